Source: an optimization exercise on an open RTL-to-GDS flow (aim: small area). Production flows keep margins and buffers that such runs may drop.
RTL that was checked went through simulation tests only; none was proved equivalent to the original.
Order is by start time. A run may have started before the one above it ended, and the first run may already hold edits.
The series may have gaps, and a smaller design here may also do less where the tests do not look.
The RTL of runs 1, 5, 8 to 11 and 14 was laid out without a check of its function.

==> flow/design.v <==
module clk (clk, rst, clkout, tick);
   input clk;			 
   input rst;			 
   output clkout;		 
   output tick;			 
	parameter num = 1;					 
	parameter clk0 = 'd50_000_000;	 
	parameter width = 'd26;				 
	reg [width-1:0] count;		 
	reg out;							 
	wire [25:0] a = clk0 / num;	 
	assign clkout = out;
	assign tick = (count >= a) && !out;
	always@(posedge clk or negedge rst)
		if(!rst)
		begin
			count <= 'd0;
			out <= 1'b0;
		end
		else if(count < a)
			count <= count + 'd1;
		else
		begin
			count <= 'd0;
			out <= ~out;
		end
endmodule
module debounce (clk,rst,key,key_pulse);
   parameter N = 1;				 
   parameter CW = 20;			 
	input clk, rst;
   input [N-1:0] key;			 
	output [N-1:0] key_pulse;	 
   reg [N-1:0] key_rst_pre;
   reg [N-1:0] key_rst;
   wire [N-1:0] key_edge;		 
	reg [N-1:0] key_sec_pre;
   reg [N-1:0] key_sec;
   reg [CW-1:0] cnt;
   assign key_edge = key_rst_pre & (~key_rst);
	assign key_pulse = key_sec_pre & (~key_sec);
	always @(posedge clk or negedge rst)
	if (!rst)
	begin
		key_rst <= {N{1'b1}};
		key_rst_pre <= {N{1'b1}};
	end
	else
	begin
		key_rst <= key;
		key_rst_pre <= key_rst;
	end
   always @(posedge clk or negedge rst)
	if(!rst)
		cnt <= {CW{1'b0}};
	else if(key_edge)
		cnt <= {CW{1'b0}};
	else
		cnt <= cnt + 1;
   always @(posedge clk  or  negedge rst)
	if (!rst)
		key_sec <= {N{1'b1}};
	else if (cnt == {CW{1'b1}})
		key_sec <= key;
   always @(posedge clk  or  negedge rst)
	if (!rst)
		key_sec_pre <= {N{1'b1}};
	else
		key_sec_pre <= key_sec;
endmodule
module score(clk, rst, key, start, A, B, player);
	input clk, rst, start;
	input [3:0] key;
	output [3:0] A, B;		 
	output [1:0] player;	 
	reg [3:0] a, b;			 
	reg [1:0] p;
	assign A = a;			 
	assign B = b;			 
	assign player = p;
	always@(posedge clk or negedge rst)
	if(!rst)
	begin
		a <= 4'h0;
		b <= 4'h0;
	end
	else
		if(start && (~^p))
			case(key)
			4'b0010: a <= a + 4'h1;
			4'b0011: b <= b + 4'h1;
			4'b0100: b <= b + 4'h1;
			4'b0110: a <= a + 4'h1;
			4'b0111: a <= a + 4'h1;
			4'b1000: b <= b + 4'h1;
			default: ;
			endcase
	always@(posedge clk or negedge rst)
	if(!rst)
		p <= 2'b00;
	else
		if(~^p)
		begin
			if(a == 4'h3)		 
				p <= 2'b10;
			if(b == 4'h3)		 
				p <= 2'b01;
		end
endmodule
module round(clk, ce_1k, rst, key, ready, start, col_r, col_g, row_o, A, B);
	input clk, ce_1k, rst;		 
	input [3:0] key;
	input ready, start;
	output [7:0] col_r;
	output [7:0] col_g;
	output [7:0] row_o;
	output [3:0] A, B;			 
	reg [7:0] red, green;
	reg [7:0] row;
	reg show;
	reg [10:0] count;
	integer pic;
	integer over;
	reg [8:0] cnt;
	wire [1:0] player;			 
	always@(posedge clk or negedge rst)
	if(!rst)
		show <= 1'b0;
	else
		if(~^player)
			begin
				if(ready)
					show <= 1'b0;
				if(start && (~show))
					show <= 1'b1;
			end
	always@(posedge clk or negedge rst)
	if(!rst)
		row <= 8'h01;
	else if(ce_1k)
	begin
		if(row == 8'h80)
			row <= 8'h01;
		else
			row <= row * 2;
	end
	assign row_o = ~row;
	assign col_r = red;
	assign col_g = green;
	score s1(clk, rst, key, start, A, B, player);
	always@(posedge clk or negedge rst)
	if(!rst)
	begin
		red <= 8'h00;
		green <= 8'h00;
		pic <= 0;
		over <= 0;
		cnt <= 9'h000;
		count <= 11'h001;
	end
	else if(ce_1k)
	begin
		if(pic < 8)
		begin
			case(pic)
			0: begin
				case(row)
					8'h01: 
					begin
						red <= 8'h00;
						green <= 8'h00;
					end
					8'h02: 
					begin
						red <= 8'he7;
						green <= 8'he7;
					end
					8'h04: 
					begin
						red <= 8'he7;
						green <= 8'he7;
					end
					8'h08: 
					begin
						red <= 8'he7;
						green <= 8'he7;
					end
					8'h10: 
					begin
						red <= 8'he7;
						green <= 8'he7;
					end
					8'h20: 
					begin
						red <= 8'h00;
						green <= 8'h00;
					end
					8'h40: 
					begin
						red <= 8'h00;
						green <= 8'h00;
					end
					8'h80: 
					begin
						red <= 8'h00;
						green <= 8'h00;
					end
					default: 
					begin
						red <= 8'h00;
						green <= 8'h00;
					end
				endcase
				end
			1: begin
				case(row)
					8'h01: 
					begin
						red <= 8'h00;
						green <= 8'h00;
					end
					8'h02: 
					begin
						red <= 8'h24;
						green <= 8'h24;
					end
					8'h04: 
					begin
						red <= 8'hc3;
						green <= 8'hc3;
					end
					8'h08: 
					begin
						red <= 8'hc3;
						green <= 8'hc3;
					end
					8'h10: 
					begin
						red <= 8'h24;
						green <= 8'h24;
					end
					8'h20: 
					begin
						red <= 8'h00;
						green <= 8'h00;
					end
					8'h40: 
					begin
						red <= 8'h00;
						green <= 8'h00;
					end
					8'h80: 
					begin
						red <= 8'h00;
						green <= 8'h00;
					end
					default: 
					begin
						red <= 8'h00;
						green <= 8'h00;
					end
				endcase
				end
			2: begin
				case(row)
					8'h01: 
					begin
						red <= 8'h00;
						green <= 8'h00;
					end
					8'h02: 
					begin
						red <= 8'h42;
						green <= 8'h42;
					end
					8'h04: 
					begin
						red <= 8'he7;
						green <= 8'he7;
					end
					8'h08: 
					begin
						red <= 8'he7;
						green <= 8'he7;
					end
					8'h10: 
					begin
						red <= 8'h42;
						green <= 8'h42;
					end
					8'h20: 
					begin
						red <= 8'h00;
						green <= 8'h00;
					end
					8'h40: 
					begin
						red <= 8'h00;
						green <= 8'h00;
					end
					8'h80: 
					begin
						red <= 8'h00;
						green <= 8'h00;
					end
					default: 
					begin
						red <= 8'h00;
						green <= 8'h00;
					end
				endcase
				end
			3: begin			 
				case(row)
					8'h01: 
					begin
						red <= 8'hc3;
						green <= 8'hc3;
					end
					8'h02: 
					begin
						red <= 8'hc3;
						green <= 8'hc3;
					end
					8'h04: 
					begin
						red <= 8'h0c;
						green <= 8'h0c;
					end
					8'h08: 
					begin
						red <= 8'h30;
						green <= 8'h30;
					end
					8'h10: 
					begin
						red <= 8'hc3;
						green <= 8'hc3;
					end
					8'h20: 
					begin
						red <= 8'hc3;
						green <= 8'hc3;
					end
					8'h40: 
					begin
						red <= 8'h3c;
						green <= 8'h3c;
					end
					8'h80: 
					begin
						red <= 8'h3c;
						green <= 8'h3c;
					end
					default: 
					begin
						red <= 8'h00;
						green <= 8'h00;
					end
				endcase
				end
			4: begin			 
				case(row)
					8'h01: 
					begin
						red <= 8'hff;
						green <= 8'hff;
					end
					8'h02: 
					begin
						red <= 8'h18;
						green <= 8'h18;
					end
					8'h04: 
					begin
						red <= 8'h18;
						green <= 8'h18;
					end
					8'h08: 
					begin
						red <= 8'h18;
						green <= 8'h18;
					end
					8'h10: 
					begin
						red <= 8'h18;
						green <= 8'h18;
					end
					8'h20: 
					begin
						red <= 8'h18;
						green <= 8'h18;
					end
					8'h40: 
					begin
						red <= 8'h18;
						green <= 8'h18;
					end
					8'h80: 
					begin
						red <= 8'hff;
						green <= 8'hff;
					end
					default: 
					begin
						red <= 8'h00;
						green <= 8'h00;
					end
				endcase
				end
			5: begin			 
				case(row)
					8'h01: 
					begin
						red <= 8'h18;
						green <= 8'h18;
					end
					8'h02: 
					begin
						red <= 8'h24;
						green <= 8'h24;
					end
					8'h04: 
					begin
						red <= 8'h24;
						green <= 8'h24;
					end
					8'h08: 
					begin
						red <= 8'h7e;
						green <= 8'h7e;
					end
					8'h10: 
					begin
						red <= 8'h7e;
						green <= 8'h7e;
					end
					8'h20: 
					begin
						red <= 8'hc3;
						green <= 8'hc3;
					end
					8'h40: 
					begin
						red <= 8'hc3;
						green <= 8'hc3;
					end
					8'h80: 
					begin
						red <= 8'h18;
						green <= 8'h18;
					end
					default: 
					begin
						red <= 8'h00;
						green <= 8'h00;
					end
				endcase
				end
			6: begin			 
				case(row)
					8'h01: 
					begin
						red <= 8'hc3;
						green <= 8'hc3;
					end
					8'h02: 
					begin
						red <= 8'hc3;
						green <= 8'hc3;
					end
					8'h04: 
					begin
						red <= 8'h3f;
						green <= 8'h3f;
					end
					8'h08: 
					begin
						red <= 8'h1f;
						green <= 8'h1f;
					end
					8'h10: 
					begin
						red <= 8'h3b;
						green <= 8'h3b;
					end
					8'h20: 
					begin
						red <= 8'h73;
						green <= 8'h73;
					end
					8'h40: 
					begin
						red <= 8'he3;
						green <= 8'he3;
					end
					8'h80: 
					begin
						red <= 8'h3f;
						green <= 8'h3f;
					end
					default: 
					begin
						red <= 8'h00;
						green <= 8'h00;
					end
				endcase
				end
			7: begin			 
				case(row)
					8'h01: 
					begin
						red <= 8'hff;
						green <= 8'hff;
					end
					8'h02: 
					begin
						red <= 8'h18;
						green <= 8'h18;
					end
					8'h04: 
					begin
						red <= 8'h18;
						green <= 8'h18;
					end
					8'h08: 
					begin
						red <= 8'h18;
						green <= 8'h18;
					end
					8'h10: 
					begin
						red <= 8'h18;
						green <= 8'h18;
					end
					8'h20: 
					begin
						red <= 8'h18;
						green <= 8'h18;
					end
					8'h40: 
					begin
						red <= 8'h18;
						green <= 8'h18;
					end
					8'h80: 
					begin
						red <= 8'hff;
						green <= 8'hff;
					end
					default: 
					begin
						red <= 8'h00;
						green <= 8'h00;
					end
				endcase
				end
			default: begin
				case(row)
					8'h01: 
					begin
						red <= 8'h00;
						green <= 8'h00;
					end
					8'h02: 
					begin
						red <= 8'h00;
						green <= 8'h00;
					end
					8'h04: 
					begin
						red <= 8'h00;
						green <= 8'h00;
					end
					8'h08: 
					begin
						red <= 8'h00;
						green <= 8'h00;
					end
					8'h10: 
					begin
						red <= 8'h00;
						green <= 8'h00;
					end
					8'h20: 
					begin
						red <= 8'h00;
						green <= 8'h00;
					end
					8'h40: 
					begin
						red <= 8'h00;
						green <= 8'h00;
					end
					8'h80: 
					begin
						red <= 8'h00;
						green <= 8'h00;
					end
					default: 
					begin
						red <= 8'h00;
						green <= 8'h00;
					end
				endcase
				end
			endcase
			cnt <= cnt + 1;
			if(cnt == 9'd500)
			begin
				cnt <= 9'h000;
				pic <= pic + 1;
			end
		end
		else if(~show)
		begin
			green <= 8'h00;
			red <= 8'h00;
			count <= 11'h001;
		end
		else if(show)
			if(|count)
			begin
				case(key)
				4'b0001:
				begin
					case(row)
						8'h01: 
						begin
							red <= 8'h00;
							green <= 8'h00;
						end
						8'h02: 
						begin
							red <= 8'h00;
							green <= 8'he7;
						end
						8'h04: 
						begin
							red <= 8'h00;
							green <= 8'he7;
						end
						8'h08: 
						begin
							red <= 8'h00;
							green <= 8'he7;
						end
						8'h10: 
						begin
							red <= 8'h00;
							green <= 8'he7;
						end
						8'h20: 
						begin
							red <= 8'h00;
							green <= 8'h00;
						end
						8'h40: 
						begin
							red <= 8'h00;
							green <= 8'h00;
						end
						8'h80: 
						begin
							red <= 8'h00;
							green <= 8'h00;
						end
						default: 
						begin
							red <= 8'h00;
							green <= 8'h00;
						end
					endcase
				end
				4'b0010:
				begin
					case(row)
						8'h01: 
						begin
							red <= 8'h00;
							green <= 8'h00;
						end
						8'h02: 
						begin
							red <= 8'h04;
							green <= 8'he0;
						end
						8'h04: 
						begin
							red <= 8'h03;
							green <= 8'he0;
						end
						8'h08: 
						begin
							red <= 8'h03;
							green <= 8'he0;
						end
						8'h10: 
						begin
							red <= 8'h04;
							green <= 8'he0;
						end
						8'h20: 
						begin
							red <= 8'h00;
							green <= 8'h00;
						end
						8'h40: 
						begin
							red <= 8'h00;
							green <= 8'h00;
						end
						8'h80: 
						begin
							red <= 8'h00;
							green <= 8'h00;
						end
						default: 
						begin
							red <= 8'h00;
							green <= 8'h00;
						end
					endcase
				end
				4'b0011:
				begin
					case(row)
						8'h01: 
						begin
							red <= 8'h00;
							green <= 8'h00;
						end
						8'h02: 
						begin
							red <= 8'he0;
							green <= 8'h02;
						end
						8'h04: 
						begin
							red <= 8'he0;
							green <= 8'h07;
						end
						8'h08: 
						begin
							red <= 8'he0;
							green <= 8'h07;
						end
						8'h10: 
						begin
							red <= 8'he0;
							green <= 8'h02;
						end
						8'h20: 
						begin
							red <= 8'h00;
							green <= 8'h00;
						end
						8'h40: 
						begin
							red <= 8'h00;
							green <= 8'h00;
						end
						8'h80: 
						begin
							red <= 8'h00;
							green <= 8'h00;
						end
						default: 
						begin
							red <= 8'h00;
							green <= 8'h00;
						end
					endcase
				end
				4'b0100:
				begin
					case(row)
						8'h01: 
						begin
							red <= 8'h00;
							green <= 8'h00;
						end
						8'h02: 
						begin
							red <= 8'h20;
							green <= 8'h07;
						end
						8'h04: 
						begin
							red <= 8'hc0;
							green <= 8'h07;
						end
						8'h08: 
						begin
							red <= 8'hc0;
							green <= 8'h07;
						end
						8'h10: 
						begin
							red <= 8'h20;
							green <= 8'h07;
						end
						8'h20: 
						begin
							red <= 8'h00;
							green <= 8'h00;
						end
						8'h40: 
						begin
							red <= 8'h00;
							green <= 8'h00;
						end
						8'h80: 
						begin
							red <= 8'h00;
							green <= 8'h00;
						end
						default: 
						begin
							red <= 8'h00;
							green <= 8'h00;
						end
					endcase
				end
				4'b0101:
				begin
					case(row)
						8'h01: 
						begin
							red <= 8'h00;
							green <= 8'h00;
						end
						8'h02: 
						begin
							red <= 8'h00;
							green <= 8'h24;
						end
						8'h04: 
						begin
							red <= 8'h00;
							green <= 8'hc3;
						end
						8'h08: 
						begin
							red <= 8'h00;
							green <= 8'hc3;
						end
						8'h10: 
						begin
							red <= 8'h00;
							green <= 8'h24;
						end
						8'h20: 
						begin
							red <= 8'h00;
							green <= 8'h00;
						end
						8'h40: 
						begin
							red <= 8'h00;
							green <= 8'h00;
						end
						8'h80: 
						begin
							red <= 8'h00;
							green <= 8'h00;
						end
						default: 
						begin
							red <= 8'h00;
							green <= 8'h00;
						end
					endcase
				end
				4'b0110:
				begin
					case(row)
						8'h01: 
						begin
							red <= 8'h00;
							green <= 8'h00;
						end
						8'h02: 
						begin
							red <= 8'h02;
							green <= 8'h20;
						end
						8'h04: 
						begin
							red <= 8'h07;
							green <= 8'hc0;
						end
						8'h08: 
						begin
							red <= 8'h07;
							green <= 8'hc0;
						end
						8'h10: 
						begin
							red <= 8'h02;
							green <= 8'h20;
						end
						8'h20: 
						begin
							red <= 8'h00;
							green <= 8'h00;
						end
						8'h40: 
						begin
							red <= 8'h00;
							green <= 8'h00;
						end
						8'h80: 
						begin
							red <= 8'h00;
							green <= 8'h00;
						end
						default: 
						begin
							red <= 8'h00;
							green <= 8'h00;
						end
					endcase
				end
				4'b0111:
				begin
					case(row)
						8'h01: 
						begin
							red <= 8'h00;
							green <= 8'h00;
						end
						8'h02: 
						begin
							red <= 8'h07;
							green <= 8'h40;
						end
						8'h04: 
						begin
							red <= 8'h07;
							green <= 8'he0;
						end
						8'h08: 
						begin
							red <= 8'h07;
							green <= 8'he0;
						end
						8'h10: 
						begin
							red <= 8'h07;
							green <= 8'h40;
						end
						8'h20: 
						begin
							red <= 8'h00;
							green <= 8'h00;
						end
						8'h40: 
						begin
							red <= 8'h00;
							green <= 8'h00;
						end
						8'h80: 
						begin
							red <= 8'h00;
							green <= 8'h00;
						end
						default: 
						begin
							red <= 8'h00;
							green <= 8'h00;
						end
					endcase
				end
				4'b1000:
				begin
					case(row)
						8'h01: 
						begin
							red <= 8'h00;
							green <= 8'h00;
						end
						8'h02: 
						begin
							red <= 8'h40;
							green <= 8'h04;
						end
						8'h04: 
						begin
							red <= 8'he0;
							green <= 8'h03;
						end
						8'h08: 
						begin
							red <= 8'he0;
							green <= 8'h03;
						end
						8'h10: 
						begin
							red <= 8'h40;
							green <= 8'h04;
						end
						8'h20: 
						begin
							red <= 8'h00;
							green <= 8'h00;
						end
						8'h40: 
						begin
							red <= 8'h00;
							green <= 8'h00;
						end
						8'h80: 
						begin
							red <= 8'h00;
							green <= 8'h00;
						end
						default: 
						begin
							red <= 8'h00;
							green <= 8'h00;
						end
					endcase
				end
				4'b1001:
				begin
					case(row)
						8'h01: 
						begin
							red <= 8'h00;
							green <= 8'h00;
						end
						8'h02: 
						begin
							red <= 8'h00;
							green <= 8'h42;
						end
						8'h04: 
						begin
							red <= 8'h00;
							green <= 8'he7;
						end
						8'h08: 
						begin
							red <= 8'h00;
							green <= 8'he7;
						end
						8'h10: 
						begin
							red <= 8'h00;
							green <= 8'h42;
						end
						8'h20: 
						begin
							red <= 8'h00;
							green <= 8'h00;
						end
						8'h40: 
						begin
							red <= 8'h00;
							green <= 8'h00;
						end
						8'h80: 
						begin
							red <= 8'h00;
							green <= 8'h00;
						end
						default: 
						begin
							red <= 8'h00;
							green <= 8'h00;
						end
					endcase
				end
				default:
				begin
					case(row)
						8'h01: 
						begin
							red <= 8'h00;
							green <= 8'h00;
						end
						8'h02: 
						begin
							red <= 8'h00;
							green <= 8'h00;
						end
						8'h04: 
						begin
							red <= 8'h00;
							green <= 8'h00;
						end
						8'h08: 
						begin
							red <= 8'h00;
							green <= 8'h00;
						end
						8'h10: 
						begin
							red <= 8'h00;
							green <= 8'h00;
						end
						8'h20: 
						begin
							red <= 8'h00;
							green <= 8'h00;
						end
						8'h40: 
						begin
							red <= 8'h00;
							green <= 8'h00;
						end
						8'h80: 
						begin
							red <= 8'h00;
							green <= 8'h00;
						end
						default: 
						begin
							red <= 8'h00;
							green <= 8'h00;
						end
					endcase
				end
				endcase
			count <= count + 1;
			end
			else
				if((A != 3) && (B != 3))
					count <= 11'h001;
		else if(^player)
		begin
			if(over < 4)
			begin
				case(over)
				0: begin				 
					case(row)
					8'h01: 
					begin
						red <= 8'h3c;
						green <= 8'h3c;
					end
					8'h02: 
					begin
						red <= 8'hc3;
						green <= 8'hc3;
					end
					8'h04: 
					begin
						red <= 8'hc3;
						green <= 8'hc3;
					end
					8'h08: 
					begin
						red <= 8'hc3;
						green <= 8'hc3;
					end
					8'h10: 
					begin
						red <= 8'hc3;
						green <= 8'hc3;
					end
					8'h20: 
					begin
						red <= 8'h3c;
						green <= 8'h3c;
					end
					8'h40: 
					begin
						red <= 8'h3c;
						green <= 8'h3c;
					end
					8'h80: 
					begin
						red <= 8'h3c;
						green <= 8'h3c;
					end
					default: 
					begin
						red <= 8'h00;
						green <= 8'h00;
					end
				endcase
				end
				1: begin				 
					case(row)
					8'h01: 
					begin
						red <= 8'hc3;
						green <= 8'hc3;
					end
					8'h02: 
					begin
						red <= 8'h42;
						green <= 8'h42;
					end
					8'h04: 
					begin
						red <= 8'h66;
						green <= 8'h66;
					end
					8'h08: 
					begin
						red <= 8'h24;
						green <= 8'h24;
					end
					8'h10: 
					begin
						red <= 8'h3c;
						green <= 8'h3c;
					end
					8'h20: 
					begin
						red <= 8'h18;
						green <= 8'h18;
					end
					8'h40: 
					begin
						red <= 8'h18;
						green <= 8'h18;
					end
					8'h80: 
					begin
						red <= 8'h81;
						green <= 8'h81;
					end
					default: 
					begin
						red <= 8'h00;
						green <= 8'h00;
					end
				endcase
				end
				2: begin				 
					case(row)
					8'h01: 
					begin
						red <= 8'hff;
						green <= 8'hff;
					end
					8'h02: 
					begin
						red <= 8'h03;
						green <= 8'h03;
					end
					8'h04: 
					begin
						red <= 8'h3f;
						green <= 8'h3f;
					end
					8'h08: 
					begin
						red <= 8'h3f;
						green <= 8'h3f;
					end
					8'h10: 
					begin
						red <= 8'h03;
						green <= 8'h03;
					end
					8'h20: 
					begin
						red <= 8'hff;
						green <= 8'hff;
					end
					8'h40: 
					begin
						red <= 8'hff;
						green <= 8'hff;
					end
					8'h80: 
					begin
						red <= 8'hff;
						green <= 8'hff;
					end
					default: 
					begin
						red <= 8'h00;
						green <= 8'h00;
					end
				endcase
				end
				3: begin				 
					case(row)
					8'h01: 
					begin
						red <= 8'hc3;
						green <= 8'hc3;
					end
					8'h02: 
					begin
						red <= 8'hc3;
						green <= 8'hc3;
					end
					8'h04: 
					begin
						red <= 8'h3f;
						green <= 8'h3f;
					end
					8'h08: 
					begin
						red <= 8'h1f;
						green <= 8'h1f;
					end
					8'h10: 
					begin
						red <= 8'h3b;
						green <= 8'h3b;
					end
					8'h20: 
					begin
						red <= 8'h73;
						green <= 8'h73;
					end
					8'h40: 
					begin
						red <= 8'he3;
						green <= 8'he3;
					end
					8'h80: 
					begin
						red <= 8'h3f;
						green <= 8'h3f;
					end
					default: 
					begin
						red <= 8'h00;
						green <= 8'h00;
					end
				endcase
				end
				endcase
				cnt <= cnt + 1;
				if(cnt == 'd500)
				begin
					cnt <= 9'h000;
					over <= over + 1;
				end
			end
			else
			begin
				case(player)
				2'b10: 
				begin
					red <= 8'h0f;
					green <= 8'hf0;
				end
				2'b01:
				begin
					red <= 8'hf0;
					green <= 8'h0f;
				end
				endcase
			end
		end
	end
endmodule
module segment(clk, ce, rst, num1, num2, DIG, Y);
	input clk, ce, rst;			 
	input [3:0] num1, num2;		 
	output [7:0] DIG;				 
	output [7:0] Y;				 
	reg cnt;							 
	reg [7:0] DIG_r, Y_r;
	function [7:0] seg;
		input [3:0] n;
		case(n)
		4'd0: seg = 8'hc0;
		4'd1: seg = 8'hf9;
		4'd2: seg = 8'ha4;
		4'd3: seg = 8'hb0;
		4'd4: seg = 8'h99;
		4'd5: seg = 8'h92;
		4'd6: seg = 8'h82;
		4'd7: seg = 8'hf8;
		4'd8: seg = 8'h80;
		4'd9: seg = 8'h90;
		default: seg = 8'h00;
		endcase
	endfunction
	assign DIG = ~DIG_r;
	assign Y = ~Y_r;
	always@(posedge clk or negedge rst)
	if(!rst)
		cnt <= 1'b0;
	else if(ce)
		cnt <= cnt + 1'd1;
	always@(posedge clk or negedge rst)
	if(!rst)
		DIG_r <= 8'h00;
	else if(ce)
		case(cnt)
			1'b0: DIG_r <= 8'h10;
			1'b1: DIG_r <= 8'h20;
			default: DIG_r <= 8'h00;
		endcase
	always@(posedge clk or negedge rst)
	if(!rst)
		Y_r <= 8'h00;
	else if(ce)
		case(cnt)
			1'b0: Y_r <= seg(num1);
			1'b1: Y_r <= seg(num2);
		endcase
endmodule
module lcd_1602_driver(
                clk    ,
                rst_n  ,
                lcd_en ,
                lcd_rw ,   
                lcd_rs ,
                lcd_data,
					 A, B
              );
	input        clk    ;
	input        rst_n  ;
	input [3:0] A, B;
	output       lcd_en ;
	output       lcd_rw ;
	output       lcd_rs ;
	output [7:0] lcd_data;
	wire         clk;
	wire         rst_n  ;
	wire         lcd_en ;
	wire         lcd_rw;
	reg  [7:0]   lcd_data;
	reg          lcd_rs  ;
	wire         write_flag;
	reg [5:0]    c_state ;
	reg [5:0]    n_state ;
	reg [127:0]  r_row_1;
	reg [127:0]  r_row_2;
	wire  [127:0]  row_1;
	wire  [127:0]  row_2;
	assign row_1 = r_row_1;
	assign row_2 = r_row_2;
	parameter TIME_20MS = 1000_000 ;  
	parameter TIME_500HZ= 100_000  ; 
	parameter         IDLE=    8'h00  ;   
	parameter SET_FUNCTION=    8'h01  ;       
	parameter     DISP_OFF=    8'h03  ;
	parameter   DISP_CLEAR=    8'h02  ;
	parameter   ENTRY_MODE=    8'h06  ;
	parameter   DISP_ON   =    8'h07  ;
	parameter    ROW1_ADDR=    8'h05  ;       
	parameter       ROW1_0=    8'h04  ;
	parameter       ROW1_1=    8'h0C  ;
	parameter       ROW1_2=    8'h0D  ;
	parameter       ROW1_3=    8'h0F  ;
	parameter       ROW1_4=    8'h0E  ;
	parameter       ROW1_5=    8'h0A  ;
	parameter       ROW1_6=    8'h0B  ;
	parameter       ROW1_7=    8'h09  ;
	parameter       ROW1_8=    8'h08  ;
	parameter       ROW1_9=    8'h18  ;
	parameter       ROW1_A=    8'h19  ;
	parameter       ROW1_B=    8'h1B  ;
	parameter       ROW1_C=    8'h1A  ;
	parameter       ROW1_D=    8'h1E  ;
	parameter       ROW1_E=    8'h1F  ;
	parameter       ROW1_F=    8'h1D  ;
	parameter    ROW2_ADDR=    8'h1C  ;
	parameter       ROW2_0=    8'h14  ;
	parameter       ROW2_1=    8'h15  ;
	parameter       ROW2_2=    8'h17  ;
	parameter       ROW2_3=    8'h16  ;
	parameter       ROW2_4=    8'h12  ;
	parameter       ROW2_5=    8'h13  ;
	parameter       ROW2_6=    8'h11  ;
	parameter       ROW2_7=    8'h10  ;
	parameter       ROW2_8=    8'h30  ;
	parameter       ROW2_9=    8'h31  ;
	parameter       ROW2_A=    8'h33  ;
	parameter       ROW2_B=    8'h32  ;
	parameter       ROW2_C=    8'h36  ;
	parameter       ROW2_D=    8'h37  ;
	parameter       ROW2_E=    8'h35  ;
	parameter       ROW2_F=    8'h34  ;
	reg [19:0] cnt_20ms ;
	always  @(posedge clk or negedge rst_n)begin
		 if(rst_n==1'b0)begin
			  cnt_20ms<=0;
		 end
		 else if(cnt_20ms == TIME_20MS -1)begin
			  cnt_20ms<=cnt_20ms;
		 end
		 else
			  cnt_20ms<=cnt_20ms + 1 ;
	end
	wire delay_done = (cnt_20ms==TIME_20MS-1)? 1'b1 : 1'b0 ;
	reg [19:0] cnt_500hz;
	always  @(posedge clk or negedge rst_n)begin
		 if(rst_n==1'b0)begin
			  cnt_500hz <= 0;
		 end
		 else if(delay_done==1)begin
			  if(cnt_500hz== TIME_500HZ - 1)
					cnt_500hz<=0;
			  else
					cnt_500hz<=cnt_500hz + 1 ;
		 end
		 else
			  cnt_500hz<=0;
	end
	assign lcd_en = (cnt_500hz>(TIME_500HZ-1)/2)? 1'b0 : 1'b1;
	assign write_flag = (cnt_500hz==TIME_500HZ - 1) ? 1'b1 : 1'b0 ;
	always@(posedge clk or negedge rst_n)
	if(!rst_n)
	begin
		r_row_1 <= "Player A : 0    ";
		r_row_2 <= "Player B : 0    ";
	end
	else
	begin
		case(A)		 
		4'h1: r_row_1 <= "Player A : 1    ";
		4'h2: r_row_1 <= "Player A : 2    ";
		4'h3: r_row_1 <= "Player A : 3    ";
		default: r_row_1 <= "Player A : 0    ";
		endcase
		case(B)		 
		4'h1: r_row_2 <= "Player B : 1    ";
		4'h2: r_row_2 <= "Player B : 2    ";
		4'h3: r_row_2 <= "Player B : 3    ";
		default: r_row_2 <= "Player B : 0    ";
		endcase
	end
	always  @(posedge clk or negedge rst_n)begin
		 if(rst_n==1'b0)begin
			  c_state <= IDLE    ;
		 end
		 else if(write_flag==1) begin
			  c_state<= n_state  ;
		 end
		 else
			  c_state<=c_state   ;
	end
	always  @(*)begin
		 case (c_state)
			  IDLE: n_state = SET_FUNCTION ;
	SET_FUNCTION: n_state = DISP_OFF     ;
		 DISP_OFF: n_state = DISP_CLEAR   ;
	  DISP_CLEAR: n_state = ENTRY_MODE   ;
	  ENTRY_MODE: n_state = DISP_ON      ;
	  DISP_ON   : n_state = ROW1_ADDR    ;
		ROW1_ADDR: n_state = ROW1_0       ;
			ROW1_0: n_state = ROW1_1       ;
			ROW1_1: n_state = ROW1_2       ;
			ROW1_2: n_state = ROW1_3       ;
			ROW1_3: n_state = ROW1_4       ;
			ROW1_4: n_state = ROW1_5       ;
			ROW1_5: n_state = ROW1_6       ;
			ROW1_6: n_state = ROW1_7       ;
			ROW1_7: n_state = ROW1_8       ;
			ROW1_8: n_state = ROW1_9       ;
			ROW1_9: n_state = ROW1_A       ;
			ROW1_A: n_state = ROW1_B       ;
			ROW1_B: n_state = ROW1_C       ;
			ROW1_C: n_state = ROW1_D       ;
			ROW1_D: n_state = ROW1_E       ;
			ROW1_E: n_state = ROW1_F       ;
			ROW1_F: n_state = ROW2_ADDR    ;
		ROW2_ADDR: n_state = ROW2_0       ;
			ROW2_0: n_state = ROW2_1       ;
			ROW2_1: n_state = ROW2_2       ;
			ROW2_2: n_state = ROW2_3       ;
			ROW2_3: n_state = ROW2_4       ;
			ROW2_4: n_state = ROW2_5       ;
			ROW2_5: n_state = ROW2_6       ;
			ROW2_6: n_state = ROW2_7       ;
			ROW2_7: n_state = ROW2_8       ;
			ROW2_8: n_state = ROW2_9       ;
			ROW2_9: n_state = ROW2_A       ;
			ROW2_A: n_state = ROW2_B       ;
			ROW2_B: n_state = ROW2_C       ;
			ROW2_C: n_state = ROW2_D       ;
			ROW2_D: n_state = ROW2_E       ;
			ROW2_E: n_state = ROW2_F       ;
			ROW2_F: n_state = ROW1_ADDR    ;
		  default: n_state = IDLE         ;
		endcase 
		end   
		assign lcd_rw = 0;
		always  @(posedge clk or negedge rst_n)begin
			 if(rst_n==1'b0)begin
				  lcd_rs <= 0 ;    
			 end
			 else if(write_flag == 1)begin
				  if((n_state==SET_FUNCTION)||(n_state==DISP_OFF)||
					  (n_state==DISP_CLEAR)||(n_state==ENTRY_MODE)||
					  (n_state==DISP_ON ) ||(n_state==ROW1_ADDR)||
					  (n_state==ROW2_ADDR))begin
				  lcd_rs<=0 ;
				  end 
				  else  begin
				  lcd_rs<= 1;
				  end
			 end
			 else begin
				  lcd_rs<=lcd_rs;
			 end     
		end                   
		always  @(posedge clk or negedge rst_n)begin
			 if(rst_n==1'b0)begin
				  lcd_data<=0 ;
			 end
			 else  if(write_flag)begin
				  case(n_state)
						  IDLE: lcd_data <= 8'h00;
				SET_FUNCTION: lcd_data <= 8'h38;  
					 DISP_OFF: lcd_data <= 8'h08;
				  DISP_CLEAR: lcd_data <= 8'h01;
				  ENTRY_MODE: lcd_data <= 8'h06;
				  DISP_ON   : lcd_data <= 8'h0c;
					ROW1_ADDR: lcd_data <= 8'h80;  
						ROW1_0: lcd_data <= row_1 [127:120];
						ROW1_1: lcd_data <= row_1 [119:112];
						ROW1_2: lcd_data <= row_1 [111:104];
						ROW1_3: lcd_data <= row_1 [103: 96];
						ROW1_4: lcd_data <= row_1 [ 95: 88];
						ROW1_5: lcd_data <= row_1 [ 87: 80];
						ROW1_6: lcd_data <= row_1 [ 79: 72];
						ROW1_7: lcd_data <= row_1 [ 71: 64];
						ROW1_8: lcd_data <= row_1 [ 63: 56];
						ROW1_9: lcd_data <= row_1 [ 55: 48];
						ROW1_A: lcd_data <= row_1 [ 47: 40];
						ROW1_B: lcd_data <= row_1 [ 39: 32];
						ROW1_C: lcd_data <= row_1 [ 31: 24];
						ROW1_D: lcd_data <= row_1 [ 23: 16];
						ROW1_E: lcd_data <= row_1 [ 15:  8];
						ROW1_F: lcd_data <= row_1 [  7:  0];
					ROW2_ADDR: lcd_data <= 8'hc0;       
						ROW2_0: lcd_data <= row_2 [127:120];
						ROW2_1: lcd_data <= row_2 [119:112];
						ROW2_2: lcd_data <= row_2 [111:104];
						ROW2_3: lcd_data <= row_2 [103: 96];
						ROW2_4: lcd_data <= row_2 [ 95: 88];
						ROW2_5: lcd_data <= row_2 [ 87: 80];
						ROW2_6: lcd_data <= row_2 [ 79: 72];
						ROW2_7: lcd_data <= row_2 [ 71: 64];
						ROW2_8: lcd_data <= row_2 [ 63: 56];
						ROW2_9: lcd_data <= row_2 [ 55: 48];
						ROW2_A: lcd_data <= row_2 [ 47: 40];
						ROW2_B: lcd_data <= row_2 [ 39: 32];
						ROW2_C: lcd_data <= row_2 [ 31: 24];
						ROW2_D: lcd_data <= row_2 [ 23: 16];
						ROW2_E: lcd_data <= row_2 [ 15:  8];
						ROW2_F: lcd_data <= row_2 [  7:  0];
				  endcase                     
			 end
			 else
					  lcd_data<=lcd_data ;
		end
endmodule
module beep(clk, rst, beep);
	parameter DIV5M = 4;			 
	parameter DIV4HZ = 6250000;	 
	input clk;				 
	input rst;				 
	output beep;			 
	reg [23:0] counter4Hz;		 
	reg [3:0] counter5MHz;		 
	reg [13:0] count, origin;	 
	reg audiof;						 
	reg clk_5MHz, clk_4Hz;		 
	reg [4:0] j;					 
	reg [5:0] len;					 
	wire ce_5MHz = (counter5MHz == DIV5M) && !clk_5MHz;
	wire ce_4Hz = (counter4Hz == DIV4HZ) && !clk_4Hz;
	assign beep= audiof;
	always @(posedge clk or negedge rst)       
	if(!rst)
	begin
		counter5MHz <= 0;
		clk_5MHz <= 0;
	end
	else
		if(counter5MHz==DIV5M)
		begin
			counter5MHz <= 0;
			clk_5MHz <= ~clk_5MHz;
		end
		else
			counter5MHz <= counter5MHz + 1;
	always @(posedge clk or negedge rst)       
	if(!rst)
	begin
		counter4Hz <= 0;
		clk_4Hz <= 0;
	end
	else
		if(counter4Hz == DIV4HZ)
		begin
			counter4Hz <= 0;
			clk_4Hz <= ~clk_4Hz;
		end
		else
			counter4Hz <= counter4Hz + 1;
	always @(posedge clk or negedge rst)
	if(!rst)
	begin
		audiof <= 0;
		count <= 0;
	end
	else if(ce_5MHz)
		if(origin == 'd10000)
			audiof <= 0;
		else if(count == 'd9556)
		begin
			count <= origin;
			audiof <= ~audiof;
		end
		else
			count <= count + 1;
	always @(posedge clk or negedge rst)
	if(!rst)
		origin <= 'd10000;
	else if(ce_4Hz)
		 case(j)
		 'd0 : origin <= 'd10000;
		 'd1 : origin <= 'd0;
		 'd2 : origin <= 'd1045;
		 'd3 : origin <= 'd1972;
		 'd4 : origin <= 'd2398;
		 'd5 : origin <= 'd3180;
		 'd6 : origin <= 'd3875;
		 'd7 : origin <= 'd4495;
		 'd8 : origin <= 'd4779;
		 'd9 : origin <= 'd5300;
		 'd10: origin <= 'd5765;
		 'd11: origin <= 'd5978;
		 'd12: origin <= 'd6368;
		 'd13: origin <= 'd6716;
		 'd14: origin <= 'd7026;
		 'd15: origin <= 'd7175;
		 'd16: origin <= 'd7428;
		 'd17: origin <= 'd7660;
		 'd18: origin <= 'd7767;
		 'd19: origin <= 'd7962;
		 'd20: origin <= 'd8136;
		 'd21: origin <= 'd8291;
		 default: origin <= 'd011111;
		 endcase
	always @(posedge clk or negedge rst)
	if(!rst)
	begin
		len <= 0;
		j <= 0;
	end
	else if(ce_4Hz)
		begin
			len <= len + 1;
			case(len)
			0 : j <= 10;
			1 : j <= 6;
			2 : j <= 5;
			3 : j <= 6;
			4 : j <= 6;
			5 : j <= 9;
			6 : j <= 9;
			7 : j <= 10;
			8 : j <= 9;
			9 : j <= 5;
			10: j <= 3;
			11: j <= 5;
			12: j <= 5;
			13: j <= 5;
			14: j <= 5;
			15: j <= 3;
			16: j <= 5;
			17: j <= 5;
			18: j <= 3;
			19: j <= 5;
			20: j <= 5;
			21: j <= 5;
			22: j <= 5;
			23: j <= 9;
			24: j <= 8;
			25: j <= 8;
			26: j <= 7;
			27: j <= 8;
			28: j <= 8;
			29: j <= 8;
			30: j <= 8;
			31: j <= 9;
			32: j <= 10;
			33: j <= 6;
			34: j <= 5;
			35: j <= 6;
			36: j <= 6;
			37: j <= 6;
			38: j <= 9;
			39: j <= 10;
			40: j <= 9;
			41: j <= 5;
			42: j <= 3;
			43: j <= 8;
			44: j <= 5;
			45: j <= 5;
			46: j <= 5;
			47: j <= 5;
			48: j <= 3;
			49: j <= 5;
			50: j <= 5;
			51: j <= 3;
			52: j <= 5;
			53: j <= 5;
			54: j <= 5;
			55: j <= 9;
			56: j <= 8;
			57: j <= 8;
			58: j <= 6;
			59: j <= 6;
			60: j <= 6;
			61: j <= 6;
			62: j <= 6;
			63: j <= 0;
			default: j <= 0;
			endcase
		end
endmodule
module Game520(clk, rst, row, r_col, g_col, led,
	btn1_i, btn2_i, btn3_i, ready_i, start_i, btn6_i, btn7_i, btn8_i,
	DIG, Y, lcd_en, lcd_rw, lcd_rs, lcd_data, speaker);
	input clk, rst;						 
	input btn1_i, btn2_i, btn3_i, btn6_i, btn7_i, btn8_i;		 
	input ready_i, start_i;				 
	output [7:0] row, r_col, g_col;	 
	output [7:0] led;						 
	output [7:0] DIG, Y;					 
	output       lcd_en ;				 
	output       lcd_rw ;				 
	output       lcd_rs ;				 
	output [7:0] lcd_data;				 
	output speaker;						 
	wire clk_1k, ce_1k;
	wire btn1, btn2, btn3, btn6, btn7, btn8;
	wire [2:0] btn123, btn678;
	wire ready, start;
	reg btn;
	reg [2:0] b123, b678;
	reg [3:0] a;
	wire [3:0] key;		 
	wire [3:0] A, B;
	reg r;
	assign led = {btn123, ~r, r, btn678};
	clk #(.num(1000), .clk0(5000)) c1(clk, rst, clk_1k, ce_1k);
	debounce #(.CW(8)) u2(clk, rst, btn1_i, btn1);
	debounce #(.CW(8)) u3(clk, rst, btn2_i, btn2);
	debounce #(.CW(8)) u4(clk, rst, btn3_i, btn3);
	debounce #(.CW(8)) u5(clk, rst, btn6_i, btn6);
	debounce #(.CW(8)) u6(clk, rst, btn7_i, btn7);
	debounce #(.CW(8)) u7(clk, rst, btn8_i, btn8);
	debounce #(.CW(8)) u8(clk, rst, ready_i, ready);
	debounce #(.CW(8)) u9(clk, rst, start_i, start);
	always@(posedge clk or negedge rst)
	if(!rst)
	begin
		btn <= 1'b0;
		r <= 1'b0;
	end
	else
		if((A != 3) && (B != 3))
		begin
			if(ready)
			begin
				btn <= 1'b1;
				r <= 1'b1;
			end
			if(start)
			begin
				btn <= 1'b0;
				r <= 1'b0;
			end
		end
	always@(posedge clk or negedge rst)
	if(!rst)
		b123 <= 3'b000;
	else
	begin
		if(ready)
			b123 <= 3'b000;
		if(btn)
			if(btn1)
				b123 <= 3'b100;
			else if(btn2)
				b123 <= 3'b010;
			else if(btn3)
				b123 <= 3'b001;
	end
	always@(posedge clk or negedge rst)
	if(!rst)
		b678 <= 3'b000;
	else
	begin
		if(ready)
			b678 <= 3'b000;
		if(btn)
			if(btn6)
				b678 <= 3'b100;
			else if(btn7)
				b678 <= 3'b010;
			else if(btn8)
				b678 <= 3'b001;
	end
	assign btn123 = b123;
	assign btn678 = b678;
	always@*
	begin
		case(btn123)
		'b100: a = 'd0;
		'b010: a = 'd3;
		'b001: a = 'd6;
		default: a = 'd0;
		endcase
		case(btn678)
		'b100: a = a + 'd1;
		'b010: a = a + 'd2;
		'b001: a = a + 'd3;
		default: a = 'd0;
		endcase
	end
	assign key = a;
	round r1(clk, ce_1k, rst, key, ready, start, r_col, g_col, row, A, B);
	segment s1(clk, ce_1k, rst, A, B, DIG, Y);
	lcd_1602_driver #(.TIME_20MS(2000), .TIME_500HZ(20)) l1(clk, rst, lcd_en, lcd_rw, lcd_rs, lcd_data, A, B);
	beep #(.DIV5M(0), .DIV4HZ(9999)) b1(clk, rst, speaker);
endmodule
==> flow/run.sh <==
#!/bin/bash
# synth_recipe.tcl (not shown) runs the flow's synth.tcl, then flattens the netlist and writes it again
# the make line also repeats each setting of config.mk as NAME=value (left out here)
make -C /OpenROAD-flow-scripts/flow DESIGN_CONFIG=/design/flow/config.mk WORK_HOME=/design/flow/orfs CLKGATE_MAP_FILE= SYNTH_SCRIPT=/design/flow/synth_recipe.tcl finish
==> flow/config.mk <==
export PLATFORM = sky130hd
export DESIGN_NAME = Game520
export DESIGN_NICKNAME = Game520
export VERILOG_FILES = /design/flow/design.v
export SDC_FILE = /design/flow/constraint.sdc
export NUM_CORES = 4
export LEC_CHECK = 0
export CAP_MARGIN = 20
export CORE_MARGIN = 2
export CORE_UTILIZATION = 40
export SLEW_MARGIN = 20
==> flow/constraint.sdc <==
create_clock -name core_clock -period 10.0 [get_ports {clk}]
set_input_delay 2.0000 -clock core_clock [delete_from_list [all_inputs] [get_ports {clk}]]
set_output_delay 2.0000 -clock core_clock [all_outputs]
set_load 0.01 [all_outputs]
==> tab_implementation.tex, run 1 <==
\begin{tabular}{lr}
\hline
Metric & Value \\
\hline
\multicolumn{2}{l}{\textbf{Place}} \\
Final Wtd Congestion & 0.891 \\
Detailed placer's ending HPWL & 29.9 mm \\
Placed Instance Area & 21300 um2 \\
Number of buffers added on ports & 62 \\
\multicolumn{2}{l}{\textbf{Floorplan}} \\
Die area & 51900 um2 \\
CORE AREA & 49200 um2 \\
Initial cell density of the core & 40.7\% \\
Top-level port count & 70 \\
Floorplan die width & 228 um \\
FP Rows & 81 \\
Die extent in y & 228 um \\
\multicolumn{2}{l}{\textbf{CTS}} \\
Hold-fix buffer count after cts & 0 \\
TritonCTS buffer count & 43 \\
Post-CTS setup buffer count & 0 \\
Worst-case clock buffer depth & 3 \\
TritonCTS clock tree & done \\
Cells resized by post-CTS repair & 0 \\
Clock network latency to the later pin of the worst-skew pair & 570 ps \\
Register clock-pin slew on the reported worst setup and hold paths & 60 ps \\
CTS sink count & 387 \\
Clock Tree Root & sky130\_fd\_sc\_hd\_\_clkbuf\_16 \\
Maximum level of the CTS H-tree & 2 \\
\multicolumn{2}{l}{\textbf{Yosys}} \\
Synthesized cell area & 20000 um2 \\
Post-synthesis sequential element count & 387 \\
Count of flip-flops with a built-in enable after synthesis & 0 \\
Async set or reset register ratio after synthesis & 100\% \\
Mapped Avg Cell Area & 9.48 um2 \\
Part of the Yosys area used for sequential elements & 48.6\% \\
Distinct cell type count of the synthesized netlist & 81 \\
Number of instances in the synthesized netlist & 2111 \\
Main synth FF type & sky130\_fd\_sc\_hd\_\_dfrtp\_1 \\
Synth warn & 8 \\
\multicolumn{2}{l}{\textbf{Global route}} \\
First-pass GRT wire length & 74.3 mm \\
Number of global-route vias before repair & 14800 \\
Largest net degree at the start of global routing & 143 \\
Number of antenna violations at the first check in global routing & 0 \\
GRT Overall Usage & 16.8\% \\
Overflow after GRT & 0 \\
\multicolumn{2}{l}{\textbf{Worst setup path}} \\
Worst flop-to-flop path startpoint & b123[2] \\
Kind of end point of the critical path & output pin \\
Slack of the worst reg-to-reg path & 6380 ps \\
Series of cell instances along the critical path & nor4\_1 -> nand4\_1 -> a211oi\_1 -> clkdlybuf4s50\_1 \\
Worst path max stage delay & 570 ps \\
Required time of the critical path & 8000 ps \\
Critical path class & reg -> out \\
Slowest cell on the critical path & sky130\_fd\_sc\_hd\_\_clkdlybuf4s50\_1 \\
End of the worst register-to-register path & r1.s1.b[1] \\
Worst-path fanout max & 5 \\
Data arrival, critical path & 2440 ps \\
R2R cell count & 9 \\
Launching element type of the critical path & flip-flop \\
\multicolumn{2}{l}{\textbf{Drt}} \\
TritonRoute pass-1 iters & 6 \\
Iteration-0 DRC count of the detailed router & 1184 \\
Drt via density & 5.35 \\
Antenna Violating Nets Remaining & 0 \\
Number of DRC violations after detailed routing & 0 \\
Routed length per placed instance & 15.2 um \\
Vias after detailed routing & 15300 \\
Aggregate routed wire length & 43.4 mm \\
\multicolumn{2}{l}{\textbf{STA}} \\
Max Freq & 225 MHz \\
Unrepaired setup endpoints after global routing & false \\
Transition time at the pin with the least slew margin & 967 ps \\
Worst setup skew after layout & 17.5 ps \\
Setup total negative slack & 0 ps \\
Final-report setup violation count & 0 \\
Post-layout min period & 4440 ps \\
Max Slew Vio Count & 0 \\
Share of the clock period used by the worst path & 44.4\% \\
Max-Slew Margin vs Limit & 35.1\% \\
Final Hold Vio Count & 0 \\
\multicolumn{2}{l}{\textbf{Finish}} \\
Layout cell share with drive strength beyond 1 & 7.11\% \\
Most common cell after layout, fill and taps aside & sky130\_fd\_sc\_hd\_\_dfrtp\_1 \\
Most frequent cells in the layout & sky130\_fd\_sc\_hd\_\_dfrtp\_1 (348), sky130\_fd\_sc\_hd\_\_nand2\_1 (212), sky130\_fd\_sc\_hd\_\_nor2\_1 (200), sky130\_fd\_sc\_hd\_\_o21ai\_0 (127), sky130\_fd\_sc\_hd\_\_xnor2\_1 (120) \\
Net count, final & 2227 \\
Inserted Diodes & 0 \\
Final cell area excluding filler cells & 22700 um2 \\
Layout area overhead & 13.3\% \\
\multicolumn{2}{l}{\textbf{Min path}} \\
Hold path start & u9.key\_rst \\
Min-delay worst type & reg -> reg \\
Worst Hold Path Cells & 0 \\
Sink of the worst hold path & u9.key\_rst\_pre \\
\multicolumn{2}{l}{\textbf{Run}} \\
Max-cap violations & 0 \\
\multicolumn{2}{l}{\textbf{Outcome}} \\
Result of the run & no timing/DRC/antenna violations \\
\hline
\end{tabular}
cell usage after synthesis (all sizes together) (14+ instances only):
| cell | n | area [um2] |
|---|---|---|
| a211oi | 15 | 125 |
| a21oi | 107 | 536 |
| a31oi | 19 | 119 |
| and3 | 65 | 407 |
| and4 | 15 | 131 |
| buf | 21 | 135 |
| clkbuf | 76 | 287 |
| dfrtp | 348 | 8710 |
| dfstp | 39 | 1020 |
| ha | 55 | 688 |
| inv | 83 | 312 |
| mux2 | 16 | 180 |
| nand2 | 212 | 796 |
| nand2b | 14 | 87.6 |
| nand3 | 115 | 581 |
| nand4 | 54 | 338 |
| nor2 | 200 | 751 |
| nor2b | 44 | 275 |
| nor3 | 28 | 140 |
| nor4 | 45 | 333 |
| o211ai | 16 | 120 |
| o21ai | 135 | 676 |
| o22ai | 18 | 113 |
| or3 | 19 | 119 |
| xnor2 | 120 | 1050 |
| xor2 | 73 | 639 |
layout make-up:
class	instances	area (um2)
Clock buffer	63	1230
Clock inverter	16	173
Fill cell	4676	26500
Inverter	84	315
Multi-Input combinational cell	1570	9660
Sequential cell	387	9730
Tap cell	664	831
Timing Repair Buffer	75	736
worst max path at each step:
stage | cells past startpoint | start | slack (ps) | endpoint
detailed placement | 4 | l1.cnt_500hz[13] | 6160 | lcd_en
global placement | 4 | l1.cnt_500hz[12] | 6150 | lcd_en
finish | 4 | l1.cnt_500hz[12] | 5560 | lcd_en
floorplan | 3 | l1.cnt_500hz[9] | 6820 | lcd_en
CTS | 4 | l1.cnt_500hz[13] | 5550 | lcd_en
global route | 4 | l1.cnt_500hz[13] | 5430 | lcd_en
flip-flops by register name, summed over array words and instances (netlist names), 9 cells and up:
name	count
r1.cnt	9
b1.count	14
b1.origin	14
l1.cnt_20ms	20
r1.over	32
b1.counter4Hz	24
r1.count	11
l1.cnt_500hz	20
r1.pic	32
c1.count	26
logic make-up after synthesis:
kind of cell    count (synthesis)  share of synthesized area (%)
simple gates                  851                           21.3
compound gates                415                           12.9
flops                         387                           48.6
xor+xnor                      193                           8.44
buf+inv                       181                           3.68
fa+ha+maj                      56                           3.54
mux                            26                           1.52
other cells                     2                         0.0375
routing by layer:
layer	up-vias	track usage (%)	wire (um)	share of wire, %
li1	7517	-	-	-
met1	7389	24.0	20900	48
met2	337	25.8	19300	44
met3	64	3.46	2250	5.2
met5	-	0	0	0
met4	0	4.93	981	2.3
critical path: cells and delay by family (launching register included):
kind | cells | cell delay (ps)
and+or+nand+nor | 2 | 640
AOI/OAI and AO/OA | 1 | 250
DFF | 1 | 430
buffers and inverters | 1 | 570
stage by stage:
step	instances	worst slack, ps	utilization [%]	hold slack [ps]
floorplan	2138	6820	-	354
global placement	2780	6150	43.3	356
detailed placement	2780	6160	43.3	357
CTS	2859	5550	46.1	366
global route	2859	5430	46.1	367
finish	2859	5560	46.1	363
Power of run 1 is not shown: the default activity estimate is doubtful for this run.
==> run 2: changes to the inputs <==
==> flow/design.v (replaced) <==
module debounce (clk, rst, key, key_pulse);
	input clk, rst;
	input key;				 
	output key_pulse;		 
	reg key_rst, key_rst_pre;
	reg key_sec, key_sec_pre;
	reg [7:0] cnt;
	wire key_edge = key_rst_pre & ~key_rst;
	assign key_pulse = key_sec_pre & ~key_sec;
	always @(posedge clk or negedge rst)
	if (!rst)
	begin
		key_rst <= 1'b1;
		key_sec <= 1'b1;
		cnt <= 8'd0;
	end
	else
	begin
		key_rst <= key;
		if (key_edge)
			cnt <= 8'd0;
		else
			cnt <= cnt + 8'd1;
		if (&cnt)
			key_sec <= key;
	end
	always @(posedge clk)
	begin
		key_rst_pre <= key_rst;
		key_sec_pre <= key_sec;
	end
endmodule
module Game520(clk, rst, row, r_col, g_col, led,
	btn1_i, btn2_i, btn3_i, ready_i, start_i, btn6_i, btn7_i, btn8_i,
	DIG, Y, lcd_en, lcd_rw, lcd_rs, lcd_data, speaker);
	input clk, rst;						 
	input btn1_i, btn2_i, btn3_i, btn6_i, btn7_i, btn8_i;		 
	input ready_i, start_i;				 
	output [7:0] row, r_col, g_col;	 
	output [7:0] led;						 
	output [7:0] DIG, Y;					 
	output       lcd_en ;				 
	output       lcd_rw ;				 
	output       lcd_rs ;				 
	output [7:0] lcd_data;				 
	output speaker;						 
	reg [1:0] t3;
	reg [4:0] t20;
	reg [9:0] t1k;
	always @(posedge clk or negedge rst)
	if (!rst)
	begin
		t3 <= 2'd0;
		t20 <= 5'd0;
		t1k <= 10'd0;
	end
	else
	begin
		t3 <= (t3 == 2'd2) ? 2'd0 : t3 + 2'd1;
		if (t20 == 5'd19)
		begin
			t20 <= 5'd0;
			t1k <= (t1k == 10'd999) ? 10'd0 : t1k + 10'd1;
		end
		else
			t20 <= t20 + 5'd1;
	end
	wire ce_1k = (t3 == 2'd2) && (t20[1:0] == 2'd1);		 
	wire ce_5m = ~t20[0];										 
	wire ce_4hz = (t1k == 10'd499) && (t20 == 5'd19);		 
	wire btn1, btn2, btn3, btn6, btn7, btn8, ready, start;
	debounce u2(clk, rst, btn1_i, btn1);
	debounce u3(clk, rst, btn2_i, btn2);
	debounce u4(clk, rst, btn3_i, btn3);
	debounce u5(clk, rst, btn6_i, btn6);
	debounce u6(clk, rst, btn7_i, btn7);
	debounce u7(clk, rst, btn8_i, btn8);
	debounce u8(clk, rst, ready_i, ready);
	debounce u9(clk, rst, start_i, start);
	reg [1:0] sa, sb;		 
	reg pover;				 
	reg btn;					 
	reg [1:0] ca, cb;		 
	reg show;
	wire a3 = &sa;
	wire b3 = &sb;
	wire notover = ~a3 & ~b3;
	assign led = {ca == 2'd1, ca == 2'd2, ca == 2'd3, ~btn, btn,
		cb == 2'd1, cb == 2'd2, cb == 2'd3};
	reg [3:0] key;
	always @*
	begin
		case (ca)
		2'd2: key = 4'd3;
		2'd3: key = 4'd6;
		default: key = 4'd0;
		endcase
		if (cb == 2'd0)
			key = 4'd0;
		else
			key = key + {2'b00, cb};
	end
	wire a_wins = (key == 4'd2) || (key == 4'd6) || (key == 4'd7);
	wire b_wins = (key == 4'd3) || (key == 4'd4) || (key == 4'd8);
	always @(posedge clk or negedge rst)
	if (!rst)
	begin
		sa <= 2'd0;
		sb <= 2'd0;
		pover <= 1'b0;
		btn <= 1'b0;
		ca <= 2'd0;
		cb <= 2'd0;
		show <= 1'b0;
	end
	else
	begin
		pover <= a3 | b3;
		if (start && !pover)
		begin
			if (a_wins)
				sa <= sa + 2'd1;
			if (b_wins)
				sb <= sb + 2'd1;
		end
		if (notover)
		begin
			if (ready)
				btn <= 1'b1;
			if (start)
				btn <= 1'b0;
		end
		if (ready)
		begin
			ca <= 2'd0;
			cb <= 2'd0;
		end
		if (btn)
		begin
			if (btn1)
				ca <= 2'd1;
			else if (btn2)
				ca <= 2'd2;
			else if (btn3)
				ca <= 2'd3;
			if (btn6)
				cb <= 2'd1;
			else if (btn7)
				cb <= 2'd2;
			else if (btn8)
				cb <= 2'd3;
		end
		if (!pover)
		begin
			if (ready)
				show <= 1'b0;
			if (start && !show)
				show <= 1'b1;
		end
	end
	reg [2:0] rp;			 
	reg [3:0] ph;
	reg [10:0] x;
	reg [7:0] red, green;
	assign row = ~(8'h01 << rp);
	assign r_col = red;
	assign g_col = green;
	function [63:0] pict;	 
		input [3:0] n;
		case (n)
		4'd0: pict = 64'h00_00_00_e7_e7_e7_e7_00;
		4'd1: pict = 64'h00_00_00_24_c3_c3_24_00;
		4'd2: pict = 64'h00_00_00_42_e7_e7_42_00;
		4'd3: pict = 64'h3c_3c_c3_c3_30_0c_c3_c3;	 
		4'd4: pict = 64'hff_18_18_18_18_18_18_ff;	 
		4'd5: pict = 64'h18_c3_c3_7e_7e_24_24_18;	 
		4'd6: pict = 64'h3f_e3_73_3b_1f_3f_c3_c3;	 
		4'd7: pict = 64'hff_18_18_18_18_18_18_ff;	 
		4'd8: pict = 64'h3c_3c_3c_c3_c3_c3_c3_3c;	 
		4'd9: pict = 64'h3c_3c_3c_c3_c3_c3_c3_3c;	 
		4'd10: pict = 64'h81_18_18_3c_24_66_42_c3;	 
		4'd11: pict = 64'hff_ff_ff_03_3f_3f_03_ff;	 
		4'd12: pict = 64'h3f_e3_73_3b_1f_3f_c3_c3;	 
		default: pict = 64'h0;
		endcase
	endfunction
	function [15:0] res;
		input [3:0] k;
		input mid;
		case (k)
		4'd1: res = mid ? 16'h00e7 : 16'h00e7;
		4'd2: res = mid ? 16'h03e0 : 16'h04e0;
		4'd3: res = mid ? 16'he007 : 16'he002;
		4'd4: res = mid ? 16'hc007 : 16'h2007;
		4'd5: res = mid ? 16'h00c3 : 16'h0024;
		4'd6: res = mid ? 16'h07c0 : 16'h0220;
		4'd7: res = mid ? 16'h07e0 : 16'h0740;
		4'd8: res = mid ? 16'he003 : 16'h4004;
		4'd9: res = mid ? 16'h00e7 : 16'h0042;
		default: res = 16'h0000;
		endcase
	endfunction
	wire [63:0] pic_bits = pict(ph);
	wire [7:0] prow = pic_bits[{rp, 3'b000} +: 8];
	wire rows14 = (rp == 3'd1) || (rp == 3'd4);
	wire rows23 = (rp == 3'd2) || (rp == 3'd3);
	wire [15:0] rrow = (rows14 | rows23) ? res(key, rows23) : 16'h0000;
	always @(posedge clk or negedge rst)
	if (!rst)
	begin
		rp <= 3'd0;
		ph <= 4'd0;
		x <= 11'd0;
		red <= 8'h00;
		green <= 8'h00;
	end
	else if (ce_1k)
	begin
		rp <= rp + 3'd1;
		if (ph == 4'd8)
		begin
			if (!show)
			begin
				red <= 8'h00;
				green <= 8'h00;
				x <= 11'd1;
			end
			else if (|x)
			begin
				red <= rrow[15:8];
				green <= rrow[7:0];
				x <= x + 11'd1;
			end
			else if (notover)
				x <= 11'd1;
			else if (pover)
			begin
				red <= prow;
				green <= prow;
				x <= 11'd1;
				ph <= 4'd9;
			end
		end
		else if (ph == 4'd13)
		begin
			red <= a3 ? 8'h0f : 8'hf0;
			green <= a3 ? 8'hf0 : 8'h0f;
		end
		else
		begin
			red <= prow;
			green <= prow;
			if (x == 11'd500)
			begin
				x <= {10'd0, ph == 4'd7};
				ph <= ph + 4'd1;
			end
			else
				x <= x + 11'd1;
		end
	end
	reg seg_on;
	reg [1:0] sc;
	always @(posedge clk or negedge rst)
	if (!rst)
		seg_on <= 1'b0;
	else if (ce_1k)
		seg_on <= 1'b1;
	always @(posedge clk)
	if (ce_1k)
		sc <= rp[0] ? sb : sa;
	reg [7:0] yseg;
	always @*
		case (sc)
		2'd0: yseg = 8'h3f;
		2'd1: yseg = 8'h06;
		2'd2: yseg = 8'h5b;
		default: yseg = 8'h4f;
		endcase
	assign DIG = seg_on ? (rp[0] ? 8'hef : 8'hdf) : 8'hff;
	assign Y = seg_on ? yseg : 8'hff;
	reg [5:0] cs;
	reg [1:0] dig;			 
	wire lcd_idle = (cs == 6'd0);
	wire lcd_go = ~lcd_idle | (t1k == 10'd100);		 
	wire lcd_write = lcd_go & (t20 == 5'd18);
	assign lcd_en = ~(lcd_go & (t20 >= 5'd9) & (t20 <= 5'd18));
	assign lcd_rw = 1'b0;
	assign lcd_rs = cs[5];
	always @(posedge clk or negedge rst)
	if (!rst)
		cs <= 6'd0;
	else if (lcd_write)
	begin
		if (cs[5])
		begin
			if (&cs[3:0])
				cs <= {5'b00011, ~cs[4]};
			else
				cs <= cs + 6'd1;
		end
		else if (cs == 6'd6)
			cs <= 6'd32;
		else if (cs == 6'd7)
			cs <= 6'd48;
		else
			cs <= cs + 6'd1;
	end
	always @(posedge clk)
	if ((t20 == 5'd17) && cs[5] && (cs[3:0] == 4'd10))
		dig <= cs[4] ? sb : sa;
	reg [7:0] lcd_d;
	always @*
		if (cs[5])
			case (cs[3:0])
			4'd0: lcd_d = 8'h50;		 
			4'd1: lcd_d = 8'h6c;		 
			4'd2: lcd_d = 8'h61;		 
			4'd3: lcd_d = 8'h79;		 
			4'd4: lcd_d = 8'h65;		 
			4'd5: lcd_d = 8'h72;		 
			4'd7: lcd_d = cs[4] ? 8'h42 : 8'h41;	 
			4'd9: lcd_d = 8'h3a;		 
			4'd11: lcd_d = {6'b001100, dig};
			default: lcd_d = 8'h20;
			endcase
		else
			case (cs[2:0])
			3'd1: lcd_d = 8'h38;
			3'd2: lcd_d = 8'h08;
			3'd3: lcd_d = 8'h01;
			3'd4: lcd_d = 8'h06;
			3'd5: lcd_d = 8'h0c;
			3'd6: lcd_d = 8'h80;
			3'd7: lcd_d = 8'hc0;
			default: lcd_d = 8'h00;
			endcase
	assign lcd_data = lcd_d;
	reg [5:0] len;
	reg beat1;				 
	reg [13:0] tc;			 
	reg aud;
	assign speaker = aud;
	reg [3:0] note;
	always @*
		case (len)
		6'd0: note = 4'd6;
		6'd1: note = 4'd0;
		6'd2: note = 4'd10;
		6'd3: note = 4'd6;
		6'd4: note = 4'd5;
		6'd5: note = 4'd6;
		6'd6: note = 4'd6;
		6'd7: note = 4'd9;
		6'd8: note = 4'd9;
		6'd9: note = 4'd10;
		6'd10: note = 4'd9;
		6'd11: note = 4'd5;
		6'd12: note = 4'd3;
		6'd13: note = 4'd5;
		6'd14: note = 4'd5;
		6'd15: note = 4'd5;
		6'd16: note = 4'd5;
		6'd17: note = 4'd3;
		6'd18: note = 4'd5;
		6'd19: note = 4'd5;
		6'd20: note = 4'd3;
		6'd21: note = 4'd5;
		6'd22: note = 4'd5;
		6'd23: note = 4'd5;
		6'd24: note = 4'd5;
		6'd25: note = 4'd9;
		6'd26: note = 4'd8;
		6'd27: note = 4'd8;
		6'd28: note = 4'd7;
		6'd29: note = 4'd8;
		6'd30: note = 4'd8;
		6'd31: note = 4'd8;
		6'd32: note = 4'd8;
		6'd33: note = 4'd9;
		6'd34: note = 4'd10;
		6'd35: note = 4'd6;
		6'd36: note = 4'd5;
		6'd37: note = 4'd6;
		6'd38: note = 4'd6;
		6'd39: note = 4'd6;
		6'd40: note = 4'd9;
		6'd41: note = 4'd10;
		6'd42: note = 4'd9;
		6'd43: note = 4'd5;
		6'd44: note = 4'd3;
		6'd45: note = 4'd8;
		6'd46: note = 4'd5;
		6'd47: note = 4'd5;
		6'd48: note = 4'd5;
		6'd49: note = 4'd5;
		6'd50: note = 4'd3;
		6'd51: note = 4'd5;
		6'd52: note = 4'd5;
		6'd53: note = 4'd3;
		6'd54: note = 4'd5;
		6'd55: note = 4'd5;
		6'd56: note = 4'd5;
		6'd57: note = 4'd9;
		6'd58: note = 4'd8;
		6'd59: note = 4'd8;
		6'd60: note = 4'd6;
		6'd61: note = 4'd6;
		6'd62: note = 4'd6;
		6'd63: note = 4'd6;
		default: note = 4'd0;
		endcase
	reg [13:0] org;
	always @*
		case (note)
		4'd3: org = 14'd1972;
		4'd5: org = 14'd3180;
		4'd6: org = 14'd3875;
		4'd7: org = 14'd4495;
		4'd8: org = 14'd4779;
		4'd9: org = 14'd5300;
		default: org = 14'd5765;
		endcase
	wire rest = (len == 6'd1) || ((len == 6'd0) && !beat1);
	always @(posedge clk or negedge rst)
	if (!rst)
	begin
		len <= 6'd0;
		beat1 <= 1'b0;
		tc <= 14'd0;
		aud <= 1'b0;
	end
	else
	begin
		if (ce_4hz)
		begin
			len <= len + 6'd1;
			beat1 <= 1'b1;
		end
		if (ce_5m)
		begin
			if (rest)
				aud <= 1'b0;
			else if (tc == 14'd9556)
			begin
				tc <= org;
				aud <= ~aud;
			end
			else
				tc <= tc + 14'd1;
		end
	end
endmodule
==> run 2 against run 1 <==
Wire length decreased by 37%. Via count down 37%. Hold slack improved by 43 ps. Global-route usage up 1.4 points. Clock-buffer cell count down 46. Sequential cell count decreased by 196. First-iteration DRC count is 38% lower.
==> tab_implementation.tex, run 2 <==
\begin{tabular}{lr}
\hline
Metric & Value \\
\hline
\multicolumn{2}{l}{\textbf{Outcome}} \\
Result of the run & no timing/DRC/antenna violations (unchanged) \\
\multicolumn{2}{l}{\textbf{Run}} \\
Max-cap violations & 0 (unchanged) \\
\multicolumn{2}{l}{\textbf{STA}} \\
Max-Slew Margin vs Limit & 37.2\% (was 35.1\%) \\
Worst setup skew after layout & 14.6 ps (was 17.5 ps) \\
Post-layout min period & 4650 ps (was 4440 ps) \\
Max Slew Vio Count & 0 (unchanged) \\
Final-report setup violation count & 0 (unchanged) \\
Unrepaired setup endpoints after global routing & false (unchanged) \\
Share of the clock period used by the worst path & 46.5\% (was 44.4\%) \\
Transition time at the pin with the least slew margin & 935 ps (was 967 ps) \\
Setup total negative slack & 0 ps (unchanged) \\
Final Hold Vio Count & 0 (unchanged) \\
Max Freq & 215 MHz (was 225 MHz) \\
\multicolumn{2}{l}{\textbf{Finish}} \\
Total area of sequential cells & 4740 um2 (was 9730 um2) \\
Inserted Diodes & 0 (unchanged) \\
Multi-input gate area & 6220 um2 (was 9660 um2) \\
Layout area overhead & 12.7\% (was 13.3\%) \\
Final cell area excluding filler cells & 12900 um2 (was 22700 um2) \\
Leading registers by flop count & tc x14, x x11, t1k x10 (was r1.over x32, r1.pic x32, c1.count x26) \\
Number of standard cells in the final layout excluding fillers & 1730 (was 2859) \\
Most frequent cells in the layout & sky130\_fd\_sc\_hd\_\_dfrtp\_1 (155), sky130\_fd\_sc\_hd\_\_nor2\_1 (148), sky130\_fd\_sc\_hd\_\_o21ai\_0 (113), sky130\_fd\_sc\_hd\_\_nand2\_1 (111), sky130\_fd\_sc\_hd\_\_nand3\_1 (77) (was sky130\_fd\_sc\_hd\_\_dfrtp\_1 (348), sky130\_fd\_sc\_hd\_\_nand2\_1 (212), sky130\_fd\_sc\_hd\_\_nor2\_1 (200), sky130\_fd\_sc\_hd\_\_o21ai\_0 (127), sky130\_fd\_sc\_hd\_\_xnor2\_1 (120)) \\
Largest register FFs & 14 \\
Most common cell after layout, fill and taps aside & sky130\_fd\_sc\_hd\_\_dfrtp\_1 (unchanged) \\
Net count, final & 1394 (was 2227) \\
Filler Cells Inserted & 2807 (was 4676) \\
Layout cell share with drive strength beyond 1 & 7.73\% (was 7.11\%) \\
Register containing the most flip-flops in the final layout & tc \\
\multicolumn{2}{l}{\textbf{Drt}} \\
Aggregate routed wire length & 27.4 mm (was 43.4 mm) \\
Iteration-0 DRC count of the detailed router & 729 (was 1184) \\
Drt via density & 5.58 (was 5.35) \\
Antenna Violating Nets Remaining & 0 (unchanged) \\
Vias after detailed routing & 9649 (was 15300) \\
TritonRoute pass-1 iters & 5 (was 6) \\
Routed length per placed instance & 15.8 um (was 15.2 um) \\
Number of DRC violations after detailed routing & 0 (unchanged) \\
\multicolumn{2}{l}{\textbf{Worst setup path}} \\
Worst-path fanout max & 22 (was 5) \\
R2R cell count & 9 (unchanged) \\
End of the worst register-to-register path & red[2] (was r1.s1.b[1]) \\
Worst flop-to-flop path startpoint & rp[1] (was b123[2]) \\
Data arrival, critical path & 2650 ps (was 2440 ps) \\
Required time of the critical path & 8000 ps (about the same) \\
Critical path class & reg -> out (unchanged) \\
Kind of end point of the critical path & output pin (unchanged) \\
Slack of the worst reg-to-reg path & 6590 ps (was 6380 ps) \\
Launching element type of the critical path & flip-flop (unchanged) \\
\multicolumn{2}{l}{\textbf{Min path}} \\
Sink of the worst hold path & u5.key\_rst\_pre (was u9.key\_rst\_pre) \\
Worst Hold Path Cells & 0 (unchanged) \\
Hold path start & u5.key\_rst (was u9.key\_rst) \\
Min-delay worst type & reg -> reg (unchanged) \\
\multicolumn{2}{l}{\textbf{CTS}} \\
Hold-fix buffer count after cts & 0 (unchanged) \\
TritonCTS clock tree & done (unchanged) \\
Cells resized by post-CTS repair & 0 (unchanged) \\
Clock Tree Root & sky130\_fd\_sc\_hd\_\_clkbuf\_16 (unchanged) \\
CTS sink count & 191 (was 387) \\
TritonCTS buffer count & 17 (was 43) \\
Clock network latency to the later pin of the worst-skew pair & 440 ps (was 570 ps) \\
Register clock-pin slew on the reported worst setup and hold paths & 90 ps (was 60 ps) \\
Maximum level of the CTS H-tree & 4 (was 2) \\
Post-CTS setup buffer count & 0 (unchanged) \\
Worst-case clock buffer depth & 2 (was 3) \\
\multicolumn{2}{l}{\textbf{Floorplan}} \\
Initial cell density of the core & 40.3\% (was 40.7\%) \\
Die area & 30100 um2 (was 51900 um2) \\
FP Rows & 62 (was 81) \\
Floorplan die width & 173 um (was 228 um) \\
CORE AREA & 28500 um2 (was 49200 um2) \\
Top-level port count & 70 (unchanged) \\
Die extent in y & 173 um (was 228 um) \\
\multicolumn{2}{l}{\textbf{Yosys}} \\
Library cell with the largest summed area after synthesis & sky130\_fd\_sc\_hd\_\_dfrtp\_1 (unchanged) \\
Synth warn & 2 (was 8) \\
Area share of the leading cell type in the synthesized netlist & 33.8\% (was 43.5\%) \\
Synthesized cell area & 11500 um2 (was 20000 um2) \\
Distinct cell type count of the synthesized netlist & 86 (was 81) \\
Part of the Yosys area used for sequential elements & 41.3\% (was 48.6\%) \\
Count of flip-flops with a built-in enable after synthesis & 4 (was 0) \\
Main synth FF type & sky130\_fd\_sc\_hd\_\_dfrtp\_1 (unchanged) \\
Top post-synthesis cells by area & sky130\_fd\_sc\_hd\_\_dfrtp\_1 (34\%), sky130\_fd\_sc\_hd\_\_ha\_1 (5.4\%), sky130\_fd\_sc\_hd\_\_o21ai\_0 (4.9\%) (was sky130\_fd\_sc\_hd\_\_dfrtp\_1 (43\%), sky130\_fd\_sc\_hd\_\_xnor2\_1 (5.2\%), sky130\_fd\_sc\_hd\_\_dfstp\_2 (5.1\%)) \\
Async set or reset register ratio after synthesis & 89.5\% (was 100\%) \\
Number of instances in the synthesized netlist & 1317 (was 2111) \\
Mapped Avg Cell Area & 8.72 um2 (was 9.48 um2) \\
Post-synthesis sequential element count & 191 (was 387) \\
Most common cell in the netlist & sky130\_fd\_sc\_hd\_\_dfrtp\_1 (unchanged) \\
Synth top cells by count & sky130\_fd\_sc\_hd\_\_dfrtp\_1 (155), sky130\_fd\_sc\_hd\_\_nor2\_1 (148), sky130\_fd\_sc\_hd\_\_o21ai\_0 (113) (was sky130\_fd\_sc\_hd\_\_dfrtp\_1 (348), sky130\_fd\_sc\_hd\_\_nand2\_1 (212), sky130\_fd\_sc\_hd\_\_nor2\_1 (200)) \\
\multicolumn{2}{l}{\textbf{Global route}} \\
Number of antenna violations at the first check in global routing & 0 (unchanged) \\
First-pass GRT wire length & 45.7 mm (was 74.3 mm) \\
Overflow after GRT & 0 (unchanged) \\
GRT Overall Usage & 18.3\% (was 16.8\%) \\
Largest net degree at the start of global routing & 64 (was 143) \\
Number of global-route vias before repair & 8818 (was 14800) \\
\multicolumn{2}{l}{\textbf{Place}} \\
Final Wtd Congestion & 0.911 (was 0.891) \\
Number of buffers added on ports & 61 (was 62) \\
Placed Instance Area & 12300 um2 (was 21300 um2) \\
Cells after DPL & 1698 (was 2780) \\
Detailed placer's ending HPWL & 19.3 mm (was 29.9 mm) \\
\hline
\end{tabular}
==> run 2: cell types whose count changed after synthesis, sizes merged, moves of 40 or more <==
| cell | change |
|---|---|
| xnor2 | -89 |
| nor2 | -50 |
| and3 | -46 |
| xor2 | -46 |
| dfrtp | -193 |
| inv | -41 |
| nand2 | -100 |
| nor4 | -40 |
==> run 2: stage by stage <==
step / util (%) / worst slack (ps) / hold WS (ps)
2_1_floorplan: - / 6490 / 395
3_3_place_gp: 43.2 / 5940 / 397
3_5_place_dp: 43.2 / 5870 / 399
4_1_cts: 45.5 / 5370 / 404
5_1_grt: 45.5 / 5210 / 412
6_report: 45.5 / 5350 / 407
==> run 2: per-layer routing <==
| metal | track usage [%] | wire (um) |
|---|---|---|
| met5 | 0 | 0 |
| met2 | 27.8 | 12200 |
| met1 | 26.4 | 13200 |
| met4 | 6.25 | 566 |
| met3 | 2.96 | 1350 |
==> run 2: kinds of logic after synthesis <==
| kind of cell | Yosys count | synth area share, % |
|---|---|---|
| AOI/OAI and AO/OA | 332 | 18.5 |
| xor gates and xnor gates | 58 | 4.42 |
| adders and majority gates | 51 | 5.62 |
| buffers and inverters | 126 | 4.79 |
| DFF | 191 | 41.3 |
| muxes | 27 | 2.54 |
| other | 2 | 0.0654 |
| and+or+nand+nor | 530 | 22.8 |
==> run 2: worst max-delay path by stage <==
stage / startpoint / end / slack, ps / cells after the start
3_3_place_gp: rp[2] / row[3] / 5940 / 4
6_report: rp[2] / row[3] / 5350 / 4
4_1_cts: rp[2] / row[3] / 5370 / 4
2_1_floorplan: cs[0] / lcd_data[0] / 6490 / 6
3_5_place_dp: rp[2] / row[3] / 5870 / 4
5_1_grt: rp[2] / row[3] / 5210 / 4
==> run 2: area by class of cell <==
type	count	share of cell area (%)
inverter	48	1.39
clock inverter	15	1.81
sequential	191	36.6
timing repair buffer	69	5.19
tap	384	3.71
clock buffer	17	3.29
multi-input combinational	1006	48.0
==> run 2: worst max-delay path: stages (launching register included) <==
cell	delay [ps]
sky130_fd_sc_hd__dfrtp_1	790
sky130_fd_sc_hd__clkinv_1	500
sky130_fd_sc_hd__ha_1	340
sky130_fd_sc_hd__inv_1	50
sky130_fd_sc_hd__clkdlybuf4s50_1	530
Power of run 2 is not shown: the default activity estimate is doubtful for this run.
==> run 3: changes to the inputs <==
==> flow/design.v (replaced) <==
module timebase(clk, rst, ce_1k, ce_5m, ce_4hz, t20, t2000);
	input clk, rst;
	output ce_1k;		 
	output ce_5m;		 
	output ce_4hz;		 
	output [4:0] t20;	 
	output t2000;		 
	reg [1:0] t3;
	reg [4:0] t20;
	reg [9:0] t1k;		 
	always @(posedge clk or negedge rst)
	if (!rst)
	begin
		t3 <= 2'd0;
		t20 <= 5'd0;
		t1k <= 10'd0;
	end
	else
	begin
		t3 <= (t3 == 2'd2) ? 2'd0 : t3 + 2'd1;
		if (t20 == 5'd19)
		begin
			t20 <= 5'd0;
			t1k <= (t1k == 10'h2b2) ? 10'd0 : {t1k[8:0], ~(t1k[9] ^ t1k[6])};	 
		end
		else
			t20 <= t20 + 5'd1;
	end
	wire ce_1k = (t3 == 2'd2) && (t20[1:0] == 2'd1);		 
	wire ce_5m = ~t20[0];										 
	wire ce_4hz = (t1k == 10'h0ad) && (t20 == 5'd19);	 
	assign t2000 = (t1k == 10'h1f3);	 
endmodule
module debounce (clk, rst, key, key_pulse);
	input clk, rst;
	input key;				 
	output key_pulse;		 
	reg key_rst, key_rst_pre;
	reg key_sec, key_sec_pre;
	reg [7:0] cnt;
	wire key_edge = key_rst_pre & ~key_rst;
	wire low0 = ~|cnt[6:0];
	wire fb = cnt[7] ^ cnt[5] ^ cnt[4] ^ cnt[3] ^ low0;	 
	wire last = cnt[7] & low0;		 
	assign key_pulse = key_sec_pre & ~key_sec;
	always @(posedge clk or negedge rst)
	if (!rst)
	begin
		key_rst <= 1'b1;
		key_sec <= 1'b1;
		cnt <= 8'd0;
	end
	else
	begin
		key_rst <= key;
		if (key_edge)
			cnt <= 8'd0;
		else
			cnt <= {cnt[6:0], fb};
		if (last)
			key_sec <= key;
	end
	always @(posedge clk)
	begin
		key_rst_pre <= key_rst;
		key_sec_pre <= key_sec;
	end
endmodule
module score(clk, rst, key, start, A, B, pover);
	input clk, rst, start;
	input [3:0] key;		 
	output [1:0] A, B;		 
	output pover;			 
	reg [1:0] sa, sb;
	reg pover;
	assign A = sa;
	assign B = sb;
	wire a_wins = (key == 4'd2) || (key == 4'd6) || (key == 4'd7);
	wire b_wins = (key == 4'd3) || (key == 4'd4) || (key == 4'd8);
	always @(posedge clk or negedge rst)
	if (!rst)
	begin
		sa <= 2'd0;
		sb <= 2'd0;
		pover <= 1'b0;
	end
	else
	begin
		pover <= (&sa) | (&sb);
		if (start && !pover)
		begin
			if (a_wins)
				sa <= sa + 2'd1;
			if (b_wins)
				sb <= sb + 2'd1;
		end
	end
endmodule
module round(clk, ce_1k, rst, key, ready, start, A, B, pover, col_r, col_g, row_o, rp0);
	input clk, ce_1k, rst;		 
	input [3:0] key;			 
	input ready, start;
	input [1:0] A, B;			 
	input pover;				 
	output [7:0] col_r, col_g, row_o;
	output rp0;					 
	wire a3 = &A;
	wire notover = ~a3 & ~(&B);
	reg show;
	always @(posedge clk or negedge rst)
	if (!rst)
		show <= 1'b0;
	else if (!pover)
	begin
		if (ready)
			show <= 1'b0;
		if (start && !show)
			show <= 1'b1;
	end
	reg [2:0] rp;			 
	reg [3:0] ph;
	reg [10:0] x;
	reg [4:0] id;
	reg [2:0] rs;
	wire [10:0] x1 = x + 11'd1;
	assign row_o = ~(8'h01 << rp);
	assign rp0 = rp[0];
	function [3:0] pid;
		input [3:0] n;
		case (n)
		4'd0: pid = 4'd1;
		4'd1: pid = 4'd2;
		4'd2: pid = 4'd3;
		4'd3: pid = 4'd4;		 
		4'd4: pid = 4'd5;		 
		4'd5: pid = 4'd6;		 
		4'd6: pid = 4'd7;		 
		4'd7: pid = 4'd5;		 
		4'd8: pid = 4'd8;		 
		4'd9: pid = 4'd8;		 
		4'd10: pid = 4'd9;		 
		4'd11: pid = 4'd10;	 
		4'd12: pid = 4'd7;		 
		default: pid = 4'd0;
		endcase
	endfunction
	always @(posedge clk or negedge rst)
	if (!rst)
	begin
		rp <= 3'd0;
		ph <= 4'd0;
		x <= 11'd0;
		id <= 5'd0;
		rs <= 3'd0;
	end
	else if (ce_1k)
	begin
		rp <= rp + 3'd1;
		if (ph == 4'd8)
		begin
			if (!show)
			begin
				id <= 5'd0;
				x <= 11'd1;
			end
			else if (|x)
			begin
				id <= {1'b1, key};
				rs <= rp;
				x <= x1;
			end
			else if (notover)
				x <= 11'd1;
			else if (pover)
			begin
				id <= {1'b0, pid(ph)};
				rs <= rp;
				x <= 11'd1;
				ph <= 4'd9;
			end
		end
		else if (ph == 4'd13)
			id <= 5'd11;
		else
		begin
			id <= {1'b0, pid(ph)};
			rs <= rp;
			if (x == 11'd500)
			begin
				x <= {10'd0, ph == 4'd7};
				ph <= ph + 4'd1;
			end
			else
				x <= x1;
		end
	end
	function [63:0] pict;	 
		input [3:0] n;
		case (n)
		4'd1: pict = 64'h00_00_00_e7_e7_e7_e7_00;
		4'd2: pict = 64'h00_00_00_24_c3_c3_24_00;
		4'd3: pict = 64'h00_00_00_42_e7_e7_42_00;
		4'd4: pict = 64'h3c_3c_c3_c3_30_0c_c3_c3;	 
		4'd5: pict = 64'hff_18_18_18_18_18_18_ff;	 
		4'd6: pict = 64'h18_c3_c3_7e_7e_24_24_18;	 
		4'd7: pict = 64'h3f_e3_73_3b_1f_3f_c3_c3;	 
		4'd8: pict = 64'h3c_3c_3c_c3_c3_c3_c3_3c;	 
		4'd9: pict = 64'h81_18_18_3c_24_66_42_c3;	 
		4'd10: pict = 64'hff_ff_ff_03_3f_3f_03_ff;	 
		default: pict = 64'h0;
		endcase
	endfunction
	function [15:0] res;
		input [3:0] k;
		input mid;
		case (k)
		4'd1: res = mid ? 16'h00e7 : 16'h00e7;
		4'd2: res = mid ? 16'h03e0 : 16'h04e0;
		4'd3: res = mid ? 16'he007 : 16'he002;
		4'd4: res = mid ? 16'hc007 : 16'h2007;
		4'd5: res = mid ? 16'h00c3 : 16'h0024;
		4'd6: res = mid ? 16'h07c0 : 16'h0220;
		4'd7: res = mid ? 16'h07e0 : 16'h0740;
		4'd8: res = mid ? 16'he003 : 16'h4004;
		4'd9: res = mid ? 16'h00e7 : 16'h0042;
		default: res = 16'h0000;
		endcase
	endfunction
	wire [63:0] pic_bits = pict(id[3:0]);
	wire [7:0] prow = pic_bits[{rs, 3'b000} +: 8];
	wire rows14 = (rs == 3'd1) || (rs == 3'd4);
	wire rows23 = (rs == 3'd2) || (rs == 3'd3);
	wire [15:0] rrow = (rows14 | rows23) ? res(id[3:0], rows23) : 16'h0000;
	reg [15:0] cols;
	always @*
		if (id[4])
			cols = rrow;
		else if (id[3:0] == 4'd11)
			cols = a3 ? 16'h0ff0 : 16'hf00f;
		else
			cols = {prow, prow};
	assign col_r = cols[15:8];
	assign col_g = cols[7:0];
endmodule
module segment(clk, ce_1k, rst, rp0, A, B, DIG, Y);
	input clk, ce_1k, rst;
	input rp0;				 
	input [1:0] A, B;		 
	output [7:0] DIG, Y;
	reg seg_on;
	reg [1:0] sc;
	always @(posedge clk or negedge rst)
	if (!rst)
		seg_on <= 1'b0;
	else if (ce_1k)
		seg_on <= 1'b1;
	always @(posedge clk)
	if (ce_1k)
		sc <= rp0 ? B : A;
	reg [7:0] yseg;
	always @*
		case (sc)
		2'd0: yseg = 8'h3f;
		2'd1: yseg = 8'h06;
		2'd2: yseg = 8'h5b;
		default: yseg = 8'h4f;
		endcase
	assign DIG = seg_on ? (rp0 ? 8'hef : 8'hdf) : 8'hff;
	assign Y = seg_on ? yseg : 8'hff;
endmodule
module lcd_1602_driver(clk, rst, t20, t2000, A, B, lcd_en, lcd_rw, lcd_rs, lcd_data);
	input clk, rst;
	input [4:0] t20;		 
	input t2000;			 
	input [1:0] A, B;		 
	output lcd_en, lcd_rw, lcd_rs;
	output [7:0] lcd_data;
	reg [5:0] cs;
	reg [1:0] dig;			 
	wire lcd_idle = (cs == 6'd0);
	wire lcd_go = ~lcd_idle | t2000;		 
	wire lcd_write = lcd_go & (t20 == 5'd18);
	assign lcd_en = ~(lcd_go & (t20 >= 5'd9) & (t20 <= 5'd18));
	assign lcd_rw = 1'b0;
	assign lcd_rs = cs[5];
	always @(posedge clk or negedge rst)
	if (!rst)
		cs <= 6'd0;
	else if (lcd_write)
	begin
		if (cs[5])
		begin
			if (&cs[3:0])
				cs <= {5'b00011, ~cs[4]};
			else
				cs <= cs + 6'd1;
		end
		else if (cs == 6'd6)
			cs <= 6'd32;
		else if (cs == 6'd7)
			cs <= 6'd48;
		else
			cs <= cs + 6'd1;
	end
	always @(posedge clk)
	if ((t20 == 5'd17) && cs[5] && (cs[3:0] == 4'd10))
		dig <= cs[4] ? B : A;
	reg [7:0] lcd_d;
	always @*
		if (cs[5])
			case (cs[3:0])
			4'd0: lcd_d = 8'h50;		 
			4'd1: lcd_d = 8'h6c;		 
			4'd2: lcd_d = 8'h61;		 
			4'd3: lcd_d = 8'h79;		 
			4'd4: lcd_d = 8'h65;		 
			4'd5: lcd_d = 8'h72;		 
			4'd7: lcd_d = cs[4] ? 8'h42 : 8'h41;	 
			4'd9: lcd_d = 8'h3a;		 
			4'd11: lcd_d = {6'b001100, dig};
			default: lcd_d = 8'h20;
			endcase
		else
			case (cs[2:0])
			3'd1: lcd_d = 8'h38;
			3'd2: lcd_d = 8'h08;
			3'd3: lcd_d = 8'h01;
			3'd4: lcd_d = 8'h06;
			3'd5: lcd_d = 8'h0c;
			3'd6: lcd_d = 8'h80;
			3'd7: lcd_d = 8'hc0;
			default: lcd_d = 8'h00;
			endcase
	assign lcd_data = lcd_d;
endmodule
module beep(clk, rst, ce_5m, ce_4hz, speaker);
	input clk, rst;
	input ce_5m, ce_4hz;		 
	output speaker;
	reg [5:0] len;
	reg beat1;				 
	reg [13:0] tc;			 
	reg aud;
	assign speaker = aud;
	reg [3:0] note;
	always @*
		case (len)
		6'd0: note = 4'd6;
		6'd1: note = 4'd0;
		6'd2: note = 4'd10;
		6'd3: note = 4'd6;
		6'd4: note = 4'd5;
		6'd5: note = 4'd6;
		6'd6: note = 4'd6;
		6'd7: note = 4'd9;
		6'd8: note = 4'd9;
		6'd9: note = 4'd10;
		6'd10: note = 4'd9;
		6'd11: note = 4'd5;
		6'd12: note = 4'd3;
		6'd13: note = 4'd5;
		6'd14: note = 4'd5;
		6'd15: note = 4'd5;
		6'd16: note = 4'd5;
		6'd17: note = 4'd3;
		6'd18: note = 4'd5;
		6'd19: note = 4'd5;
		6'd20: note = 4'd3;
		6'd21: note = 4'd5;
		6'd22: note = 4'd5;
		6'd23: note = 4'd5;
		6'd24: note = 4'd5;
		6'd25: note = 4'd9;
		6'd26: note = 4'd8;
		6'd27: note = 4'd8;
		6'd28: note = 4'd7;
		6'd29: note = 4'd8;
		6'd30: note = 4'd8;
		6'd31: note = 4'd8;
		6'd32: note = 4'd8;
		6'd33: note = 4'd9;
		6'd34: note = 4'd10;
		6'd35: note = 4'd6;
		6'd36: note = 4'd5;
		6'd37: note = 4'd6;
		6'd38: note = 4'd6;
		6'd39: note = 4'd6;
		6'd40: note = 4'd9;
		6'd41: note = 4'd10;
		6'd42: note = 4'd9;
		6'd43: note = 4'd5;
		6'd44: note = 4'd3;
		6'd45: note = 4'd8;
		6'd46: note = 4'd5;
		6'd47: note = 4'd5;
		6'd48: note = 4'd5;
		6'd49: note = 4'd5;
		6'd50: note = 4'd3;
		6'd51: note = 4'd5;
		6'd52: note = 4'd5;
		6'd53: note = 4'd3;
		6'd54: note = 4'd5;
		6'd55: note = 4'd5;
		6'd56: note = 4'd5;
		6'd57: note = 4'd9;
		6'd58: note = 4'd8;
		6'd59: note = 4'd8;
		6'd60: note = 4'd6;
		6'd61: note = 4'd6;
		6'd62: note = 4'd6;
		6'd63: note = 4'd6;
		default: note = 4'd0;
		endcase
	reg [13:0] org;
	always @*
		case (note)
		4'd3: org = 14'h0adc;	 
		4'd5: org = 14'h1ee1;	 
		4'd6: org = 14'h076f;	 
		4'd7: org = 14'h38a1;	 
		4'd8: org = 14'h2502;	 
		4'd9: org = 14'h24e5;	 
		default: org = 14'h1ed4;	 
		endcase
	wire rest = (len == 6'd1) || ((len == 6'd0) && !beat1);
	always @(posedge clk or negedge rst)
	if (!rst)
	begin
		len <= 6'd0;
		beat1 <= 1'b0;
		tc <= 14'd0;
		aud <= 1'b0;
	end
	else
	begin
		if (ce_4hz)
		begin
			len <= len + 6'd1;
			beat1 <= 1'b1;
		end
		if (ce_5m)
		begin
			if (rest)
				aud <= 1'b0;
			else if (tc == 14'h1456)	 
			begin
				tc <= org;
				aud <= ~aud;
			end
			else
				tc <= {tc[12:0], ~(tc[13] ^ tc[12])};
		end
	end
endmodule
module Game520(clk, rst, row, r_col, g_col, led,
	btn1_i, btn2_i, btn3_i, ready_i, start_i, btn6_i, btn7_i, btn8_i,
	DIG, Y, lcd_en, lcd_rw, lcd_rs, lcd_data, speaker);
	input clk, rst;						 
	input btn1_i, btn2_i, btn3_i, btn6_i, btn7_i, btn8_i;		 
	input ready_i, start_i;				 
	output [7:0] row, r_col, g_col;	 
	output [7:0] led;						 
	output [7:0] DIG, Y;					 
	output       lcd_en ;				 
	output       lcd_rw ;				 
	output       lcd_rs ;				 
	output [7:0] lcd_data;				 
	output speaker;						 
	wire ce_1k, ce_5m, ce_4hz, t2000;
	wire [4:0] t20;
	timebase tb0(clk, rst, ce_1k, ce_5m, ce_4hz, t20, t2000);
	wire btn1, btn2, btn3, btn6, btn7, btn8, ready, start;
	debounce u2(clk, rst, btn1_i, btn1);
	debounce u3(clk, rst, btn2_i, btn2);
	debounce u4(clk, rst, btn3_i, btn3);
	debounce u5(clk, rst, btn6_i, btn6);
	debounce u6(clk, rst, btn7_i, btn7);
	debounce u7(clk, rst, btn8_i, btn8);
	debounce u8(clk, rst, ready_i, ready);
	debounce u9(clk, rst, start_i, start);
	reg btn;					 
	reg [1:0] ca, cb;		 
	wire [1:0] A, B;		 
	wire pover;
	wire notover = ~(&A) & ~(&B);
	assign led = {ca == 2'd1, ca == 2'd2, ca == 2'd3, ~btn, btn,
		cb == 2'd1, cb == 2'd2, cb == 2'd3};
	reg [3:0] key;
	always @*
	begin
		case (ca)
		2'd2: key = 4'd3;
		2'd3: key = 4'd6;
		default: key = 4'd0;
		endcase
		if (cb == 2'd0)
			key = 4'd0;
		else
			key = key + {2'b00, cb};
	end
	always @(posedge clk or negedge rst)
	if (!rst)
	begin
		btn <= 1'b0;
		ca <= 2'd0;
		cb <= 2'd0;
	end
	else
	begin
		if (notover)
		begin
			if (ready)
				btn <= 1'b1;
			if (start)
				btn <= 1'b0;
		end
		if (ready)
		begin
			ca <= 2'd0;
			cb <= 2'd0;
		end
		if (btn)
		begin
			if (btn1)
				ca <= 2'd1;
			else if (btn2)
				ca <= 2'd2;
			else if (btn3)
				ca <= 2'd3;
			if (btn6)
				cb <= 2'd1;
			else if (btn7)
				cb <= 2'd2;
			else if (btn8)
				cb <= 2'd3;
		end
	end
	wire rp0;
	score s1(clk, rst, key, start, A, B, pover);
	round r1(clk, ce_1k, rst, key, ready, start, A, B, pover, r_col, g_col, row, rp0);
	segment sg(clk, ce_1k, rst, rp0, A, B, DIG, Y);
	lcd_1602_driver l1(clk, rst, t20, t2000, A, B, lcd_en, lcd_rw, lcd_rs, lcd_data);
	beep b1(clk, rst, ce_5m, ce_4hz, speaker);
endmodule
==> run 3 against run 2 <==
Clock skew shrank 6.4 ps. Wire length shrank 16%. Global-route usage shrank 1.3 points. Non-clock buffer count shrank 5. Final area shrank 7.5%. Final cell count shrank 13%. Sequential cell count shrank 8. Sequential share of layout area grew 1.3 points. Area after synthesis shrank 7.2%. Register-to-register slack gained 590 ps. Critical path depth grew 5. Largest cell class unchanged. Highest routed layer unchanged.
==> tab_implementation.tex, run 3 <==
\begin{tabular}{lr}
\hline
Metric & Value \\
\hline
\multicolumn{2}{l}{\textbf{Outcome}} \\
Result of the run & no timing/DRC/antenna violations (unchanged) \\
\multicolumn{2}{l}{\textbf{Place}} \\
Final Wtd Congestion & 0.871 (was 0.911) \\
Number of buffers added on ports & 61 (unchanged) \\
Pre-CTS worst setup slack & 4750 ps (was 5870 ps) \\
Placed Instance Area & 11400 um2 (was 12300 um2) \\
Detailed placer's ending HPWL & 16.0 mm (was 19.3 mm) \\
\multicolumn{2}{l}{\textbf{Yosys}} \\
Most common cell in the netlist & sky130\_fd\_sc\_hd\_\_dfrtp\_1 (unchanged) \\
Library cell with the largest summed area after synthesis & sky130\_fd\_sc\_hd\_\_dfrtp\_1 (unchanged) \\
Count of flip-flops with a built-in enable after synthesis & 4 (unchanged) \\
Main synth FF type & sky130\_fd\_sc\_hd\_\_dfrtp\_1 (unchanged) \\
Post-synthesis sequential element count & 183 (was 191) \\
Area share of the leading cell type in the synthesized netlist & 34.5\% (was 33.8\%) \\
Synth warn & 8 (was 2) \\
Synthesized cell area & 10700 um2 (was 11500 um2) \\
Number of instances in the synthesized netlist & 1141 (was 1317) \\
Part of the Yosys area used for sequential elements & 42.6\% (was 41.3\%) \\
Synth top cells by count & sky130\_fd\_sc\_hd\_\_dfrtp\_1 (147), sky130\_fd\_sc\_hd\_\_nor2\_1 (94), sky130\_fd\_sc\_hd\_\_nand2\_1 (89) (was sky130\_fd\_sc\_hd\_\_dfrtp\_1 (155), sky130\_fd\_sc\_hd\_\_nor2\_1 (148), sky130\_fd\_sc\_hd\_\_o21ai\_0 (113)) \\
Distinct cell type count of the synthesized netlist & 96 (was 86) \\
Async set or reset register ratio after synthesis & 89.1\% (was 89.5\%) \\
Top post-synthesis cells by area & sky130\_fd\_sc\_hd\_\_dfrtp\_1 (34\%), sky130\_fd\_sc\_hd\_\_ha\_1 (5.4\%), sky130\_fd\_sc\_hd\_\_and2\_1 (4.2\%) (was sky130\_fd\_sc\_hd\_\_dfrtp\_1 (34\%), sky130\_fd\_sc\_hd\_\_ha\_1 (5.4\%), sky130\_fd\_sc\_hd\_\_o21ai\_0 (4.9\%)) \\
Mapped Avg Cell Area & 9.35 um2 (was 8.72 um2) \\
\multicolumn{2}{l}{\textbf{Drt}} \\
Number of DRC violations after detailed routing & 0 (unchanged) \\
Vias after detailed routing & 8218 (was 9649) \\
Iteration-0 DRC count of the detailed router & 499 (was 729) \\
TritonRoute pass-1 iters & 23 (was 5) \\
Drt via density & 5.46 (was 5.58) \\
Antenna Violating Nets Remaining & 0 (unchanged) \\
Aggregate routed wire length & 22.9 mm (was 27.4 mm) \\
Routed length per placed instance & 15.2 um (was 15.8 um) \\
\multicolumn{2}{l}{\textbf{Global route}} \\
Number of global-route vias before repair & 7814 (was 8818) \\
GRT Max-Usage Layer & met2 (unchanged) \\
Number of antenna violations at the first check in global routing & 0 (unchanged) \\
GRT Overall Usage & 17.0\% (was 18.3\%) \\
Met3 GRT Util & 2.98\% (was 2.96\%) \\
Largest net degree at the start of global routing & 100 (was 64) \\
Overflow after GRT & 0 (unchanged) \\
Grt met1 use & 25.0\% (was 26.4\%) \\
Global Route met2 Usage & 25.4\% (was 27.8\%) \\
First-pass GRT wire length & 39.8 mm (was 45.7 mm) \\
\multicolumn{2}{l}{\textbf{CTS}} \\
Register clock-pin slew on the reported worst setup and hold paths & 80 ps (was 90 ps) \\
CTS sink count & 183 (was 191) \\
TritonCTS buffer count & 17 (unchanged) \\
Worst-case clock buffer depth & 2 (unchanged) \\
Post-CTS setup buffer count & 0 (unchanged) \\
TritonCTS clock tree & done (unchanged) \\
Clock network latency to the later pin of the worst-skew pair & 430 ps (was 440 ps) \\
Hold-fix buffer count after cts & 0 (unchanged) \\
Clock Tree Root & sky130\_fd\_sc\_hd\_\_clkbuf\_16 (unchanged) \\
Maximum level of the CTS H-tree & 4 (unchanged) \\
Cells resized by post-CTS repair & 0 (unchanged) \\
\multicolumn{2}{l}{\textbf{Floorplan}} \\
Initial cell density of the core & 40.8\% (was 40.3\%) \\
FP Rows & 59 (was 62) \\
CORE AREA & 26100 um2 (was 28500 um2) \\
Die extent in y & 167 um (was 173 um) \\
Top-level port count & 70 (unchanged) \\
Floorplan die width & 167 um (was 173 um) \\
Die area & 28000 um2 (was 30100 um2) \\
\multicolumn{2}{l}{\textbf{Finish}} \\
Net count, final & 1214 (was 1394) \\
Layout cell share with drive strength beyond 1 & 8.46\% (was 7.73\%) \\
Register containing the most flip-flops in the final layout & b1.tc (was tc) \\
Most frequent cells in the layout & sky130\_fd\_sc\_hd\_\_dfrtp\_1 (147), sky130\_fd\_sc\_hd\_\_nor2\_1 (94), sky130\_fd\_sc\_hd\_\_nand2\_1 (89), sky130\_fd\_sc\_hd\_\_and2\_1 (71) (was sky130\_fd\_sc\_hd\_\_dfrtp\_1 (155), sky130\_fd\_sc\_hd\_\_nor2\_1 (148), sky130\_fd\_sc\_hd\_\_o21ai\_0 (113), sky130\_fd\_sc\_hd\_\_nand2\_1 (111), sky130\_fd\_sc\_hd\_\_nand3\_1 (77)) \\
Final cell area excluding filler cells & 12000 um2 (was 12900 um2) \\
Layout area overhead & 12.3\% (was 12.7\%) \\
Leading registers by flop count & b1.tc x14, r1.x x11, tb0.t1k x10 (was tc x14, x x11, t1k x10) \\
Most common cell after layout, fill and taps aside & sky130\_fd\_sc\_hd\_\_dfrtp\_1 (unchanged) \\
Largest register FFs & 14 (unchanged) \\
Inserted Diodes & 0 (unchanged) \\
\multicolumn{2}{l}{\textbf{Worst setup path}} \\
Worst-path fanout max & 22 (unchanged) \\
Required time of the critical path & 8000 ps (about the same) \\
Data arrival, critical path & 3770 ps (was 2650 ps) \\
Launching element type of the critical path & flip-flop (unchanged) \\
Critical path class & reg -> out (unchanged) \\
Kind of end point of the critical path & output pin (unchanged) \\
\multicolumn{2}{l}{\textbf{STA}} \\
Worst setup skew after layout & 8.20 ps (was 14.6 ps) \\
Final-report setup violation count & 0 (unchanged) \\
Final Hold Vio Count & 0 (unchanged) \\
Max Slew Vio Count & 0 (unchanged) \\
Setup total negative slack & 0 ps (unchanged) \\
Max-Slew Margin vs Limit & 40.0\% (was 37.2\%) \\
Final WS setup & 4230 ps (was 5350 ps) \\
Max Freq & 173 MHz (was 215 MHz) \\
Transition time at the pin with the least slew margin & 899 ps (was 935 ps) \\
Unrepaired setup endpoints after global routing & false (unchanged) \\
Post-layout min period & 5770 ps (was 4650 ps) \\
Share of the clock period used by the worst path & 57.7\% (was 46.5\%) \\
\multicolumn{2}{l}{\textbf{Run}} \\
Max-cap violations & 0 (unchanged) \\
\multicolumn{2}{l}{\textbf{Min path}} \\
Min-delay worst type & reg -> reg (unchanged) \\
\hline
\end{tabular}
==> run 3: cell types whose count changed after synthesis, moves of 12 or more <==
cell	previous run	this run
sky130_fd_sc_hd__a211oi_1	10	22
sky130_fd_sc_hd__and2_1	5	71
sky130_fd_sc_hd__nor4_1	3	18
sky130_fd_sc_hd__or3_1	20	0
sky130_fd_sc_hd__and3_1	17	4
sky130_fd_sc_hd__xor2_1	27	3
sky130_fd_sc_hd__o21ai_0	113	61
sky130_fd_sc_hd__nand3_1	77	22
sky130_fd_sc_hd__nand2b_1	15	39
sky130_fd_sc_hd__nor2_1	148	94
sky130_fd_sc_hd__nor2b_1	39	14
sky130_fd_sc_hd__nand2_1	111	89
==> run 3: layout make-up <==
type | count | area [um2]
tap | 335 | 419
timing repair buffer | 64 | 634
sequential | 183 | 4540
multi-input combinational | 838 | 5580
clock inverter | 15 | 180
clock buffer | 17 | 425
inverter | 53 | 199
fill | 2497 | 14200
==> run 3: final timing paths <==
kind,from,endpoint,slack (ps),depth (start not counted)
worst max-delay path,r1.id[0],r_col[1],4230,9
worst min-delay path,u3.key_rst,u3.key_rst_pre,400,0
worst max register to register,ca[1],s1.sb[1],7180,11
worst min register to register,u3.key_rst,u3.key_rst_pre,400,0
max in group asynchronous,rst,r1.x[10],6950,2
min in group asynchronous,rst,u6.cnt[1],1670,1
==> run 3: routing by layer <==
metal,up-vias,part of all wire [%]
li1,4081,-
met2,191,44
met1,3925,51
met3,21,4.2
met4,0,1.2
met5,-,0
==> run 3: kinds of logic after synthesis <==
family | after synthesis | share of synthesized area, %
adder cells (fa/ha/maj) | 47 | 5.59
multiplexers | 39 | 3.92
AO/OA/AOI/OAI | 272 | 17.5
buffers and inverters | 126 | 5.32
flip-flops | 183 | 42.6
AND/OR/NAND/NOR | 436 | 22.0
XOR/XNOR | 36 | 3.03
other | 2 | 0.0704
==> run 3: critical path: stages, from the launching register on <==
cell	delay, ps
sky130_fd_sc_hd__dfrtp_1	490
sky130_fd_sc_hd__inv_1	180
sky130_fd_sc_hd__ha_1	690
sky130_fd_sc_hd__nor2_1	230
sky130_fd_sc_hd__a221oi_1	300
sky130_fd_sc_hd__o221ai_1	180
sky130_fd_sc_hd__a211oi_1	450
sky130_fd_sc_hd__nor2_1	70
sky130_fd_sc_hd__o21ai_1	170
sky130_fd_sc_hd__clkdlybuf4s50_1	560
==> run 3: through the flow <==
step | instances | utilization (%) | hold WS [ps]
floorplan | 1147 | - | 391
global placement | 1473 | 43.5 | 394
detailed placement | 1473 | 43.5 | 394
CTS | 1505 | 45.8 | 405
global route | 1505 | 45.8 | 409
finish | 1505 | 45.8 | 404
Power of run 3 is not shown: the default activity estimate is doubtful for this run.
==> run 4: changes to the inputs <==
==> flow/flow/run.sh (new file) <==
#!/bin/bash
# Layout flow: the standard synthesis, then the combinational logic
# between the registers is mapped again with a stronger ABC script (the
# registers, their names and cell types are kept as the standard synthesis
# made them), then the standard layout from floorplan to finish.
# Each tool's output goes to a log file of its own in this folder.
set -euo pipefail
work=$(pwd)
res=$work/orfs/results/$FLOW_PLATFORM/Game520/base
yosys_bin=$FLOW_HOME/../tools/install/yosys/bin/yosys
lib=$FLOW_HOME/platforms/$FLOW_PLATFORM/lib/sky130_fd_sc_hd__tt_025C_1v80.lib

# 1. standard synthesis
bash standard.sh "$res/1_2_yosys.v" > "$work/flow_1_synth.log" 2>&1
cp "$res/1_2_yosys.v" "$work/standard_1_2_yosys.v"

# 2. map the combinational logic again
dontuse=$(grep -o -- "-dont_use [A-Za-z0-9_]*" "$work/orfs/logs/$FLOW_PLATFORM/Game520/base/1_2_yosys.log" | sort -u | tr '\n' ' ')
abc_script=$(tr -d '\n' < "$work/flow/abc.script" | sed 's/[&#]/\\&/g')
sed -e "s#@LIB@#$lib#g" -e "s#@NET@#$work/standard_1_2_yosys.v#g" \
    -e "s#@OUT@#$res/1_2_yosys.v#g" -e "s#@MID@#$work/resynth_mid.v#g" -e "s#@TOP@#$FLOW_TOP#g" \
    -e "s#@DONTUSE@#$dontuse#g" -e "s#@ABC@#$abc_script#g" \
    "$work/flow/resynth.ys" > "$work/resynth.ys"
"$yosys_bin" -s "$work/resynth.ys" > "$work/flow_2_resynth.log" 2>&1

# 3. standard layout on the new netlist
bash standard.sh > "$work/flow_3_layout.log" 2>&1
test -f "$work/out/final.def"
==> flow/flow/abc.script (new file) <==
strash;&get,-n;&deepsyn,-T,60;&dch;&nf,-R,1000;&put
==> flow/flow/resynth.ys (new file) <==
# Combinational cells are read as their logic functions and flattened away;
# the flip-flop cells stay as they are (black boxes keep their instances,
# names and types). ABC maps the logic between them again.
read_liberty -ignore_miss_func @LIB@
blackbox sky130_fd_sc_hd__df* sky130_fd_sc_hd__edf* sky130_fd_sc_hd__sdf*
read_verilog @NET@
hierarchy -top @TOP@
flatten
opt_clean -purge
opt
abc -liberty @LIB@ @DONTUSE@ -script +@ABC@
opt_clean -purge
write_verilog -noattr @MID@
# read the mapped netlist back against the library's cells, then finish it
# as the standard synthesis does (tie cells, buffers for pass-through wires)
design -reset
read_liberty -lib -ignore_miss_dir -setattr blackbox @LIB@
read_verilog @MID@
hierarchy -top @TOP@
splitnets
opt_clean -purge
hilomap -singleton -hicell sky130_fd_sc_hd__conb_1 HI -locell sky130_fd_sc_hd__conb_1 LO
insbuf -buf sky130_fd_sc_hd__buf_4 A X
check -assert
stat -liberty @LIB@
write_verilog -noattr -nohex -nodec @OUT@
==> flow/standard.sh (new file) <==
#!/bin/bash
# synth_recipe.tcl (not shown) runs the flow's synth.tcl, then flattens the netlist and writes it again
# the make line also repeats each setting of config.mk as NAME=value (left out here)
make -C /OpenROAD-flow-scripts/flow DESIGN_CONFIG=/design/flow/config.mk WORK_HOME=/design/flow/orfs CLKGATE_MAP_FILE= SYNTH_SCRIPT=/design/flow/synth_recipe.tcl "${@:-finish}"
removed: flow/run.sh
==> run 4 against run 3 <==
Synthesized cell count decreased by 26%. Non-clock buffer count down 1. Global-route usage is 0.43 points lower.
==> tab_implementation.tex, run 4 <==
\begin{tabular}{lr}
\hline
Metric & Value \\
\hline
\multicolumn{2}{l}{\textbf{Drt}} \\
Routed length per placed instance & 14.2 um (was 15.2 um) \\
TritonRoute pass-1 iters & 5 (was 23) \\
Vias after detailed routing & 6259 (was 8218) \\
Drt via density & 5.16 (was 5.46) \\
Iteration-0 DRC count of the detailed router & 294 (was 499) \\
Aggregate routed wire length & 17.2 mm (was 22.9 mm) \\
Number of DRC violations after detailed routing & 0 (unchanged) \\
Antenna Violating Nets Remaining & 0 (unchanged) \\
\multicolumn{2}{l}{\textbf{STA}} \\
Hold WS & 402 ps (was 404 ps) \\
Worst setup skew after layout & 14.2 ps (was 8.20 ps) \\
Final-report setup violation count & 0 (unchanged) \\
Transition time at the pin with the least slew margin & 934 ps (was 899 ps) \\
Post-layout min period & 5710 ps (was 5770 ps) \\
Final Hold Vio Count & 0 (unchanged) \\
Share of the clock period used by the worst path & 57.1\% (was 57.7\%) \\
Max Freq & 175 MHz (was 173 MHz) \\
Max Slew Vio Count & 0 (unchanged) \\
Setup total negative slack & 0 ps (unchanged) \\
Unrepaired setup endpoints after global routing & false (unchanged) \\
Max-Slew Margin vs Limit & 37.7\% (was 40.0\%) \\
\multicolumn{2}{l}{\textbf{CTS}} \\
CTS sink count & 183 (unchanged) \\
Post-CTS setup buffer count & 0 (unchanged) \\
TritonCTS buffer count & 17 (unchanged) \\
Register clock-pin slew on the reported worst setup and hold paths & 70 ps (was 80 ps) \\
TritonCTS clock tree & done (unchanged) \\
Clock network latency to the later pin of the worst-skew pair & 430 ps (about the same) \\
Clock Tree Root & sky130\_fd\_sc\_hd\_\_clkbuf\_16 (unchanged) \\
Hold-fix buffer count after cts & 0 (unchanged) \\
Worst-case clock buffer depth & 2 (unchanged) \\
Maximum level of the CTS H-tree & 4 (unchanged) \\
Cells resized by post-CTS repair & 0 (unchanged) \\
\multicolumn{2}{l}{\textbf{Worst setup path}} \\
Launching element type of the critical path & flip-flop (unchanged) \\
Worst-path fanout max & 17 (was 22) \\
Data arrival, critical path & 3710 ps (was 3770 ps) \\
Critical path class & reg -> out (unchanged) \\
Required time of the critical path & 8000 ps (about the same) \\
Kind of end point of the critical path & output pin (unchanged) \\
R2R cell count & 11 (unchanged) \\
\multicolumn{2}{l}{\textbf{Finish}} \\
Layout area overhead & 17.8\% (was 12.3\%) \\
Layout cell share with drive strength beyond 1 & 5.22\% (was 8.46\%) \\
Most common cell after layout, fill and taps aside & sky130\_fd\_sc\_hd\_\_dfrtp\_1 (unchanged) \\
Largest register FFs & 14 (unchanged) \\
Most frequent cells in the layout & sky130\_fd\_sc\_hd\_\_dfrtp\_1 (147), sky130\_fd\_sc\_hd\_\_nor2\_1 (88), sky130\_fd\_sc\_hd\_\_nand2\_1 (75), sky130\_fd\_sc\_hd\_\_and2\_0 (66), sky130\_fd\_sc\_hd\_\_clkdlybuf4s50\_1 (60) (was sky130\_fd\_sc\_hd\_\_dfrtp\_1 (147), sky130\_fd\_sc\_hd\_\_nor2\_1 (94), sky130\_fd\_sc\_hd\_\_nand2\_1 (89), sky130\_fd\_sc\_hd\_\_and2\_1 (71)) \\
Inserted Diodes & 0 (unchanged) \\
Multi-input gate area & 3730 um2 (was 5580 um2) \\
Register containing the most flip-flops in the final layout & b1.tc (unchanged) \\
Leading registers by flop count & b1.tc x14, r1.x x11, tb0.t1k x10 (unchanged) \\
Total area of sequential cells & 4540 um2 (unchanged) \\
Filler Cells Inserted & 1959 (was 2497) \\
Net count, final & 935 (was 1214) \\
\multicolumn{2}{l}{\textbf{Global route}} \\
Overflow after GRT & 0 (unchanged) \\
Number of antenna violations at the first check in global routing & 0 (unchanged) \\
First-pass GRT wire length & 29.7 mm (was 39.8 mm) \\
Met3 GRT Util & 3.09\% (was 2.98\%) \\
Grt met1 use & 23.2\% (was 25.0\%) \\
GRT Overall Usage & 16.5\% (was 17.0\%) \\
Largest net degree at the start of global routing & 106 (was 100) \\
Global Route met2 Usage & 25.4\% (about the same) \\
Number of global-route vias before repair & 5966 (was 7814) \\
GRT Max-Usage Layer & met2 (unchanged) \\
\multicolumn{2}{l}{\textbf{Min path}} \\
Worst Hold Path Cells & 0 (unchanged) \\
Min-delay worst type & reg -> reg (unchanged) \\
\multicolumn{2}{l}{\textbf{Yosys}} \\
Synth warn & 8 (unchanged) \\
Synthesized cell area & 8410 um2 (was 10700 um2) \\
Mapped Avg Cell Area & 9.93 um2 (was 9.35 um2) \\
Number of instances in the synthesized netlist & 847 (was 1141) \\
\multicolumn{2}{l}{\textbf{Floorplan}} \\
Die extent in y & 149 um (was 167 um) \\
Floorplan die width & 149 um (was 167 um) \\
Initial cell density of the core & 40.4\% (was 40.8\%) \\
CORE AREA & 20800 um2 (was 26100 um2) \\
Die area & 22200 um2 (was 28000 um2) \\
FP Rows & 53 (was 59) \\
Top-level port count & 70 (unchanged) \\
\multicolumn{2}{l}{\textbf{Place}} \\
Detailed placer's ending HPWL & 12.0 mm (was 16.0 mm) \\
Number of buffers added on ports & 61 (unchanged) \\
Final Wtd Congestion & 0.889 (was 0.871) \\
\multicolumn{2}{l}{\textbf{Outcome}} \\
Result of the run & no timing/DRC/antenna violations (unchanged) \\
\multicolumn{2}{l}{\textbf{Run}} \\
Max-cap violations & 0 (unchanged) \\
\hline
\end{tabular}
-- run 4: metal layers --
| layer | part of all wire (%) | vias to the layer above | wire length [um] |
|---|---|---|---|
| li1 | - | 3147 | - |
| met1 | 49 | 2956 | 8410 |
| met2 | 45 | 133 | 7760 |
| met3 | 4.2 | 23 | 727 |
| met4 | 1.7 | 0 | 287 |
| met5 | 0 | - | 0 |
-- run 4: final timing paths --
kind	end	startpoint	slack, ps
setup / recovery	g_col[6]	r1.rs[1]	4290
hold / removal	u9.key_rst_pre	u9.key_rst	400
setup reg to reg	r1.x[8]	r1.x[4]	6480
hold reg to reg	u9.key_rst_pre	u9.key_rst	400
max in group asynchronous	u7.cnt[0]	rst	6980
min in group asynchronous	tb0.t20[3]	rst	1650
-- run 4: final cells by class --
cell class / instances / area share [%]
clock buffers: 21 / 4.55
clock inverters: 11 / 1.20
inverters: 24 / 0.910
multi-input cells: 636 / 37.7
flip-flops and latches: 183 / 45.8
well taps: 275 / 3.47
repair buffers: 63 / 6.33
-- run 4: stage by stage --
stage | cell area (um2) | utilization, % | std cells | worst slack [ps]
floorplan | 8430 | - | 853 | 5480
global placement | 9340 | 44.8 | 1181 | 4790
detailed placement | 9340 | 44.8 | 1181 | 4770
CTS | 9900 | 47.6 | 1213 | 4310
global route | 9900 | 47.6 | 1213 | 3900
finish | 9900 | 47.6 | 1213 | 4290
-- run 4: worst max-delay path: stages, from the launching register on --
cell and delay [ps]:
sky130_fd_sc_hd__dfrtp_1 560, sky130_fd_sc_hd__or2_0 420, sky130_fd_sc_hd__o31ai_1 220, sky130_fd_sc_hd__o21ai_0 160
sky130_fd_sc_hd__a32oi_1 310, sky130_fd_sc_hd__nor3_1 100, sky130_fd_sc_hd__a22oi_1 230, sky130_fd_sc_hd__nor2_1 100
sky130_fd_sc_hd__o211a_1 240, sky130_fd_sc_hd__a22oi_1 180, sky130_fd_sc_hd__nand2_1 90, sky130_fd_sc_hd__or2_0 190
sky130_fd_sc_hd__clkdlybuf4s50_1 480
Power of run 4 is not shown: the default activity estimate is doubtful for this run.
==> run 5: changes to the inputs <==
--- a/flow/design.v
+++ b/flow/design.v
@@ -31,39 +31,39 @@
 	wire ce_4hz = (t1k == 10'h0ad) && (t20 == 5'd19);	 
 	assign t2000 = (t1k == 10'h1f3);	 
 endmodule
-module debounce (clk, rst, key, key_pulse);
+module debounce (clk, rst, run, key, key_pulse);
 	input clk, rst;
+	input run;				 
 	input key;				 
 	output key_pulse;		 
 	reg key_rst, key_rst_pre;
-	reg key_sec, key_sec_pre;
+	reg nkey_sec, nkey_sec_pre;		 
 	reg [7:0] cnt;
 	wire key_edge = key_rst_pre & ~key_rst;
 	wire low0 = ~|cnt[6:0];
 	wire fb = cnt[7] ^ cnt[5] ^ cnt[4] ^ cnt[3] ^ low0;	 
-	wire last = cnt[7] & low0;		 
-	assign key_pulse = key_sec_pre & ~key_sec;
+	wire last = run & cnt[7] & low0;		 
+	assign key_pulse = ~nkey_sec_pre & nkey_sec;
 	always @(posedge clk or negedge rst)
 	if (!rst)
 	begin
 		key_rst <= 1'b1;
-		key_sec <= 1'b1;
-		cnt <= 8'd0;
+		nkey_sec <= 1'b0;
 	end
 	else
 	begin
 		key_rst <= key;
-		if (key_edge)
-			cnt <= 8'd0;
-		else
-			cnt <= {cnt[6:0], fb};
 		if (last)
-			key_sec <= key;
+			nkey_sec <= ~key;
 	end
 	always @(posedge clk)
 	begin
+		if (key_edge | ~run)
+			cnt <= {7'd0, ~run};
+		else
+			cnt <= {cnt[6:0], fb};
 		key_rst_pre <= key_rst;
-		key_sec_pre <= key_sec;
+		nkey_sec_pre <= nkey_sec;
 	end
 endmodule
 module score(clk, rst, key, start, A, B, pover);
@@ -119,10 +119,10 @@
 	end
 	reg [2:0] rp;			 
 	reg [3:0] ph;
-	reg [10:0] x;
+	reg [10:0] x;			 
 	reg [4:0] id;
-	reg [2:0] rs;
-	wire [10:0] x1 = x + 11'd1;
+	reg h;
+	wire [10:0] x1 = {x[9:0], x[10] ^ x[8] ^ ~|x[9:0]};	 
 	assign row_o = ~(8'h01 << rp);
 	assign rp0 = rp[0];
 	function [3:0] pid;
@@ -151,11 +151,12 @@
 		ph <= 4'd0;
 		x <= 11'd0;
 		id <= 5'd0;
-		rs <= 3'd0;
+		h <= 1'b0;
 	end
 	else if (ce_1k)
 	begin
 		rp <= rp + 3'd1;
+		h <= 1'b0;
 		if (ph == 4'd8)
 		begin
 			if (!show)
@@ -166,26 +167,28 @@
 			else if (|x)
 			begin
 				id <= {1'b1, key};
-				rs <= rp;
 				x <= x1;
 			end
 			else if (notover)
+			begin
 				x <= 11'd1;
+				h <= 1'b1;
+			end
 			else if (pover)
 			begin
 				id <= {1'b0, pid(ph)};
-				rs <= rp;
 				x <= 11'd1;
 				ph <= 4'd9;
 			end
+			else
+				h <= 1'b1;
 		end
 		else if (ph == 4'd13)
 			id <= 5'd11;
 		else
 		begin
 			id <= {1'b0, pid(ph)};
-			rs <= rp;
-			if (x == 11'd500)
+			if (x == 11'h44c)	 
 			begin
 				x <= {10'd0, ph == 4'd7};
 				ph <= ph + 4'd1;
@@ -227,9 +230,11 @@
 		endcase
 	endfunction
 	wire [63:0] pic_bits = pict(id[3:0]);
+	wire [2:0] rs = rp - 3'd1;				 
+	wire [2:0] rr = rp - {2'b01, h} + 3'd1;	 
 	wire [7:0] prow = pic_bits[{rs, 3'b000} +: 8];
-	wire rows14 = (rs == 3'd1) || (rs == 3'd4);
-	wire rows23 = (rs == 3'd2) || (rs == 3'd3);
+	wire rows14 = (rr == 3'd1) || (rr == 3'd4);
+	wire rows23 = (rr == 3'd2) || (rr == 3'd3);
 	wire [15:0] rrow = (rows14 | rows23) ? res(id[3:0], rows23) : 16'h0000;
 	reg [15:0] cols;
 	always @*
@@ -275,66 +280,61 @@
 	input [1:0] A, B;		 
 	output lcd_en, lcd_rw, lcd_rs;
 	output [7:0] lcd_data;
-	reg [5:0] cs;
+	reg row;
+	reg [4:0] k;
 	reg [1:0] dig;			 
-	wire lcd_idle = (cs == 6'd0);
+	wire lcd_idle = (k == 5'd0);
 	wire lcd_go = ~lcd_idle | t2000;		 
 	wire lcd_write = lcd_go & (t20 == 5'd18);
+	wire chars = (k >= 5'd7);
 	assign lcd_en = ~(lcd_go & (t20 >= 5'd9) & (t20 <= 5'd18));
 	assign lcd_rw = 1'b0;
-	assign lcd_rs = cs[5];
+	assign lcd_rs = chars;
 	always @(posedge clk or negedge rst)
 	if (!rst)
-		cs <= 6'd0;
+	begin
+		row <= 1'b0;
+		k <= 5'd0;
+	end
 	else if (lcd_write)
 	begin
-		if (cs[5])
+		if (k == 5'd22)
 		begin
-			if (&cs[3:0])
-				cs <= {5'b00011, ~cs[4]};
-			else
-				cs <= cs + 6'd1;
+			k <= 5'd6;
+			row <= ~row;
 		end
-		else if (cs == 6'd6)
-			cs <= 6'd32;
-		else if (cs == 6'd7)
-			cs <= 6'd48;
 		else
-			cs <= cs + 6'd1;
+			k <= k + 5'd1;
 	end
 	always @(posedge clk)
-	if ((t20 == 5'd17) && cs[5] && (cs[3:0] == 4'd10))
-		dig <= cs[4] ? B : A;
+	if ((t20 == 5'd17) && (k == 5'd17))
+		dig <= row ? B : A;
 	reg [7:0] lcd_d;
 	always @*
-		if (cs[5])
-			case (cs[3:0])
-			4'd0: lcd_d = 8'h50;		 
-			4'd1: lcd_d = 8'h6c;		 
-			4'd2: lcd_d = 8'h61;		 
-			4'd3: lcd_d = 8'h79;		 
-			4'd4: lcd_d = 8'h65;		 
-			4'd5: lcd_d = 8'h72;		 
-			4'd7: lcd_d = cs[4] ? 8'h42 : 8'h41;	 
-			4'd9: lcd_d = 8'h3a;		 
-			4'd11: lcd_d = {6'b001100, dig};
-			default: lcd_d = 8'h20;
-			endcase
-		else
-			case (cs[2:0])
-			3'd1: lcd_d = 8'h38;
-			3'd2: lcd_d = 8'h08;
-			3'd3: lcd_d = 8'h01;
-			3'd4: lcd_d = 8'h06;
-			3'd5: lcd_d = 8'h0c;
-			3'd6: lcd_d = 8'h80;
-			3'd7: lcd_d = 8'hc0;
-			default: lcd_d = 8'h00;
-			endcase
+		case (k)
+		5'd1: lcd_d = 8'h38;
+		5'd2: lcd_d = 8'h08;
+		5'd3: lcd_d = 8'h01;
+		5'd4: lcd_d = 8'h06;
+		5'd5: lcd_d = 8'h0c;
+		5'd6: lcd_d = row ? 8'hc0 : 8'h80;	 
+		5'd7: lcd_d = 8'h50;		 
+		5'd8: lcd_d = 8'h6c;		 
+		5'd9: lcd_d = 8'h61;		 
+		5'd10: lcd_d = 8'h79;		 
+		5'd11: lcd_d = 8'h65;		 
+		5'd12: lcd_d = 8'h72;		 
+		5'd14: lcd_d = row ? 8'h42 : 8'h41;	 
+		5'd16: lcd_d = 8'h3a;		 
+		5'd18: lcd_d = {6'b001100, dig};
+		5'd13, 5'd15, 5'd17, 5'd19, 5'd20, 5'd21, 5'd22: lcd_d = 8'h20;
+		default: lcd_d = 8'h00;
+		endcase
 	assign lcd_data = lcd_d;
 endmodule
-module beep(clk, rst, ce_5m, ce_4hz, speaker);
+module beep(clk, rst, run, ce_5m, ce_4hz, speaker);
 	input clk, rst;
+	input run;					 
 	input ce_5m, ce_4hz;		 
 	output speaker;
 	reg [5:0] len;
@@ -428,7 +428,6 @@
 	begin
 		len <= 6'd0;
 		beat1 <= 1'b0;
-		tc <= 14'd0;
 		aud <= 1'b0;
 	end
 	else
@@ -442,15 +441,21 @@
 		begin
 			if (rest)
 				aud <= 1'b0;
-			else if (tc == 14'h1456)	 
-			begin
-				tc <= org;
+			else if (tc_end)
 				aud <= ~aud;
-			end
-			else
-				tc <= {tc[12:0], ~(tc[13] ^ tc[12])};
 		end
 	end
+	wire tc_end = (tc == 14'h1456);	 
+	always @(posedge clk)
+	if (!run)
+		tc <= 14'd0;
+	else if (ce_5m && !rest)
+	begin
+		if (tc_end)
+			tc <= org;
+		else
+			tc <= {tc[12:0], ~(tc[13] ^ tc[12])};
+	end
 endmodule
 module Game520(clk, rst, row, r_col, g_col, led,
 	btn1_i, btn2_i, btn3_i, ready_i, start_i, btn6_i, btn7_i, btn8_i,
@@ -470,14 +475,20 @@
 	wire [4:0] t20;
 	timebase tb0(clk, rst, ce_1k, ce_5m, ce_4hz, t20, t2000);
 	wire btn1, btn2, btn3, btn6, btn7, btn8, ready, start;
-	debounce u2(clk, rst, btn1_i, btn1);
-	debounce u3(clk, rst, btn2_i, btn2);
-	debounce u4(clk, rst, btn3_i, btn3);
-	debounce u5(clk, rst, btn6_i, btn6);
-	debounce u6(clk, rst, btn7_i, btn7);
-	debounce u7(clk, rst, btn8_i, btn8);
-	debounce u8(clk, rst, ready_i, ready);
-	debounce u9(clk, rst, start_i, start);
+	reg run;
+	always @(posedge clk or negedge rst)
+	if (!rst)
+		run <= 1'b0;
+	else
+		run <= 1'b1;
+	debounce u2(clk, rst, run, btn1_i, btn1);
+	debounce u3(clk, rst, run, btn2_i, btn2);
+	debounce u4(clk, rst, run, btn3_i, btn3);
+	debounce u5(clk, rst, run, btn6_i, btn6);
+	debounce u6(clk, rst, run, btn7_i, btn7);
+	debounce u7(clk, rst, run, btn8_i, btn8);
+	debounce u8(clk, rst, run, ready_i, ready);
+	debounce u9(clk, rst, run, start_i, start);
 	reg btn;					 
 	reg [1:0] ca, cb;		 
 	wire [1:0] A, B;		 
@@ -540,5 +551,5 @@
 	round r1(clk, ce_1k, rst, key, ready, start, A, B, pover, r_col, g_col, row, rp0);
 	segment sg(clk, ce_1k, rst, rp0, A, B, DIG, Y);
 	lcd_1602_driver l1(clk, rst, t20, t2000, A, B, lcd_en, lcd_rw, lcd_rs, lcd_data);
-	beep b1(clk, rst, ce_5m, ce_4hz, speaker);
+	beep b1(clk, rst, run, ce_5m, ce_4hz, speaker);
 endmodule
--- a/flow/flow/run.sh
+++ b/flow/flow/run.sh
@@ -23,6 +23,8 @@
     "$work/flow/resynth.ys" > "$work/resynth.ys"
 "$yosys_bin" -s "$work/resynth.ys" > "$work/flow_2_resynth.log" 2>&1
 
-# 3. standard layout on the new netlist
-bash standard.sh > "$work/flow_3_layout.log" 2>&1
+# 3. standard layout on the new netlist, with the ports buffered by the
+# smallest buffer and a clock tree of smaller buffers (flow/layout.args)
+mapfile -t layout_args < <(grep -v '^#' "$work/flow/layout.args" | grep .)
+bash standard.sh "${layout_args[@]}" finish > "$work/flow_3_layout.log" 2>&1
 test -f "$work/out/final.def"
==> flow/flow/layout.args (new file) <==
# one make variable per line, passed to standard.sh for the layout steps
BUFFER_PORTS_ARGS=-buffer_cell sky130_fd_sc_hd__buf_1
CTS_ARGS=-sink_clustering_enable -repair_clock_nets -dont_use_dummy_load -buf_list sky130_fd_sc_hd__clkbuf_8 -root_buf sky130_fd_sc_hd__clkbuf_16
==> run 5 against run 4 <==
Final cell count grew 0.99%. Clock skew grew 23 ps. Global-route usage shrank 0.21 points. Sequential cell count shrank 1. Core utilization shrank 2.5 points. Non-clock buffer count grew 1. Worst setup slack lost 1100 ps. Highest routed layer unchanged. Synthesized cell count grew 4.1%. Wire length shrank 2.4%.
==> tab_implementation.tex, run 5 <==
\begin{tabular}{lr}
\hline
Metric & Value \\
\hline
\multicolumn{2}{l}{\textbf{CTS}} \\
Cells resized by post-CTS repair & 0 (unchanged) \\
Clock network latency to the later pin of the worst-skew pair & 390 ps (was 430 ps) \\
Maximum level of the CTS H-tree & 4 (unchanged) \\
TritonCTS buffer count & 17 (unchanged) \\
Register clock-pin slew on the reported worst setup and hold paths & 100 ps (was 70 ps) \\
TritonCTS clock tree & done (unchanged) \\
Clock Tree Root & sky130\_fd\_sc\_hd\_\_clkbuf\_16 (unchanged) \\
Worst-case clock buffer depth & 2 (unchanged) \\
CTS sink count & 182 (was 183) \\
Hold-fix buffer count after cts & 0 (unchanged) \\
Post-CTS setup buffer count & 0 (unchanged) \\
\multicolumn{2}{l}{\textbf{Finish}} \\
Layout area overhead & 9.78\% (was 17.8\%) \\
Inserted Diodes & 0 (unchanged) \\
Layout cell share with drive strength beyond 1 & 3.13\% (was 5.22\%) \\
Register containing the most flip-flops in the final layout & b1.tc (unchanged) \\
Net count, final & 972 (was 935) \\
Most frequent cells in the layout & sky130\_fd\_sc\_hd\_\_nand2\_1 (99), sky130\_fd\_sc\_hd\_\_dfxtp\_1 (94), sky130\_fd\_sc\_hd\_\_o21ai\_0 (79), sky130\_fd\_sc\_hd\_\_dfrtp\_1 (76), sky130\_fd\_sc\_hd\_\_nor2\_1 (72) (was sky130\_fd\_sc\_hd\_\_dfrtp\_1 (147), sky130\_fd\_sc\_hd\_\_nor2\_1 (88), sky130\_fd\_sc\_hd\_\_nand2\_1 (75), sky130\_fd\_sc\_hd\_\_and2\_0 (66), sky130\_fd\_sc\_hd\_\_clkdlybuf4s50\_1 (60)) \\
Leading registers by flop count & b1.tc x14, r1.x x11, tb0.t1k x10 (unchanged) \\
Largest register FFs & 14 (unchanged) \\
Most common cell after layout, fill and taps aside & sky130\_fd\_sc\_hd\_\_nand2\_1 (was sky130\_fd\_sc\_hd\_\_dfrtp\_1) \\
\multicolumn{2}{l}{\textbf{STA}} \\
Max Slew Vio Count & 0 (unchanged) \\
Share of the clock period used by the worst path & 67.9\% (was 57.1\%) \\
Final-report setup violation count & 0 (unchanged) \\
Hold WS & 404 ps (was 402 ps) \\
Transition time at the pin with the least slew margin & 861 ps (was 934 ps) \\
Post-layout min period & 6790 ps (was 5710 ps) \\
Setup total negative slack & 0 ps (unchanged) \\
Unrepaired setup endpoints after global routing & false (unchanged) \\
Final WS setup & 3210 ps (was 4290 ps) \\
Final Hold Vio Count & 0 (unchanged) \\
Max Freq & 147 MHz (was 175 MHz) \\
Worst setup skew after layout & 37.4 ps (was 14.2 ps) \\
Max-Slew Margin vs Limit & 42.1\% (was 37.7\%) \\
\multicolumn{2}{l}{\textbf{Run}} \\
Max-cap violations & 0 (unchanged) \\
\multicolumn{2}{l}{\textbf{Worst setup path}} \\
Launching element type of the critical path & flip-flop (unchanged) \\
Kind of end point of the critical path & output pin (unchanged) \\
Critical path class & reg -> out (unchanged) \\
R2R cell count & 9 (was 11) \\
Worst-path fanout max & 15 (was 17) \\
End of the worst register-to-register path & r1.x[0] (was r1.x[8]) \\
Data arrival, critical path & 4790 ps (was 3710 ps) \\
Required time of the critical path & 8000 ps (about the same) \\
Worst flop-to-flop path startpoint & r1.x[8] (was r1.x[4]) \\
Slack of the worst reg-to-reg path & 7040 ps (was 6480 ps) \\
\multicolumn{2}{l}{\textbf{Floorplan}} \\
Floorplan die width & 146 um (was 149 um) \\
Initial cell density of the core & 41.1\% (was 40.4\%) \\
Die area & 21300 um2 (was 22200 um2) \\
Die extent in y & 146 um (was 149 um) \\
FP Rows & 51 (was 53) \\
Top-level port count & 70 (unchanged) \\
CORE AREA & 19700 um2 (was 20800 um2) \\
\multicolumn{2}{l}{\textbf{Drt}} \\
Drt via density & 5.15 (was 5.16) \\
Number of DRC violations after detailed routing & 0 (unchanged) \\
Routed length per placed instance & 13.7 um (was 14.2 um) \\
Aggregate routed wire length & 16.8 mm (was 17.2 mm) \\
Iteration-0 DRC count of the detailed router & 262 (was 294) \\
TritonRoute pass-1 iters & 4 (was 5) \\
Vias after detailed routing & 6309 (was 6259) \\
Antenna Violating Nets Remaining & 0 (unchanged) \\
\multicolumn{2}{l}{\textbf{Place}} \\
Detailed placer's ending HPWL & 12.1 mm (was 12.0 mm) \\
Number of buffers added on ports & 61 (unchanged) \\
Pre-CTS worst setup slack & 3690 ps (was 4770 ps) \\
Final Wtd Congestion & 0.900 (was 0.889) \\
\multicolumn{2}{l}{\textbf{Global route}} \\
Overflow after GRT & 0 (unchanged) \\
First-pass GRT wire length & 29.0 mm (was 29.7 mm) \\
Largest net degree at the start of global routing & 69 (was 106) \\
Number of global-route vias before repair & 5861 (was 5966) \\
GRT Overall Usage & 16.3\% (was 16.5\%) \\
Number of antenna violations at the first check in global routing & 0 (unchanged) \\
\multicolumn{2}{l}{\textbf{Min path}} \\
Worst Hold Path Cells & 0 (unchanged) \\
Sink of the worst hold path & u4.nkey\_sec\_pre (was u9.key\_rst\_pre) \\
Hold path start & u4.nkey\_sec (was u9.key\_rst) \\
Min-delay worst type & reg -> reg (unchanged) \\
\multicolumn{2}{l}{\textbf{Yosys}} \\
Synth warn & 8 (unchanged) \\
Synthesized cell area & 8070 um2 (was 8410 um2) \\
Number of instances in the synthesized netlist & 882 (was 847) \\
Mapped Avg Cell Area & 9.15 um2 (was 9.93 um2) \\
\multicolumn{2}{l}{\textbf{Outcome}} \\
Result of the run & no timing/DRC/antenna violations (unchanged) \\
\hline
\end{tabular}
[run 5: worst max path at each step]
stage	startpoint	to	slack, ps	cells past startpoint
6_report	r1.id[0]	r_col[5]	3210	20
5_1_grt	r1.id[0]	r_col[5]	2680	20
4_1_cts	r1.id[0]	r_col[5]	3240	20
3_5_place_dp	r1.id[0]	r_col[5]	3690	20
3_3_place_gp	r1.id[0]	r_col[5]	3900	20
2_1_floorplan	r1.id[0]	r_col[5]	4260	19
[run 5: per-layer routing]
| metal | up-vias | global-route usage, % | share of wire (%) |
|---|---|---|---|
| met1 | 2894 | 23.5 | 50 |
| met2 | 156 | 24.4 | 43 |
| li1 | 3238 | - | - |
| met3 | 21 | 3.66 | 5.0 |
| met4 | 0 | 5.15 | 1.5 |
| met5 | - | 0 | 0 |
[run 5: worst max-delay path: stages, from the launching register on]
cell                       delay (ps)
sky130_fd_sc_hd__dfrtp_1          650
sky130_fd_sc_hd__clkinv_1         230
sky130_fd_sc_hd__nand2_1          150
sky130_fd_sc_hd__nor3b_1           70
sky130_fd_sc_hd__a21oi_1          190
sky130_fd_sc_hd__a21oi_1           60
sky130_fd_sc_hd__o21ai_0          250
sky130_fd_sc_hd__nor3_1            80
sky130_fd_sc_hd__a221o_1          300
sky130_fd_sc_hd__nor4_1           540
sky130_fd_sc_hd__nor2_1            80
sky130_fd_sc_hd__o21ai_0          170
sky130_fd_sc_hd__o211ai_1         160
sky130_fd_sc_hd__a21o_1           200
sky130_fd_sc_hd__o21ai_0          240
sky130_fd_sc_hd__o21ai_0          160
sky130_fd_sc_hd__or2_0            240
sky130_fd_sc_hd__a21oi_1          260
sky130_fd_sc_hd__or3_1            150
sky130_fd_sc_hd__nand3_1           70
sky130_fd_sc_hd__buf_1            140
[run 5: area by class of cell]
cell class | count | area (um2)
clock buffers | 17 | 245
flip-flops and latches | 182 | 4110
fillers | 1956 | 10800
well taps | 265 | 332
repair buffers | 64 | 255
inverters | 30 | 113
multi-input cells | 667 | 3800
[run 5: metrics by stage]
step	cells	util (%)	cell area, um2
6_report	1225	45.1	8860
5_1_grt	1225	45.1	8860
4_1_cts	1225	45.1	8860
3_5_place_dp	1208	43.8	8620
3_3_place_gp	1208	43.8	8620
2_1_floorplan	889	-	8100
Power of run 5 is not shown: the default activity estimate is doubtful for this run.
==> run 6: changes to the inputs <==
--- a/flow/design.v
+++ b/flow/design.v
@@ -66,17 +66,18 @@
 		nkey_sec_pre <= nkey_sec;
 	end
 endmodule
-module score(clk, rst, key, start, A, B, pover);
+module score(clk, rst, ca, cb, start, A, B, pover);
 	input clk, rst, start;
-	input [3:0] key;		 
+	input [1:0] ca, cb;		 
 	output [1:0] A, B;		 
 	output pover;			 
 	reg [1:0] sa, sb;
 	reg pover;
 	assign A = sa;
 	assign B = sb;
-	wire a_wins = (key == 4'd2) || (key == 4'd6) || (key == 4'd7);
-	wire b_wins = (key == 4'd3) || (key == 4'd4) || (key == 4'd8);
+	wire [1:0] a = (ca == 2'd0) ? 2'd1 : ca;
+	wire a_wins = ((a == 2'd1) && (cb == 2'd2)) || ((a == 2'd2) && (cb == 2'd3)) || ((a == 2'd3) && (cb == 2'd1));
+	wire b_wins = ((a == 2'd1) && (cb == 2'd3)) || ((a == 2'd2) && (cb == 2'd1)) || ((a == 2'd3) && (cb == 2'd2));
 	always @(posedge clk or negedge rst)
 	if (!rst)
 	begin
@@ -217,15 +218,18 @@
 		input [3:0] k;
 		input mid;
 		case (k)
-		4'd1: res = mid ? 16'h00e7 : 16'h00e7;
-		4'd2: res = mid ? 16'h03e0 : 16'h04e0;
-		4'd3: res = mid ? 16'he007 : 16'he002;
-		4'd4: res = mid ? 16'hc007 : 16'h2007;
-		4'd5: res = mid ? 16'h00c3 : 16'h0024;
-		4'd6: res = mid ? 16'h07c0 : 16'h0220;
-		4'd7: res = mid ? 16'h07e0 : 16'h0740;
-		4'd8: res = mid ? 16'he003 : 16'h4004;
-		4'd9: res = mid ? 16'h00e7 : 16'h0042;
+		4'd1: res = mid ? 16'h00e7 : 16'h00e7;	 
+		4'd2: res = mid ? 16'h03e0 : 16'h04e0;	 
+		4'd3: res = mid ? 16'he007 : 16'he002;	 
+		4'd5: res = mid ? 16'h00e7 : 16'h00e7;	 
+		4'd6: res = mid ? 16'h03e0 : 16'h04e0;	 
+		4'd7: res = mid ? 16'he007 : 16'he002;	 
+		4'd9: res = mid ? 16'hc007 : 16'h2007;	 
+		4'd10: res = mid ? 16'h00c3 : 16'h0024;	 
+		4'd11: res = mid ? 16'h07c0 : 16'h0220;	 
+		4'd13: res = mid ? 16'h07e0 : 16'h0740;	 
+		4'd14: res = mid ? 16'he003 : 16'h4004;	 
+		4'd15: res = mid ? 16'h00e7 : 16'h0042;	 
 		default: res = 16'h0000;
 		endcase
 	endfunction
@@ -496,19 +500,6 @@
 	wire notover = ~(&A) & ~(&B);
 	assign led = {ca == 2'd1, ca == 2'd2, ca == 2'd3, ~btn, btn,
 		cb == 2'd1, cb == 2'd2, cb == 2'd3};
-	reg [3:0] key;
-	always @*
-	begin
-		case (ca)
-		2'd2: key = 4'd3;
-		2'd3: key = 4'd6;
-		default: key = 4'd0;
-		endcase
-		if (cb == 2'd0)
-			key = 4'd0;
-		else
-			key = key + {2'b00, cb};
-	end
 	always @(posedge clk or negedge rst)
 	if (!rst)
 	begin
@@ -547,8 +538,8 @@
 		end
 	end
 	wire rp0;
-	score s1(clk, rst, key, start, A, B, pover);
-	round r1(clk, ce_1k, rst, key, ready, start, A, B, pover, r_col, g_col, row, rp0);
+	score s1(clk, rst, ca, cb, start, A, B, pover);
+	round r1(clk, ce_1k, rst, {ca, cb}, ready, start, A, B, pover, r_col, g_col, row, rp0);
 	segment sg(clk, ce_1k, rst, rp0, A, B, DIG, Y);
 	lcd_1602_driver l1(clk, rst, t20, t2000, A, B, lcd_en, lcd_rw, lcd_rs, lcd_data);
 	beep b1(clk, rst, run, ce_5m, ce_4hz, speaker);
==> flow/flow/abc.script (replaced) <==
strash;&get,-n;&deepsyn,-T,60;&put;strash;dch;map,-a;&get,-n;&dch;&nf,-R,1000;&put
==> flow/flow/layout.args (replaced) <==
# one make variable per line, passed to standard.sh for the layout steps
BUFFER_PORTS_ARGS=-buffer_cell sky130_fd_sc_hd__buf_1
CTS_ARGS=-sink_clustering_enable -repair_clock_nets -dont_use_dummy_load -buf_list "sky130_fd_sc_hd__clkbuf_4 sky130_fd_sc_hd__clkbuf_8" -root_buf sky130_fd_sc_hd__clkbuf_8
--- a/flow/config.mk
+++ b/flow/config.mk
@@ -7,5 +7,6 @@
 export LEC_CHECK = 0
 export CAP_MARGIN = 20
 export CORE_MARGIN = 2
-export CORE_UTILIZATION = 40
+export CORE_UTILIZATION = 65
+export PLACE_DENSITY = 0.75
 export SLEW_MARGIN = 20
==> run 6 against run 5 <==
The flow now stops in clock tree synthesis (4_1_cts). Area after synthesis is 1.2% lower. Synthesized cell count is 2.0% lower.
==> tab_implementation.tex, run 6 <==
\begin{tabular}{lr}
\hline
Metric & Value \\
\hline
\multicolumn{2}{l}{\textbf{Outcome}} \\
Result of the run & did not finish (was no timing/DRC/antenna violations) \\
Stage where the flow stopped & clock tree synthesis (4\_1\_cts) \\
Error msg & [ERROR STA-0564] clock\_tree\_synthesis positional arguments not supported. \\
\multicolumn{2}{l}{\textbf{Floorplan}} \\
FP Rows & 40 (was 51) \\
Initial cell density of the core & 66.4\% (was 41.1\%) \\
Top-level port count & 70 (unchanged) \\
Die extent in y & 115 um (was 146 um) \\
Floorplan die width & 115 um (was 146 um) \\
\multicolumn{2}{l}{\textbf{Place}} \\
Final Wtd Congestion & 0.870 (was 0.900) \\
Detailed placer's ending HPWL & 12.2 mm (was 12.1 mm) \\
Number of buffers added on ports & 61 (unchanged) \\
\multicolumn{2}{l}{\textbf{Yosys}} \\
Synthesized cell area & 7970 um2 (was 8070 um2) \\
Synth warn & 8 (unchanged) \\
Number of instances in the synthesized netlist & 864 (was 882) \\
Mapped Avg Cell Area & 9.23 um2 (was 9.15 um2) \\
\hline
\end{tabular}
-- run 6: worst max-delay path by stage --
stage	endpoint	slack, ps	depth (start not counted)
2_1_floorplan	g_col[2]	3810	23
3_3_place_gp	g_col[2]	3100	23
3_5_place_dp	g_col[2]	2990	23
-- run 6: through the flow --
stage | util, % | area [um2] | setup slack (ps) | instances
3_5_place_dp | 69.6 | 8360 | 2990 | 1071
2_1_floorplan | - | 8000 | 3810 | 871
3_3_place_gp | 69.6 | 8360 | 3100 | 1071
==> run 7: changes to the inputs <==
==> flow/flow/layout.args (replaced) <==
# one make variable per line, passed to standard.sh for the layout steps
BUFFER_PORTS_ARGS=-buffer_cell sky130_fd_sc_hd__buf_1
CTS_ARGS=-sink_clustering_enable -repair_clock_nets -dont_use_dummy_load -buf_list sky130_fd_sc_hd__clkbuf_8 -root_buf sky130_fd_sc_hd__clkbuf_8
==> run 7 against run 6 <==
The run now finishes clean. Area after synthesis is the same. Synthesized cell count unchanged.
==> tab_implementation.tex, run 7 <==
\begin{tabular}{lr}
\hline
Metric & Value \\
\hline
\multicolumn{2}{l}{\textbf{CTS}} \\
Cells resized by post-CTS repair & 0 \\
TritonCTS buffer count & 17 \\
Hold-fix buffer count after cts & 0 \\
Post-CTS setup buffer count & 0 \\
CTS sink count & 182 \\
Maximum level of the CTS H-tree & 4 \\
Worst-case clock buffer depth & 2 \\
Clock Tree Root & sky130\_fd\_sc\_hd\_\_clkbuf\_8 \\
Clock network latency to the later pin of the worst-skew pair & 460 ps \\
Register clock-pin slew on the reported worst setup and hold paths & 90 ps \\
TritonCTS clock tree & done \\
\multicolumn{2}{l}{\textbf{Finish}} \\
Layout area overhead & 7.88\% \\
Leading registers by flop count & b1.tc x14, r1.x x11, tb0.t1k x10 \\
Net count, final & 953 \\
Register containing the most flip-flops in the final layout & b1.tc \\
Largest register FFs & 14 \\
Filler Cells Inserted & 883 \\
Inserted Diodes & 0 \\
Most common cell after layout, fill and taps aside & sky130\_fd\_sc\_hd\_\_nand2\_1 \\
Most frequent cells in the layout & sky130\_fd\_sc\_hd\_\_nand2\_1 (119), sky130\_fd\_sc\_hd\_\_dfxtp\_1 (94), sky130\_fd\_sc\_hd\_\_nor2\_1 (80), sky130\_fd\_sc\_hd\_\_dfrtp\_1 (75), sky130\_fd\_sc\_hd\_\_buf\_1 (60) \\
Multi-input gate area & 3720 um2 \\
Layout cell share with drive strength beyond 1 & 3.19\% \\
Final cell area excluding filler cells & 8600 um2 \\
Total area of sequential cells & 4120 um2 \\
\multicolumn{2}{l}{\textbf{Drt}} \\
Antenna Violating Nets Remaining & 0 \\
Drt via density & 6.06 \\
Vias after detailed routing & 6592 \\
Number of DRC violations after detailed routing & 0 \\
Iteration-0 DRC count of the detailed router & 593 \\
TritonRoute pass-1 iters & 6 \\
Routed length per placed instance & 15.8 um \\
Aggregate routed wire length & 17.1 mm \\
\multicolumn{2}{l}{\textbf{Floorplan}} \\
Initial cell density of the core & 66.4\% (unchanged) \\
Top-level port count & 70 (unchanged) \\
Die area & 13200 um2 \\
Floorplan die width & 115 um (unchanged) \\
CORE AREA & 12000 um2 \\
FP Rows & 40 (unchanged) \\
Die extent in y & 115 um (unchanged) \\
\multicolumn{2}{l}{\textbf{Min path}} \\
Min-delay worst type & reg -> reg \\
Sink of the worst hold path & u2.key\_rst\_pre \\
Worst Hold Path Cells & 0 \\
Hold path start & u2.key\_rst \\
\multicolumn{2}{l}{\textbf{Worst setup path}} \\
Worst path max stage delay & 820 ps \\
Category of cells accounting for the largest share of critical-path delay & compound AO/OA/AOI/OAI gates \\
End of the worst register-to-register path & b1.len[5] \\
Worst-path fanout max & 21 \\
Series of cell instances along the critical path & nand2\_1 -> a32oi\_1 -> nand3\_1 -> o21ai\_0 -> a21oi\_1 -> a21oi\_1 -> a21oi\_1 -> a22oi\_1 -> xnor2\_1 -> a21oi\_1 -> a31oi\_1 -> a21oi\_1 -> nor4bb\_1 -> a211oi\_1 -> a21oi\_1 -> or3\_1 -> o21ai\_0 -> clkinv\_1 -> o21ai\_0 -> nor3\_1 -> a221oi\_1 -> nor2\_1 -> buf\_1 \\
Kind of end point of the critical path & output pin \\
Slowest cell on the critical path & sky130\_fd\_sc\_hd\_\_dfrtp\_1 \\
Launching element type of the critical path & flip-flop \\
Data arrival, critical path & 5650 ps \\
Worst flop-to-flop path startpoint & tb0.t20[0] \\
Slack of the worst reg-to-reg path & 7170 ps \\
Critical path class & reg -> out \\
Stages on the worst setup path & 23 \\
Combined buffer and inverter count along the critical path & 2 \\
Crit path top cell by count & sky130\_fd\_sc\_hd\_\_a21oi\_1 \\
R2R cell count & 6 \\
Required time of the critical path & 8000 ps \\
\multicolumn{2}{l}{\textbf{STA}} \\
Final Hold Vio Count & 0 \\
Setup total negative slack & 0 ps \\
Max-Slew Margin vs Limit & 40.6\% \\
Max Freq & 131 MHz \\
Post-layout min period & 7650 ps \\
Final-report setup violation count & 0 \\
Share of the clock period used by the worst path & 76.5\% \\
Worst setup skew after layout & 28.6 ps \\
Transition time at the pin with the least slew margin & 883 ps \\
Max Slew Vio Count & 0 \\
Unrepaired setup endpoints after global routing & false \\
\multicolumn{2}{l}{\textbf{Global route}} \\
GRT Overall Usage & 27.0\% \\
Largest net degree at the start of global routing & 85 \\
Number of global-route vias before repair & 6182 \\
First-pass GRT wire length & 28.5 mm \\
Number of antenna violations at the first check in global routing & 0 \\
Overflow after GRT & 0 \\
\multicolumn{2}{l}{\textbf{Place}} \\
Final Wtd Congestion & 0.870 (unchanged) \\
Number of buffers added on ports & 61 (unchanged) \\
Detailed placer's ending HPWL & 12.2 mm (unchanged) \\
Placed Instance Area & 8360 um2 (unchanged) \\
\multicolumn{2}{l}{\textbf{Yosys}} \\
Mapped Avg Cell Area & 9.23 um2 (unchanged) \\
Synth warn & 8 (unchanged) \\
Number of instances in the synthesized netlist & 864 (unchanged) \\
Synthesized cell area & 7970 um2 (unchanged) \\
\multicolumn{2}{l}{\textbf{Run}} \\
Max-cap violations & 0 \\
\multicolumn{2}{l}{\textbf{Outcome}} \\
Result of the run & no timing/DRC/antenna violations (was did not finish) \\
\hline
\end{tabular}
run 7: final cells by class:
| class | instances | share of cell area [%] |
|---|---|---|
| Multi-Input combinational cell | 653 | 43.2 |
| Timing Repair Buffer | 63 | 2.92 |
| Clock buffer | 17 | 2.72 |
| Inverter | 26 | 1.13 |
| Sequential cell | 182 | 47.8 |
| Tap cell | 147 | 2.14 |
run 7: worst reg2reg max path, cell delays in order, from the launching register on:
cell and delay, ps:
sky130_fd_sc_hd__dfrtp_1 420, sky130_fd_sc_hd__and2_0 330, sky130_fd_sc_hd__nand3_1 430, sky130_fd_sc_hd__nor4_1 860, sky130_fd_sc_hd__nand4_1 350, sky130_fd_sc_hd__o21ai_0 250
sky130_fd_sc_hd__o31ai_1 90
run 7: worst max path at each step:
stage	from	to	slack, ps
floorplan	r1.rp[0]	g_col[2]	3810
global placement	r1.id[0]	g_col[2]	3100
detailed placement	r1.id[0]	g_col[2]	2990
CTS	r1.id[0]	g_col[2]	2480
global route	r1.id[0]	g_col[2]	1770
finish	r1.id[0]	g_col[2]	2350
run 7: stage by stage:
step	worst slack (ps)	utilization, %	instances	hold WS (ps)
after floorplan	3810	-	871	361
after global placement	3100	69.6	1071	379
after detailed placement	2990	69.6	1071	378
after CTS	2480	71.5	1088	385
after global routing	1770	71.6	1088	383
final	2350	71.6	1088	385
run 7: per-layer routing:
metal	GRT usage, %	up-vias	part of all wire (%)
li1	-	3189	-
met1	35.5	3150	45
met2	44.1	219	48
met3	5.27	34	5.3
met4	11.2	0	2.0
met5	0	-	0
Power of run 7 is not shown: the default activity estimate is doubtful for this run.
==> run 8: changes to the inputs <==
--- a/flow/design.v
+++ b/flow/design.v
@@ -346,85 +346,85 @@
 	reg [13:0] tc;			 
 	reg aud;
 	assign speaker = aud;
-	reg [3:0] note;
+	reg [2:0] note;
 	always @*
 		case (len)
-		6'd0: note = 4'd6;
-		6'd1: note = 4'd0;
-		6'd2: note = 4'd10;
-		6'd3: note = 4'd6;
-		6'd4: note = 4'd5;
-		6'd5: note = 4'd6;
-		6'd6: note = 4'd6;
-		6'd7: note = 4'd9;
-		6'd8: note = 4'd9;
-		6'd9: note = 4'd10;
-		6'd10: note = 4'd9;
-		6'd11: note = 4'd5;
-		6'd12: note = 4'd3;
-		6'd13: note = 4'd5;
-		6'd14: note = 4'd5;
-		6'd15: note = 4'd5;
-		6'd16: note = 4'd5;
-		6'd17: note = 4'd3;
-		6'd18: note = 4'd5;
-		6'd19: note = 4'd5;
-		6'd20: note = 4'd3;
-		6'd21: note = 4'd5;
-		6'd22: note = 4'd5;
-		6'd23: note = 4'd5;
-		6'd24: note = 4'd5;
-		6'd25: note = 4'd9;
-		6'd26: note = 4'd8;
-		6'd27: note = 4'd8;
-		6'd28: note = 4'd7;
-		6'd29: note = 4'd8;
-		6'd30: note = 4'd8;
-		6'd31: note = 4'd8;
-		6'd32: note = 4'd8;
-		6'd33: note = 4'd9;
-		6'd34: note = 4'd10;
-		6'd35: note = 4'd6;
-		6'd36: note = 4'd5;
-		6'd37: note = 4'd6;
-		6'd38: note = 4'd6;
-		6'd39: note = 4'd6;
-		6'd40: note = 4'd9;
-		6'd41: note = 4'd10;
-		6'd42: note = 4'd9;
-		6'd43: note = 4'd5;
-		6'd44: note = 4'd3;
-		6'd45: note = 4'd8;
-		6'd46: note = 4'd5;
-		6'd47: note = 4'd5;
-		6'd48: note = 4'd5;
-		6'd49: note = 4'd5;
-		6'd50: note = 4'd3;
-		6'd51: note = 4'd5;
-		6'd52: note = 4'd5;
-		6'd53: note = 4'd3;
-		6'd54: note = 4'd5;
-		6'd55: note = 4'd5;
-		6'd56: note = 4'd5;
-		6'd57: note = 4'd9;
-		6'd58: note = 4'd8;
-		6'd59: note = 4'd8;
-		6'd60: note = 4'd6;
-		6'd61: note = 4'd6;
-		6'd62: note = 4'd6;
-		6'd63: note = 4'd6;
-		default: note = 4'd0;
+		6'd0: note = 3'd0;
+		6'd1: note = 3'd2;
+		6'd2: note = 3'd2;
+		6'd3: note = 3'd0;
+		6'd4: note = 3'd1;
+		6'd5: note = 3'd0;
+		6'd6: note = 3'd0;
+		6'd7: note = 3'd5;
+		6'd8: note = 3'd5;
+		6'd9: note = 3'd2;
+		6'd10: note = 3'd5;
+		6'd11: note = 3'd1;
+		6'd12: note = 3'd3;
+		6'd13: note = 3'd1;
+		6'd14: note = 3'd1;
+		6'd15: note = 3'd1;
+		6'd16: note = 3'd1;
+		6'd17: note = 3'd3;
+		6'd18: note = 3'd1;
+		6'd19: note = 3'd1;
+		6'd20: note = 3'd3;
+		6'd21: note = 3'd1;
+		6'd22: note = 3'd1;
+		6'd23: note = 3'd1;
+		6'd24: note = 3'd1;
+		6'd25: note = 3'd5;
+		6'd26: note = 3'd4;
+		6'd27: note = 3'd4;
+		6'd28: note = 3'd6;
+		6'd29: note = 3'd4;
+		6'd30: note = 3'd4;
+		6'd31: note = 3'd4;
+		6'd32: note = 3'd4;
+		6'd33: note = 3'd5;
+		6'd34: note = 3'd2;
+		6'd35: note = 3'd0;
+		6'd36: note = 3'd1;
+		6'd37: note = 3'd0;
+		6'd38: note = 3'd0;
+		6'd39: note = 3'd0;
+		6'd40: note = 3'd5;
+		6'd41: note = 3'd2;
+		6'd42: note = 3'd5;
+		6'd43: note = 3'd1;
+		6'd44: note = 3'd3;
+		6'd45: note = 3'd4;
+		6'd46: note = 3'd1;
+		6'd47: note = 3'd1;
+		6'd48: note = 3'd1;
+		6'd49: note = 3'd1;
+		6'd50: note = 3'd3;
+		6'd51: note = 3'd1;
+		6'd52: note = 3'd1;
+		6'd53: note = 3'd3;
+		6'd54: note = 3'd1;
+		6'd55: note = 3'd1;
+		6'd56: note = 3'd1;
+		6'd57: note = 3'd5;
+		6'd58: note = 3'd4;
+		6'd59: note = 3'd4;
+		6'd60: note = 3'd0;
+		6'd61: note = 3'd0;
+		6'd62: note = 3'd0;
+		6'd63: note = 3'd0;
 		endcase
 	reg [13:0] org;
 	always @*
 		case (note)
-		4'd3: org = 14'h0adc;	 
-		4'd5: org = 14'h1ee1;	 
-		4'd6: org = 14'h076f;	 
-		4'd7: org = 14'h38a1;	 
-		4'd8: org = 14'h2502;	 
-		4'd9: org = 14'h24e5;	 
-		default: org = 14'h1ed4;	 
+		3'd3: org = 14'h0adc;
+		3'd1: org = 14'h1ee1;
+		3'd0: org = 14'h076f;
+		3'd6: org = 14'h38a1;
+		3'd4: org = 14'h2502;
+		3'd5: org = 14'h24e5;
+		3'd2: org = 14'h1ed4;
+		default: org = 14'h0;
 		endcase
 	wire rest = (len == 6'd1) || ((len == 6'd0) && !beat1);
 	always @(posedge clk or negedge rst)
@@ -452,7 +452,7 @@
 	wire tc_end = (tc == 14'h1456);	 
 	always @(posedge clk)
 	if (!run)
-		tc <= 14'd0;
+		tc <= 14'h0000;
 	else if (ce_5m && !rest)
 	begin
 		if (tc_end)
==> run 8 against run 7 <==
Wire length up 4.6%. Critical path type unchanged. Via count up 3.5%. Worst setup slack better by 460 ps. Area after synthesis up 0.86%. Highest routed layer unchanged. Register-to-register slack worse by 90 ps. Hold slack better by 17 ps. Core utilization up 0.57 points. Synthesized cell count up 1.9%.
==> tab_implementation.tex, run 8 <==
\begin{tabular}{lr}
\hline
Metric & Value \\
\hline
\multicolumn{2}{l}{\textbf{Outcome}} \\
Result of the run & no timing/DRC/antenna violations (unchanged) \\
\multicolumn{2}{l}{\textbf{Global route}} \\
Largest net degree at the start of global routing & 65 (was 85) \\
First-pass GRT wire length & 30.0 mm (was 28.5 mm) \\
Number of global-route vias before repair & 6378 (was 6182) \\
Overflow after GRT & 0 (unchanged) \\
Number of antenna violations at the first check in global routing & 0 (unchanged) \\
GRT Overall Usage & 28.1\% (was 27.0\%) \\
\multicolumn{2}{l}{\textbf{CTS}} \\
Hold-fix buffer count after cts & 0 (unchanged) \\
Post-CTS setup buffer count & 0 (unchanged) \\
Cells resized by post-CTS repair & 0 (unchanged) \\
TritonCTS buffer count & 17 (unchanged) \\
Register clock-pin slew on the reported worst setup and hold paths & 90 ps (about the same) \\
CTS sink count & 182 (unchanged) \\
Clock Tree Root & sky130\_fd\_sc\_hd\_\_clkbuf\_8 (unchanged) \\
Worst-case clock buffer depth & 2 (unchanged) \\
Maximum level of the CTS H-tree & 4 (unchanged) \\
Clock network latency to the later pin of the worst-skew pair & 460 ps (about the same) \\
TritonCTS clock tree & done (unchanged) \\
\multicolumn{2}{l}{\textbf{Worst setup path}} \\
R2R cell count & 11 (was 6) \\
Worst-path fanout max & 25 (was 21) \\
Worst flop-to-flop path startpoint & b1.len[1] (was tb0.t20[0]) \\
Kind of end point of the critical path & output pin (unchanged) \\
Launching element type of the critical path & flip-flop (unchanged) \\
Data arrival, critical path & 5190 ps (was 5650 ps) \\
Required time of the critical path & 8000 ps (about the same) \\
End of the worst register-to-register path & b1.tc[0] (was b1.len[5]) \\
Critical path class & reg -> out (unchanged) \\
Slack of the worst reg-to-reg path & 7080 ps (was 7170 ps) \\
\multicolumn{2}{l}{\textbf{STA}} \\
Worst setup skew after layout & 24.8 ps (was 28.6 ps) \\
Final-report setup violation count & 0 (unchanged) \\
Transition time at the pin with the least slew margin & 785 ps (was 883 ps) \\
Setup total negative slack & 0 ps (unchanged) \\
Max-Slew Margin vs Limit & 47.7\% (was 40.6\%) \\
Max Freq & 139 MHz (was 131 MHz) \\
Share of the clock period used by the worst path & 71.9\% (was 76.5\%) \\
Final Hold Vio Count & 0 (unchanged) \\
Final WS setup & 2810 ps (was 2350 ps) \\
Hold WS & 402 ps (was 385 ps) \\
Post-layout min period & 7190 ps (was 7650 ps) \\
Max Slew Vio Count & 0 (unchanged) \\
Unrepaired setup endpoints after global routing & false (unchanged) \\
\multicolumn{2}{l}{\textbf{Finish}} \\
Most common cell after layout, fill and taps aside & sky130\_fd\_sc\_hd\_\_nand2\_1 (unchanged) \\
Total area of sequential cells & 4110 um2 (was 4120 um2) \\
Layout Utilization & 72.2\% (was 71.6\%) \\
Leading registers by flop count & b1.tc x14, r1.x x11, tb0.t1k x10 (unchanged) \\
Most frequent cells in the layout & sky130\_fd\_sc\_hd\_\_nand2\_1 (121), sky130\_fd\_sc\_hd\_\_dfxtp\_1 (94), sky130\_fd\_sc\_hd\_\_nor2\_1 (84), sky130\_fd\_sc\_hd\_\_dfrtp\_1 (76), sky130\_fd\_sc\_hd\_\_buf\_1 (60) (was sky130\_fd\_sc\_hd\_\_nand2\_1 (119), sky130\_fd\_sc\_hd\_\_dfxtp\_1 (94), sky130\_fd\_sc\_hd\_\_nor2\_1 (80), sky130\_fd\_sc\_hd\_\_dfrtp\_1 (75), sky130\_fd\_sc\_hd\_\_buf\_1 (60)) \\
Net count, final & 971 (was 953) \\
Layout cell share with drive strength beyond 1 & 3.23\% (was 3.19\%) \\
Layout area overhead & 8.26\% (was 7.88\%) \\
Inserted Diodes & 0 (unchanged) \\
Multi-input gate area & 3800 um2 (was 3720 um2) \\
Largest register FFs & 14 (unchanged) \\
Filler Cells Inserted & 922 (was 883) \\
Register containing the most flip-flops in the final layout & b1.tc (unchanged) \\
\multicolumn{2}{l}{\textbf{Floorplan}} \\
Die area & 13300 um2 (was 13200 um2) \\
Floorplan die width & 115 um (about the same) \\
Die extent in y & 115 um (about the same) \\
Initial cell density of the core & 66.7\% (was 66.4\%) \\
Top-level port count & 70 (unchanged) \\
FP Rows & 40 (unchanged) \\
CORE AREA & 12100 um2 (was 12000 um2) \\
\multicolumn{2}{l}{\textbf{Min path}} \\
Sink of the worst hold path & u5.nkey\_sec\_pre (was u2.key\_rst\_pre) \\
Worst Hold Path Cells & 0 (unchanged) \\
Min-delay worst type & reg -> reg (unchanged) \\
Hold path start & u5.nkey\_sec (was u2.key\_rst) \\
\multicolumn{2}{l}{\textbf{Drt}} \\
Drt via density & 6.06 (about the same) \\
Iteration-0 DRC count of the detailed router & 659 (was 593) \\
Antenna Violating Nets Remaining & 0 (unchanged) \\
Aggregate routed wire length & 17.9 mm (was 17.1 mm) \\
TritonRoute pass-1 iters & 5 (was 6) \\
Number of DRC violations after detailed routing & 0 (unchanged) \\
Routed length per placed instance & 15.9 um (was 15.8 um) \\
Vias after detailed routing & 6826 (was 6592) \\
\multicolumn{2}{l}{\textbf{Place}} \\
Pre-CTS worst setup slack & 3420 ps (was 2990 ps) \\
Final Wtd Congestion & 0.942 (was 0.870) \\
Detailed placer's ending HPWL & 12.7 mm (was 12.2 mm) \\
Number of buffers added on ports & 61 (unchanged) \\
\multicolumn{2}{l}{\textbf{Yosys}} \\
Mapped Avg Cell Area & 9.14 um2 (was 9.23 um2) \\
Synthesized cell area & 8040 um2 (was 7970 um2) \\
Synth warn & 8 (unchanged) \\
Number of instances in the synthesized netlist & 880 (was 864) \\
\multicolumn{2}{l}{\textbf{Run}} \\
Max-cap violations & 0 (unchanged) \\
\hline
\end{tabular}
-- run 8: changes by cell type in the layout (fill, tap and decap cells not counted), sizes merged, moves of 7 or more --
cell and delta:
o31ai +7, a21oi -10, and3 +10, nor3 +7
-- run 8: how the worst max path moves through the flow --
| stage | cells past startpoint | slack (ps) | end | from |
|---|---|---|---|---|
| 2_1_floorplan | 24 | 4230 | g_col[5] | r1.id[3] |
| 3_3_place_gp | 23 | 3540 | g_col[5] | r1.rp[1] |
| 3_5_place_dp | 23 | 3420 | g_col[5] | r1.rp[1] |
| 4_1_cts | 23 | 2940 | g_col[5] | r1.rp[1] |
| 5_1_grt | 23 | 2210 | g_col[5] | r1.rp[1] |
| 6_report | 23 | 2810 | g_col[5] | r1.rp[1] |
-- run 8: cell type report --
| type | count | share of cell area [%] |
|---|---|---|
| Sequential cell | 182 | 47.2 |
| Multi-Input combinational cell | 672 | 43.6 |
| Timing Repair Buffer | 65 | 3.02 |
| Clock buffer | 17 | 2.69 |
| Tap cell | 168 | 2.41 |
| Inverter | 23 | 0.992 |
-- run 8: per-stage QoR --
step	std cells	cell area, um2
2_1_floorplan	887	8070
3_3_place_gp	1110	8470
3_5_place_dp	1110	8470
4_1_cts	1127	8710
5_1_grt	1127	8710
6_report	1127	8710
-- run 8: worst max-delay path, stage by stage, from the launching register on --
cell and delay, ps:
sky130_fd_sc_hd__dfrtp_1 800, sky130_fd_sc_hd__nor2_1 320, sky130_fd_sc_hd__o21bai_1 200, sky130_fd_sc_hd__a21oi_1 90, sky130_fd_sc_hd__a21oi_1 320, sky130_fd_sc_hd__a21oi_1 70, sky130_fd_sc_hd__nand3b_1 140, sky130_fd_sc_hd__o211a_1 210
sky130_fd_sc_hd__o21ai_0 130, sky130_fd_sc_hd__nor3_1 150, sky130_fd_sc_hd__nor3_1 80, sky130_fd_sc_hd__a31oi_1 180, sky130_fd_sc_hd__o21ai_0 100, sky130_fd_sc_hd__and2_0 150, sky130_fd_sc_hd__nand2_1 120, sky130_fd_sc_hd__nor2_1 70
sky130_fd_sc_hd__nor3_1 440, sky130_fd_sc_hd__nand2b_1 210, sky130_fd_sc_hd__o211ai_1 130, sky130_fd_sc_hd__nor3b_1 270, sky130_fd_sc_hd__a21oi_1 150, sky130_fd_sc_hd__xor2_1 170, sky130_fd_sc_hd__nand2_1 70, sky130_fd_sc_hd__buf_1 150
-- run 8: layer usage --
| metal | wire length, um | share of wire [%] | global-route usage [%] |
|---|---|---|---|
| met3 | 1040 | 5.8 | 6.17 |
| met5 | 0 | 0 | 0 |
| met4 | 288 | 1.6 | 9.40 |
| met2 | 8490 | 47 | 45.3 |
| met1 | 8110 | 45 | 38.1 |
Power of run 8 is not shown: the default activity estimate is doubtful for this run.
==> run 9: changes to the inputs <==
--- a/flow/flow/run.sh
+++ b/flow/flow/run.sh
@@ -14,14 +14,32 @@
 bash standard.sh "$res/1_2_yosys.v" > "$work/flow_1_synth.log" 2>&1
 cp "$res/1_2_yosys.v" "$work/standard_1_2_yosys.v"
 
-# 2. map the combinational logic again
+# 2. map the combinational logic again: ABC's deepsyn is randomised, so it
+# runs with several seeds at once (flow/abc.script, @SEED@) and the
+# smallest netlist is kept
 dontuse=$(grep -o -- "-dont_use [A-Za-z0-9_]*" "$work/orfs/logs/$FLOW_PLATFORM/Game520/base/1_2_yosys.log" | sort -u | tr '\n' ' ')
-abc_script=$(tr -d '\n' < "$work/flow/abc.script" | sed 's/[&#]/\\&/g')
-sed -e "s#@LIB@#$lib#g" -e "s#@NET@#$work/standard_1_2_yosys.v#g" \
-    -e "s#@OUT@#$res/1_2_yosys.v#g" -e "s#@MID@#$work/resynth_mid.v#g" -e "s#@TOP@#$FLOW_TOP#g" \
-    -e "s#@DONTUSE@#$dontuse#g" -e "s#@ABC@#$abc_script#g" \
-    "$work/flow/resynth.ys" > "$work/resynth.ys"
-"$yosys_bin" -s "$work/resynth.ys" > "$work/flow_2_resynth.log" 2>&1
+best=""
+best_area=""
+for seed in 1 2 3 4; do
+  abc_script=$(tr -d '\n' < "$work/flow/abc.script" | sed -e "s/@SEED@/$seed/g" -e 's/[&#]/\\&/g')
+  sed -e "s#@LIB@#$lib#g" -e "s#@NET@#$work/standard_1_2_yosys.v#g" \
+      -e "s#@OUT@#$work/resynth_$seed.v#g" -e "s#@MID@#$work/resynth_mid_$seed.v#g" -e "s#@TOP@#$FLOW_TOP#g" \
+      -e "s#@DONTUSE@#$dontuse#g" -e "s#@ABC@#$abc_script#g" \
+      "$work/flow/resynth.ys" > "$work/resynth_$seed.ys"
+  "$yosys_bin" -s "$work/resynth_$seed.ys" > "$work/flow_2_resynth_$seed.log" 2>&1 &
+done
+wait
+for seed in 1 2 3 4; do
+  area=$(grep "Chip area" "$work/flow_2_resynth_$seed.log" | tail -1 | awk '{print $NF}')
+  echo "seed $seed: $area" >> "$work/flow_2_resynth_pick.log"
+  if [[ -n "$area" ]] && { [[ -z "$best_area" ]] || awk -v a="$area" -v b="$best_area" 'BEGIN { exit !(a < b) }'; }; then
+    best=$seed
+    best_area=$area
+  fi
+done
+echo "kept seed $best" >> "$work/flow_2_resynth_pick.log"
+test -n "$best"
+cp "$work/resynth_$best.v" "$res/1_2_yosys.v"
 
 # 3. standard layout on the new netlist, with the ports buffered by the
 # smallest buffer and a clock tree of smaller buffers (flow/layout.args)
==> flow/flow/abc.script (replaced) <==
strash;&get,-n;&deepsyn,-T,60,-S,@SEED@;&put;strash;dch;map,-a;&get,-n;&dch;&nf,-R,1000;&put
==> run 9 against run 8 <==
Die area down 1.1%. Non-clock buffer count shrank 1. Critical path depth is 7 lower. Core utilization decreased by 0.45 points. Clock skew is 12 ps higher. Sequential share of layout area increased by 0.70 points. Final cell count fell by 4.2%. Sequential cell count stayed put. Synthesized cell count is 2.8% lower. Hold slack lost 2.7 ps. First-iteration DRC count is 0.30% lower.
==> tab_implementation.tex, run 9 <==
\begin{tabular}{lr}
\hline
Metric & Value \\
\hline
\multicolumn{2}{l}{\textbf{Drt}} \\
Number of DRC violations after detailed routing & 0 (unchanged) \\
Vias after detailed routing & 6501 (was 6826) \\
Iteration-0 DRC count of the detailed router & 657 (was 659) \\
Routed length per placed instance & 15.7 um (was 15.9 um) \\
Drt via density & 6.02 (was 6.06) \\
Antenna Violating Nets Remaining & 0 (unchanged) \\
Length of routed met2 wiring & 7.98 mm (was 8.49 mm) \\
TritonRoute pass-1 iters & 5 (unchanged) \\
Highest routed metal layer & met4 (unchanged) \\
Aggregate routed wire length & 16.9 mm (was 17.9 mm) \\
Met1 Routed Length & 7.71 mm (was 8.11 mm) \\
Met3 wire length & 984 um (was 1.04 mm) \\
\multicolumn{2}{l}{\textbf{STA}} \\
Final Hold Vio Count & 0 (unchanged) \\
Worst setup skew after layout & 37.1 ps (was 24.8 ps) \\
Max Slew Vio Count & 0 (unchanged) \\
Final-report setup violation count & 0 (unchanged) \\
Unrepaired setup endpoints after global routing & false (unchanged) \\
Max-Slew Margin vs Limit & 33.4\% (was 47.7\%) \\
Transition time at the pin with the least slew margin & 992 ps (was 785 ps) \\
Share of the clock period used by the worst path & 61.8\% (was 71.9\%) \\
Max Freq & 162 MHz (was 139 MHz) \\
Setup total negative slack & 0 ps (unchanged) \\
Post-layout min period & 6180 ps (was 7190 ps) \\
\multicolumn{2}{l}{\textbf{Finish}} \\
Register containing the most flip-flops in the final layout & b1.tc (unchanged) \\
Largest register FFs & 14 (unchanged) \\
Multi-input gate area & 3690 um2 (was 3800 um2) \\
Most frequent cells in the layout & sky130\_fd\_sc\_hd\_\_nand2\_1 (106), sky130\_fd\_sc\_hd\_\_dfxtp\_1 (94), sky130\_fd\_sc\_hd\_\_nor2\_1 (81), sky130\_fd\_sc\_hd\_\_dfrtp\_1 (76), sky130\_fd\_sc\_hd\_\_o21ai\_0 (63) (was sky130\_fd\_sc\_hd\_\_nand2\_1 (121), sky130\_fd\_sc\_hd\_\_dfxtp\_1 (94), sky130\_fd\_sc\_hd\_\_nor2\_1 (84), sky130\_fd\_sc\_hd\_\_dfrtp\_1 (76), sky130\_fd\_sc\_hd\_\_buf\_1 (60)) \\
Inserted Diodes & 0 (unchanged) \\
Leading registers by flop count & b1.tc x14, r1.x x11, tb0.t1k x10 (unchanged) \\
Net count, final & 945 (was 971) \\
Filler Cells Inserted & 896 (was 922) \\
Total area of sequential cells & 4110 um2 (unchanged) \\
Layout area overhead & 7.93\% (was 8.26\%) \\
Layout cell share with drive strength beyond 1 & 3.22\% (was 3.23\%) \\
Most common cell after layout, fill and taps aside & sky130\_fd\_sc\_hd\_\_nand2\_1 (unchanged) \\
\multicolumn{2}{l}{\textbf{Worst setup path}} \\
Worst-path fanout max & 19 (was 25) \\
Kind of end point of the critical path & output pin (unchanged) \\
Series of cell instances along the critical path & and2\_0 -> nand3\_1 -> a31oi\_1 -> nand2\_1 -> o21ai\_0 -> o41ai\_1 -> nand2b\_1 -> a211o\_1 -> mux2\_1 -> o21ai\_0 -> o21ai\_0 -> nor2\_1 -> nor2\_1 -> a21oi\_1 -> o311ai\_0 -> buf\_1 (was nor2\_1 -> o21bai\_1 -> a21oi\_1 -> a21oi\_1 -> a21oi\_1 -> nand3b\_1 -> o211a\_1 -> o21ai\_0 -> nor3\_1 -> nor3\_1 -> a31oi\_1 -> o21ai\_0 -> and2\_0 -> nand2\_1 -> nor2\_1 -> nor3\_1 -> nand2b\_1 -> o211ai\_1 -> nor3b\_1 -> a21oi\_1 -> xor2\_1 -> nand2\_1 -> buf\_1) \\
Slack of the worst reg-to-reg path & 7250 ps (was 7080 ps) \\
Worst flop-to-flop path startpoint & r1.x[1] (was b1.len[1]) \\
R2R cell count & 10 (was 11) \\
Launching element type of the critical path & flip-flop (unchanged) \\
Slowest cell on the critical path & sky130\_fd\_sc\_hd\_\_dfrtp\_1 (unchanged) \\
Combined buffer and inverter count along the critical path & 1 (unchanged) \\
Worst path max stage delay & 700 ps (was 800 ps) \\
Critical path class & reg -> out (unchanged) \\
Termination of the worst setup path & r\_col[5] (was g\_col[5]) \\
Crit path top cell by count & sky130\_fd\_sc\_hd\_\_o21ai\_0 (was sky130\_fd\_sc\_hd\_\_a21oi\_1) \\
Stages on the worst setup path & 16 (was 23) \\
Category of cells accounting for the largest share of critical-path delay & compound AO/OA/AOI/OAI gates (was simple AND/OR/NAND/NOR gates) \\
Required time of the critical path & 8000 ps (about the same) \\
Data arrival, critical path & 4180 ps (was 5190 ps) \\
End of the worst register-to-register path & r1.x[0] (was b1.tc[0]) \\
CP startpoint & r1.id[1] (was r1.rp[1]) \\
\multicolumn{2}{l}{\textbf{Yosys}} \\
Number of instances in the synthesized netlist & 855 (was 880) \\
Mapped Avg Cell Area & 9.30 um2 (was 9.14 um2) \\
Synthesized cell area & 7950 um2 (was 8040 um2) \\
Synth warn & 8 (unchanged) \\
\multicolumn{2}{l}{\textbf{Global route}} \\
First-pass GRT wire length & 28.5 mm (was 30.0 mm) \\
Largest net degree at the start of global routing & 55 (was 65) \\
GRT Overall Usage & 27.1\% (was 28.1\%) \\
Number of antenna violations at the first check in global routing & 0 (unchanged) \\
Overflow after GRT & 0 (unchanged) \\
Number of global-route vias before repair & 5952 (was 6378) \\
\multicolumn{2}{l}{\textbf{CTS}} \\
Register clock-pin slew on the reported worst setup and hold paths & 100 ps (was 90 ps) \\
CTS sink count & 182 (unchanged) \\
Cells resized by post-CTS repair & 0 (unchanged) \\
Worst-case clock buffer depth & 2 (unchanged) \\
Maximum level of the CTS H-tree & 4 (unchanged) \\
TritonCTS clock tree & done (unchanged) \\
Hold-fix buffer count after cts & 0 (unchanged) \\
TritonCTS buffer count & 17 (unchanged) \\
Clock network latency to the later pin of the worst-skew pair & 450 ps (was 460 ps) \\
Clock Tree Root & sky130\_fd\_sc\_hd\_\_clkbuf\_8 (unchanged) \\
Post-CTS setup buffer count & 0 (unchanged) \\
\multicolumn{2}{l}{\textbf{Place}} \\
Final Wtd Congestion & 0.896 (was 0.942) \\
Number of buffers added on ports & 61 (unchanged) \\
Detailed placer's ending HPWL & 12.1 mm (was 12.7 mm) \\
\multicolumn{2}{l}{\textbf{Min path}} \\
Min-delay worst type & reg -> reg (unchanged) \\
\multicolumn{2}{l}{\textbf{Floorplan}} \\
CORE AREA & 12000 um2 (was 12100 um2) \\
Initial cell density of the core & 66.5\% (was 66.7\%) \\
Die area & 13100 um2 (was 13300 um2) \\
FP Rows & 40 (unchanged) \\
Top-level port count & 70 (unchanged) \\
Die extent in y & 115 um (about the same) \\
Floorplan die width & 115 um (about the same) \\
\multicolumn{2}{l}{\textbf{Run}} \\
Max-cap violations & 0 (unchanged) \\
\multicolumn{2}{l}{\textbf{Outcome}} \\
Result of the run & no timing/DRC/antenna violations (unchanged) \\
\hline
\end{tabular}
-- run 9: worst min path at each step --
stage	start	endpoint	slack (ps)	depth (start not counted)
finish	u8.nkey_sec	u8.nkey_sec_pre	400	0
global route	u3.key_rst	u3.key_rst_pre	410	0
CTS	u5.nkey_sec	u5.nkey_sec_pre	410	0
detailed placement	u4.nkey_sec	u4.nkey_sec_pre	390	0
global placement	u8.nkey_sec	u8.nkey_sec_pre	380	0
floorplan	u6.nkey_sec	u6.nkey_sec_pre	360	0
-- run 9: metrics by stage --
step / worst slack, ps / instance area (um2) / utilization, % / cells / hold slack (ps)
6_report: 3820 / 8580 / 71.7 / 1080 / 399
5_1_grt: 3460 / 8580 / 71.7 / 1080 / 413
4_1_cts: 3850 / 8580 / 71.7 / 1080 / 407
3_5_place_dp: 4350 / 8350 / 69.8 / 1063 / 389
3_3_place_gp: 4380 / 8350 / 69.8 / 1063 / 376
2_1_floorplan: 4990 / 7980 / - / 862 / 361
-- run 9: metal layers --
metal / GRT usage (%) / up-vias
li1: - / 3162
met1: 37.4 / 3088
met2: 43.4 / 229
met3: 6.25 / 22
met4: 7.24 / 0
met5: 0 / -
-- run 9: final cells by class --
cell class,count,area share [%]
clock buffer,17,2.73
inverter,28,1.22
multi-input combinational,642,43.0
sequential,182,47.9
tap,147,2.14
timing repair buffer,64,2.97
-- run 9: worst reg2reg max path, delay by kind of cell (launching register included) --
family          cells  cell delay [ps]
buf+inv             1              100
simple gates        7             1650
compound gates      2              390
flops               1              410
Power of run 9 is not shown: the default activity estimate is doubtful for this run.
==> run 10: changes to the inputs <==
==> flow/flow/abc.script (replaced) <==
strash;&get,-n;&deepsyn,-T,60,-S,@SEED@;&put;strash;dch;amap,-m,-F,20,-A,20,-C,1000
==> run 10 against run 9 <==
Area after synthesis decreased by 0.99%. Clock skew shrank 3.6 ps. Wire length down 5.8%. First-iteration DRC count is 12% lower. Critical endpoint unchanged. Non-clock buffer count fell by 1. Via count up 2.6%. Final area down 1.0%. Largest cell class unchanged. Final cell count rose by 8.0%. Hold slack worse by 13 ps.
==> tab_implementation.tex, run 10 <==
\begin{tabular}{lr}
\hline
Metric & Value \\
\hline
\multicolumn{2}{l}{\textbf{Finish}} \\
Layout cell share with drive strength beyond 1 & 2.85\% (was 3.22\%) \\
Largest register FFs & 14 (unchanged) \\
Layout area overhead & 7.90\% (was 7.93\%) \\
Most common cell after layout, fill and taps aside & sky130\_fd\_sc\_hd\_\_clkinv\_1 (was sky130\_fd\_sc\_hd\_\_nand2\_1) \\
Register containing the most flip-flops in the final layout & b1.tc (unchanged) \\
Net count, final & 1031 (was 945) \\
Most frequent cells in the layout & sky130\_fd\_sc\_hd\_\_clkinv\_1 (160), sky130\_fd\_sc\_hd\_\_nor2\_1 (148), sky130\_fd\_sc\_hd\_\_dfxtp\_1 (94), sky130\_fd\_sc\_hd\_\_o21ai\_0 (93), sky130\_fd\_sc\_hd\_\_dfrtp\_1 (76) (was sky130\_fd\_sc\_hd\_\_nand2\_1 (106), sky130\_fd\_sc\_hd\_\_dfxtp\_1 (94), sky130\_fd\_sc\_hd\_\_nor2\_1 (81), sky130\_fd\_sc\_hd\_\_dfrtp\_1 (76), sky130\_fd\_sc\_hd\_\_o21ai\_0 (63)) \\
Inserted Diodes & 0 (unchanged) \\
Number of standard cells in the final layout excluding fillers & 1166 (was 1080) \\
Leading registers by flop count & b1.tc x14, r1.x x11, tb0.t1k x10 (unchanged) \\
\multicolumn{2}{l}{\textbf{Global route}} \\
Number of global-route vias before repair & 6066 (was 5952) \\
GRT Overall Usage & 25.9\% (was 27.1\%) \\
Largest net degree at the start of global routing & 75 (was 55) \\
Number of antenna violations at the first check in global routing & 0 (unchanged) \\
First-pass GRT wire length & 27.2 mm (was 28.5 mm) \\
Overflow after GRT & 0 (unchanged) \\
\multicolumn{2}{l}{\textbf{CTS}} \\
TritonCTS clock tree & done (unchanged) \\
TritonCTS buffer count & 17 (unchanged) \\
Hold-fix buffer count after cts & 0 (unchanged) \\
Cells resized by post-CTS repair & 0 (unchanged) \\
Post-CTS setup buffer count & 0 (unchanged) \\
Register clock-pin slew on the reported worst setup and hold paths & 90 ps (was 100 ps) \\
Clock Tree Root & sky130\_fd\_sc\_hd\_\_clkbuf\_8 (unchanged) \\
Worst-case clock buffer depth & 2 (unchanged) \\
Clock network latency to the later pin of the worst-skew pair & 460 ps (was 450 ps) \\
Maximum level of the CTS H-tree & 4 (unchanged) \\
CTS sink count & 182 (unchanged) \\
\multicolumn{2}{l}{\textbf{Worst setup path}} \\
Kind of end point of the critical path & output pin (unchanged) \\
Critical path class & reg -> out (unchanged) \\
Data arrival, critical path & 4370 ps (was 4180 ps) \\
Worst path max stage delay & 540 ps (was 700 ps) \\
Stages on the worst setup path & 17 (was 16) \\
Series of cell instances along the critical path & clkinv\_1 -> nor2\_1 -> clkinv\_1 -> nor3\_1 -> o2111a\_1 -> o32ai\_1 -> clkinv\_1 -> nand2\_1 -> a211oi\_1 -> o311ai\_0 -> nor4\_1 -> a31oi\_1 -> nor2\_1 -> nand2\_1 -> o21ai\_0 -> o211ai\_1 -> buf\_1 (was and2\_0 -> nand3\_1 -> a31oi\_1 -> nand2\_1 -> o21ai\_0 -> o41ai\_1 -> nand2b\_1 -> a211o\_1 -> mux2\_1 -> o21ai\_0 -> o21ai\_0 -> nor2\_1 -> nor2\_1 -> a21oi\_1 -> o311ai\_0 -> buf\_1) \\
Launching element type of the critical path & flip-flop (unchanged) \\
R2R cell count & 14 (was 10) \\
Worst-path fanout max & 12 (was 19) \\
Crit path top cell by count & sky130\_fd\_sc\_hd\_\_clkinv\_1 (was sky130\_fd\_sc\_hd\_\_o21ai\_0) \\
Slowest cell on the critical path & sky130\_fd\_sc\_hd\_\_dfrtp\_1 (unchanged) \\
Combined buffer and inverter count along the critical path & 4 (was 1) \\
Required time of the critical path & 8000 ps (about the same) \\
Category of cells accounting for the largest share of critical-path delay & compound AO/OA/AOI/OAI gates (unchanged) \\
\multicolumn{2}{l}{\textbf{Drt}} \\
Vias after detailed routing & 6670 (was 6501) \\
TritonRoute pass-1 iters & 5 (unchanged) \\
Iteration-0 DRC count of the detailed router & 575 (was 657) \\
Drt via density & 5.72 (was 6.02) \\
Routed length per placed instance & 13.7 um (was 15.7 um) \\
Number of DRC violations after detailed routing & 0 (unchanged) \\
Antenna Violating Nets Remaining & 0 (unchanged) \\
Aggregate routed wire length & 15.9 mm (was 16.9 mm) \\
\multicolumn{2}{l}{\textbf{Floorplan}} \\
Die area & 13000 um2 (was 13100 um2) \\
Floorplan die width & 114 um (was 115 um) \\
Die extent in y & 114 um (was 115 um) \\
Initial cell density of the core & 66.1\% (was 66.5\%) \\
Top-level port count & 70 (unchanged) \\
FP Rows & 40 (unchanged) \\
CORE AREA & 11900 um2 (was 12000 um2) \\
\multicolumn{2}{l}{\textbf{STA}} \\
Final-report setup violation count & 0 (unchanged) \\
Post-layout min period & 6370 ps (was 6180 ps) \\
Hold WS & 387 ps (was 399 ps) \\
Max Slew Vio Count & 0 (unchanged) \\
Final Hold Vio Count & 0 (unchanged) \\
Max Freq & 157 MHz (was 162 MHz) \\
Transition time at the pin with the least slew margin & 1070 ps (was 992 ps) \\
Setup total negative slack & 0 ps (unchanged) \\
Share of the clock period used by the worst path & 63.7\% (was 61.8\%) \\
Worst setup skew after layout & 33.5 ps (was 37.1 ps) \\
Unrepaired setup endpoints after global routing & false (unchanged) \\
Max-Slew Margin vs Limit & 28.1\% (was 33.4\%) \\
\multicolumn{2}{l}{\textbf{Place}} \\
Cells after DPL & 1149 (was 1063) \\
Final Wtd Congestion & 0.970 (was 0.896) \\
Detailed placer's ending HPWL & 11.7 mm (was 12.1 mm) \\
Number of buffers added on ports & 61 (unchanged) \\
\multicolumn{2}{l}{\textbf{Min path}} \\
Min-delay worst type & reg -> reg (unchanged) \\
Worst Hold Path Cells & 0 (unchanged) \\
\multicolumn{2}{l}{\textbf{Yosys}} \\
Mapped Avg Cell Area & 8.36 um2 (was 9.30 um2) \\
Number of instances in the synthesized netlist & 942 (was 855) \\
Synth warn & 8 (unchanged) \\
Synthesized cell area & 7870 um2 (was 7950 um2) \\
\multicolumn{2}{l}{\textbf{Run}} \\
Max-cap violations & 0 (unchanged) \\
\multicolumn{2}{l}{\textbf{Outcome}} \\
Result of the run & no timing/DRC/antenna violations (unchanged) \\
\hline
\end{tabular}
run 10: cell count changes in the layout (fill, tap and decap cells not counted), sizes merged, moves of 11 or more:
cell / delta
a22o: -11
and2: -45
and3: -26
clkinv: +132
nand2: -35
nand2b: -16
nor2: +67
o21ai: +30
o22ai: +30
xnor2: -22
xor2: -23
run 10: area by class of cell:
type                       count  area [um2]
inverter                     160         601
timing repair buffer          63         248
fill                         984        3420
tap                          147         184
multi-input combinational    597        3110
clock buffer                  17         234
sequential                   182        4110
run 10: per-layer routing:
metal	vias to the layer above	share of wire [%]	GRT usage, %
met3	33	6.0	6.27
met4	0	1.9	9.35
met5	-	0	0
met1	3023	47	35.3
li1	3396	-	-
met2	218	45	40.5
run 10: metrics by stage:
| stage | instance area, um2 | setup WS, ps | util [%] |
|---|---|---|---|
| detailed placement | 8250 | 4240 | 69.3 |
| global route | 8490 | 3190 | 71.3 |
| floorplan | 7900 | 5020 | - |
| CTS | 8490 | 3740 | 71.3 |
| global placement | 8250 | 4210 | 69.3 |
| finish | 8490 | 3630 | 71.3 |
run 10: worst paths after layout:
check,start,to,slack [ps]
min in group asynchronous,rst,tb0.t1k[5],1390
max,r1.id[0],r_col[5],3630
max in group asynchronous,rst,r1.id[1],7430
min,u5.nkey_sec,u5.nkey_sec_pre,390
max reg2reg,tb0.t20[2],b1.len[5],6570
min reg2reg,u5.nkey_sec,u5.nkey_sec_pre,390
Power of run 10 is not shown: the default activity estimate is doubtful for this run.
==> run 11: changes to the inputs <==
--- a/flow/design.v
+++ b/flow/design.v
@@ -38,7 +38,9 @@
 	output key_pulse;		 
 	reg key_rst, key_rst_pre;
 	reg nkey_sec, nkey_sec_pre;		 
-	reg [7:0] cnt;
+	localparam [7:0] POL = 8'b10101010;
+	reg [7:0] cnt_s;
+	wire [7:0] cnt = cnt_s ^ POL;
 	wire key_edge = key_rst_pre & ~key_rst;
 	wire low0 = ~|cnt[6:0];
 	wire fb = cnt[7] ^ cnt[5] ^ cnt[4] ^ cnt[3] ^ low0;	 
@@ -59,9 +61,9 @@
 	always @(posedge clk)
 	begin
 		if (key_edge | ~run)
-			cnt <= {7'd0, ~run};
+			cnt_s <= {7'd0, ~run} ^ POL;
 		else
-			cnt <= {cnt[6:0], fb};
+			cnt_s <= {cnt[6:0], fb} ^ POL;
 		key_rst_pre <= key_rst;
 		nkey_sec_pre <= nkey_sec;
 	end
--- a/flow/flow/run.sh
+++ b/flow/flow/run.sh
@@ -15,21 +15,22 @@
 cp "$res/1_2_yosys.v" "$work/standard_1_2_yosys.v"
 
 # 2. map the combinational logic again: ABC's deepsyn is randomised, so it
-# runs with several seeds at once (flow/abc.script, @SEED@) and the
+# runs with several seeds, four at a time (flow/abc.script, @SEED@), and the
 # smallest netlist is kept
 dontuse=$(grep -o -- "-dont_use [A-Za-z0-9_]*" "$work/orfs/logs/$FLOW_PLATFORM/Game520/base/1_2_yosys.log" | sort -u | tr '\n' ' ')
 best=""
 best_area=""
-for seed in 1 2 3 4; do
+for seed in 1 2 3 4 5 6 7 8; do
   abc_script=$(tr -d '\n' < "$work/flow/abc.script" | sed -e "s/@SEED@/$seed/g" -e 's/[&#]/\\&/g')
   sed -e "s#@LIB@#$lib#g" -e "s#@NET@#$work/standard_1_2_yosys.v#g" \
       -e "s#@OUT@#$work/resynth_$seed.v#g" -e "s#@MID@#$work/resynth_mid_$seed.v#g" -e "s#@TOP@#$FLOW_TOP#g" \
       -e "s#@DONTUSE@#$dontuse#g" -e "s#@ABC@#$abc_script#g" \
       "$work/flow/resynth.ys" > "$work/resynth_$seed.ys"
   "$yosys_bin" -s "$work/resynth_$seed.ys" > "$work/flow_2_resynth_$seed.log" 2>&1 &
+  if (( seed % 4 == 0 )); then wait; fi
 done
 wait
-for seed in 1 2 3 4; do
+for seed in 1 2 3 4 5 6 7 8; do
   area=$(grep "Chip area" "$work/flow_2_resynth_$seed.log" | tail -1 | awk '{print $NF}')
   echo "seed $seed: $area" >> "$work/flow_2_resynth_pick.log"
   if [[ -n "$area" ]] && { [[ -z "$best_area" ]] || awk -v a="$area" -v b="$best_area" 'BEGIN { exit !(a < b) }'; }; then
==> run 11 against run 10 <==
Still clean. Sequential share of layout area rose by 0.45 points. Wire length rose by 9.2%. Final cell count fell by 2.7%. Register-to-register slack got worse by 360 ps. Clock-buffer cell count did not move. Largest cell class unchanged. Highest routed layer unchanged.
==> tab_implementation.tex, run 11 <==
\begin{tabular}{lr}
\hline
Metric & Value \\
\hline
\multicolumn{2}{l}{\textbf{Drt}} \\
Drt via density & 6.08 (was 5.72) \\
TritonRoute pass-1 iters & 6 (was 5) \\
Aggregate routed wire length & 17.4 mm (was 15.9 mm) \\
Antenna Violating Nets Remaining & 0 (unchanged) \\
Routed length per placed instance & 15.3 um (was 13.7 um) \\
Vias after detailed routing & 6900 (was 6670) \\
Number of DRC violations after detailed routing & 0 (unchanged) \\
Iteration-0 DRC count of the detailed router & 632 (was 575) \\
\multicolumn{2}{l}{\textbf{STA}} \\
Final-report setup violation count & 0 (unchanged) \\
Worst setup skew after layout & 36.5 ps (was 33.5 ps) \\
Post-layout min period & 6340 ps (was 6370 ps) \\
Transition time at the pin with the least slew margin & 799 ps (was 1070 ps) \\
Final Hold Vio Count & 0 (unchanged) \\
Max-Slew Margin vs Limit & 46.2\% (was 28.1\%) \\
Setup total negative slack & 0 ps (unchanged) \\
Max Freq & 158 MHz (was 157 MHz) \\
Max Slew Vio Count & 0 (unchanged) \\
Unrepaired setup endpoints after global routing & false (unchanged) \\
Share of the clock period used by the worst path & 63.4\% (was 63.7\%) \\
\multicolumn{2}{l}{\textbf{Place}} \\
Detailed placer's ending HPWL & 12.7 mm (was 11.7 mm) \\
Final Wtd Congestion & 0.934 (was 0.970) \\
Number of buffers added on ports & 61 (unchanged) \\
\multicolumn{2}{l}{\textbf{Worst setup path}} \\
Critical path class & reg -> out (unchanged) \\
Data arrival, critical path & 4340 ps (was 4370 ps) \\
Slack of the worst reg-to-reg path & 6210 ps (was 6570 ps) \\
Worst-path fanout max & 8 (was 12) \\
Kind of end point of the critical path & output pin (unchanged) \\
Worst flop-to-flop path startpoint & tb0.t20[0] (was tb0.t20[2]) \\
Required time of the critical path & 8000 ps (about the same) \\
R2R cell count & 17 (was 14) \\
Launching element type of the critical path & flip-flop (unchanged) \\
End of the worst register-to-register path & b1.len[5] (unchanged) \\
\multicolumn{2}{l}{\textbf{Floorplan}} \\
Die extent in y & 113 um (was 114 um) \\
CORE AREA & 11600 um2 (was 11900 um2) \\
Floorplan die width & 113 um (was 114 um) \\
Die area & 12900 um2 (was 13000 um2) \\
Top-level port count & 70 (unchanged) \\
Initial cell density of the core & 67.4\% (was 66.1\%) \\
FP Rows & 39 (was 40) \\
\multicolumn{2}{l}{\textbf{Min path}} \\
Min-delay worst type & reg -> reg (unchanged) \\
Hold path start & u6.nkey\_sec (was u5.nkey\_sec) \\
Sink of the worst hold path & u6.nkey\_sec\_pre (was u5.nkey\_sec\_pre) \\
Worst Hold Path Cells & 0 (unchanged) \\
\multicolumn{2}{l}{\textbf{Global route}} \\
First-pass GRT wire length & 29.7 mm (was 27.2 mm) \\
GRT Overall Usage & 28.1\% (was 25.9\%) \\
Number of antenna violations at the first check in global routing & 0 (unchanged) \\
Overflow after GRT & 0 (unchanged) \\
Largest net degree at the start of global routing & 85 (was 75) \\
Number of global-route vias before repair & 6606 (was 6066) \\
\multicolumn{2}{l}{\textbf{Yosys}} \\
Synth warn & 8 (unchanged) \\
Number of instances in the synthesized netlist & 914 (was 942) \\
Mapped Avg Cell Area & 8.52 um2 (was 8.36 um2) \\
Synthesized cell area & 7790 um2 (was 7870 um2) \\
\multicolumn{2}{l}{\textbf{Run}} \\
Max-cap violations & 0 (unchanged) \\
\multicolumn{2}{l}{\textbf{CTS}} \\
TritonCTS buffer count & 17 (unchanged) \\
Clock Tree Root & sky130\_fd\_sc\_hd\_\_clkbuf\_8 (unchanged) \\
CTS sink count & 182 (unchanged) \\
Maximum level of the CTS H-tree & 4 (unchanged) \\
Hold-fix buffer count after cts & 0 (unchanged) \\
Worst-case clock buffer depth & 2 (unchanged) \\
Cells resized by post-CTS repair & 0 (unchanged) \\
TritonCTS clock tree & done (unchanged) \\
Register clock-pin slew on the reported worst setup and hold paths & 90 ps (about the same) \\
Clock network latency to the later pin of the worst-skew pair & 450 ps (was 460 ps) \\
Post-CTS setup buffer count & 0 (unchanged) \\
\multicolumn{2}{l}{\textbf{Finish}} \\
Layout cell share with drive strength beyond 1 & 2.92\% (was 2.85\%) \\
Most frequent cells in the layout & sky130\_fd\_sc\_hd\_\_nor2\_1 (142), sky130\_fd\_sc\_hd\_\_clkinv\_1 (123), sky130\_fd\_sc\_hd\_\_dfxtp\_1 (94), sky130\_fd\_sc\_hd\_\_dfrtp\_1 (76), sky130\_fd\_sc\_hd\_\_o21ai\_0 (73) (was sky130\_fd\_sc\_hd\_\_clkinv\_1 (160), sky130\_fd\_sc\_hd\_\_nor2\_1 (148), sky130\_fd\_sc\_hd\_\_dfxtp\_1 (94), sky130\_fd\_sc\_hd\_\_o21ai\_0 (93), sky130\_fd\_sc\_hd\_\_dfrtp\_1 (76)) \\
Inserted Diodes & 0 (unchanged) \\
Leading registers by flop count & b1.tc x14, r1.x x11, tb0.t1k x10 (unchanged) \\
Most common cell after layout, fill and taps aside & sky130\_fd\_sc\_hd\_\_nor2\_1 (was sky130\_fd\_sc\_hd\_\_clkinv\_1) \\
Register containing the most flip-flops in the final layout & b1.tc (unchanged) \\
Net count, final & 1004 (was 1031) \\
Layout area overhead & 8.00\% (was 7.90\%) \\
Largest register FFs & 14 (unchanged) \\
Filler Cells Inserted & 858 (was 984) \\
\multicolumn{2}{l}{\textbf{Outcome}} \\
Result of the run & no timing/DRC/antenna violations (unchanged) \\
\hline
\end{tabular}
## run 11: layout make-up
type                       instances  area [um2]  area share [%]
tap                              143         179            2.13
multi-input combinational        606        3170            37.6
inverter                         123         462            5.49
timing repair buffer              64         259            3.08
clock buffer                      17         234            2.78
sequential                       182        4110            48.9
## run 11: per-layer routing
metal	up-vias	GRT usage [%]	wire [um]
li1	3342	-	-
met1	3267	34.7	7480
met2	255	49.0	8690
met3	36	6.00	875
met4	0	10.1	345
met5	-	0	0
## run 11: worst max path at each step
stage,from,slack [ps],to
after floorplan,r1.id[3],4940,r_col[2]
after global placement,r1.id[3],4230,r_col[2]
after detailed placement,r1.id[3],4250,r_col[2]
after CTS,r1.id[3],3730,r_col[2]
after global routing,r1.id[1],3300,r_col[2]
final,r1.id[3],3660,r_col[2]
## run 11: stage by stage
stage	std cells	instance area (um2)	utilization (%)	setup WS, ps	hold WS (ps)
after CTS	1135	8410	72.7	3730	392
after floorplan	921	7820	-	4940	360
after detailed placement	1118	8180	70.7	4250	379
final	1135	8410	72.8	3660	397
after global placement	1118	8180	70.7	4230	376
after global routing	1135	8410	72.8	3300	397
## run 11: critical path, cell delays in order (launching register included)
cell and delay [ps]:
sky130_fd_sc_hd__dfrtp_1 500, sky130_fd_sc_hd__clkinv_1 250, sky130_fd_sc_hd__nor2_1 380, sky130_fd_sc_hd__clkinv_1 270
sky130_fd_sc_hd__o22ai_1 250, sky130_fd_sc_hd__o21a_1 150, sky130_fd_sc_hd__a31oi_1 60, sky130_fd_sc_hd__o2111ai_1 370
sky130_fd_sc_hd__clkinv_1 180, sky130_fd_sc_hd__nand2_1 90, sky130_fd_sc_hd__a31oi_1 90, sky130_fd_sc_hd__nor2b_1 180
sky130_fd_sc_hd__a31oi_1 210, sky130_fd_sc_hd__clkinv_1 150, sky130_fd_sc_hd__a221oi_1 280, sky130_fd_sc_hd__or3_1 150
sky130_fd_sc_hd__o311ai_0 150, sky130_fd_sc_hd__buf_1 180
Power of run 11 is not shown: the default activity estimate is doubtful for this run.
==> run 12: changes to the inputs <==
--- a/flow/design.v
+++ b/flow/design.v
@@ -42,9 +42,10 @@
 	reg [7:0] cnt_s;
 	wire [7:0] cnt = cnt_s ^ POL;
 	wire key_edge = key_rst_pre & ~key_rst;
-	wire low0 = ~|cnt[6:0];
-	wire fb = cnt[7] ^ cnt[5] ^ cnt[4] ^ cnt[3] ^ low0;	 
-	wire last = run & cnt[7] & low0;		 
+	wire any04 = cnt[0] | cnt[4];
+	wire any_other = cnt[1] | cnt[2] | cnt[3] | cnt[5] | cnt[6];
+	wire fb = cnt[7] ^ (any04 | ~any_other);
+	wire last = run & cnt[7] & ~(any04 | any_other);		 
 	assign key_pulse = ~nkey_sec_pre & nkey_sec;
 	always @(posedge clk or negedge rst)
 	if (!rst)
==> run 12 against run 11 <==
Final area decreased by 0.25%. Area after synthesis decreased by 0.22%. Sequential cell count unchanged. Synthesized cell count increased by 0.22%. Critical endpoint is now r_col[0]. Die area decreased by 0.21%. Via count decreased by 2.0%. Worst setup slack improved by 280 ps. Sequential share of layout area increased by 0.12 points. Core utilization decreased by 0.18 points. Clock skew decreased by 10 ps. Wire length decreased by 3.5%. Register-to-register slack improved by 1000 ps.
==> tab_implementation.tex, run 12 <==
\begin{tabular}{lr}
\hline
Metric & Value \\
\hline
\multicolumn{2}{l}{\textbf{CTS}} \\
TritonCTS clock tree & done (unchanged) \\
Clock Tree Root & sky130\_fd\_sc\_hd\_\_clkbuf\_8 (unchanged) \\
Maximum level of the CTS H-tree & 4 (unchanged) \\
Cells resized by post-CTS repair & 0 (unchanged) \\
TritonCTS buffer count & 17 (unchanged) \\
Hold-fix buffer count after cts & 0 (unchanged) \\
Register clock-pin slew on the reported worst setup and hold paths & 80 ps (was 90 ps) \\
CTS sink count & 182 (unchanged) \\
Clock network latency to the later pin of the worst-skew pair & 460 ps (was 450 ps) \\
Worst-case clock buffer depth & 2 (unchanged) \\
Post-CTS setup buffer count & 0 (unchanged) \\
\multicolumn{2}{l}{\textbf{STA}} \\
Hold WS & 389 ps (was 397 ps) \\
Final-report setup violation count & 0 (unchanged) \\
Worst setup skew after layout & 26.3 ps (was 36.5 ps) \\
Max Freq & 165 MHz (was 158 MHz) \\
Max Slew Vio Count & 0 (unchanged) \\
Post-layout min period & 6060 ps (was 6340 ps) \\
Unrepaired setup endpoints after global routing & false (unchanged) \\
Max-Slew Margin vs Limit & 27.7\% (was 46.2\%) \\
Setup total negative slack & 0 ps (unchanged) \\
Share of the clock period used by the worst path & 60.6\% (was 63.4\%) \\
Final Hold Vio Count & 0 (unchanged) \\
Transition time at the pin with the least slew margin & 1070 ps (was 799 ps) \\
\multicolumn{2}{l}{\textbf{Drt}} \\
Drt via density & 5.95 (was 6.08) \\
Aggregate routed wire length & 16.8 mm (was 17.4 mm) \\
Number of DRC violations after detailed routing & 0 (unchanged) \\
TritonRoute pass-1 iters & 6 (unchanged) \\
Iteration-0 DRC count of the detailed router & 682 (was 632) \\
Vias after detailed routing & 6762 (was 6900) \\
Routed length per placed instance & 14.8 um (was 15.3 um) \\
Antenna Violating Nets Remaining & 0 (unchanged) \\
\multicolumn{2}{l}{\textbf{Finish}} \\
Most frequent cells in the layout & sky130\_fd\_sc\_hd\_\_clkinv\_1 (147), sky130\_fd\_sc\_hd\_\_nor2\_1 (146), sky130\_fd\_sc\_hd\_\_dfxtp\_1 (94), sky130\_fd\_sc\_hd\_\_o21ai\_0 (83), sky130\_fd\_sc\_hd\_\_dfrtp\_1 (76) (was sky130\_fd\_sc\_hd\_\_nor2\_1 (142), sky130\_fd\_sc\_hd\_\_clkinv\_1 (123), sky130\_fd\_sc\_hd\_\_dfxtp\_1 (94), sky130\_fd\_sc\_hd\_\_dfrtp\_1 (76), sky130\_fd\_sc\_hd\_\_o21ai\_0 (73)) \\
Leading registers by flop count & b1.tc x14, r1.x x11, tb0.t1k x10 (unchanged) \\
Most common cell after layout, fill and taps aside & sky130\_fd\_sc\_hd\_\_clkinv\_1 (was sky130\_fd\_sc\_hd\_\_nor2\_1) \\
Largest register FFs & 14 (unchanged) \\
Register containing the most flip-flops in the final layout & b1.tc (unchanged) \\
Layout cell share with drive strength beyond 1 & 2.92\% (about the same) \\
Layout area overhead & 7.97\% (was 8.00\%) \\
Inserted Diodes & 0 (unchanged) \\
Net count, final & 1006 (was 1004) \\
\multicolumn{2}{l}{\textbf{Global route}} \\
Number of antenna violations at the first check in global routing & 0 (unchanged) \\
GRT Overall Usage & 27.4\% (was 28.1\%) \\
Number of global-route vias before repair & 6366 (was 6606) \\
Overflow after GRT & 0 (unchanged) \\
Largest net degree at the start of global routing & 78 (was 85) \\
First-pass GRT wire length & 28.6 mm (was 29.7 mm) \\
\multicolumn{2}{l}{\textbf{Floorplan}} \\
FP Rows & 39 (unchanged) \\
Floorplan die width & 113 um (about the same) \\
Die extent in y & 113 um (about the same) \\
Die area & 12900 um2 (about the same) \\
Top-level port count & 70 (unchanged) \\
Initial cell density of the core & 67.2\% (was 67.4\%) \\
CORE AREA & 11600 um2 (unchanged) \\
\multicolumn{2}{l}{\textbf{Worst setup path}} \\
Data arrival, critical path & 4060 ps (was 4340 ps) \\
Required time of the critical path & 8000 ps (about the same) \\
Kind of end point of the critical path & output pin (unchanged) \\
Worst-path fanout max & 14 (was 8) \\
Critical path class & reg -> out (unchanged) \\
Launching element type of the critical path & flip-flop (unchanged) \\
\multicolumn{2}{l}{\textbf{Place}} \\
Final Wtd Congestion & 1.02 (was 0.934) \\
Number of buffers added on ports & 61 (unchanged) \\
Detailed placer's ending HPWL & 12.3 mm (was 12.7 mm) \\
\multicolumn{2}{l}{\textbf{Yosys}} \\
Synthesized cell area & 7770 um2 (was 7790 um2) \\
Synth warn & 8 (unchanged) \\
Number of instances in the synthesized netlist & 916 (was 914) \\
Mapped Avg Cell Area & 8.49 um2 (was 8.52 um2) \\
\multicolumn{2}{l}{\textbf{Run}} \\
Max-cap violations & 0 (unchanged) \\
\multicolumn{2}{l}{\textbf{Outcome}} \\
Result of the run & no timing/DRC/antenna violations (unchanged) \\
\multicolumn{2}{l}{\textbf{Min path}} \\
Min-delay worst type & reg -> reg (unchanged) \\
\hline
\end{tabular}
-- run 12: layout make-up --
class	count	area, um2
tap	143	179
clock buffer	17	234
sequential	182	4110
inverter	147	552
multi-input combinational	584	3060
fill	853	3170
timing repair buffer	64	255
-- run 12: worst paths after layout --
path	cells past startpoint	endpoint	from	slack [ps]
hold / removal	0	u7.nkey_sec_pre	u7.nkey_sec	390
min in group asynchronous	1	tb0.t1k[6]	rst	1370
max in group asynchronous	2	s1.sa[1]	rst	7470
setup / recovery	14	r_col[0]	r1.id[1]	3940
setup reg to reg	7	b1.tc[8]	b1.tc[7]	7250
hold reg to reg	0	u7.nkey_sec_pre	u7.nkey_sec	390
-- run 12: through the flow --
step | setup slack [ps] | cells | instance area (um2) | utilization, %
detailed placement | 4560 | 1120 | 8160 | 70.6
finish | 3940 | 1137 | 8390 | 72.6
CTS | 4070 | 1137 | 8390 | 72.6
floorplan | 5210 | 923 | 7800 | -
global placement | 4530 | 1120 | 8160 | 70.6
global route | 3580 | 1137 | 8390 | 72.6
-- run 12: worst max-delay path: stages (launching register included) --
cell and delay [ps]:
sky130_fd_sc_hd__dfrtp_1 500, sky130_fd_sc_hd__clkinv_1 400, sky130_fd_sc_hd__o22ai_1 550, sky130_fd_sc_hd__a31oi_1 150, sky130_fd_sc_hd__nand3_1 120, sky130_fd_sc_hd__nor2_1 50, sky130_fd_sc_hd__o21ai_0 150, sky130_fd_sc_hd__o21ai_0 130
sky130_fd_sc_hd__o32ai_1 200, sky130_fd_sc_hd__o21ai_0 170, sky130_fd_sc_hd__nor2b_1 150, sky130_fd_sc_hd__o21ai_0 380, sky130_fd_sc_hd__clkinv_1 140, sky130_fd_sc_hd__or3_1 380, sky130_fd_sc_hd__buf_1 130
-- run 12: per-layer routing --
layer / routed length, um / track usage (%)
met5: 0 / 0
met4: 299 / 9.92
met3: 1060 / 6.05
met2: 7940 / 43.9
met1: 7500 / 36.9
Power of run 12 is not shown: the default activity estimate is doubtful for this run.
==> run 13: changes to the inputs <==
--- a/flow/design.v
+++ b/flow/design.v
@@ -38,7 +38,7 @@
 	output key_pulse;		 
 	reg key_rst, key_rst_pre;
 	reg nkey_sec, nkey_sec_pre;		 
-	localparam [7:0] POL = 8'b10101010;
+	localparam [7:0] POL = 8'b00101110;
 	reg [7:0] cnt_s;
 	wire [7:0] cnt = cnt_s ^ POL;
 	wire key_edge = key_rst_pre & ~key_rst;
--- a/flow/flow/run.sh
+++ b/flow/flow/run.sh
@@ -20,7 +20,7 @@
 dontuse=$(grep -o -- "-dont_use [A-Za-z0-9_]*" "$work/orfs/logs/$FLOW_PLATFORM/Game520/base/1_2_yosys.log" | sort -u | tr '\n' ' ')
 best=""
 best_area=""
-for seed in 1 2 3 4 5 6 7 8; do
+for seed in 1 2 3 4 5 6 7 8 9 10 11 12; do
   abc_script=$(tr -d '\n' < "$work/flow/abc.script" | sed -e "s/@SEED@/$seed/g" -e 's/[&#]/\\&/g')
   sed -e "s#@LIB@#$lib#g" -e "s#@NET@#$work/standard_1_2_yosys.v#g" \
       -e "s#@OUT@#$work/resynth_$seed.v#g" -e "s#@MID@#$work/resynth_mid_$seed.v#g" -e "s#@TOP@#$FLOW_TOP#g" \
@@ -30,7 +30,7 @@
   if (( seed % 4 == 0 )); then wait; fi
 done
 wait
-for seed in 1 2 3 4 5 6 7 8; do
+for seed in 1 2 3 4 5 6 7 8 9 10 11 12; do
   area=$(grep "Chip area" "$work/flow_2_resynth_$seed.log" | tail -1 | awk '{print $NF}')
   echo "seed $seed: $area" >> "$work/flow_2_resynth_pick.log"
   if [[ -n "$area" ]] && { [[ -z "$best_area" ]] || awk -v a="$area" -v b="$best_area" 'BEGIN { exit !(a < b) }'; }; then
==> run 13 against run 12 <==
Via count is 0.50% lower. Core utilization decreased by 0.070 points. Die area down 0.93%. Global-route usage grew 1.8 points. Clock skew up 15 ps. Highest routed layer unchanged. Register-to-register slack got worse by 690 ps. Final cell count decreased by 3.0%. First-iteration DRC count grew 2.2%. Maximum frequency is 0.11% higher. Critical path type unchanged.
==> tab_implementation.tex, run 13 <==
\begin{tabular}{lr}
\hline
Metric & Value \\
\hline
\multicolumn{2}{l}{\textbf{Drt}} \\
Aggregate routed wire length & 17.9 mm (was 16.8 mm) \\
Iteration-0 DRC count of the detailed router & 697 (was 682) \\
Antenna Violating Nets Remaining & 0 (unchanged) \\
Number of DRC violations after detailed routing & 0 (unchanged) \\
Routed length per placed instance & 16.2 um (was 14.8 um) \\
Drt via density & 6.10 (was 5.95) \\
Vias after detailed routing & 6728 (was 6762) \\
TritonRoute pass-1 iters & 6 (unchanged) \\
\multicolumn{2}{l}{\textbf{STA}} \\
Final WS setup & 3950 ps (was 3940 ps) \\
Max Freq & 165 MHz (about the same) \\
Setup total negative slack & 0 ps (unchanged) \\
Max-Slew Margin vs Limit & 43.7\% (was 27.7\%) \\
Share of the clock period used by the worst path & 60.5\% (was 60.6\%) \\
Unrepaired setup endpoints after global routing & false (unchanged) \\
Max Slew Vio Count & 0 (unchanged) \\
Post-layout min period & 6050 ps (was 6060 ps) \\
Worst setup skew after layout & 41.5 ps (was 26.3 ps) \\
Final Hold Vio Count & 0 (unchanged) \\
Transition time at the pin with the least slew margin & 833 ps (was 1070 ps) \\
Final-report setup violation count & 0 (unchanged) \\
\multicolumn{2}{l}{\textbf{Place}} \\
Final Wtd Congestion & 0.905 (was 1.02) \\
Pre-CTS worst setup slack & 4470 ps (was 4560 ps) \\
Detailed placer's ending HPWL & 12.9 mm (was 12.3 mm) \\
Number of buffers added on ports & 61 (unchanged) \\
\multicolumn{2}{l}{\textbf{CTS}} \\
Cells resized by post-CTS repair & 0 (unchanged) \\
Worst-case clock buffer depth & 2 (unchanged) \\
Post-CTS setup buffer count & 0 (unchanged) \\
Hold-fix buffer count after cts & 0 (unchanged) \\
Register clock-pin slew on the reported worst setup and hold paths & 80 ps (about the same) \\
Maximum level of the CTS H-tree & 4 (unchanged) \\
TritonCTS clock tree & done (unchanged) \\
CTS sink count & 182 (unchanged) \\
Clock Tree Root & sky130\_fd\_sc\_hd\_\_clkbuf\_8 (unchanged) \\
TritonCTS buffer count & 17 (unchanged) \\
Clock network latency to the later pin of the worst-skew pair & 470 ps (was 460 ps) \\
\multicolumn{2}{l}{\textbf{Finish}} \\
Inserted Diodes & 0 (unchanged) \\
Register containing the most flip-flops in the final layout & b1.tc (unchanged) \\
Leading registers by flop count & b1.tc x14, r1.x x11, tb0.t1k x10 (unchanged) \\
Layout cell share with drive strength beyond 1 & 2.92\% (about the same) \\
Largest register FFs & 14 (unchanged) \\
Layout area overhead & 8.00\% (was 7.97\%) \\
Most frequent cells in the layout & sky130\_fd\_sc\_hd\_\_nor2\_1 (134), sky130\_fd\_sc\_hd\_\_clkinv\_1 (126), sky130\_fd\_sc\_hd\_\_dfxtp\_1 (94), sky130\_fd\_sc\_hd\_\_dfrtp\_1 (76) (was sky130\_fd\_sc\_hd\_\_clkinv\_1 (147), sky130\_fd\_sc\_hd\_\_nor2\_1 (146), sky130\_fd\_sc\_hd\_\_dfxtp\_1 (94), sky130\_fd\_sc\_hd\_\_o21ai\_0 (83), sky130\_fd\_sc\_hd\_\_dfrtp\_1 (76)) \\
Most common cell after layout, fill and taps aside & sky130\_fd\_sc\_hd\_\_nor2\_1 (was sky130\_fd\_sc\_hd\_\_clkinv\_1) \\
Net count, final & 972 (was 1006) \\
\multicolumn{2}{l}{\textbf{Yosys}} \\
Synthesized cell area & 7700 um2 (was 7770 um2) \\
Number of instances in the synthesized netlist & 883 (was 916) \\
Mapped Avg Cell Area & 8.72 um2 (was 8.49 um2) \\
Synth warn & 8 (unchanged) \\
\multicolumn{2}{l}{\textbf{Floorplan}} \\
Initial cell density of the core & 67.1\% (was 67.2\%) \\
Die area & 12700 um2 (was 12900 um2) \\
CORE AREA & 11500 um2 (was 11600 um2) \\
FP Rows & 39 (unchanged) \\
Top-level port count & 70 (unchanged) \\
Die extent in y & 113 um (about the same) \\
Floorplan die width & 113 um (about the same) \\
\multicolumn{2}{l}{\textbf{Min path}} \\
Min-delay worst type & reg -> reg (unchanged) \\
\multicolumn{2}{l}{\textbf{Global route}} \\
Overflow after GRT & 0 (unchanged) \\
First-pass GRT wire length & 30.2 mm (was 28.6 mm) \\
GRT Overall Usage & 29.2\% (was 27.4\%) \\
Number of antenna violations at the first check in global routing & 0 (unchanged) \\
Number of global-route vias before repair & 6549 (was 6366) \\
Largest net degree at the start of global routing & 85 (was 78) \\
\multicolumn{2}{l}{\textbf{Worst setup path}} \\
Critical path class & reg -> out (unchanged) \\
Launching element type of the critical path & flip-flop (unchanged) \\
Series of cell instances along the critical path & clkinv\_1 -> nor2\_1 -> clkinv\_1 -> o21ai\_0 -> clkinv\_1 -> o221ai\_1 -> or2\_0 -> a21o\_1 -> o21ai\_0 -> nor2\_1 -> nand3\_1 -> or3\_1 -> o21a\_1 -> o311ai\_0 -> buf\_1 (was clkinv\_1 -> o22ai\_1 -> a31oi\_1 -> nand3\_1 -> nor2\_1 -> o21ai\_0 -> o21ai\_0 -> o32ai\_1 -> o21ai\_0 -> nor2b\_1 -> o21ai\_0 -> clkinv\_1 -> or3\_1 -> buf\_1) \\
Slowest cell on the critical path & sky130\_fd\_sc\_hd\_\_dfrtp\_1 (was sky130\_fd\_sc\_hd\_\_o22ai\_1) \\
Data arrival, critical path & 4050 ps (was 4060 ps) \\
Worst-path fanout max & 14 (unchanged) \\
Worst path max stage delay & 470 ps (was 550 ps) \\
Crit path top cell by count & sky130\_fd\_sc\_hd\_\_clkinv\_1 (was sky130\_fd\_sc\_hd\_\_o21ai\_0) \\
Kind of end point of the critical path & output pin (unchanged) \\
Required time of the critical path & 8000 ps (about the same) \\
\multicolumn{2}{l}{\textbf{Run}} \\
Max-cap violations & 0 (unchanged) \\
\multicolumn{2}{l}{\textbf{Outcome}} \\
Result of the run & no timing/DRC/antenna violations (unchanged) \\
\hline
\end{tabular}
[run 13: worst max-delay path: cells and delay by family (launching register included)]
| kind | cells | cell delay, ps |
|---|---|---|
| buffers and inverters | 4 | 940 |
| AOI/OAI and AO/OA | 6 | 1010 |
| and+or+nand+nor | 5 | 1180 |
| DFF | 1 | 470 |
[run 13: area by class of cell]
| cell class | instances | area, um2 |
|---|---|---|
| Inverter | 126 | 473 |
| Tap cell | 143 | 179 |
| Multi-Input combinational cell | 572 | 3060 |
| Timing Repair Buffer | 63 | 251 |
| Fill cell | 840 | 3150 |
| Sequential cell | 182 | 4110 |
| Clock buffer | 17 | 234 |
[run 13: metal layers]
| metal | track usage (%) | up-vias | part of all wire [%] |
|---|---|---|---|
| li1 | - | 3237 | - |
| met1 | 38.1 | 3179 | 43 |
| met2 | 48.9 | 280 | 48 |
| met3 | 5.46 | 32 | 6.3 |
| met4 | 10.9 | 0 | 1.9 |
| met5 | 0 | - | 0 |
[run 13: metrics by stage]
stage / cells / util, % / hold WS, ps / cell area, um2
floorplan: 890 / - / 361 / 7720
global placement: 1086 / 70.4 / 379 / 8080
detailed placement: 1086 / 70.4 / 383 / 8080
CTS: 1103 / 72.5 / 410 / 8310
global route: 1103 / 72.5 / 416 / 8310
finish: 1103 / 72.5 / 414 / 8310
[run 13: final timing paths]
kind	slack [ps]	start	end	cells after the start
setup / recovery	3950	r1.rp[1]	r_col[1]	15
hold / removal	410	u8.nkey_sec	u8.nkey_sec_pre	0
setup reg to reg	6560	tb0.t20[0]	b1.len[5]	16
hold reg to reg	410	u8.nkey_sec	u8.nkey_sec_pre	0
max in group asynchronous	7750	rst	s1.sb[0]	2
min in group asynchronous	1700	rst	tb0.t1k[0]	2
Power of run 13 is not shown: the default activity estimate is doubtful for this run.
==> run 14: changes to the inputs <==
--- a/flow/design.v
+++ b/flow/design.v
@@ -6,25 +6,29 @@
 	output [4:0] t20;	 
 	output t2000;		 
 	reg [1:0] t3;
-	reg [4:0] t20;
-	reg [9:0] t1k;		 
+	localparam [4:0] T20POL = 5'b00100;
+	localparam [9:0] T1KPOL = 10'b0000010000;
+	reg [4:0] t20_s;
+	assign t20 = t20_s ^ T20POL;
+	reg [9:0] t1k_s;
+	wire [9:0] t1k = t1k_s ^ T1KPOL;		 
 	always @(posedge clk or negedge rst)
 	if (!rst)
 	begin
 		t3 <= 2'd0;
-		t20 <= 5'd0;
-		t1k <= 10'd0;
+		t20_s <= (5'd0) ^ T20POL;
+		t1k_s <= (10'd0) ^ T1KPOL;
 	end
 	else
 	begin
 		t3 <= (t3 == 2'd2) ? 2'd0 : t3 + 2'd1;
 		if (t20 == 5'd19)
 		begin
-			t20 <= 5'd0;
-			t1k <= (t1k == 10'h2b2) ? 10'd0 : {t1k[8:0], ~(t1k[9] ^ t1k[6])};	 
+			t20_s <= (5'd0) ^ T20POL;
+			t1k_s <= ((t1k == 10'h2b2) ? 10'd0 : {t1k[8:0], ~(t1k[9] ^ t1k[6])}) ^ T1KPOL;	 
 		end
 		else
-			t20 <= t20 + 5'd1;
+			t20_s <= (t20 + 5'd1) ^ T20POL;
 	end
 	wire ce_1k = (t3 == 2'd2) && (t20[1:0] == 2'd1);		 
 	wire ce_5m = ~t20[0];										 
@@ -36,12 +40,12 @@
 	input run;				 
 	input key;				 
 	output key_pulse;		 
-	reg key_rst, key_rst_pre;
+	reg key_rst, nkey_rst_pre;		 
 	reg nkey_sec, nkey_sec_pre;		 
 	localparam [7:0] POL = 8'b00101110;
 	reg [7:0] cnt_s;
 	wire [7:0] cnt = cnt_s ^ POL;
-	wire key_edge = key_rst_pre & ~key_rst;
+	wire key_edge = ~nkey_rst_pre & ~key_rst;
 	wire any04 = cnt[0] | cnt[4];
 	wire any_other = cnt[1] | cnt[2] | cnt[3] | cnt[5] | cnt[6];
 	wire fb = cnt[7] ^ (any04 | ~any_other);
@@ -65,7 +69,7 @@
 			cnt_s <= {7'd0, ~run} ^ POL;
 		else
 			cnt_s <= {cnt[6:0], fb} ^ POL;
-		key_rst_pre <= key_rst;
+		nkey_rst_pre <= ~key_rst;
 		nkey_sec_pre <= nkey_sec;
 	end
 endmodule
@@ -123,7 +127,9 @@
 	end
 	reg [2:0] rp;			 
 	reg [3:0] ph;
-	reg [10:0] x;			 
+	localparam [10:0] XPOL = 11'b01101011110;	 
+	reg [10:0] x_s;
+	wire [10:0] x = x_s ^ XPOL;			 
 	reg [4:0] id;
 	reg h;
 	wire [10:0] x1 = {x[9:0], x[10] ^ x[8] ^ ~|x[9:0]};	 
@@ -153,7 +159,7 @@
 	begin
 		rp <= 3'd0;
 		ph <= 4'd0;
-		x <= 11'd0;
+		x_s <= (11'd0) ^ XPOL;
 		id <= 5'd0;
 		h <= 1'b0;
 	end
@@ -166,22 +172,22 @@
 			if (!show)
 			begin
 				id <= 5'd0;
-				x <= 11'd1;
+				x_s <= (11'd1) ^ XPOL;
 			end
 			else if (|x)
 			begin
 				id <= {1'b1, key};
-				x <= x1;
+				x_s <= (x1) ^ XPOL;
 			end
 			else if (notover)
 			begin
-				x <= 11'd1;
+				x_s <= (11'd1) ^ XPOL;
 				h <= 1'b1;
 			end
 			else if (pover)
 			begin
 				id <= {1'b0, pid(ph)};
-				x <= 11'd1;
+				x_s <= (11'd1) ^ XPOL;
 				ph <= 4'd9;
 			end
 			else
@@ -194,11 +200,11 @@
 			id <= {1'b0, pid(ph)};
 			if (x == 11'h44c)	 
 			begin
-				x <= {10'd0, ph == 4'd7};
+				x_s <= ({10'd0, ph == 4'd7}) ^ XPOL;
 				ph <= ph + 4'd1;
 			end
 			else
-				x <= x1;
+				x_s <= (x1) ^ XPOL;
 		end
 	end
 	function [63:0] pict;	 
@@ -346,7 +352,9 @@
 	output speaker;
 	reg [5:0] len;
 	reg beat1;				 
-	reg [13:0] tc;			 
+	localparam [13:0] TCPOL = 14'h0800;	 
+	reg [13:0] tc_s;
+	wire [13:0] tc = tc_s ^ TCPOL;			 
 	reg aud;
 	assign speaker = aud;
 	reg [2:0] note;
@@ -455,13 +463,13 @@
 	wire tc_end = (tc == 14'h1456);	 
 	always @(posedge clk)
 	if (!run)
-		tc <= 14'h0000;
+		tc_s <= (14'h0000) ^ TCPOL;
 	else if (ce_5m && !rest)
 	begin
 		if (tc_end)
-			tc <= org;
+			tc_s <= (org) ^ TCPOL;
 		else
-			tc <= {tc[12:0], ~(tc[13] ^ tc[12])};
+			tc_s <= ({tc[12:0], ~(tc[13] ^ tc[12])}) ^ TCPOL;
 	end
 endmodule
 module Game520(clk, rst, row, r_col, g_col, led,
==> flow/flow/layout.args (replaced) <==
# one make variable per line, passed to standard.sh for the layout steps
BUFFER_PORTS_ARGS=-buffer_cell sky130_fd_sc_hd__buf_1
CTS_ARGS=-sink_clustering_enable -repair_clock_nets -dont_use_dummy_load -buf_list sky130_fd_sc_hd__clkbuf_8 -root_buf sky130_fd_sc_hd__clkbuf_8
SKIP_REPAIR_TIE_FANOUT=1
==> run 14 against run 13 <==
Still clean on timing, DRC and antenna. Sequential cell count stayed put. Sequential share of layout area up 0.22 points. First-iteration DRC count decreased by 3.4%. Maximum frequency shrank 5.0%. Clock-buffer cell count stayed put. Wire length decreased by 3.7%. Final area shrank 0.17%. Register-to-register slack worse by 370 ps. Area after synthesis rose by 0.15%. Critical path depth unchanged. Global-route usage down 0.79 points.
==> tab_implementation.tex, run 14 <==
\begin{tabular}{lr}
\hline
Metric & Value \\
\hline
\multicolumn{2}{l}{\textbf{Finish}} \\
Register containing the most flip-flops in the final layout & b1.tc\_s (was b1.tc) \\
Most frequent cells in the layout & sky130\_fd\_sc\_hd\_\_nor2\_1 (134), sky130\_fd\_sc\_hd\_\_clkinv\_1 (130), sky130\_fd\_sc\_hd\_\_dfxtp\_1 (94), sky130\_fd\_sc\_hd\_\_o21ai\_0 (73), sky130\_fd\_sc\_hd\_\_dfrtp\_1 (67) (was sky130\_fd\_sc\_hd\_\_nor2\_1 (134), sky130\_fd\_sc\_hd\_\_clkinv\_1 (126), sky130\_fd\_sc\_hd\_\_dfxtp\_1 (94), sky130\_fd\_sc\_hd\_\_dfrtp\_1 (76)) \\
Leading registers by flop count & b1.tc\_s x14, r1.x\_s x11, tb0.t1k\_s x10 (was b1.tc x14, r1.x x11, tb0.t1k x10) \\
Largest register FFs & 14 (unchanged) \\
Layout area overhead & 7.66\% (was 8.00\%) \\
Inserted Diodes & 0 (unchanged) \\
Number of standard cells in the final layout excluding fillers & 1092 (was 1103) \\
Most common cell after layout, fill and taps aside & sky130\_fd\_sc\_hd\_\_nor2\_1 (unchanged) \\
Layout cell share with drive strength beyond 1 & 4.00\% (was 2.92\%) \\
Net count, final & 961 (was 972) \\
\multicolumn{2}{l}{\textbf{Global route}} \\
Overflow after GRT & 0 (unchanged) \\
Number of antenna violations at the first check in global routing & 0 (unchanged) \\
GRT Max-Usage Layer & met2 (unchanged) \\
Grt met1 use & 37.1\% (was 38.1\%) \\
Largest net degree at the start of global routing & 62 (was 85) \\
GRT Overall Usage & 28.4\% (was 29.2\%) \\
Number of global-route vias before repair & 6521 (was 6549) \\
Global Route met2 Usage & 47.5\% (was 48.9\%) \\
First-pass GRT wire length & 29.5 mm (was 30.2 mm) \\
Met3 GRT Util & 6.00\% (was 5.46\%) \\
\multicolumn{2}{l}{\textbf{Min path}} \\
Worst Hold Path Cells & 0 (unchanged) \\
Min-delay worst type & reg -> reg (unchanged) \\
Hold path start & u5.nkey\_sec (was u8.nkey\_sec) \\
Sink of the worst hold path & u5.nkey\_sec\_pre (was u8.nkey\_sec\_pre) \\
\multicolumn{2}{l}{\textbf{CTS}} \\
TritonCTS clock tree & done (unchanged) \\
Worst-case clock buffer depth & 2 (unchanged) \\
Maximum level of the CTS H-tree & 4 (unchanged) \\
Post-CTS setup buffer count & 0 (unchanged) \\
Clock network latency to the later pin of the worst-skew pair & 450 ps (was 470 ps) \\
Hold-fix buffer count after cts & 0 (unchanged) \\
Clock Tree Root & sky130\_fd\_sc\_hd\_\_clkbuf\_8 (unchanged) \\
Cells resized by post-CTS repair & 0 (unchanged) \\
TritonCTS buffer count & 17 (unchanged) \\
Register clock-pin slew on the reported worst setup and hold paths & 90 ps (was 80 ps) \\
CTS sink count & 182 (unchanged) \\
\multicolumn{2}{l}{\textbf{Worst setup path}} \\
Series of cell instances along the critical path & clkinv\_1 -> nor2\_1 -> o21ai\_0 -> a221o\_1 -> o21ai\_0 -> o221ai\_1 -> a21oi\_1 -> o22ai\_1 -> o21ai\_0 -> nor3b\_1 -> nor3\_1 -> nor2\_1 -> a31oi\_1 -> o211ai\_1 -> buf\_1 (was clkinv\_1 -> nor2\_1 -> clkinv\_1 -> o21ai\_0 -> clkinv\_1 -> o221ai\_1 -> or2\_0 -> a21o\_1 -> o21ai\_0 -> nor2\_1 -> nand3\_1 -> or3\_1 -> o21a\_1 -> o311ai\_0 -> buf\_1) \\
Worst-path fanout max & 11 (was 14) \\
R2R cell count & 16 (unchanged) \\
Data arrival, critical path & 4370 ps (was 4050 ps) \\
Critical path class & reg -> out (unchanged) \\
End of the worst register-to-register path & b1.len[5] (unchanged) \\
Slowest cell on the critical path & sky130\_fd\_sc\_hd\_\_dfrtp\_1 (unchanged) \\
Combined buffer and inverter count along the critical path & 2 (was 4) \\
Kind of end point of the critical path & output pin (unchanged) \\
Worst path max stage delay & 500 ps (was 470 ps) \\
Launching element type of the critical path & flip-flop (unchanged) \\
Slack of the worst reg-to-reg path & 6190 ps (was 6560 ps) \\
Required time of the critical path & 8000 ps (about the same) \\
Worst flop-to-flop path startpoint & tb0.t20\_s[0] (was tb0.t20[0]) \\
Crit path top cell by count & sky130\_fd\_sc\_hd\_\_o21ai\_0 (was sky130\_fd\_sc\_hd\_\_clkinv\_1) \\
Category of cells accounting for the largest share of critical-path delay & compound AO/OA/AOI/OAI gates (was simple AND/OR/NAND/NOR gates) \\
\multicolumn{2}{l}{\textbf{STA}} \\
Max-Slew Margin vs Limit & 44.5\% (was 43.7\%) \\
Final-report setup violation count & 0 (unchanged) \\
Final Hold Vio Count & 0 (unchanged) \\
Post-layout min period & 6370 ps (was 6050 ps) \\
Max Freq & 157 MHz (was 165 MHz) \\
Share of the clock period used by the worst path & 63.7\% (was 60.5\%) \\
Worst setup skew after layout & 28.6 ps (was 41.5 ps) \\
Unrepaired setup endpoints after global routing & false (unchanged) \\
Setup total negative slack & 0 ps (unchanged) \\
Max Slew Vio Count & 0 (unchanged) \\
Transition time at the pin with the least slew margin & 827 ps (was 833 ps) \\
Hold WS & 403 ps (was 414 ps) \\
\multicolumn{2}{l}{\textbf{Yosys}} \\
Synth warn & 8 (unchanged) \\
Number of instances in the synthesized netlist & 879 (was 883) \\
Synthesized cell area & 7710 um2 (was 7700 um2) \\
Mapped Avg Cell Area & 8.77 um2 (was 8.72 um2) \\
\multicolumn{2}{l}{\textbf{Floorplan}} \\
FP Rows & 39 (unchanged) \\
Floorplan die width & 113 um (about the same) \\
Initial cell density of the core & 66.9\% (was 67.1\%) \\
Top-level port count & 70 (unchanged) \\
Die area & 12700 um2 (about the same) \\
Die extent in y & 113 um (about the same) \\
CORE AREA & 11500 um2 (about the same) \\
\multicolumn{2}{l}{\textbf{Drt}} \\
Drt via density & 6.10 (about the same) \\
Iteration-0 DRC count of the detailed router & 673 (was 697) \\
Antenna Violating Nets Remaining & 0 (unchanged) \\
Routed length per placed instance & 15.8 um (was 16.2 um) \\
Number of DRC violations after detailed routing & 0 (unchanged) \\
TritonRoute pass-1 iters & 19 (was 6) \\
Aggregate routed wire length & 17.2 mm (was 17.9 mm) \\
Vias after detailed routing & 6666 (was 6728) \\
\multicolumn{2}{l}{\textbf{Place}} \\
Number of buffers added on ports & 61 (unchanged) \\
Final Wtd Congestion & 0.952 (was 0.905) \\
Detailed placer's ending HPWL & 12.5 mm (was 12.9 mm) \\
Cells after DPL & 1075 (was 1086) \\
\multicolumn{2}{l}{\textbf{Outcome}} \\
Result of the run & no timing/DRC/antenna violations (unchanged) \\
\multicolumn{2}{l}{\textbf{Run}} \\
Max-cap violations & 0 (unchanged) \\
\hline
\end{tabular}
run 14: area by class of cell:
| type | instances | area, um2 |
|---|---|---|
| multi-input cells | 557 | 3030 |
| fillers | 857 | 3220 |
| inverters | 130 | 488 |
| clock buffers | 17 | 234 |
| well taps | 143 | 179 |
| repair buffers | 63 | 248 |
| flip-flops and latches | 182 | 4130 |
run 14: metrics by stage:
step                      utilization (%)  area (um2)  setup slack [ps]
after floorplan                         -        7710              5040
after global placement               70.0        8060              4330
after detailed placement             70.0        8060              4220
after CTS                            72.0        8300              3750
after global routing                 72.1        8300              3350
final                                72.1        8300              3630
run 14: worst max path at each step:
| stage | from | endpoint | cells past startpoint |
|---|---|---|---|
| global placement | r1.id[3] | r_col[1] | 15 |
| floorplan | r1.id[0] | r_col[1] | 14 |
| CTS | r1.id[3] | r_col[2] | 15 |
| detailed placement | r1.id[3] | r_col[2] | 15 |
| global route | r1.id[3] | r_col[2] | 15 |
| finish | r1.id[3] | r_col[1] | 15 |
run 14: worst register-to-register path: stages, from the launching register on:
cell,delay [ps]
sky130_fd_sc_hd__dfrtp_1,430
sky130_fd_sc_hd__clkinv_1,190
sky130_fd_sc_hd__nor2_1,270
sky130_fd_sc_hd__clkinv_1,150
sky130_fd_sc_hd__nor2_1,520
sky130_fd_sc_hd__clkinv_1,390
sky130_fd_sc_hd__o22ai_1,320
sky130_fd_sc_hd__nand4_1,200
sky130_fd_sc_hd__nor2_1,200
sky130_fd_sc_hd__clkinv_1,100
sky130_fd_sc_hd__nor2_1,140
sky130_fd_sc_hd__clkinv_1,120
sky130_fd_sc_hd__nor2_1,220
sky130_fd_sc_hd__clkinv_1,150
sky130_fd_sc_hd__nor2_1,190
sky130_fd_sc_hd__nor2_1,60
sky130_fd_sc_hd__a21oi_1,110
run 14: metal layers:
layer	wire length, um	up-vias
li1	-	3214
met1	7410	3120
met2	8330	288
met3	1130	44
met4	356	0
met5	0	-
Power of run 14 is not shown: the default activity estimate is doubtful for this run.
==> run 15: changes to the inputs <==
--- a/flow/design.v
+++ b/flow/design.v
@@ -6,29 +6,25 @@
 	output [4:0] t20;	 
 	output t2000;		 
 	reg [1:0] t3;
-	localparam [4:0] T20POL = 5'b00100;
-	localparam [9:0] T1KPOL = 10'b0000010000;
-	reg [4:0] t20_s;
-	assign t20 = t20_s ^ T20POL;
-	reg [9:0] t1k_s;
-	wire [9:0] t1k = t1k_s ^ T1KPOL;		 
+	reg [4:0] t20;
+	reg [9:0] t1k;		 
 	always @(posedge clk or negedge rst)
 	if (!rst)
 	begin
 		t3 <= 2'd0;
-		t20_s <= (5'd0) ^ T20POL;
-		t1k_s <= (10'd0) ^ T1KPOL;
+		t20 <= 5'd0;
+		t1k <= 10'd0;
 	end
 	else
 	begin
 		t3 <= (t3 == 2'd2) ? 2'd0 : t3 + 2'd1;
 		if (t20 == 5'd19)
 		begin
-			t20_s <= (5'd0) ^ T20POL;
-			t1k_s <= ((t1k == 10'h2b2) ? 10'd0 : {t1k[8:0], ~(t1k[9] ^ t1k[6])}) ^ T1KPOL;	 
+			t20 <= 5'd0;
+			t1k <= (t1k == 10'h2b2) ? 10'd0 : {t1k[8:0], ~(t1k[9] ^ t1k[6])};	 
 		end
 		else
-			t20_s <= (t20 + 5'd1) ^ T20POL;
+			t20 <= t20 + 5'd1;
 	end
 	wire ce_1k = (t3 == 2'd2) && (t20[1:0] == 2'd1);		 
 	wire ce_5m = ~t20[0];										 
@@ -53,23 +49,17 @@
 	assign key_pulse = ~nkey_sec_pre & nkey_sec;
 	always @(posedge clk or negedge rst)
 	if (!rst)
-	begin
-		key_rst <= 1'b1;
 		nkey_sec <= 1'b0;
-	end
-	else
-	begin
-		key_rst <= key;
-		if (last)
-			nkey_sec <= ~key;
-	end
+	else if (last)
+		nkey_sec <= ~key;
 	always @(posedge clk)
 	begin
 		if (key_edge | ~run)
 			cnt_s <= {7'd0, ~run} ^ POL;
 		else
 			cnt_s <= {cnt[6:0], fb} ^ POL;
-		nkey_rst_pre <= ~key_rst;
+		key_rst <= key;
+		nkey_rst_pre <= ~(key_rst | ~run);
 		nkey_sec_pre <= nkey_sec;
 	end
 endmodule
@@ -127,9 +117,7 @@
 	end
 	reg [2:0] rp;			 
 	reg [3:0] ph;
-	localparam [10:0] XPOL = 11'b01101011110;	 
-	reg [10:0] x_s;
-	wire [10:0] x = x_s ^ XPOL;			 
+	reg [10:0] x;			 
 	reg [4:0] id;
 	reg h;
 	wire [10:0] x1 = {x[9:0], x[10] ^ x[8] ^ ~|x[9:0]};	 
@@ -159,7 +147,7 @@
 	begin
 		rp <= 3'd0;
 		ph <= 4'd0;
-		x_s <= (11'd0) ^ XPOL;
+		x <= 11'd0;
 		id <= 5'd0;
 		h <= 1'b0;
 	end
@@ -172,22 +160,22 @@
 			if (!show)
 			begin
 				id <= 5'd0;
-				x_s <= (11'd1) ^ XPOL;
+				x <= 11'd1;
 			end
 			else if (|x)
 			begin
 				id <= {1'b1, key};
-				x_s <= (x1) ^ XPOL;
+				x <= x1;
 			end
 			else if (notover)
 			begin
-				x_s <= (11'd1) ^ XPOL;
+				x <= 11'd1;
 				h <= 1'b1;
 			end
 			else if (pover)
 			begin
 				id <= {1'b0, pid(ph)};
-				x_s <= (11'd1) ^ XPOL;
+				x <= 11'd1;
 				ph <= 4'd9;
 			end
 			else
@@ -200,11 +188,11 @@
 			id <= {1'b0, pid(ph)};
 			if (x == 11'h44c)	 
 			begin
-				x_s <= ({10'd0, ph == 4'd7}) ^ XPOL;
+				x <= {10'd0, ph == 4'd7};
 				ph <= ph + 4'd1;
 			end
 			else
-				x_s <= (x1) ^ XPOL;
+				x <= x1;
 		end
 	end
 	function [63:0] pict;	 
@@ -352,9 +340,7 @@
 	output speaker;
 	reg [5:0] len;
 	reg beat1;				 
-	localparam [13:0] TCPOL = 14'h0800;	 
-	reg [13:0] tc_s;
-	wire [13:0] tc = tc_s ^ TCPOL;			 
+	reg [13:0] tc;			 
 	reg aud;
 	assign speaker = aud;
 	reg [2:0] note;
@@ -463,13 +449,13 @@
 	wire tc_end = (tc == 14'h1456);	 
 	always @(posedge clk)
 	if (!run)
-		tc_s <= (14'h0000) ^ TCPOL;
+		tc <= 14'h0000;
 	else if (ce_5m && !rest)
 	begin
 		if (tc_end)
-			tc_s <= (org) ^ TCPOL;
+			tc <= org;
 		else
-			tc_s <= ({tc[12:0], ~(tc[13] ^ tc[12])}) ^ TCPOL;
+			tc <= {tc[12:0], ~(tc[13] ^ tc[12])};
 	end
 endmodule
 module Game520(clk, rst, row, r_col, g_col, led,
==> flow/flow/layout.args (replaced) <==
# one make variable per line, passed to standard.sh for the layout steps
BUFFER_PORTS_ARGS=-buffer_cell sky130_fd_sc_hd__buf_1
CTS_ARGS=-sink_clustering_enable -repair_clock_nets -dont_use_dummy_load -buf_list sky130_fd_sc_hd__clkbuf_8 -root_buf sky130_fd_sc_hd__clkbuf_8
==> run 15 against run 14 <==
Still clean on timing, DRC and antenna. Clock-buffer cell count unchanged. First-iteration DRC count grew 11%. Synthesized cell count up 0.46%. Clock skew is 2.0 ps higher. Non-clock buffer count decreased by 1. Critical path depth did not move. Area after synthesis shrank 0.75%. Register-to-register slack improved by 80 ps. Maximum frequency up 0.45%. Core utilization about the same.
==> tab_implementation.tex, run 15 <==
\begin{tabular}{lr}
\hline
Metric & Value \\
\hline
\multicolumn{2}{l}{\textbf{STA}} \\
Max Freq & 158 MHz (was 157 MHz) \\
Share of the clock period used by the worst path & 63.4\% (was 63.7\%) \\
Setup total negative slack & 0 ps (unchanged) \\
Final Hold Vio Count & 0 (unchanged) \\
Worst setup skew after layout & 30.7 ps (was 28.6 ps) \\
Post-layout min period & 6340 ps (was 6370 ps) \\
Max Slew Vio Count & 0 (unchanged) \\
Unrepaired setup endpoints after global routing & false (unchanged) \\
Transition time at the pin with the least slew margin & 949 ps (was 827 ps) \\
Final-report setup violation count & 0 (unchanged) \\
Max-Slew Margin vs Limit & 36.7\% (was 44.5\%) \\
\multicolumn{2}{l}{\textbf{Floorplan}} \\
Die extent in y & 113 um (about the same) \\
Top-level port count & 70 (unchanged) \\
CORE AREA & 11500 um2 (about the same) \\
Floorplan die width & 113 um (about the same) \\
FP Rows & 39 (unchanged) \\
Die area & 12700 um2 (about the same) \\
Initial cell density of the core & 66.7\% (was 66.9\%) \\
\multicolumn{2}{l}{\textbf{CTS}} \\
TritonCTS clock tree & done (unchanged) \\
Clock Tree Root & sky130\_fd\_sc\_hd\_\_clkbuf\_8 (unchanged) \\
Cells resized by post-CTS repair & 0 (unchanged) \\
CTS sink count & 182 (unchanged) \\
TritonCTS buffer count & 17 (unchanged) \\
Maximum level of the CTS H-tree & 4 (unchanged) \\
Clock network latency to the later pin of the worst-skew pair & 460 ps (was 450 ps) \\
Worst-case clock buffer depth & 2 (unchanged) \\
Hold-fix buffer count after cts & 0 (unchanged) \\
Post-CTS setup buffer count & 0 (unchanged) \\
Register clock-pin slew on the reported worst setup and hold paths & 90 ps (about the same) \\
\multicolumn{2}{l}{\textbf{Drt}} \\
TritonRoute pass-1 iters & 6 (was 19) \\
Routed length per placed instance & 16.0 um (was 15.8 um) \\
Iteration-0 DRC count of the detailed router & 744 (was 673) \\
Drt via density & 6.13 (was 6.10) \\
Antenna Violating Nets Remaining & 0 (unchanged) \\
Vias after detailed routing & 6758 (was 6666) \\
Number of DRC violations after detailed routing & 0 (unchanged) \\
Aggregate routed wire length & 17.6 mm (was 17.2 mm) \\
\multicolumn{2}{l}{\textbf{Run}} \\
Max-cap violations & 0 (unchanged) \\
\multicolumn{2}{l}{\textbf{Finish}} \\
Layout cell share with drive strength beyond 1 & 2.09\% (was 4.00\%) \\
Layout area overhead & 7.96\% (was 7.66\%) \\
Most frequent cells in the layout & sky130\_fd\_sc\_hd\_\_nor2\_1 (141), sky130\_fd\_sc\_hd\_\_clkinv\_1 (126), sky130\_fd\_sc\_hd\_\_dfxtp\_1 (102), sky130\_fd\_sc\_hd\_\_dfrtp\_1 (76), sky130\_fd\_sc\_hd\_\_o21ai\_0 (74) (was sky130\_fd\_sc\_hd\_\_nor2\_1 (134), sky130\_fd\_sc\_hd\_\_clkinv\_1 (130), sky130\_fd\_sc\_hd\_\_dfxtp\_1 (94), sky130\_fd\_sc\_hd\_\_o21ai\_0 (73), sky130\_fd\_sc\_hd\_\_dfrtp\_1 (67)) \\
Largest register FFs & 14 (unchanged) \\
Leading registers by flop count & b1.tc x14, r1.x x11, tb0.t1k x10 (was b1.tc\_s x14, r1.x\_s x11, tb0.t1k\_s x10) \\
Most common cell after layout, fill and taps aside & sky130\_fd\_sc\_hd\_\_nor2\_1 (unchanged) \\
Filler Cells Inserted & 810 (was 857) \\
Net count, final & 971 (was 961) \\
Inserted Diodes & 0 (unchanged) \\
Layout Utilization & 72.0\% (was 72.1\%) \\
Register containing the most flip-flops in the final layout & b1.tc (was b1.tc\_s) \\
\multicolumn{2}{l}{\textbf{Worst setup path}} \\
Worst path max stage delay & 530 ps (was 500 ps) \\
Crit path top cell by count & sky130\_fd\_sc\_hd\_\_clkinv\_1 (was sky130\_fd\_sc\_hd\_\_o21ai\_0) \\
Worst-path fanout max & 16 (was 11) \\
Data arrival, critical path & 4340 ps (was 4370 ps) \\
Launching element type of the critical path & flip-flop (unchanged) \\
Category of cells accounting for the largest share of critical-path delay & compound AO/OA/AOI/OAI gates (unchanged) \\
Series of cell instances along the critical path & clkinv\_1 -> o21ai\_0 -> clkinv\_1 -> and3\_1 -> nor3\_1 -> nand2\_1 -> o221ai\_1 -> o22ai\_1 -> a222oi\_1 -> clkinv\_1 -> o21ai\_0 -> o211ai\_1 -> clkinv\_1 -> o21ai\_0 -> buf\_1 (was clkinv\_1 -> nor2\_1 -> o21ai\_0 -> a221o\_1 -> o21ai\_0 -> o221ai\_1 -> a21oi\_1 -> o22ai\_1 -> o21ai\_0 -> nor3b\_1 -> nor3\_1 -> nor2\_1 -> a31oi\_1 -> o211ai\_1 -> buf\_1) \\
Slowest cell on the critical path & sky130\_fd\_sc\_hd\_\_dfrtp\_1 (unchanged) \\
Critical path class & reg -> out (unchanged) \\
CP startpoint & r1.rp[0] (was r1.id[3]) \\
Required time of the critical path & 8000 ps (about the same) \\
Kind of end point of the critical path & output pin (unchanged) \\
Worst flop-to-flop path startpoint & b1.len[5] (was tb0.t20\_s[0]) \\
Combined buffer and inverter count along the critical path & 5 (was 2) \\
\multicolumn{2}{l}{\textbf{Outcome}} \\
Result of the run & no timing/DRC/antenna violations (unchanged) \\
\multicolumn{2}{l}{\textbf{Place}} \\
Number of buffers added on ports & 61 (unchanged) \\
Detailed placer's ending HPWL & 13.0 mm (was 12.5 mm) \\
Final Wtd Congestion & 0.947 (was 0.952) \\
\multicolumn{2}{l}{\textbf{Min path}} \\
Min-delay worst type & reg -> reg (unchanged) \\
Hold path start & u9.nkey\_sec (was u5.nkey\_sec) \\
\multicolumn{2}{l}{\textbf{Yosys}} \\
Synth warn & 8 (unchanged) \\
Number of instances in the synthesized netlist & 883 (was 879) \\
Synthesized cell area & 7650 um2 (was 7710 um2) \\
Mapped Avg Cell Area & 8.67 um2 (was 8.77 um2) \\
\multicolumn{2}{l}{\textbf{Global route}} \\
Overflow after GRT & 0 (unchanged) \\
GRT Overall Usage & 29.4\% (was 28.4\%) \\
Number of antenna violations at the first check in global routing & 0 (unchanged) \\
Number of global-route vias before repair & 6714 (was 6521) \\
First-pass GRT wire length & 30.5 mm (was 29.5 mm) \\
Largest net degree at the start of global routing & 77 (was 62) \\
\hline
\end{tabular}
==> run 15: area by class of cell <==
cell class              instances  area [um2]  area share (%)
inverters                     126         473            5.72
repair buffers                 62         240            2.91
well taps                     143         179            2.17
multi-input cells             572        3070            37.2
flip-flops and latches        182        4060            49.2
clock buffers                  17         234            2.83
==> run 15: stage by stage <==
step	worst slack [ps]	cell area (um2)	hold WS, ps	cells
global placement	4380	8020	378	1085
floorplan	4900	7680	361	890
detailed placement	4290	8020	381	1085
CTS	3760	8260	388	1102
global route	3120	8260	407	1102
finish	3660	8260	397	1102
==> run 15: worst register-to-register path: cells and delay by family (launching register included) <==
| kind | cells | cell delay (ps) |
|---|---|---|
| compound gates | 9 | 2100 |
| flops | 1 | 410 |
| simple gates | 2 | 320 |
| buf+inv | 4 | 750 |
==> run 15: worst paths after layout <==
path                                    to  slack (ps)  cells after the start
max                               r_col[0]        3660                     15
min                        u9.nkey_sec_pre         400                      0
max reg2reg                       b1.tc[7]        6270                     15
min reg2reg                u9.nkey_sec_pre         400                      0
max in group asynchronous          r1.x[8]        7570                      2
min in group asynchronous       tb0.t1k[7]        1780                      2
==> run 15: routing by layer <==
metal  track usage, %  share of wire, %  vias to the layer above
met2             49.5                50                      263
li1                 -                 -                     3232
met4             12.3               2.7                        0
met5                0                 0                        -
met1             37.4                42                     3220
met3             5.89               5.6                       43
Power of run 15 is not shown: the default activity estimate is doubtful for this run.
==> run 16: changes to the inputs <==
--- a/flow/design.v
+++ b/flow/design.v
@@ -248,18 +248,13 @@
 	assign col_r = cols[15:8];
 	assign col_g = cols[7:0];
 endmodule
-module segment(clk, ce_1k, rst, rp0, A, B, DIG, Y);
+module segment(clk, ce_1k, rst, seg_on, rp0, A, B, DIG, Y);
 	input clk, ce_1k, rst;
+	input seg_on;			 
 	input rp0;				 
 	input [1:0] A, B;		 
 	output [7:0] DIG, Y;
-	reg seg_on;
 	reg [1:0] sc;
-	always @(posedge clk or negedge rst)
-	if (!rst)
-		seg_on <= 1'b0;
-	else if (ce_1k)
-		seg_on <= 1'b1;
 	always @(posedge clk)
 	if (ce_1k)
 		sc <= rp0 ? B : A;
@@ -333,13 +328,13 @@
 		endcase
 	assign lcd_data = lcd_d;
 endmodule
-module beep(clk, rst, run, ce_5m, ce_4hz, speaker);
+module beep(clk, rst, run, beat1, ce_5m, ce_4hz, speaker);
 	input clk, rst;
+	input beat1;				 
 	input run;					 
 	input ce_5m, ce_4hz;		 
 	output speaker;
 	reg [5:0] len;
-	reg beat1;				 
 	reg [13:0] tc;			 
 	reg aud;
 	assign speaker = aud;
@@ -428,16 +423,12 @@
 	if (!rst)
 	begin
 		len <= 6'd0;
-		beat1 <= 1'b0;
 		aud <= 1'b0;
 	end
 	else
 	begin
 		if (ce_4hz)
-		begin
 			len <= len + 6'd1;
-			beat1 <= 1'b1;
-		end
 		if (ce_5m)
 		begin
 			if (rest)
@@ -476,12 +467,21 @@
 	wire [4:0] t20;
 	timebase tb0(clk, rst, ce_1k, ce_5m, ce_4hz, t20, t2000);
 	wire btn1, btn2, btn3, btn6, btn7, btn8, ready, start;
-	reg run;
+	reg ep1, ep0;
 	always @(posedge clk or negedge rst)
 	if (!rst)
-		run <= 1'b0;
+	begin
+		ep1 <= 1'b0;
+		ep0 <= 1'b0;
+	end
 	else
-		run <= 1'b1;
+	begin
+		ep1 <= ep1 | (ep0 & ce_1k);
+		ep0 <= ~ep1 | (ep0 & ~ce_4hz);
+	end
+	wire run = ep1 | ep0;			 
+	wire seg_on = ep1;				 
+	wire beat1 = ep1 & ~ep0;		 
 	debounce u2(clk, rst, run, btn1_i, btn1);
 	debounce u3(clk, rst, run, btn2_i, btn2);
 	debounce u4(clk, rst, run, btn3_i, btn3);
@@ -537,7 +537,7 @@
 	wire rp0;
 	score s1(clk, rst, ca, cb, start, A, B, pover);
 	round r1(clk, ce_1k, rst, {ca, cb}, ready, start, A, B, pover, r_col, g_col, row, rp0);
-	segment sg(clk, ce_1k, rst, rp0, A, B, DIG, Y);
+	segment sg(clk, ce_1k, rst, seg_on, rp0, A, B, DIG, Y);
 	lcd_1602_driver l1(clk, rst, t20, t2000, A, B, lcd_en, lcd_rw, lcd_rs, lcd_data);
-	beep b1(clk, rst, run, ce_5m, ce_4hz, speaker);
+	beep b1(clk, rst, run, beat1, ce_5m, ce_4hz, speaker);
 endmodule
--- a/flow/flow/resynth.ys
+++ b/flow/flow/resynth.ys
@@ -20,7 +20,7 @@
 splitnets
 opt_clean -purge
 hilomap -singleton -hicell sky130_fd_sc_hd__conb_1 HI -locell sky130_fd_sc_hd__conb_1 LO
-insbuf -buf sky130_fd_sc_hd__buf_4 A X
+insbuf -buf sky130_fd_sc_hd__buf_1 A X
 check -assert
 stat -liberty @LIB@
 write_verilog -noattr -nohex -nodec @OUT@
==> run 16 against run 15 <==
Sequential share of layout area fell by 0.087 points. Global-route usage fell by 1.2 points. Synthesized cell count rose by 1.1%. Critical endpoint is now r_col[2]. Non-clock buffer count rose by 1. Core utilization barely moved. Final cell count rose by 0.91%. Critical path depth rose by 2. Maximum frequency fell by 1.2%. Hold slack got worse by 9.3 ps. Sequential cell count fell by 1.
==> tab_implementation.tex, run 16 <==
\begin{tabular}{lr}
\hline
Metric & Value \\
\hline
\multicolumn{2}{l}{\textbf{Finish}} \\
Layout area overhead & 8.48\% (was 7.96\%) \\
Net count, final & 981 (was 971) \\
Most common cell after layout, fill and taps aside & sky130\_fd\_sc\_hd\_\_nor2\_1 (unchanged) \\
Most frequent cells in the layout & sky130\_fd\_sc\_hd\_\_nor2\_1 (155), sky130\_fd\_sc\_hd\_\_clkinv\_1 (123), sky130\_fd\_sc\_hd\_\_dfxtp\_1 (102), sky130\_fd\_sc\_hd\_\_o21ai\_0 (78), sky130\_fd\_sc\_hd\_\_dfrtp\_1 (75) (was sky130\_fd\_sc\_hd\_\_nor2\_1 (141), sky130\_fd\_sc\_hd\_\_clkinv\_1 (126), sky130\_fd\_sc\_hd\_\_dfxtp\_1 (102), sky130\_fd\_sc\_hd\_\_dfrtp\_1 (76), sky130\_fd\_sc\_hd\_\_o21ai\_0 (74)) \\
Leading registers by flop count & b1.tc x14, r1.x x11, tb0.t1k x10 (unchanged) \\
Largest register FFs & 14 (unchanged) \\
Register containing the most flip-flops in the final layout & b1.tc (unchanged) \\
Layout cell share with drive strength beyond 1 & 2.06\% (was 2.09\%) \\
Inserted Diodes & 0 (unchanged) \\
Filler Cells Inserted & 878 (was 810) \\
\multicolumn{2}{l}{\textbf{Floorplan}} \\
Die extent in y & 112 um (was 113 um) \\
FP Rows & 39 (unchanged) \\
Die area & 12500 um2 (was 12700 um2) \\
Floorplan die width & 112 um (was 113 um) \\
CORE AREA & 11400 um2 (was 11500 um2) \\
Top-level port count & 70 (unchanged) \\
Initial cell density of the core & 66.4\% (was 66.7\%) \\
\multicolumn{2}{l}{\textbf{Worst setup path}} \\
Launching element type of the critical path & flip-flop (unchanged) \\
End of the worst register-to-register path & b1.len[5] (was b1.tc[7]) \\
Slack of the worst reg-to-reg path & 6710 ps (was 6270 ps) \\
Series of cell instances along the critical path & clkinv\_1 -> nor2\_1 -> clkinv\_1 -> o21ai\_0 -> o22ai\_1 -> a221oi\_1 -> a311oi\_1 -> nor2\_1 -> nor2b\_1 -> nor2\_1 -> a21boi\_0 -> o21ai\_0 -> clkinv\_1 -> nor3b\_1 -> clkinv\_1 -> o22ai\_1 -> buf\_1 (was clkinv\_1 -> o21ai\_0 -> clkinv\_1 -> and3\_1 -> nor3\_1 -> nand2\_1 -> o221ai\_1 -> o22ai\_1 -> a222oi\_1 -> clkinv\_1 -> o21ai\_0 -> o211ai\_1 -> clkinv\_1 -> o21ai\_0 -> buf\_1) \\
Kind of end point of the critical path & output pin (unchanged) \\
Data arrival, critical path & 4420 ps (was 4340 ps) \\
Required time of the critical path & 8000 ps (about the same) \\
Slowest cell on the critical path & sky130\_fd\_sc\_hd\_\_dfrtp\_1 (unchanged) \\
Combined buffer and inverter count along the critical path & 5 (unchanged) \\
Critical path class & reg -> out (unchanged) \\
Worst flop-to-flop path startpoint & tb0.t20[0] (was b1.len[5]) \\
R2R cell count & 11 (was 15) \\
Worst-path fanout max & 11 (was 16) \\
Crit path top cell by count & sky130\_fd\_sc\_hd\_\_clkinv\_1 (unchanged) \\
Worst path max stage delay & 560 ps (was 530 ps) \\
Category of cells accounting for the largest share of critical-path delay & compound AO/OA/AOI/OAI gates (unchanged) \\
\multicolumn{2}{l}{\textbf{STA}} \\
Final-report setup violation count & 0 (unchanged) \\
Worst setup skew after layout & 29.8 ps (was 30.7 ps) \\
Final Hold Vio Count & 0 (unchanged) \\
Max-Slew Margin vs Limit & 37.1\% (was 36.7\%) \\
Transition time at the pin with the least slew margin & 944 ps (was 949 ps) \\
Setup total negative slack & 0 ps (unchanged) \\
Share of the clock period used by the worst path & 64.2\% (was 63.4\%) \\
Post-layout min period & 6420 ps (was 6340 ps) \\
Unrepaired setup endpoints after global routing & false (unchanged) \\
Max Slew Vio Count & 0 (unchanged) \\
Max Freq & 156 MHz (was 158 MHz) \\
\multicolumn{2}{l}{\textbf{Drt}} \\
TritonRoute pass-1 iters & 5 (was 6) \\
Antenna Violating Nets Remaining & 0 (unchanged) \\
Routed length per placed instance & 15.7 um (was 16.0 um) \\
Vias after detailed routing & 6605 (was 6758) \\
Aggregate routed wire length & 17.4 mm (was 17.6 mm) \\
Iteration-0 DRC count of the detailed router & 591 (was 744) \\
Drt via density & 5.94 (was 6.13) \\
Number of DRC violations after detailed routing & 0 (unchanged) \\
\multicolumn{2}{l}{\textbf{Yosys}} \\
Number of instances in the synthesized netlist & 893 (was 883) \\
Mapped Avg Cell Area & 8.49 um2 (was 8.67 um2) \\
Synth warn & 8 (unchanged) \\
Synthesized cell area & 7580 um2 (was 7650 um2) \\
\multicolumn{2}{l}{\textbf{Place}} \\
Number of buffers added on ports & 61 (unchanged) \\
Final Wtd Congestion & 0.932 (was 0.947) \\
Detailed placer's ending HPWL & 12.9 mm (was 13.0 mm) \\
\multicolumn{2}{l}{\textbf{Min path}} \\
Sink of the worst hold path & u7.nkey\_sec\_pre (was u9.nkey\_sec\_pre) \\
Worst Hold Path Cells & 0 (unchanged) \\
Hold path start & u7.nkey\_sec (was u9.nkey\_sec) \\
Min-delay worst type & reg -> reg (unchanged) \\
\multicolumn{2}{l}{\textbf{Global route}} \\
Largest net degree at the start of global routing & 76 (was 77) \\
Overflow after GRT & 0 (unchanged) \\
First-pass GRT wire length & 29.0 mm (was 30.5 mm) \\
Number of global-route vias before repair & 6392 (was 6714) \\
GRT Overall Usage & 28.2\% (was 29.4\%) \\
Number of antenna violations at the first check in global routing & 0 (unchanged) \\
\multicolumn{2}{l}{\textbf{CTS}} \\
Clock network latency to the later pin of the worst-skew pair & 450 ps (was 460 ps) \\
TritonCTS buffer count & 17 (unchanged) \\
Register clock-pin slew on the reported worst setup and hold paths & 80 ps (was 90 ps) \\
Maximum level of the CTS H-tree & 4 (unchanged) \\
Hold-fix buffer count after cts & 0 (unchanged) \\
Post-CTS setup buffer count & 0 (unchanged) \\
CTS sink count & 181 (was 182) \\
Cells resized by post-CTS repair & 0 (unchanged) \\
Clock Tree Root & sky130\_fd\_sc\_hd\_\_clkbuf\_8 (unchanged) \\
Worst-case clock buffer depth & 2 (unchanged) \\
TritonCTS clock tree & done (unchanged) \\
\multicolumn{2}{l}{\textbf{Outcome}} \\
Result of the run & no timing/DRC/antenna violations (unchanged) \\
\multicolumn{2}{l}{\textbf{Run}} \\
Max-cap violations & 0 (unchanged) \\
\hline
\end{tabular}
-- run 16: final cells by class --
| type | instances | area [um2] | share of cell area, % |
|---|---|---|---|
| sequential | 181 | 4040 | 49.1 |
| multi-input combinational | 585 | 3070 | 37.3 |
| inverter | 123 | 462 | 5.61 |
| timing repair buffer | 63 | 245 | 2.98 |
| clock buffer | 17 | 234 | 2.84 |
| tap | 143 | 179 | 2.18 |
-- run 16: stage by stage --
stage	area [um2]	utilization [%]	setup WS, ps	cells	hold WS, ps
2_1_floorplan	7600	-	4890	899	361
3_3_place_gp	7990	69.9	4280	1094	378
3_5_place_dp	7990	70.0	4180	1095	389
4_1_cts	8230	72.0	3670	1112	387
5_1_grt	8230	72.0	3110	1112	394
6_report	8230	72.0	3580	1112	388
-- run 16: how the worst max path moves through the flow --
stage	from	end	slack, ps	cells past startpoint
finish	r1.id[0]	r_col[2]	3580	17
global route	r1.id[0]	r_col[2]	3110	17
CTS	r1.id[0]	r_col[2]	3670	17
detailed placement	r1.id[0]	r_col[2]	4180	17
global placement	r1.id[0]	r_col[2]	4280	17
floorplan	r1.id[0]	r_col[2]	4890	16
-- run 16: per-layer routing --
metal  part of all wire (%)  global-route usage (%)  up-vias
li1                       -                       -     3240
met1                     43                    36.3     3086
met2                     49                    48.2      245
met3                    5.9                    4.95       34
met4                    2.1                    10.4        0
met5                      0                       0        -
Power of run 16 is not shown: the default activity estimate is doubtful for this run.

## afterwards: timing with drivers on the ports
No port has a modelled driver above. Below, the same layouts with a new extraction and two added sets of constraints.
Step 1 assumes that a clkbuf_16 drives the clock port and a buf_2 every other input.
Step 2 moves the port delays by t, midway between the first and last clock arrival at a register: inputs arrive t later, outputs are due t later. That takes back most of the time a late clock gives input paths.
Three values: ideal ports, drivers, drivers and shift; two values: the first two.
run | t, ns | slack for setup (ns) | clock arrival spread, ns | worst slew at a driven data input, ns
run 1 | 0.621 | 5.564 / 5.504 / 6.125 | 0.018 / 0.018 | 0.06
run 2 | 0.485 | 5.346 / 5.295 / 5.780 | 0.016 / 0.016 | 0.04
run 3 | 0.468 | 4.229 / 4.184 / 4.652 | 0.013 / 0.012 | 0.05
run 4 | 0.471 | 4.293 / 4.247 / 4.717 | 0.015 / 0.015 | 0.04
run 5 | 0.416 | 3.210 / 3.166 / 3.582 | 0.046 / 0.046 | 0.03
run 7 | 0.481 | 2.351 / 2.314 / 2.794 | 0.029 / 0.029 | 0.04
run 8 | 0.482 | 2.813 / 2.776 / 3.258 | 0.026 / 0.026 | 0.04
run 9 | 0.472 | 3.823 / 3.786 / 4.258 | 0.037 / 0.038 | 0.05
run 10 | 0.475 | 3.632 / 3.596 / 4.070 | 0.035 / 0.035 | 0.03
run 11 | 0.478 | 3.656 / 3.616 / 4.094 | 0.041 / 0.041 | 0.03
run 12 | 0.481 | 3.940 / 3.902 / 4.383 | 0.028 / 0.027 | 0.03
run 13 | 0.485 | 3.947 / 3.909 / 4.394 | 0.046 / 0.046 | 0.03
run 14 | 0.465 | 3.629 / 3.593 / 4.058 | 0.036 / 0.036 | 0.04
run 15 | 0.485 | 3.658 / 3.621 / 4.106 | 0.033 / 0.032 | 0.04
run 16 | 0.474 | 3.581 / 3.545 / 4.019 | 0.030 / 0.030 | 0.04
After both steps every run listed still meets setup and hold.
